From an optimization exercise on the open Yosys and OpenROAD flow, aimed at small area and a short achievable clock period; shortcuts taken in it are not production practice.
At most, simulation tests tie the RTL to the original design; equivalence was not proved.
Order is by start time. A run may have started before the one above it ended, and the first run may already hold edits.
Some runs may be left out. An edit can pass the tests and still lose a function that they never use.
Only the layout flow was run in runs 3 to 6; the RTL was not checked for function there.

$ cat design/flow/run.sh
#!/bin/bash
# synth_recipe.tcl (not shown) runs the flow's synth.tcl, then flattens the netlist and writes it again
# the make line also repeats each setting of config.mk as NAME=value (left out here)
make -C /OpenROAD-flow-scripts/flow DESIGN_CONFIG=/design/flow/config.mk WORK_HOME=/design/flow/orfs CLKGATE_MAP_FILE= SYNTH_SCRIPT=/design/flow/synth_recipe.tcl finish
$ cat design/flow/config.mk
export PLATFORM = sky130hd
export DESIGN_NAME = switch_4port
export DESIGN_NICKNAME = switch_4port
export VERILOG_FILES = /design/flow/design.v
export SDC_FILE = /design/flow/constraint.sdc
export NUM_CORES = 4
export LEC_CHECK = 0
export CAP_MARGIN = 20
export CORE_MARGIN = 2
export CORE_UTILIZATION = 40
export SLEW_MARGIN = 20
$ cat design/flow/constraint.sdc
create_clock -name core_clock -period 5.5 [get_ports {clk}]
set_input_delay 1.1000 -clock core_clock [delete_from_list [all_inputs] [get_ports {clk}]]
set_output_delay 1.1000 -clock core_clock [all_outputs]
set_load 0.01 [all_outputs]
$ cat design/flow/design.v
package switch_defs;
	localparam PTR_W = $clog2(4);
	localparam PKT_W = 2*4 + 8;
	typedef struct packed {
		logic [4-1:0]  source;
		logic [4-1:0]  target;
		logic [8-1:0] data;
	} packet_t;
endpackage
import switch_defs::*;
module sync_fifo (
	clk,
	rst_n,
	push,
	pop,
	data_in,
	data_out,
	full,
	empty
);
	input  wire          clk;
	input  wire          rst_n;
	input  wire          push;
	input  wire          pop;
	input  wire [switch_defs::PKT_W-1:0] data_in;
	output wire [switch_defs::PKT_W-1:0] data_out;
	output wire          full;
	output wire          empty;
	parameter DEPTH = 16;
	localparam ADDR_W = $clog2(DEPTH);
	reg [switch_defs::PKT_W-1:0] mem [0:DEPTH-1];
	reg [ADDR_W-1:0]     wr_ptr;
	reg [ADDR_W-1:0]     rd_ptr;
	reg [ADDR_W:0]       count;  
	assign full  = (count == DEPTH);
	assign empty = (count == 0);
	assign data_out = mem[rd_ptr];
	always_ff @(posedge clk or negedge rst_n) begin
		if (!rst_n) begin
			wr_ptr <= 0;
			rd_ptr <= 0;
			count  <= 0;
		end else begin
			if (push && !full) begin
				mem[wr_ptr] <= data_in;
				wr_ptr      <= wr_ptr + 1'b1;
			end
			if (pop && !empty) begin
				rd_ptr <= rd_ptr + 1'b1;
			end
			if (push && !full && !(pop && !empty)) begin
				count <= count + 1;
			end
			else if (pop && !empty && !(push && !full)) begin
				count <= count - 1;
			end
		end
	end
endmodule
import switch_defs::*;
module rx_port (
	clk,
	rst_n,
	valid_in,
	pkt_in,
	grant_vec,
	pkt_out,
	pkt_valid,
	req_out
	);
	input  wire                     clk;
	input  wire                     rst_n;
	input  wire                     valid_in;   
	input  wire [switch_defs::PKT_W-1:0]            pkt_in;     
	input  wire [4-1:0]    grant_vec;  
	output wire [switch_defs::PKT_W-1:0]            pkt_out;    
	output reg                      pkt_valid;  
	output wire [4-1:0]    req_out;    
	localparam [0:0] ST_FRESH   = 1'b0;
	localparam [0:0] ST_PARTIAL = 1'b1;
	wire                  push;
	wire                  full;
	wire                  empty;
	logic		   	      pop;
	reg                   current_state;
	reg                   next_state;
	reg [4-1:0]  pending_mask;   
	reg [4-1:0]  targets_to_check;
	reg [4-1:0]  remaining_needs;
	reg                   all_serviced;
	sync_fifo #(.DEPTH(4*4)) rx_fifo (
		.clk      (clk),
		.rst_n    (rst_n),
		.push     (push),
		.pop      (pop),
		.data_in  (pkt_in),
		.data_out (pkt_out),
		.full     (full),
		.empty    (empty)
	);
	assign push = valid_in && !full;
	assign req_out = targets_to_check;
	always_comb begin
		if (current_state == ST_PARTIAL) begin
			targets_to_check = pending_mask;
		end else begin
			targets_to_check = empty ? {4{1'b0}} : pkt_out[8 +: 4]; 
		end
		remaining_needs = targets_to_check & ~grant_vec;
		all_serviced    = (remaining_needs == {4{1'b0}});
	end
	always_ff @(posedge clk or negedge rst_n) begin
		if (!rst_n) 
			current_state <= ST_FRESH;
		else 
			current_state <= next_state;
	end
	always_comb begin
		next_state = current_state; 
		case (current_state)
			ST_FRESH: begin
				if (!empty && !all_serviced) begin
					next_state = ST_PARTIAL;
				end
			end
			ST_PARTIAL: begin
				if (all_serviced) begin
					next_state = ST_FRESH;
				end
			end
		endcase
	end
	always_comb begin
		pop       = 1'b0;
		pkt_valid = 1'b0;
		case (current_state)
			ST_FRESH: begin
				if (!empty) begin
					pkt_valid = 1'b1;
					if (all_serviced) begin
						pop = 1'b1;
					end
				end
			end
			ST_PARTIAL: begin
				pkt_valid = 1'b1;
				if (all_serviced) begin
					pop = 1'b1;
				end
			end
		endcase
	end
	always_ff @(posedge clk or negedge rst_n) begin
		if (!rst_n) begin
			pending_mask <= {4{1'b0}};
		end else begin
			if (current_state == ST_FRESH && !empty && !all_serviced) begin
				pending_mask <= remaining_needs;
			end 
			else if (current_state == ST_PARTIAL && !all_serviced) begin
				pending_mask <= remaining_needs;
			end 
			else if (all_serviced) begin
				pending_mask <= {4{1'b0}};
			end
		end
	end
endmodule
import switch_defs::*;
module tx_port (
	clk,
	rst_n,
	rx_pkts,
	rx_valids,
	rx_reqs,
	grants,
	valid_out,
	pkt_out
);
	input  wire                     	 clk;
	input  wire                     	 rst_n;
	input  wire [4*switch_defs::PKT_W-1:0] rx_pkts;     
	input  wire     [4-1:0]     rx_valids;   
	input  wire     [4-1:0]     rx_reqs;     
	output reg      [4-1:0]     grants;      
	output reg                      	 valid_out;   
	output reg  [switch_defs::PKT_W-1:0]         pkt_out;     
	parameter PORT_ID = 0;
	wire [4-1:0] requests;       
	reg [switch_defs::PTR_W-1:0]       rr_ptr;         
	reg [switch_defs::PTR_W-1:0]       winner_idx;     
	reg                   winner_found;   
	genvar i;                            
	always_comb begin
		winner_found = |requests; 
		if (winner_found) begin
			winner_idx = find_next_grant(requests, rr_ptr);
		end else begin
			winner_idx = '0;
		end
	end
	always_comb begin
		grants = '0;
		if (winner_found) begin
			grants[winner_idx] = 1'b1;
		end
	end
	always_ff @(posedge clk or negedge rst_n) begin
		if (!rst_n) begin
			valid_out <= 1'b0;
			pkt_out   <= '0;
			rr_ptr    <= '0;
		end else begin
			valid_out <= 1'b0;
			if (winner_found) begin
				if (winner_idx == PORT_ID[switch_defs::PTR_W-1:0]) begin
					valid_out <= 1'b0;  
				end else begin
					valid_out <= 1'b1;  
				end
				pkt_out   <= rx_pkts[winner_idx*switch_defs::PKT_W +: switch_defs::PKT_W];
				rr_ptr    <= (winner_idx + 1'b1) % 4;
			end
		end
	end
	generate
		for (i = 0; i < 4; i++) begin : GEN_REQS
			assign requests[i] = rx_valids[i] && rx_reqs[i];
		end
	endgenerate
	function automatic reg [switch_defs::PTR_W-1:0] find_next_grant(
		input reg [4-1:0] reqs,
		input reg [switch_defs::PTR_W-1:0]     ptr
	);
		reg [switch_defs::PTR_W-1:0] idx;
		reg                          found;
		integer j;
		find_next_grant = ptr;
		found           = 1'b0;
		for (j = 0; j < 4; j++) begin
			idx = (ptr + j[switch_defs::PTR_W-1:0]) % 4;
			if (reqs[idx] && !found) begin
				find_next_grant = idx;
				found           = 1'b1;
			end
		end
	endfunction
endmodule
import switch_defs::*;
module switch_4port(
	input  logic       clk,
	input  logic       rst_n,
	input  logic       port0_valid_in,
	input  logic [3:0] port0_source_in,
	input  logic [3:0] port0_target_in,
	input  logic [7:0] port0_data_in,
	output logic       port0_valid_out,
	output logic [3:0] port0_source_out,
	output logic [3:0] port0_target_out,
	output logic [7:0] port0_data_out,
	input  logic       port1_valid_in,
	input  logic [3:0] port1_source_in,
	input  logic [3:0] port1_target_in,
	input  logic [7:0] port1_data_in,
	output logic       port1_valid_out,
	output logic [3:0] port1_source_out,
	output logic [3:0] port1_target_out,
	output logic [7:0] port1_data_out,
	input  logic       port2_valid_in,
	input  logic [3:0] port2_source_in,
	input  logic [3:0] port2_target_in,
	input  logic [7:0] port2_data_in,
	output logic       port2_valid_out,
	output logic [3:0] port2_source_out,
	output logic [3:0] port2_target_out,
	output logic [7:0] port2_data_out,
	input  logic       port3_valid_in,
	input  logic [3:0] port3_source_in,
	input  logic [3:0] port3_target_in,
	input  logic [7:0] port3_data_in,
	output logic       port3_valid_out,
	output logic [3:0] port3_source_out,
	output logic [3:0] port3_target_out,
	output logic [7:0] port3_data_out
);
	localparam NUM_PORTS = 4;
	wire [NUM_PORTS*switch_defs::PKT_W-1:0] rx_pkt_in_structs; 
	wire [NUM_PORTS*switch_defs::PKT_W-1:0] tx_pkt_out_structs;
	wire     [NUM_PORTS-1:0] rx_valids_in;
	wire     [NUM_PORTS-1:0] tx_valids_out;
	assign rx_pkt_in_structs[0*switch_defs::PKT_W +: switch_defs::PKT_W] = {port0_source_in, port0_target_in, port0_data_in};
	assign rx_pkt_in_structs[1*switch_defs::PKT_W +: switch_defs::PKT_W] = {port1_source_in, port1_target_in, port1_data_in};
	assign rx_pkt_in_structs[2*switch_defs::PKT_W +: switch_defs::PKT_W] = {port2_source_in, port2_target_in, port2_data_in};
	assign rx_pkt_in_structs[3*switch_defs::PKT_W +: switch_defs::PKT_W] = {port3_source_in, port3_target_in, port3_data_in};
	assign rx_valids_in[0] = port0_valid_in;
	assign rx_valids_in[1] = port1_valid_in;
	assign rx_valids_in[2] = port2_valid_in;
	assign rx_valids_in[3] = port3_valid_in;
	assign {port0_source_out, port0_target_out, port0_data_out} = tx_pkt_out_structs[0*switch_defs::PKT_W +: switch_defs::PKT_W];
	assign {port1_source_out, port1_target_out, port1_data_out} = tx_pkt_out_structs[1*switch_defs::PKT_W +: switch_defs::PKT_W];
	assign {port2_source_out, port2_target_out, port2_data_out} = tx_pkt_out_structs[2*switch_defs::PKT_W +: switch_defs::PKT_W];
	assign {port3_source_out, port3_target_out, port3_data_out} = tx_pkt_out_structs[3*switch_defs::PKT_W +: switch_defs::PKT_W];
	assign port0_valid_out = tx_valids_out[0];
	assign port1_valid_out = tx_valids_out[1];
	assign port2_valid_out = tx_valids_out[2];
	assign port3_valid_out = tx_valids_out[3];
	wire [NUM_PORTS*switch_defs::PKT_W-1:0] matrix_pkts;      
	wire     [NUM_PORTS-1:0] matrix_valids;    
	wire     [NUM_PORTS-1:0] matrix_reqs   [NUM_PORTS-1:0];
	wire     [NUM_PORTS-1:0] matrix_grants [NUM_PORTS-1:0];
	genvar i;
	generate
		for (i = 0; i < NUM_PORTS; i++) begin : PORTS
			logic [NUM_PORTS-1:0] my_grant_vec;
			logic [NUM_PORTS-1:0] my_req_vec;
			always_comb begin
				for (int j = 0; j < NUM_PORTS; j++) begin
					my_grant_vec[j] = matrix_grants[j][i];
					my_req_vec[j]   = matrix_reqs[j][i];
				end
			end
			rx_port rx_inst (
				.clk(clk), .rst_n(rst_n),
				.valid_in(rx_valids_in[i]), 
				.pkt_in(rx_pkt_in_structs[i*switch_defs::PKT_W +: switch_defs::PKT_W]),
				.pkt_out(matrix_pkts[i*switch_defs::PKT_W +: switch_defs::PKT_W]), 
				.pkt_valid(matrix_valids[i]), 
				.req_out(matrix_reqs[i]),
				.grant_vec(my_grant_vec)
			);
			tx_port #(.PORT_ID(i)) tx_inst (
				.clk(clk), .rst_n(rst_n),
				.rx_pkts(matrix_pkts), 
				.rx_valids(matrix_valids),
				.rx_reqs(my_req_vec),
				.grants(matrix_grants[i]), 
				.valid_out(tx_valids_out[i]), 
				.pkt_out(tx_pkt_out_structs[i*switch_defs::PKT_W +: switch_defs::PKT_W])
			);
		end
	endgenerate
endmodule
==> results of run 1 <==
-- sequential cells by signal, summed over array words and instances (netlist names) --
name,cells
PORTS.rx_inst.rx_fifo.mem,1024
PORTS.tx_inst.valid_out,4
PORTS.rx_inst.rx_fifo.wr_ptr,16
PORTS.rx_inst.pending_mask,16
PORTS.rx_inst.current_state,4
PORTS.tx_inst.rr_ptr,8
PORTS.rx_inst.rx_fifo.count,20
PORTS.tx_inst.pkt_out,64
PORTS.rx_inst.rx_fifo.rd_ptr,16
-- cells by family (layout without fill, tap and decap cells) --
kind of cell    Yosys count  count (layout)  synth area share (%)
fa+ha+maj                72              72                  1.93
other cells               0               2                     0
simple gates            690             690                  6.97
flops                  1172            1172                  71.3
xor+xnor                 44              44                 0.797
compound gates          789             789                  12.5
mux                     186             186                  4.23
buf+inv                 249             624                  2.35
-- worst min-delay path by stage --
stage                     slack [ps]                                              to  depth (start not counted)
after CTS                        310  PORTS[0].rx_inst.rx_fifo.wr_ptr[2]$_DFFE_PN0P_                          1
after floorplan                  450   PORTS[3].rx_inst.rx_fifo.count[4]$_DFFE_PN0P_                          1
final                            330  PORTS[0].rx_inst.rx_fifo.wr_ptr[2]$_DFFE_PN0P_                          1
after detailed placement         480   PORTS[3].rx_inst.rx_fifo.count[4]$_DFFE_PN0P_                          1
after global placement           470   PORTS[3].rx_inst.rx_fifo.count[4]$_DFFE_PN0P_                          1
after global routing             330  PORTS[0].rx_inst.rx_fifo.wr_ptr[2]$_DFFE_PN0P_                          1
-- layout make-up --
type / count / area (µm²)
inverters: 58 / 225
clock inverters: 72 / 843
clock buffers: 153 / 3260
repair buffers: 341 / 2990
flip-flops and latches: 1172 / 34500
fillers: 10300 / 63200
diodes: 2 / 5.00
well taps: 1612 / 2020
multi-input cells: 1781 / 13000
-- per-stage QoR --
step                      worst slack (ps)  hold WS (ps)  utilization, %
after floorplan                        574           455               -
after global placement                 215           474            43.9
after detailed placement              60.0           482            43.9
after CTS                             23.8           312            47.3
after global routing                  8.47           326            47.3
final                                  189           334            47.3
-- metal layers --
metal / GRT usage (%) / part of all wire, %
met5: 0 / 0.014
met4: 7.68 / 3.1
met3: 5.26 / 10
met2: 36.0 / 45
met1: 33.7 / 42
-- placed cells by master, fill, tap and decap left out, drive strengths merged, types with 11 or more instances in the layout --
cell type and instances:
edfxtp 1024, nor2 233, buf 204, nand2 158, clkbuf 154, dfrtp 148, a22oi 143, mux2i 140
clkdlybuf4s50 136, a21oi 102, o21ai 81, nand3 72, ha 68, a221oi 63, inv 63, a22o 57
a222oi 51, clkinv 44, and3 40, xnor2 37, a31oi 37, and2 36, mux2 35, nor3 32
a211oi 31, a32oi 26, o2bb2ai 24, nand4 24, nor2b 24, nand2b 21, a41oi 19, a2111oi 17
bufinv 16, a21boi 15, o211ai 14, o21a 12, mux4 11, a21o 11
-- cell usage after synthesis (12+ instances only) --
| master | number | area share [%] |
|---|---|---|
| edfxtp_1 | 1024 | 64 |
| nor2_1 | 229 | 1.8 |
| nand2_1 | 158 | 1.2 |
| dfrtp_1 | 148 | 7.7 |
| a22oi_1 | 141 | 2.2 |
| mux2i_1 | 140 | 2.9 |
| a21oi_1 | 101 | 1.0 |
| clkbuf_1 | 86 | 0.67 |
| o21ai_0 | 75 | 0.78 |
| nand3_1 | 71 | 0.74 |
| ha_1 | 68 | 1.8 |
| a221oi_1 | 63 | 1.1 |
| a22o_1 | 57 | 1.0 |
| buf_2 | 56 | 0.58 |
| a222oi_1 | 51 | 1.1 |
| inv_1 | 48 | 0.37 |
| and3_1 | 40 | 0.52 |
| xnor2_1 | 37 | 0.67 |
| and2_1 | 35 | 0.45 |
| a31oi_1 | 34 | 0.44 |
| a211oi_1 | 29 | 0.45 |
| nor3_1 | 29 | 0.30 |
| mux2_2 | 27 | 0.63 |
| buf_1 | 26 | 0.20 |
| a32oi_1 | 25 | 0.45 |
| o2bb2ai_1 | 24 | 0.43 |
| nand4_1 | 23 | 0.30 |
| nor2b_1 | 23 | 0.30 |
| nand2b_1 | 21 | 0.27 |
| a41oi_1 | 19 | 0.34 |
| a2111oi_0 | 14 | 0.25 |
| buf_4 | 14 | 0.22 |
| o211ai_1 | 14 | 0.22 |
| o21a_1 | 12 | 0.19 |
-- repair_timing --
action                                  CTS  global route
endpoints found under the hold margin     0             0
endpoints found under the setup margin    0             8
resized for setup                         0            14
==> summary.md, run 1 <==
| Metric | Value |
|---|---|
| Status | `no timing/DRC/antenna violations` |
| Yosys reg bits | `1172` |
| Post-CTS Setup Bufs | `0` |
| Slew HR | `27.0%` |
| Clock tree buffer depth | `3` |
| RSZ-0062 raised after global routing | `false` |
| Cells after Synth | `3202` |
| Mapped Nets | `3344` |
| Worst Path Buf+Inv | `6` |
| Clock latency on the worst-skew pair | `730 ps` |
| Fin. Hold Viols | `0` |
| Number of flops mapped to enable cells by yosys | `1024` |
| Global Route Usage Sum | `23.7%` |
| Die ar. | `124000 µm²` |
| Die Y | `352 µm` |
| Initial DRC Count | `3943` |
| Design Area, Final | `56800 µm²` |
| Drt drc | `0` |
| Worst slew pin tran | `1090 ps` |
| DR vias/cell | `5.95` |
| Worst R2R Path Depth | `25` |
| Die W | `352 µm` |
| Core Region | `120000 µm²` |
| Routed Wire Length | `148 mm` |
| CP endpoint | `PORTS[0].rx_inst.rx_fifo.count[4]$_DFFE_PN0P_` |
| Vias after detailed routing | `30900` |
| Slowest cell on the critical path | `a31oi_1` |
| Clock transition at path regs | `70 ps` |
| FMAX | `188 MHz` |
| CP top delay family | `compound AO/OA/AOI/OAI gates` |
| Placed cell count | `4963` |
| Mean post-synth cell area | `15.1 µm²` |
| Clk_skew | `52.8 ps` |
| Num CTS Buffers | `119` |
| Hold_buf cts | `0` |
| Tcrit/Tclk final | `96.6%` |
| First-pass GRT wire length | `212 mm` |
| FF-to-FF Start | `PORTS[3].rx_inst.rx_fifo.rd_ptr[0]$_DFFE_PN0P_` |
| Post-synth top flop | `edfxtp_1` |
| CTS tree | `yes` |
| Sum Neg Setup Slack | `0 ps` |
| Total gr overflow | `0` |
| Async SR Flop Fraction | `12.6%` |
| R2R Setup Slk | `190 ps` |
| CP Launch Type | `flip-flop` |
| Fin cells | `5191` |
| CP Depth | `25` |
| Cell Area, Synth | `48300 µm²` |
| Worst hold path type | `in2async` |
| Clock Sink Count | `1172` |
| Required @ worst endpoint | `6100 ps` |
| Critical Path Start | `PORTS[3].rx_inst.rx_fifo.rd_ptr[0]$_DFFE_PN0P_` |
| Drt wl/cell | `28.4 µm` |
| Core Rows | `127` |
| Vias in the first global route | `29700` |
| Setup violators final | `0` |
| DR pass1 iterations | `7` |
| I/O pins | `138` |
| Final min period | `5310 ps` |
| Initial antenna violation count | `5` |
| Critical path's largest stage delay | `680 ps` |
| Area Overhead vs Synth | `17.5%` |
| DRT antenna net count | `0` |
| Final layout net count | `3615` |
| Fraction of the yosys area taken by sequential cells | `71.3%` |
| Fin. max-slew vios | `0` |
| Crit. End Element | `flip-flop` |
| Initial core utilization | `40.3%` |
| Critical R2R Capture | `PORTS[0].rx_inst.rx_fifo.count[4]$_DFFE_PN0P_` |
| Port Buffers | `137` |
| Share of cells above drive strength 1 | `15.6%` |
| Gp weighted congestion | `0.903` |
| Placement Cell Area | `52600 µm²` |
| CTS H-tree depth | `3` |
| Clk root buf | `clkbuf_16` |
| Critical path class | `reg2reg` |
| Dpl hpwl | `94.4 mm` |
| YS warnings | `8` |
| Max cap viols | `0` |
| CP Max Fanout | `28` |
| Crit path DAT | `5910 ps` |
| Synth cell types | `103` |
| Largest net degree at the start of global routing | `50` |
Power of run 1 is not shown: the default activity estimate is doubtful for this run.
==> inputs of run 2 (changes only) <==
==> design/flow/design.v (replaced) <==
package switch_defs;
	localparam PTR_W = $clog2(4);
	localparam PKT_W = 2*4 + 8;
	typedef struct packed {
		logic [4-1:0]  source;
		logic [4-1:0]  target;
		logic [8-1:0] data;
	} packet_t;
endpackage
import switch_defs::*;
module sync_fifo (
	input  wire                          clk,
	input  wire                          we,
	input  wire [3:0]                    wr_ptr,
	input  wire [3:0]                    rd_ptr,
	input  wire [switch_defs::PKT_W-1:0] data_in,
	output wire [switch_defs::PKT_W-1:0] data_out
);
	localparam DEPTH = 15;
	reg [switch_defs::PKT_W-1:0] mem [0:DEPTH-1];
	always_ff @(posedge clk) begin
		if (we)
			mem[wr_ptr] <= data_in;
	end
	assign data_out = mem[rd_ptr];
endmodule
import switch_defs::*;
module rx_port (
	input  wire                          clk,
	input  wire                          rst_n,
	input  wire                          valid_in,
	input  wire [switch_defs::PKT_W-1:0] pkt_in,
	input  wire [4-1:0]         grant_vec,
	output reg  [switch_defs::PKT_W-1:0] hd_pkt,
	output reg  [4-1:0]         req
);
	reg        hv;         
	reg [3:0]  cnt;        
	reg [3:0]  rd_ptr;
	reg [3:0]  wr_ptr;
	reg        full;       
	wire [switch_defs::PKT_W-1:0] ring_out;
	wire [4-1:0] owed   = req & ~grant_vec;
	wire                  ld     = (owed == {4{1'b0}});  
	wire                  push   = valid_in & ~full;
	wire                  r_ne   = (cnt != 4'd0);
	wire                  deq    = ld & r_ne;           
	wire                  to_hd  = ld & ~r_ne;          
	wire                  enq    = push & ~to_hd;       
	wire [3:0] cnt_n = cnt + {3'b0, enq} - {3'b0, deq};
	wire       hv_n  = ~ld | r_ne | push;
	sync_fifo ring (
		.clk      (clk),
		.we       (enq),
		.wr_ptr   (wr_ptr),
		.rd_ptr   (rd_ptr),
		.data_in  (pkt_in),
		.data_out (ring_out)
	);
	always_ff @(posedge clk or negedge rst_n) begin
		if (!rst_n) begin
			hv     <= 1'b0;
			cnt    <= 4'd0;
			rd_ptr <= 4'd0;
			wr_ptr <= 4'd0;
			full   <= 1'b0;
			req    <= {4{1'b0}};
		end else begin
			hv     <= hv_n;
			cnt    <= cnt_n;
			full   <= hv_n & (cnt_n == 4'd15);
			if (deq) rd_ptr <= (rd_ptr == 4'd14) ? 4'd0 : rd_ptr + 4'd1;
			if (enq) wr_ptr <= (wr_ptr == 4'd14) ? 4'd0 : wr_ptr + 4'd1;
			if (!ld)
				req <= owed;
			else if (r_ne)
				req <= ring_out[8 +: 4];
			else
				req <= push ? pkt_in[8 +: 4] : {4{1'b0}};
		end
	end
	always_ff @(posedge clk) begin
		if (ld)
			hd_pkt <= r_ne ? ring_out : pkt_in;
	end
endmodule
import switch_defs::*;
module tx_port #(
	parameter PORT_ID = 0
) (
	input  wire                                     clk,
	input  wire                                     rst_n,
	input  wire [4*switch_defs::PKT_W-1:0] rx_pkts,
	input  wire [4-1:0]                    rx_reqs,
	output reg  [4-1:0]                    grants,
	output reg                                      valid_out,
	output reg  [switch_defs::PKT_W-1:0]            pkt_out
);
	reg [1:0] rr_ptr;
	reg [1:0] win;
	wire      any = |rx_reqs;
	reg [switch_defs::PKT_W-1:0] pkt_out_n;
	always_comb begin
		logic [3:0] g;
		for (int i = 0; i < 4; i++) begin
			g[i] = rx_reqs[i];
			for (int j = 0; j < 4; j++) begin
				if (j != i && ((j - rr_ptr) & 3) < ((i - rr_ptr) & 3))
					g[i] = g[i] & ~rx_reqs[j];
			end
		end
		grants = g;
		win = {g[3] | g[2], g[3] | g[1]};
	end
	always_comb begin
		logic [switch_defs::PKT_W-1:0] p;
		p = '0;
		for (int i = 0; i < 4; i++)
			p = p | ({switch_defs::PKT_W{grants[i]}} & rx_pkts[i*switch_defs::PKT_W +: switch_defs::PKT_W]);
		pkt_out_n = p;
	end
	always_ff @(posedge clk or negedge rst_n) begin
		if (!rst_n) begin
			valid_out <= 1'b0;
			rr_ptr    <= 2'd0;
		end else begin
			valid_out <= any & ~grants[PORT_ID];
			if (any)
				rr_ptr <= win + 2'd1;
		end
	end
	always_ff @(posedge clk)
		pkt_out <= pkt_out_n;
endmodule
import switch_defs::*;
module switch_4port(
	input  logic       clk,
	input  logic       rst_n,
	input  logic       port0_valid_in,
	input  logic [3:0] port0_source_in,
	input  logic [3:0] port0_target_in,
	input  logic [7:0] port0_data_in,
	output logic       port0_valid_out,
	output logic [3:0] port0_source_out,
	output logic [3:0] port0_target_out,
	output logic [7:0] port0_data_out,
	input  logic       port1_valid_in,
	input  logic [3:0] port1_source_in,
	input  logic [3:0] port1_target_in,
	input  logic [7:0] port1_data_in,
	output logic       port1_valid_out,
	output logic [3:0] port1_source_out,
	output logic [3:0] port1_target_out,
	output logic [7:0] port1_data_out,
	input  logic       port2_valid_in,
	input  logic [3:0] port2_source_in,
	input  logic [3:0] port2_target_in,
	input  logic [7:0] port2_data_in,
	output logic       port2_valid_out,
	output logic [3:0] port2_source_out,
	output logic [3:0] port2_target_out,
	output logic [7:0] port2_data_out,
	input  logic       port3_valid_in,
	input  logic [3:0] port3_source_in,
	input  logic [3:0] port3_target_in,
	input  logic [7:0] port3_data_in,
	output logic       port3_valid_out,
	output logic [3:0] port3_source_out,
	output logic [3:0] port3_target_out,
	output logic [7:0] port3_data_out
);
	localparam NUM_PORTS = 4;
	localparam W = switch_defs::PKT_W;
	wire [NUM_PORTS*W-1:0] rx_pkt_in;
	wire [NUM_PORTS*W-1:0] tx_pkt_out;
	wire [NUM_PORTS-1:0]   rx_valid_in;
	wire [NUM_PORTS-1:0]   tx_valid_out;
	assign rx_pkt_in[0*W +: W] = {port0_source_in, port0_target_in, port0_data_in};
	assign rx_pkt_in[1*W +: W] = {port1_source_in, port1_target_in, port1_data_in};
	assign rx_pkt_in[2*W +: W] = {port2_source_in, port2_target_in, port2_data_in};
	assign rx_pkt_in[3*W +: W] = {port3_source_in, port3_target_in, port3_data_in};
	assign rx_valid_in = {port3_valid_in, port2_valid_in, port1_valid_in, port0_valid_in};
	assign {port0_source_out, port0_target_out, port0_data_out} = tx_pkt_out[0*W +: W];
	assign {port1_source_out, port1_target_out, port1_data_out} = tx_pkt_out[1*W +: W];
	assign {port2_source_out, port2_target_out, port2_data_out} = tx_pkt_out[2*W +: W];
	assign {port3_source_out, port3_target_out, port3_data_out} = tx_pkt_out[3*W +: W];
	assign {port3_valid_out, port2_valid_out, port1_valid_out, port0_valid_out} = tx_valid_out;
	wire [NUM_PORTS*W-1:0] hd_pkts;
	wire [NUM_PORTS-1:0]   reqs   [NUM_PORTS-1:0];  
	wire [NUM_PORTS-1:0]   grants [NUM_PORTS-1:0];  
	genvar i;
	generate
		for (i = 0; i < NUM_PORTS; i++) begin : PORTS
			logic [NUM_PORTS-1:0] my_grant_vec;
			logic [NUM_PORTS-1:0] my_req_vec;
			always_comb begin
				for (int j = 0; j < NUM_PORTS; j++) begin
					my_grant_vec[j] = grants[j][i];
					my_req_vec[j]   = reqs[j][i];
				end
			end
			rx_port rx_inst (
				.clk(clk), .rst_n(rst_n),
				.valid_in(rx_valid_in[i]),
				.pkt_in(rx_pkt_in[i*W +: W]),
				.grant_vec(my_grant_vec),
				.hd_pkt(hd_pkts[i*W +: W]),
				.req(reqs[i])
			);
			tx_port #(.PORT_ID(i)) tx_inst (
				.clk(clk), .rst_n(rst_n),
				.rx_pkts(hd_pkts),
				.rx_reqs(my_req_vec),
				.grants(grants[i]),
				.valid_out(tx_valid_out[i]),
				.pkt_out(tx_pkt_out[i*W +: W])
			);
		end
	endgenerate
endmodule
==> summary.md, run 2 <==
| Metric | Value |
|---|---|
| Slowest cell on the critical path | `inv_2 (was a31oi_1)` |
| Final layout net count | `2988 (was 3615)` |
| Tcrit/Tclk final | `76.1% (was 96.6%)` |
| Port Buffers | `137 (unchanged)` |
| Setup WS pre-CTS | `1330 ps (was 60.0 ps)` |
| RSZ-0062 raised after global routing | `false (unchanged)` |
| Ranking of synthesized cells by area | `edfxtp_1 (65%), mux4_2 (8.4%), dfrtp_1 (4.3%), dfxtp_1 (2.7%), mux2i_1 (1.7%) (was edfxtp_1 (64%), dfrtp_1 (7.7%), mux2i_1 (2.9%), a22oi_1 (2.2%), nor2_1 (1.8%))` |
| Cells after Synth | `2684 (was 3202)` |
| Clock Sink Count | `1168 (was 1172)` |
| Clock transition at path regs | `70 ps (about the same)` |
| Worst slew pin tran | `1220 ps (was 1090 ps)` |
| Mapped Nets | `2794 (was 3344)` |
| Fraction of the yosys area taken by sequential cells | `72.3% (was 71.3%)` |
| Slew HR | `18.2% (was 27.0%)` |
| Critical path's largest stage delay | `540 ps (was 680 ps)` |
| Number of flops mapped to enable cells by yosys | `1024 (unchanged)` |
| Die W | `347 µm (was 352 µm)` |
| Hold_buf cts | `0 (unchanged)` |
| Clk root buf | `clkbuf_16 (unchanged)` |
| Initial core utilization | `40.4% (was 40.3%)` |
| Fin. max-slew vios | `0 (unchanged)` |
| Gp weighted congestion | `0.861 (was 0.903)` |
| CP Launch Type | `flip-flop (unchanged)` |
| Critical-path cell list | `inv_1 -> ha_1 -> nor2b_1 -> o31ai_1 -> nand4_2 -> inv_2 -> nand2_1 -> inv_1 -> ha_1 -> inv_1 -> ha_1 -> a21o_1 -> a21oi_1 -> xor2_1 -> nand4_1 -> a31oi_1` |
| Share of the synthesized area in the top cell type | `65.3% (was 63.6%)` |
| Status | `no timing/DRC/antenna violations (unchanged)` |
| Fin. Hold Viols | `0 (unchanged)` |
| Async SR Flop Fraction | `6.85% (was 12.6%)` |
| Drt drc | `0 (unchanged)` |
| Yosys reg bits | `1168 (was 1172)` |
| Fin cells | `4504 (was 5191)` |
| Largest net degree at the start of global routing | `66 (was 50)` |
| Commonest non-fill, non-tap cells in the layout | `edfxtp_1 (1024), mux4_2 (176), clkdlybuf4s50_1 (136) (was edfxtp_1 (1024), buf_4 (197), nor2_1 (191))` |
| First-pass GRT wire length | `180 mm (was 212 mm)` |
| Sum Neg Setup Slack | `0 ps (unchanged)` |
| Num CTS Buffers | `117 (was 119)` |
| Required @ worst endpoint | `6110 ps (was 6100 ps)` |
| Core Rows | `125 (was 127)` |
| Post-CTS sizing | `0 (unchanged)` |
| Core Region | `117000 µm² (was 120000 µm²)` |
| Total gr overflow | `0 (unchanged)` |
| Cell Area, Synth | `47100 µm² (was 48300 µm²)` |
| DRT antenna net count | `0 (unchanged)` |
| Vias in the first global route | `26200 (was 29700)` |
| Design Area, Final | `54600 µm² (was 56800 µm²)` |
| Regs by FF count | `PORTS.rx_inst.ring.mem: 960 flops, PORTS.rx_inst.hd_pkt: 64 flops, PORTS.tx_inst.pkt_out: 64 flops (was PORTS.rx_inst.rx_fifo.mem: 1024 flops, PORTS.tx_inst.pkt_out: 64 flops, PORTS.rx_inst.rx_fifo.count: 20 flops)` |
| CTS H-tree depth | `3 (unchanged)` |
| Drt wl/cell | `27.2 µm (was 28.4 µm)` |
| Vias after detailed routing | `26100 (was 30900)` |
| Area Overhead vs Synth | `16.1% (was 17.5%)` |
| Clock latency on the worst-skew pair | `710 ps (was 730 ps)` |
| Crit. End Element | `flip-flop (unchanged)` |
| Yosys top cell by area | `edfxtp_1 (unchanged)` |
| CP Max Fanout | `21 (was 28)` |
| DR vias/cell | `5.79 (was 5.95)` |
| Fillers | `9718 (was 10300)` |
| Crit path DAT | `4790 ps (was 5910 ps)` |
| Setup violators final | `0 (unchanged)` |
| Post-synth top flop | `edfxtp_1 (unchanged)` |
| Placement Cell Area | `50600 µm² (was 52600 µm²)` |
| Top-count cell post-synth | `edfxtp_1 (unchanged)` |
| Global Route Usage Sum | `20.2% (was 23.7%)` |
| Initial DRC Count | `2615 (was 3943)` |
| Final worst setup slack | `1320 ps (was 189 ps)` |
| CTS tree | `yes (unchanged)` |
| I/O pins | `138 (unchanged)` |
| Worst hold path type | `in2async (unchanged)` |
| Clk_skew | `32.0 ps (was 52.8 ps)` |
| Max cap viols | `0 (unchanged)` |
| Share of cells above drive strength 1 | `19.2% (was 15.6%)` |
| Die ar. | `120000 µm² (was 124000 µm²)` |
| Commonest non-fill, non-tap cell in the layout | `edfxtp_1 (unchanged)` |
| FMAX | `239 MHz (was 188 MHz)` |
| Mean post-synth cell area | `17.5 µm² (was 15.1 µm²)` |
| Clock tree buffer depth | `3 (unchanged)` |
| Synth cell types | `68 (was 103)` |
| Dpl hpwl | `77.6 mm (was 94.4 mm)` |
| Post-CTS Setup Bufs | `0 (unchanged)` |
| Max reg flops | `960 (was 1024)` |
| Routed Wire Length | `123 mm (was 148 mm)` |
| Initial antenna violation count | `4 (was 5)` |
| Post-synth top cells | `edfxtp_1 (1024), mux4_2 (176), nand2_1 (122) (was edfxtp_1 (1024), nor2_1 (229), nand2_1 (158))` |
| YS warnings | `7 (was 8)` |
| Die Y | `347 µm (was 352 µm)` |
| Biggest register | `PORTS.rx_inst.ring.mem (was PORTS.rx_inst.rx_fifo.mem)` |
| DR pass1 iterations | `5 (was 7)` |
| Critical path class | `reg2reg (unchanged)` |
| Final min period | `4180 ps (was 5310 ps)` |
| Placed cell count | `4282 (was 4963)` |
-- run 2: changes by cell type after synthesis, moves of 51 or more --
| cell | previous run | this run |
|---|---|---|
| a22oi_1 | 141 | 68 |
| a222oi_1 | 51 | 0 |
| nor2_1 | 229 | 93 |
| a21oi_1 | 101 | 32 |
| mux2i_1 | 140 | 81 |
| mux4_2 | 11 | 176 |
| dfrtp_1 | 148 | 80 |
| nand3_1 | 71 | 3 |
| dfxtp_1 | 0 | 64 |
| a221oi_1 | 63 | 2 |
-- run 2: area by class of cell --
class | count | area [µm²] | share of cell area, %
Sequential cell | 1168 | 34100 | 62.3
Clock buffer | 148 | 3190 | 5.84
Clock inverter | 70 | 858 | 1.57
Timing Repair Buffer | 242 | 2180 | 3.99
Inverter | 58 | 218 | 0.398
Antenna cell | 3 | 7.51 | 0.0137
Multi-Input combinational cell | 1291 | 12200 | 22.4
Tap cell | 1524 | 1910 | 3.49
-- run 2: layer usage --
layer	routed length, µm	GRT usage (%)	vias to the layer above
met5	0	0	-
met4	3040	5.30	0
met3	8620	3.56	188
met2	56700	31.5	1068
met1	54200	29.4	13600
li1	-	-	11300
-- run 2: critical path, delay by kind of cell (launching register included) --
kind	cells	cell delay [ps]
AOI/OAI and AO/OA	4	980
and+or+nand+nor	4	880
buffers and inverters	4	850
adders and majority gates	3	730
DFF	1	430
xor gates and xnor gates	1	220
-- run 2: stage by stage --
step | hold WS, ps | utilization (%)
detailed placement | 562 | 43.4
finish | 429 | 46.9
global route | 441 | 46.9
floorplan | 507 | -
CTS | 407 | 46.9
global placement | 573 | 43.4
-- run 2: logic make-up after synthesis --
family	synth area share (%)
fa+ha+maj	1.13
simple gates	4.59
mux	10.9
buf+inv	2.28
xor+xnor	0.149
compound gates	8.66
flops	72.3
-- run 2: worst paths after layout --
check,startpoint,endpoint,slack [ps],cells past startpoint
max,PORTS[3].tx_inst.rr_ptr[1]$_DFFE_PN0N_,PORTS[2].rx_inst.full$_DFF_PN0_,1320,16
min,rst_n,PORTS[1].rx_inst.wr_ptr[1]$_DFFE_PN0N_,430,1
max reg2reg,PORTS[3].tx_inst.rr_ptr[1]$_DFFE_PN0N_,PORTS[2].rx_inst.full$_DFF_PN0_,1320,16
min reg2reg,PORTS[1].rx_inst.hd_pkt[14]$_DFFE_PN_,PORTS[0].tx_inst.pkt_out[14]$_DFF_P_,590,2
max in group asynchronous,rst_n,PORTS[2].rx_inst.rd_ptr[1]$_DFFE_PN0P_,3990,2
min in group core_clock,PORTS[1].rx_inst.hd_pkt[14]$_DFFE_PN_,PORTS[0].tx_inst.pkt_out[14]$_DFF_P_,590,2
Power of run 2 is not shown: the default activity estimate is doubtful for this run.
==> inputs of run 3 (changes only) <==
--- a/design/flow/design.v
+++ b/design/flow/design.v
@@ -47,11 +47,23 @@
 	wire                  deq    = ld & r_ne;           
 	wire                  to_hd  = ld & ~r_ne;          
 	wire                  enq    = push & ~to_hd;       
-	wire [3:0] cnt_n = cnt + {3'b0, enq} - {3'b0, deq};
+	wire       c14   = (cnt == 4'd14);
+	wire [3:0] cnt_p = cnt + 4'd1;
+	wire [3:0] cnt_m = cnt - 4'd1;
+	wire [3:0] rd_i  = (rd_ptr == 4'd14) ? 4'd0 : rd_ptr + 4'd1;
+	wire [3:0] wr_i  = (wr_ptr == 4'd14) ? 4'd0 : wr_ptr + 4'd1;
 	wire       hv_n  = ~ld | r_ne | push;
+	reg [3:0] cnt_n;
+	always_comb begin
+		case ({enq, deq})
+			2'b10:   cnt_n = cnt_p;
+			2'b01:   cnt_n = cnt_m;
+			default: cnt_n = cnt;
+		endcase
+	end
 	sync_fifo ring (
 		.clk      (clk),
-		.we       (enq),
+		.we       (push),   
 		.wr_ptr   (wr_ptr),
 		.rd_ptr   (rd_ptr),
 		.data_in  (pkt_in),
@@ -68,9 +80,9 @@
 		end else begin
 			hv     <= hv_n;
 			cnt    <= cnt_n;
-			full   <= hv_n & (cnt_n == 4'd15);
-			if (deq) rd_ptr <= (rd_ptr == 4'd14) ? 4'd0 : rd_ptr + 4'd1;
-			if (enq) wr_ptr <= (wr_ptr == 4'd14) ? 4'd0 : wr_ptr + 4'd1;
+			full   <= ~ld & (full | (c14 & push));
+			if (deq) rd_ptr <= rd_i;
+			if (enq) wr_ptr <= wr_i;
 			if (!ld)
 				req <= owed;
 			else if (r_ne)
@@ -96,21 +108,18 @@
 	output reg                                      valid_out,
 	output reg  [switch_defs::PKT_W-1:0]            pkt_out
 );
-	reg [1:0] rr_ptr;
-	reg [1:0] win;
+	reg [3:0] rr;    
 	wire      any = |rx_reqs;
 	reg [switch_defs::PKT_W-1:0] pkt_out_n;
 	always_comb begin
-		logic [3:0] g;
+		logic [3:0] r;
+		r = rx_reqs;
 		for (int i = 0; i < 4; i++) begin
-			g[i] = rx_reqs[i];
-			for (int j = 0; j < 4; j++) begin
-				if (j != i && ((j - rr_ptr) & 3) < ((i - rr_ptr) & 3))
-					g[i] = g[i] & ~rx_reqs[j];
-			end
-		end
-		grants = g;
-		win = {g[3] | g[2], g[3] | g[1]};
+			grants[i] = r[i] & ( rr[i]
+				| (rr[(i+3)%4] & ~r[(i+3)%4])
+				| (rr[(i+2)%4] & ~r[(i+2)%4] & ~r[(i+3)%4])
+				| (rr[(i+1)%4] & ~r[(i+1)%4] & ~r[(i+2)%4] & ~r[(i+3)%4]));
+		end
 	end
 	always_comb begin
 		logic [switch_defs::PKT_W-1:0] p;
@@ -122,11 +131,11 @@
 	always_ff @(posedge clk or negedge rst_n) begin
 		if (!rst_n) begin
 			valid_out <= 1'b0;
-			rr_ptr    <= 2'd0;
+			rr        <= 4'b0001;
 		end else begin
 			valid_out <= any & ~grants[PORT_ID];
 			if (any)
-				rr_ptr <= win + 2'd1;
+				rr <= {grants[2:0], grants[3]};
 		end
 	end
 	always_ff @(posedge clk)
--- a/design/flow/config.mk
+++ b/design/flow/config.mk
@@ -7,5 +7,6 @@
 export LEC_CHECK = 0
 export CAP_MARGIN = 20
 export CORE_MARGIN = 2
-export CORE_UTILIZATION = 40
+export CORE_UTILIZATION = 50
+export SETUP_SLACK_MARGIN = 3.2
 export SLEW_MARGIN = 20
==> summary.md, run 3 <==
| Metric | Value |
|---|---|
| Clock transition at path regs | `70 ps (about the same)` |
| Ranking of synthesized cells by area | `edfxtp_1 (66%), mux4_2 (8.5%), dfrtp_1 (4.5%), dfxtp_1 (2.7%), mux2i_1 (2.4%) (was edfxtp_1 (65%), mux4_2 (8.4%), dfrtp_1 (4.3%), dfxtp_1 (2.7%), mux2i_1 (1.7%))` |
| Yosys top cell by area | `edfxtp_1 (unchanged)` |
| Crit. End Element | `flip-flop (unchanged)` |
| Routed Wire Length | `126 mm (was 123 mm)` |
| Mean post-synth cell area | `17.1 µm² (was 17.5 µm²)` |
| Post-synth top cells | `edfxtp_1 (1024), nand2_1 (232), mux4_2 (177) (was edfxtp_1 (1024), mux4_2 (176), nand2_1 (122))` |
| Multi-input combinational cell area | `13200 µm² (was 12200 µm²)` |
| Synth cell types | `72 (was 68)` |
| Regs by FF count | `PORTS.rx_inst.ring.mem: 960 flops, PORTS.rx_inst.hd_pkt: 64 flops, PORTS.tx_inst.pkt_out: 64 flops (unchanged)` |
| Top-count cell post-synth | `edfxtp_1 (unchanged)` |
| Core Region | `93000 µm² (was 117000 µm²)` |
| Vias in the first global route | `26600 (was 26200)` |
| RSZ-0062 raised after global routing | `true (was false)` |
| Initial antenna violation count | `3 (was 4)` |
| DR pass1 iterations | `9 (was 5)` |
| Clock latency on the worst-skew pair | `710 ps (about the same)` |
| DRT antenna net count | `0 (unchanged)` |
| Critical R2R Capture | `PORTS[0].rx_inst.cnt[3]$_DFFE_PN0P_ (was PORTS[2].rx_inst.full$_DFF_PN0_)` |
| Final layout net count | `3206 (was 2988)` |
| Drt drc | `0 (unchanged)` |
| Fin. Hold Viols | `0 (unchanged)` |
| Final min period | `2600 ps (was 4180 ps)` |
| First-pass GRT wire length | `181 mm (was 180 mm)` |
| R2R Setup Slk | `2900 ps (was 1320 ps)` |
| Sum Neg Setup Slack | `0 ps (unchanged)` |
| Core Rows | `112 (was 125)` |
| Fillers | `6690 (was 9718)` |
| Required @ worst endpoint | `6100 ps (was 6110 ps)` |
| Number of flops mapped to enable cells by yosys | `1024 (unchanged)` |
| CTS tree | `yes (unchanged)` |
| Die W | `310 µm (was 347 µm)` |
| CP endpoint | `PORTS[0].rx_inst.cnt[3]$_DFFE_PN0P_ (was PORTS[2].rx_inst.full$_DFF_PN0_)` |
| Hold_buf cts | `0 (unchanged)` |
| Clk_skew | `28.9 ps (was 32.0 ps)` |
| Total gr overflow | `0 (unchanged)` |
| CP Max Fanout | `4 (was 21)` |
| Status | `no timing/DRC/antenna violations (unchanged)` |
| Worst R2R Path Depth | `12 (was 16)` |
| CTS H-tree depth | `3 (unchanged)` |
| Num CTS Buffers | `119 (was 117)` |
| Slew HR | `36.0% (was 18.2%)` |
| Cell Area, Synth | `46800 µm² (was 47100 µm²)` |
| Setup WS pre-CTS | `1620 ps (was 1330 ps)` |
| Critical Path Start | `PORTS[0].rx_inst.cnt[0]$_DFFE_PN0P_ (was PORTS[3].tx_inst.rr_ptr[1]$_DFFE_PN0N_)` |
| CP Launch Type | `flip-flop (unchanged)` |
| DR vias/cell | `6.10 (was 5.79)` |
| Gp weighted congestion | `0.910 (was 0.861)` |
| Critical path class | `reg2reg (unchanged)` |
| Initial core utilization | `50.3% (was 40.4%)` |
| Port Buffers | `137 (unchanged)` |
| Fraction of the yosys area taken by sequential cells | `73.2% (was 72.3%)` |
| Post-synth top flop | `edfxtp_1 (unchanged)` |
| Clk root buf | `clkbuf_16 (unchanged)` |
| Final worst setup slack | `2900 ps (was 1320 ps)` |
| Share of the synthesized area in the top cell type | `65.7% (was 65.3%)` |
| Yosys reg bits | `1176 (was 1168)` |
| Diodes inserted | `0 (was 3)` |
| Worst hold path type | `in2async (unchanged)` |
| Commonest non-fill, non-tap cell in the layout | `edfxtp_1 (unchanged)` |
| Vias after detailed routing | `27300 (was 26100)` |
| Initial DRC Count | `3719 (was 2615)` |
| Clock tree buffer depth | `3 (unchanged)` |
| YS warnings | `7 (unchanged)` |
| Die Y | `310 µm (was 347 µm)` |
| Worst slew pin tran | `960 ps (was 1220 ps)` |
| Max cap viols | `0 (unchanged)` |
| Setup violators final | `0 (unchanged)` |
| Async SR Flop Fraction | `7.48% (was 6.85%)` |
| Largest net degree at the start of global routing | `42 (was 66)` |
| Mapped Nets | `2821 (was 2794)` |
| Clock Sink Count | `1176 (was 1168)` |
| Crit path DAT | `3200 ps (was 4790 ps)` |
| Seq. cell area | `34400 µm² (was 34100 µm²)` |
| Biggest register | `PORTS.rx_inst.ring.mem (unchanged)` |
| I/O pins | `138 (unchanged)` |
| Tcrit/Tclk final | `47.4% (was 76.1%)` |
| FMAX | `384 MHz (was 239 MHz)` |
| Global Route Usage Sum | `26.1% (was 20.2%)` |
| Dpl hpwl | `75.8 mm (was 77.6 mm)` |
| Commonest non-fill, non-tap cells in the layout | `edfxtp_1 (1024), nand2_1 (227), mux4_2 (177) (was edfxtp_1 (1024), mux4_2 (176), clkdlybuf4s50_1 (136))` |
| Cells after Synth | `2735 (was 2684)` |
| Share of cells above drive strength 1 | `33.1% (was 19.2%)` |
| Area Overhead vs Synth | `23.6% (was 16.1%)` |
| Fin. max-slew vios | `0 (unchanged)` |
| FF-to-FF Start | `PORTS[0].rx_inst.cnt[0]$_DFFE_PN0P_ (was PORTS[3].tx_inst.rr_ptr[1]$_DFFE_PN0N_)` |
| Drt wl/cell | `28.2 µm (was 27.2 µm)` |
| Max reg flops | `960 (unchanged)` |
| Die ar. | `96100 µm² (was 120000 µm²)` |
## run 3: cell count changes in the layout (fill, tap and decap cells not counted), sizes merged, moves of 63 or more
cell,previous run,this run
nor2,94,169
buf,106,334
a222oi,0,64
nand2,122,232
a21oi,32,95
clkdlybuf4s50,136,64
## run 3: per-layer routing
layer / part of all wire [%] / vias to the layer above / wire, µm / GRT usage, %
met4: 2.7 / 0 / 3430 / 7.27
met5: 0 / - / 0 / 0
met2: 46 / 1344 / 58200 / 40.0
met1: 43 / 14100 / 53900 / 39.4
met3: 8.6 / 203 / 10800 / 3.83
li1: - / 11700 / - / -
## run 3: cell families (layout without fill, tap and decap cells)
family	count (synthesis)	after routing	synth area share, %
DFF	1176	1176	73.2
and+or+nand+nor	560	562	5.36
AOI/OAI and AO/OA	429	429	6.28
muxes	355	355	12.5
buffers and inverters	183	670	1.91
adders and majority gates	16	16	0.492
xor gates and xnor gates	16	16	0.299
## run 3: layout make-up
| class | count | share of cell area (%) |
|---|---|---|
| Sequential cell | 1176 | 59.4 |
| Multi-Input combinational cell | 1378 | 22.8 |
| Timing Repair Buffer | 408 | 7.77 |
| Clock buffer | 165 | 5.86 |
| Tap cell | 1254 | 2.71 |
| Clock inverter | 60 | 1.14 |
| Inverter | 36 | 0.290 |
| Timing Repair inverter | 1 | 0.0130 |
## run 3: worst min path at each step
stage	slack, ps	to	startpoint
detailed placement	490	PORTS[0].tx_inst.rr[3]$_DFFE_PN0N_	PORTS[0].tx_inst.rr[3]$_DFFE_PN0N_
finish	330	PORTS[3].rx_inst.full$_DFF_PN0_	rst_n
global placement	480	PORTS[1].tx_inst.rr[3]$_DFFE_PN0N_	PORTS[1].tx_inst.rr[3]$_DFFE_PN0N_
floorplan	460	PORTS[1].rx_inst.full$_DFF_PN0_	PORTS[1].rx_inst.full$_DFF_PN0_
global route	320	PORTS[3].rx_inst.wr_ptr[1]$_DFFE_PN0P_	rst_n
CTS	290	PORTS[3].rx_inst.wr_ptr[1]$_DFFE_PN0P_	rst_n
## run 3: metrics by stage
| stage | util, % | std cells | instance area, µm² | hold slack (ps) |
|---|---|---|---|---|
| after global placement | 53.9 | 4040 | 50100 | 476 |
| after global routing | 62.2 | 4478 | 57800 | 320 |
| after detailed placement | 53.9 | 4040 | 50100 | 495 |
| final | 62.2 | 4478 | 57800 | 328 |
| after CTS | 60.7 | 4407 | 56500 | 293 |
| after floorplan | - | 2735 | 47500 | 463 |
## run 3: repair_timing
action / in CTS / in global routing
setup endpoints to repair: 1119 / 541
gates resized for setup: 516 / 129
pin swaps: 69 / 55
setup buffers: 136 / 66
cloned: 6 / 5
## run 3: worst max-delay path, cell delays in order, from the launching register on
cell and delay, ps:
dfrtp_2 410, or4_4 570, buf_12 160, nand4_1 60, buf_4 140, inv_2 50
ha_4 160, ha_1 270, a21o_1 200, a21oi_2 150, xnor2_1 130, nor2_1 60
xor2_1 130
Power of run 3 is not shown: the default activity estimate is doubtful for this run.
==> inputs of run 4 (changes only) <==
--- a/design/flow/config.mk
+++ b/design/flow/config.mk
@@ -5,6 +5,7 @@
 export SDC_FILE = /design/flow/constraint.sdc
 export NUM_CORES = 4
 export LEC_CHECK = 0
+export ABC_CLOCK_PERIOD_IN_PS = 2000
 export CAP_MARGIN = 20
 export CORE_MARGIN = 2
 export CORE_UTILIZATION = 50
==> summary.md, run 4 <==
| Metric | Value |
|---|---|
| Commonest non-fill, non-tap cell in the layout | `edfxtp_1 (unchanged)` |
| YS warnings | `7 (unchanged)` |
| Mean post-synth cell area | `17.1 µm² (unchanged)` |
| Multi-input combinational cell area | `13200 µm² (unchanged)` |
| Synth cell types | `72 (unchanged)` |
| Yosys reg bits | `1176 (unchanged)` |
| Crit path DAT | `3200 ps (about the same)` |
| DR vias/cell | `6.10 (unchanged)` |
| CTS H-tree depth | `3 (unchanged)` |
| Max cap viols | `0 (unchanged)` |
| Final min period | `2600 ps (unchanged)` |
| CTS tree | `yes (unchanged)` |
| Largest net degree at the start of global routing | `42 (unchanged)` |
| Setup violators final | `0 (unchanged)` |
| Fraction of the yosys area taken by sequential cells | `73.2% (unchanged)` |
| Diodes inserted | `0 (unchanged)` |
| Fin. max-slew vios | `0 (unchanged)` |
| FF-to-FF Start | `PORTS[0].rx_inst.cnt[0]$_DFFE_PN0P_ (unchanged)` |
| Worst hold path type | `in2async (unchanged)` |
| CP Launch Type | `flip-flop (unchanged)` |
| DR pass1 iterations | `9 (unchanged)` |
| Async SR Flop Fraction | `7.48% (unchanged)` |
| Hold_buf cts | `0 (unchanged)` |
| Initial core utilization | `50.3% (unchanged)` |
| Worst slew pin tran | `960 ps (unchanged)` |
| Number of flops mapped to enable cells by yosys | `1024 (unchanged)` |
| Sum Neg Setup Slack | `0 ps (unchanged)` |
| Critical path class | `reg2reg (unchanged)` |
| Regs by FF count | `PORTS.rx_inst.ring.mem: 960 flops, PORTS.rx_inst.hd_pkt: 64 flops, PORTS.tx_inst.pkt_out: 64 flops (unchanged)` |
| Initial DRC Count | `3719 (unchanged)` |
| Num CTS Buffers | `119 (unchanged)` |
| Max reg flops | `960 (unchanged)` |
| Vias after detailed routing | `27300 (unchanged)` |
| First-pass GRT wire length | `181 mm (unchanged)` |
| Core Region | `93000 µm² (unchanged)` |
| Ranking of synthesized cells by area | `edfxtp_1 (66%), mux4_2 (8.5%), dfrtp_1 (4.5%), dfxtp_1 (2.7%), mux2i_1 (2.4%) (unchanged)` |
| Mapped Nets | `2821 (unchanged)` |
| Area Overhead vs Synth | `23.6% (unchanged)` |
| Cells after Synth | `2735 (unchanged)` |
| Slew HR | `36.0% (unchanged)` |
| Clock Sink Count | `1176 (unchanged)` |
| Clock tree buffer depth | `3 (unchanged)` |
| Die W | `310 µm (unchanged)` |
| Die ar. | `96100 µm² (unchanged)` |
| Final layout net count | `3206 (unchanged)` |
| Clk_skew | `28.9 ps (unchanged)` |
| Commonest non-fill, non-tap cells in the layout | `edfxtp_1 (1024), nand2_1 (227), mux4_2 (177) (unchanged)` |
| Gp weighted congestion | `0.910 (unchanged)` |
| Cell Area, Synth | `46800 µm² (unchanged)` |
| DRT antenna net count | `0 (unchanged)` |
| Crit. End Element | `flip-flop (unchanged)` |
| FMAX | `384 MHz (unchanged)` |
| Core Rows | `112 (unchanged)` |
| Yosys top cell by area | `edfxtp_1 (unchanged)` |
| Status | `no timing/DRC/antenna violations (unchanged)` |
| Die Y | `310 µm (unchanged)` |
| I/O pins | `138 (unchanged)` |
| Placed cell count | `4040 (unchanged)` |
| Clock latency on the worst-skew pair | `710 ps (about the same)` |
| Post-synth top flop | `edfxtp_1 (unchanged)` |
| Clock transition at path regs | `70 ps (about the same)` |
| Clk root buf | `clkbuf_16 (unchanged)` |
| Seq. cell area | `34400 µm² (unchanged)` |
| Post-synth top cells | `edfxtp_1 (1024), nand2_1 (232), mux4_2 (177) (unchanged)` |
| Vias in the first global route | `26600 (unchanged)` |
| Global Route Usage Sum | `26.1% (unchanged)` |
| Required @ worst endpoint | `6100 ps (about the same)` |
| Drt drc | `0 (unchanged)` |
| Fin cells | `4478 (unchanged)` |
| Dpl hpwl | `75.8 mm (unchanged)` |
| RSZ-0062 raised after global routing | `true (unchanged)` |
| Share of cells above drive strength 1 | `33.1% (unchanged)` |
| Total gr overflow | `0 (unchanged)` |
| Routed Wire Length | `126 mm (unchanged)` |
| Critical Path Start | `PORTS[0].rx_inst.cnt[0]$_DFFE_PN0P_ (unchanged)` |
| Biggest register | `PORTS.rx_inst.ring.mem (unchanged)` |
| Top-count cell post-synth | `edfxtp_1 (unchanged)` |
| Fillers | `6690 (unchanged)` |
| Share of the synthesized area in the top cell type | `65.7% (unchanged)` |
| Drt wl/cell | `28.2 µm (unchanged)` |
| Tcrit/Tclk final | `47.4% (unchanged)` |
| Initial antenna violation count | `3 (unchanged)` |
| Fin. Hold Viols | `0 (unchanged)` |
| Port Buffers | `137 (unchanged)` |
| CP Max Fanout | `4 (unchanged)` |
[run 4: cell counts after synthesis]
No cell type changed its count.
[run 4: logic make-up (layout without fill, tap and decap cells)]
kind of cell | Yosys count | after routing | synth area share [%]
xor+xnor | 16 | 16 | 0.299
mux | 355 | 355 | 12.5
compound gates | 429 | 429 | 6.28
fa+ha+maj | 16 | 16 | 0.492
buf+inv | 183 | 670 | 1.91
flops | 1176 | 1176 | 73.2
simple gates | 560 | 562 | 5.36
[run 4: area by class of cell]
cell class / count / share of cell area, %
inverter: 36 / 0.290
timing repair inverter: 1 / 0.0130
sequential: 1176 / 59.4
multi-input combinational: 1378 / 22.8
clock buffer: 165 / 5.86
tap: 1254 / 2.71
timing repair buffer: 408 / 7.77
clock inverter: 60 / 1.14
[run 4: through the flow]
stage	worst slack, ps	cell area, µm²	hold slack (ps)	util [%]
after floorplan	2800	47500	463	-
after CTS	2910	56500	293	60.7
final	2900	57800	328	62.2
after global placement	1670	50100	476	53.9
after global routing	2830	57800	320	62.2
after detailed placement	1620	50100	495	53.9
[run 4: worst max-delay path, stage by stage (launching register included)]
cell	delay, ps
dfrtp_2	410
or4_4	570
buf_12	160
nand4_1	60
buf_4	140
inv_2	50
ha_4	160
ha_1	270
a21o_1	200
a21oi_2	150
xnor2_1	130
nor2_1	60
xor2_1	130
[run 4: routing by layer]
layer | track usage (%) | part of all wire [%] | wire length, µm | up-vias
met5 | 0 | 0 | 0 | -
met4 | 7.27 | 2.7 | 3430 | 0
met3 | 3.83 | 8.6 | 10800 | 203
met2 | 40.0 | 46 | 58200 | 1344
met1 | 39.4 | 43 | 53900 | 14100
li1 | - | - | - | 11700
[run 4: final timing paths]
kind,end,slack (ps),depth (start not counted)
worst min register to register,PORTS[2].tx_inst.rr[3]$_DFFE_PN0N_,530,1
worst max-delay path,PORTS[0].rx_inst.cnt[3]$_DFFE_PN0P_,2900,12
worst max register to register,PORTS[0].rx_inst.cnt[3]$_DFFE_PN0P_,2900,12
min in group core_clock,PORTS[2].tx_inst.rr[3]$_DFFE_PN0N_,530,1
worst min-delay path,PORTS[3].rx_inst.full$_DFF_PN0_,330,1
max in group asynchronous,PORTS[2].rx_inst.rd_ptr[0]$_DFFE_PN0P_,4190,2
[run 4: timing repair]
action,4_1_cts,5_1_grt
cloned,6,5
pin swaps,69,55
gates resized for setup,516,129
buffers inserted,136,66
endpoints found under the setup margin,1119,541
Power of run 4 is not shown: the default activity estimate is doubtful for this run.
==> inputs of run 5 (changes only) <==
--- a/design/flow/design.v
+++ b/design/flow/design.v
@@ -35,7 +35,6 @@
 	output reg  [4-1:0]         req
 );
 	reg        hv;         
-	reg [3:0]  cnt;        
 	reg [3:0]  rd_ptr;
 	reg [3:0]  wr_ptr;
 	reg        full;       
@@ -43,24 +42,14 @@
 	wire [4-1:0] owed   = req & ~grant_vec;
 	wire                  ld     = (owed == {4{1'b0}});  
 	wire                  push   = valid_in & ~full;
-	wire                  r_ne   = (cnt != 4'd0);
+	wire                  r_ne   = (rd_ptr != wr_ptr) | full;   
 	wire                  deq    = ld & r_ne;           
 	wire                  to_hd  = ld & ~r_ne;          
 	wire                  enq    = push & ~to_hd;       
-	wire       c14   = (cnt == 4'd14);
-	wire [3:0] cnt_p = cnt + 4'd1;
-	wire [3:0] cnt_m = cnt - 4'd1;
 	wire [3:0] rd_i  = (rd_ptr == 4'd14) ? 4'd0 : rd_ptr + 4'd1;
 	wire [3:0] wr_i  = (wr_ptr == 4'd14) ? 4'd0 : wr_ptr + 4'd1;
+	wire       c14   = (wr_i == rd_ptr);    
 	wire       hv_n  = ~ld | r_ne | push;
-	reg [3:0] cnt_n;
-	always_comb begin
-		case ({enq, deq})
-			2'b10:   cnt_n = cnt_p;
-			2'b01:   cnt_n = cnt_m;
-			default: cnt_n = cnt;
-		endcase
-	end
 	sync_fifo ring (
 		.clk      (clk),
 		.we       (push),   
@@ -72,14 +61,12 @@
 	always_ff @(posedge clk or negedge rst_n) begin
 		if (!rst_n) begin
 			hv     <= 1'b0;
-			cnt    <= 4'd0;
 			rd_ptr <= 4'd0;
 			wr_ptr <= 4'd0;
 			full   <= 1'b0;
 			req    <= {4{1'b0}};
 		end else begin
 			hv     <= hv_n;
-			cnt    <= cnt_n;
 			full   <= ~ld & (full | (c14 & push));
 			if (deq) rd_ptr <= rd_i;
 			if (enq) wr_ptr <= wr_i;
==> design/flow/config.mk (replaced) <==
export PLATFORM = sky130hd
export DESIGN_NAME = switch_4port
export DESIGN_NICKNAME = switch_4port
export VERILOG_FILES = /design/flow/design.v
export SDC_FILE = /design/flow/constraint.sdc
export NUM_CORES = 4
export LEC_CHECK = 0
export CAP_MARGIN = 20
export CORE_MARGIN = 2
export CORE_UTILIZATION = 60
export PLACE_DENSITY = 0.75
export SETUP_SLACK_MARGIN = 3.3
export SLEW_MARGIN = 20
==> summary.md, run 5 <==
| Metric | Value |
|---|---|
| Status | `no timing/DRC/antenna violations (unchanged)` |
| Vias in the first global route | `26900 (was 26600)` |
| Yosys reg bits | `1160 (was 1176)` |
| Yosys top cell by area | `edfxtp_1 (unchanged)` |
| Post-synth top cells | `edfxtp_1 (1024), mux4_2 (240), nand2_1 (225) (was edfxtp_1 (1024), nand2_1 (232), mux4_2 (177))` |
| Gp weighted congestion | `0.921 (was 0.910)` |
| Setup WS pre-CTS | `1410 ps (was 1620 ps)` |
| Die ar. | `79300 µm² (was 96100 µm²)` |
| Clock latency on the worst-skew pair | `710 ps (about the same)` |
| Simple-Gate Fraction of Synth Area | `4.37% (was 5.36%)` |
| Share of cells above drive strength 1 | `36.2% (was 33.1%)` |
| Total gr overflow | `0 (unchanged)` |
| Num CTS Buffers | `111 (was 119)` |
| CP endpoint | `PORTS[0].rx_inst.hd_pkt[3]$_DFFE_PN_ (was PORTS[0].rx_inst.cnt[3]$_DFFE_PN0P_)` |
| DR pass1 iterations | `14 (was 9)` |
| Core Rows | `101 (was 112)` |
| Critical Path Start | `PORTS[0].rx_inst.rd_ptr[0]$_DFFE_PN0P_ (was PORTS[0].rx_inst.cnt[0]$_DFFE_PN0P_)` |
| DRT antenna net count | `0 (unchanged)` |
| Commonest non-fill, non-tap cells in the layout | `edfxtp_1 (1024), mux4_2 (240), nand2_1 (197) (was edfxtp_1 (1024), nand2_1 (227), mux4_2 (177))` |
| Max reg flops | `960 (unchanged)` |
| Compound-Gate Fraction of Synth Area | `5.89% (was 6.28%)` |
| Tcrit/Tclk final | `44.6% (was 47.4%)` |
| FMAX | `408 MHz (was 384 MHz)` |
| Routed Wire Length | `129 mm (was 126 mm)` |
| R2R Setup Slk | `3050 ps (was 2900 ps)` |
| Largest net degree at the start of global routing | `91 (was 42)` |
| I/O pins | `138 (unchanged)` |
| Clock Sink Count | `1160 (was 1176)` |
| Worst hold path type | `in2async (unchanged)` |
| Sum Neg Setup Slack | `0 ps (unchanged)` |
| Post-synth top flop | `edfxtp_1 (unchanged)` |
| FF-to-FF Start | `PORTS[0].rx_inst.rd_ptr[0]$_DFFE_PN0P_ (was PORTS[0].rx_inst.cnt[0]$_DFFE_PN0P_)` |
| CP Max Fanout | `6 (was 4)` |
| Mux cell area share after synthesis | `14.6% (was 12.5%)` |
| First-pass GRT wire length | `179 mm (was 181 mm)` |
| Drt wl/cell | `31.7 µm (was 28.2 µm)` |
| RSZ-0062 raised after global routing | `true (unchanged)` |
| Busiest grt layer | `met2 (unchanged)` |
| Initial antenna violation count | `5 (was 3)` |
| Post-synthesis xor/xnor area fraction | `0.473% (was 0.299%)` |
| Fraction of the yosys area taken by sequential cells | `73.1% (was 73.2%)` |
| Mean post-synth cell area | `18.1 µm² (was 17.1 µm²)` |
| Critical R2R Capture | `PORTS[0].rx_inst.hd_pkt[3]$_DFFE_PN_ (was PORTS[0].rx_inst.cnt[3]$_DFFE_PN0P_)` |
| Biggest register | `PORTS.rx_inst.ring.mem (unchanged)` |
| Final layout net count | `3020 (was 3206)` |
| Area Overhead vs Synth | `25.1% (was 23.6%)` |
| Global Route Usage Sum | `31.3% (was 26.1%)` |
| Core Region | `76200 µm² (was 93000 µm²)` |
| Largest family of logic cells by synthesized area | `multiplexers (unchanged)` |
| Vias after detailed routing | `27800 (was 27300)` |
| Slew HR | `39.9% (was 36.0%)` |
| Post-Synth Adder-Cell Area | `0% (was 0.492%)` |
| Fin. Hold Viols | `0 (unchanged)` |
| Top-count cell post-synth | `edfxtp_1 (unchanged)` |
| Clk_skew | `36.2 ps (was 28.9 ps)` |
| Clock tree buffer depth | `3 (unchanged)` |
| Mapped Nets | `2632 (was 2821)` |
| Drt drc | `0 (unchanged)` |
| GR met1 Demand/Resource | `42.2% (was 39.4%)` |
| Met2 GRT Util | `50.8% (was 40.0%)` |
| Share of the synthesized area in the top cell type | `66.5% (was 65.7%)` |
| Dpl hpwl | `65.3 mm (was 75.8 mm)` |
| Async SR Flop Fraction | `6.21% (was 7.48%)` |
| Port Buffers | `137 (unchanged)` |
| Ranking of synthesized cells by area | `edfxtp_1 (66%), mux4_2 (12%), dfrtp_1 (3.7%), dfxtp_1 (2.8%), nand2_1 (1.8%) (was edfxtp_1 (66%), mux4_2 (8.5%), dfrtp_1 (4.5%), dfxtp_1 (2.7%), mux2i_1 (2.4%))` |
| Final min period | `2450 ps (was 2600 ps)` |
| Cells after Synth | `2562 (was 2735)` |
| Regs by FF count | `PORTS.rx_inst.ring.mem: 960 flops, PORTS.rx_inst.hd_pkt: 64 flops, PORTS.tx_inst.pkt_out: 64 flops (unchanged)` |
| Clock transition at path regs | `70 ps (about the same)` |
| Clk root buf | `clkbuf_16 (unchanged)` |
| Initial DRC Count | `4549 (was 3719)` |
| Synth cell types | `74 (was 72)` |
| Die Y | `282 µm (was 310 µm)` |
| CP Launch Type | `flip-flop (unchanged)` |
| Die W | `282 µm (was 310 µm)` |
| Max cap viols | `0 (unchanged)` |
| Critical path class | `reg2reg (unchanged)` |
| Worst R2R Path Depth | `6 (was 12)` |
| Crit. End Element | `flip-flop (unchanged)` |
| Grt met3 use | `7.33% (was 3.83%)` |
| Required @ worst endpoint | `5940 ps (was 6100 ps)` |
| Cell Area, Synth | `46300 µm² (was 46800 µm²)` |
| Setup violators final | `0 (unchanged)` |
| Initial core utilization | `60.7% (was 50.3%)` |
| Final worst setup slack | `3050 ps (was 2900 ps)` |
| DR vias/cell | `6.83 (was 6.10)` |
| Worst slew pin tran | `898 ps (was 960 ps)` |
| CTS H-tree depth | `3 (unchanged)` |
| Commonest non-fill, non-tap cell in the layout | `edfxtp_1 (unchanged)` |
| Number of flops mapped to enable cells by yosys | `1024 (unchanged)` |
| Fin. max-slew vios | `0 (unchanged)` |
| Hold_ws | `442 ps (was 328 ps)` |
| CTS tree | `yes (unchanged)` |
| YS warnings | `7 (unchanged)` |
| Crit path DAT | `2890 ps (was 3200 ps)` |
==> run 5: cell count changes after synthesis, moves of 19 or more <==
cell / previous run / this run
a221o_1: 0 / 19
nor3_1: 46 / 20
o221ai_1: 30 / 0
a222oi_1: 64 / 16
mux4_2: 177 / 240
a22oi_1: 16 / 67
mux2i_1: 114 / 78
nor2_1: 168 / 88
a21oi_1: 94 / 23
clkbuf_1: 68 / 106
==> run 5: cell type report <==
cell class | count | area, µm²
inverter | 23 | 106
sequential | 1160 | 34000
clock inverter | 59 | 604
fill | 3890 | 18300
antenna | 2 | 5.00
timing repair buffer | 426 | 5560
clock buffer | 145 | 3030
timing repair inverter | 1 | 7.51
multi-input combinational | 1227 | 13300
tap | 1030 | 1290
==> run 5: how the worst min path moves through the flow <==
stage                                           from                              endpoint  slack [ps]  depth (start not counted)
6_report                                       rst_n  PORTS[1].tx_inst.valid_out$_DFF_PN0_         440                          1
5_1_grt                                        rst_n  PORTS[1].tx_inst.valid_out$_DFF_PN0_         480                          1
4_1_cts           PORTS[2].tx_inst.rr[1]$_DFFE_PN0N_    PORTS[2].tx_inst.rr[1]$_DFFE_PN0N_         530                          1
3_5_place_dp      PORTS[3].tx_inst.rr[1]$_DFFE_PN0N_    PORTS[3].tx_inst.rr[1]$_DFFE_PN0N_         530                          1
3_3_place_gp      PORTS[3].tx_inst.rr[3]$_DFFE_PN0N_    PORTS[3].tx_inst.rr[3]$_DFFE_PN0N_         510                          1
2_1_floorplan  PORTS[2].rx_inst.hd_pkt[10]$_DFFE_PN_  PORTS[3].tx_inst.pkt_out[10]$_DFF_P_         490                          2
==> run 5: through the flow <==
step | std cells | cell area [µm²] | util (%)
6_report | 4073 | 57900 | 75.9
3_5_place_dp | 3611 | 49200 | 64.6
5_1_grt | 4072 | 57900 | 75.9
2_1_floorplan | 2562 | 47000 | -
3_3_place_gp | 3610 | 49200 | 64.5
4_1_cts | 4008 | 56400 | 74.0
==> run 5: cell families (layout without fill, tap and decap cells) <==
| kind of cell | after synthesis | count (layout) |
|---|---|---|
| other cells | 0 | 2 |
| compound gates | 390 | 390 |
| mux | 366 | 366 |
| buf+inv | 176 | 654 |
| simple gates | 445 | 446 |
| xor+xnor | 25 | 25 |
| flops | 1160 | 1160 |
==> run 5: metal layers <==
| layer | share of wire, % | routed length (µm) |
|---|---|---|
| met5 | 0.021 | 27 |
| met3 | 11 | 14300 |
| met1 | 35 | 45600 |
| met4 | 4.4 | 5630 |
| met2 | 49 | 63700 |
==> run 5: worst max-delay path: stages, from the launching register on <==
cell and delay, ps:
dfrtp_4 490, buf_6 120, buf_12 140, buf_16 140, mux4_2 520, mux4_2 480, mux2_4 290
==> run 5: timing repair <==
action | 4_1_cts | 5_1_grt
cloned | 25 | 4
pin swaps | 76 | 53
endpoints found under the setup margin | 1158 | 545
gates resized for setup | 523 | 215
hold buffers | 0 | 0
setup buffers | 168 | 59
Power of run 5 is not shown: the default activity estimate is doubtful for this run.
==> inputs of run 6 (changes only) <==
--- a/design/flow/design.v
+++ b/design/flow/design.v
@@ -52,7 +52,7 @@
 	wire       hv_n  = ~ld | r_ne | push;
 	sync_fifo ring (
 		.clk      (clk),
-		.we       (push),   
+		.we       (~full),  
 		.wr_ptr   (wr_ptr),
 		.rd_ptr   (rd_ptr),
 		.data_in  (pkt_in),
==> summary.md, run 6 <==
| Metric | Value |
|---|---|
| YS warnings | `7 (unchanged)` |
| Fillers | `4091 (was 3890)` |
| Mux cell area share after synthesis | `14.5% (was 14.6%)` |
| Critical R2R Capture | `PORTS[3].rx_inst.hd_pkt[1]$_DFFE_PN_ (was PORTS[0].rx_inst.hd_pkt[3]$_DFFE_PN_)` |
| Fin. Hold Viols | `0 (unchanged)` |
| Drt drc | `0 (unchanged)` |
| Cell Area, Synth | `46300 µm² (about the same)` |
| Placed cell count | `3675 (was 3611)` |
| Clk_skew | `38.2 ps (was 36.2 ps)` |
| I/O pins | `138 (unchanged)` |
| Core Rows | `101 (unchanged)` |
| Compound-Gate Fraction of Synth Area | `6.21% (was 5.89%)` |
| Largest net degree at the start of global routing | `73 (was 91)` |
| Clock latency on the worst-skew pair | `700 ps (was 710 ps)` |
| Most common cell on crit path | `mux4_2 (unchanged)` |
| FF-to-FF Start | `PORTS[3].rx_inst.rd_ptr[0]$_DFFE_PN0P_ (was PORTS[0].rx_inst.rd_ptr[0]$_DFFE_PN0P_)` |
| Tcrit/Tclk final | `44.6% (about the same)` |
| Number of flops mapped to enable cells by yosys | `1024 (unchanged)` |
| Max cap viols | `0 (unchanged)` |
| Status | `no timing/DRC/antenna violations (unchanged)` |
| Worst Path Buf+Inv | `3 (unchanged)` |
| DR pass1 iterations | `10 (was 14)` |
| Biggest register | `PORTS.rx_inst.ring.mem (unchanged)` |
| Ranking of synthesized cells by area | `edfxtp_1 (66%), mux4_2 (11%), dfrtp_1 (3.7%), dfxtp_1 (2.8%), a22oi_1 (2.1%) (was edfxtp_1 (66%), mux4_2 (12%), dfrtp_1 (3.7%), dfxtp_1 (2.8%), nand2_1 (1.8%))` |
| Routed Wire Length | `123 mm (was 129 mm)` |
| Total gr overflow | `0 (unchanged)` |
| Critical-path cell list | `buf_6 -> buf_12 -> buf_16 -> mux4_2 -> mux4_2 -> mux2_4 (unchanged)` |
| CP Depth | `6 (unchanged)` |
| Clock Sink Count | `1160 (unchanged)` |
| Post-synth top cells | `edfxtp_1 (1024), mux4_2 (228), nand2_1 (182) (was edfxtp_1 (1024), mux4_2 (240), nand2_1 (225))` |
| Crit path DAT | `2890 ps (about the same)` |
| Fin. max-slew vios | `0 (unchanged)` |
| Share of the synthesized area in the top cell type | `66.4% (was 66.5%)` |
| Commonest non-fill, non-tap cell in the layout | `edfxtp_1 (unchanged)` |
| CP top delay family | `multiplexers (unchanged)` |
| Crit. End Element | `flip-flop (unchanged)` |
| Synth cell types | `59 (was 74)` |
| Multi-input combinational cell area | `12900 µm² (was 13300 µm²)` |
| CTS tree | `yes (unchanged)` |
| CTS H-tree depth | `3 (unchanged)` |
| Required @ worst endpoint | `5940 ps (about the same)` |
| Largest family of logic cells by synthesized area | `multiplexers (unchanged)` |
| Setup violators final | `0 (unchanged)` |
| Die ar. | `79400 µm² (was 79300 µm²)` |
| RSZ-0062 raised after global routing | `true (unchanged)` |
| Seq. cell area | `34000 µm² (about the same)` |
| Fraction of the yosys area taken by sequential cells | `73.0% (was 73.1%)` |
| Post-Synth Adder-Cell Area | `0% (unchanged)` |
| Initial DRC Count | `4012 (was 4549)` |
| Mean post-synth cell area | `17.9 µm² (was 18.1 µm²)` |
| Sum Neg Setup Slack | `0 ps (unchanged)` |
| Slew HR | `31.5% (was 39.9%)` |
| Final layout net count | `3023 (was 3020)` |
| FMAX | `407 MHz (was 408 MHz)` |
| Die Y | `282 µm (about the same)` |
| Die W | `282 µm (about the same)` |
| R2R Setup Slk | `3050 ps (about the same)` |
| Top-count cell post-synth | `edfxtp_1 (unchanged)` |
| Vias after detailed routing | `27300 (was 27800)` |
| First-pass GRT wire length | `174 mm (was 179 mm)` |
| Yosys top cell by area | `edfxtp_1 (unchanged)` |
| Drt wl/cell | `30.0 µm (was 31.7 µm)` |
| Initial core utilization | `60.8% (was 60.7%)` |
| Initial antenna violation count | `4 (was 5)` |
| Mapped Nets | `2664 (was 2632)` |
| DR vias/cell | `6.70 (was 6.83)` |
| Clk root buf | `clkbuf_16 (unchanged)` |
| Critical Path Start | `PORTS[3].rx_inst.rd_ptr[0]$_DFFE_PN0P_ (was PORTS[0].rx_inst.rd_ptr[0]$_DFFE_PN0P_)` |
| Area Overhead vs Synth | `22.3% (was 25.1%)` |
| Vias in the first global route | `26700 (was 26900)` |
| Slowest cell on the critical path | `dfrtp_4 (was mux4_2)` |
| Clock transition at path regs | `70 ps (about the same)` |
| Gp weighted congestion | `0.902 (was 0.921)` |
| Regs by FF count | `PORTS.rx_inst.ring.mem: 960 flops, PORTS.rx_inst.hd_pkt: 64 flops, PORTS.tx_inst.pkt_out: 64 flops (unchanged)` |
| Critical path class | `reg2reg (unchanged)` |
| Worst hold path type | `reg2reg (was in2async)` |
| Clock tree buffer depth | `3 (unchanged)` |
| Max reg flops | `960 (unchanged)` |
| Post-synthesis xor/xnor area fraction | `0.454% (was 0.473%)` |
| Final min period | `2450 ps (about the same)` |
| Share of cells above drive strength 1 | `34.5% (was 36.2%)` |
| Num CTS Buffers | `113 (was 111)` |
| DRT antenna net count | `0 (unchanged)` |
| Core Region | `76200 µm² (unchanged)` |
| Commonest non-fill, non-tap cells in the layout | `edfxtp_1 (1024), mux4_2 (228), nand2_1 (180) (was edfxtp_1 (1024), mux4_2 (240), nand2_1 (197))` |
| Simple-Gate Fraction of Synth Area | `4.09% (was 4.37%)` |
| Yosys reg bits | `1160 (unchanged)` |
| CP Launch Type | `flip-flop (unchanged)` |
| Worst slew pin tran | `1030 ps (was 898 ps)` |
| Port Buffers | `137 (unchanged)` |
| Cells after Synth | `2594 (was 2562)` |
| CP Max Fanout | `7 (was 6)` |
| Post-synth top flop | `edfxtp_1 (unchanged)` |
| Critical path's largest stage delay | `540 ps (was 520 ps)` |
| Worst R2R Path Depth | `6 (unchanged)` |
| Dpl hpwl | `65.0 mm (was 65.3 mm)` |
| Async SR Flop Fraction | `6.21% (unchanged)` |
| Fin cells | `4083 (was 4073)` |
| Global Route Usage Sum | `30.1% (was 31.3%)` |
| CP endpoint | `PORTS[3].rx_inst.hd_pkt[1]$_DFFE_PN_ (was PORTS[0].rx_inst.hd_pkt[3]$_DFFE_PN_)` |
==> run 6: worst min-delay path by stage <==
stage,from,to,cells after the start
after CTS,PORTS[3].rx_inst.hd_pkt[9]$_DFFE_PN_,PORTS[0].tx_inst.pkt_out[9]$_DFF_P_,2
final,PORTS[1].rx_inst.req[2]$_DFF_PN0_,PORTS[2].tx_inst.rr[0]$_DFFE_PN1N_,1
after floorplan,PORTS[1].rx_inst.req[2]$_DFF_PN0_,PORTS[2].tx_inst.rr[0]$_DFFE_PN1N_,1
after global placement,PORTS[2].tx_inst.rr[0]$_DFFE_PN1N_,PORTS[2].tx_inst.rr[0]$_DFFE_PN1N_,2
after detailed placement,PORTS[1].tx_inst.rr[0]$_DFFE_PN1N_,PORTS[1].tx_inst.rr[0]$_DFFE_PN1N_,1
after global routing,PORTS[1].rx_inst.req[2]$_DFF_PN0_,PORTS[2].tx_inst.rr[0]$_DFFE_PN1N_,1
==> run 6: repair_timing <==
action,in CTS,in global routing
pin swaps,32,57
gates resized for setup,543,203
endpoints found under the setup margin,500,457
cloned,18,5
hold buffers,0,0
setup buffers,106,64
==> run 6: final cells by class <==
type / count / share of cell area, %
Sequential cell: 1160 / 59.9
Multi-Input combinational cell: 1241 / 22.8
Timing Repair Buffer: 407 / 8.30
Clock buffer: 149 / 5.49
Tap cell: 1030 / 2.27
Clock inverter: 63 / 0.925
Inverter: 30 / 0.225
Antenna cell: 3 / 0.0133
==> run 6: per-layer routing <==
metal  share of wire, %  vias to the layer above  track usage (%)
met5              0.024                        -                0
met4                3.7                        4             11.1
met3                 11                      345             5.68
met2                 49                     1878             48.4
met1                 36                    13900             41.6
li1                   -                    11200                -
==> run 6: cell families after synthesis <==
family | after synthesis
compound gates | 427
buf+inv | 194
flops | 1160
xor+xnor | 24
simple gates | 411
mux | 378
==> run 6: worst reg2reg max path, delay by kind of cell, from the launching register on <==
kind / cells / cell delay [ps]
buffers and inverters: 3 / 420
DFF: 1 / 540
muxes: 3 / 1240
==> run 6: per-stage QoR <==
step | hold slack [ps] | area (µm²) | worst slack, ps | util, %
after floorplan | 506 | 46700 | 3250 | -
after global placement | 536 | 49200 | 2310 | 64.5
after detailed placement | 557 | 49200 | 2260 | 64.6
after CTS | 567 | 55100 | 3040 | 72.3
after global routing | 557 | 56700 | 3020 | 74.3
final | 521 | 56700 | 3050 | 74.4
Power of run 6 is not shown: the default activity estimate is doubtful for this run.
==> inputs of run 7 (changes only) <==
--- a/design/flow/design.v
+++ b/design/flow/design.v
@@ -12,9 +12,9 @@
 	input  wire                          clk,
 	input  wire                          we,
 	input  wire [3:0]                    wr_ptr,
-	input  wire [3:0]                    rd_ptr,
+	input  wire [14:0]                   rd_oh,
 	input  wire [switch_defs::PKT_W-1:0] data_in,
-	output wire [switch_defs::PKT_W-1:0] data_out
+	output reg  [switch_defs::PKT_W-1:0] data_out
 );
 	localparam DEPTH = 15;
 	reg [switch_defs::PKT_W-1:0] mem [0:DEPTH-1];
@@ -22,7 +22,13 @@
 		if (we)
 			mem[wr_ptr] <= data_in;
 	end
-	assign data_out = mem[rd_ptr];
+	always_comb begin
+		logic [switch_defs::PKT_W-1:0] d;
+		d = '0;
+		for (int k = 0; k < DEPTH; k++)
+			d = d | ({switch_defs::PKT_W{rd_oh[k]}} & mem[k]);
+		data_out = d;
+	end
 endmodule
 import switch_defs::*;
 module rx_port (
@@ -35,40 +41,39 @@
 	output reg  [4-1:0]         req
 );
 	reg        hv;         
-	reg [3:0]  rd_ptr;
+	reg [14:0] rd_oh;      
 	reg [3:0]  wr_ptr;
 	reg        full;       
 	wire [switch_defs::PKT_W-1:0] ring_out;
 	wire [4-1:0] owed   = req & ~grant_vec;
 	wire                  ld     = (owed == {4{1'b0}});  
 	wire                  push   = valid_in & ~full;
-	wire                  r_ne   = (rd_ptr != wr_ptr) | full;   
+	wire                  r_ne   = ~rd_oh[wr_ptr] | full;   
 	wire                  deq    = ld & r_ne;           
 	wire                  to_hd  = ld & ~r_ne;          
 	wire                  enq    = push & ~to_hd;       
-	wire [3:0] rd_i  = (rd_ptr == 4'd14) ? 4'd0 : rd_ptr + 4'd1;
 	wire [3:0] wr_i  = (wr_ptr == 4'd14) ? 4'd0 : wr_ptr + 4'd1;
-	wire       c14   = (wr_i == rd_ptr);    
+	wire       c14   = rd_oh[wr_i];         
 	wire       hv_n  = ~ld | r_ne | push;
 	sync_fifo ring (
 		.clk      (clk),
 		.we       (~full),  
 		.wr_ptr   (wr_ptr),
-		.rd_ptr   (rd_ptr),
+		.rd_oh    (rd_oh),
 		.data_in  (pkt_in),
 		.data_out (ring_out)
 	);
 	always_ff @(posedge clk or negedge rst_n) begin
 		if (!rst_n) begin
 			hv     <= 1'b0;
-			rd_ptr <= 4'd0;
+			rd_oh  <= 15'd1;
 			wr_ptr <= 4'd0;
 			full   <= 1'b0;
 			req    <= {4{1'b0}};
 		end else begin
 			hv     <= hv_n;
 			full   <= ~ld & (full | (c14 & push));
-			if (deq) rd_ptr <= rd_i;
+			if (deq) rd_oh <= {rd_oh[13:0], rd_oh[14]};
 			if (enq) wr_ptr <= wr_i;
 			if (!ld)
 				req <= owed;
--- a/design/flow/config.mk
+++ b/design/flow/config.mk
@@ -8,6 +8,8 @@
 export CAP_MARGIN = 20
 export CORE_MARGIN = 2
 export CORE_UTILIZATION = 60
+export CTS_CLUSTER_DIAMETER = 80
+export CTS_CLUSTER_SIZE = 24
 export PLACE_DENSITY = 0.75
 export SETUP_SLACK_MARGIN = 3.3
 export SLEW_MARGIN = 20
==> summary.md, run 7 <==
| Metric | Value |
|---|---|
| Status | `no timing/DRC/antenna violations (unchanged)` |
| Number of flops mapped to enable cells by yosys | `1024 (unchanged)` |
| Num CTS Buffers | `57 (was 113)` |
| Mean post-synth cell area | `16.0 µm² (was 17.9 µm²)` |
| Fraction of the yosys area taken by sequential cells | `75.9% (was 73.0%)` |
| Setup violators final | `0 (unchanged)` |
| Vias in the first global route | `29000 (was 26700)` |
| CTS tree | `yes (unchanged)` |
| Mapped Nets | `2953 (was 2664)` |
| Top-count cell post-synth | `edfxtp_1 (unchanged)` |
| DR pass1 iterations | `12 (was 10)` |
| Max reg flops | `960 (unchanged)` |
| Clk_skew | `43.0 ps (was 38.2 ps)` |
| Worst slew pin tran | `941 ps (was 1030 ps)` |
| Required @ worst endpoint | `6080 ps (was 5940 ps)` |
| Total gr overflow | `0 (unchanged)` |
| Sum Neg Setup Slack | `0 ps (unchanged)` |
| Crit. End Element | `flip-flop (unchanged)` |
| Yosys reg bits | `1204 (was 1160)` |
| Worst hold path type | `in2async (was reg2reg)` |
| RSZ-0062 raised after global routing | `true (unchanged)` |
| Share of the synthesized area in the top cell type | `66.8% (was 66.4%)` |
| Final layout net count | `3246 (was 3023)` |
| Port Buffers | `137 (unchanged)` |
| Core Region | `75900 µm² (was 76200 µm²)` |
| Critical path class | `reg2reg (unchanged)` |
| Die ar. | `79000 µm² (was 79400 µm²)` |
| Async SR Flop Fraction | `9.63% (was 6.21%)` |
| Slew HR | `36.7% (was 31.5%)` |
| Most common cell on crit path | `buf_6 (was mux4_2)` |
| Biggest register | `PORTS.rx_inst.ring.mem (unchanged)` |
| Vias after detailed routing | `30800 (was 27300)` |
| Regs by FF count | `PORTS.rx_inst.ring.mem: 960 flops, PORTS.rx_inst.hd_pkt: 64 flops, PORTS.tx_inst.pkt_out: 64 flops (unchanged)` |
| Area Overhead vs Synth | `18.8% (was 22.3%)` |
| Clock latency on the worst-skew pair | `690 ps (was 700 ps)` |
| Die W | `281 µm (was 282 µm)` |
| Dpl hpwl | `75.8 mm (was 65.0 mm)` |
| CTS H-tree depth | `2 (was 3)` |
| Drt wl/cell | `32.8 µm (was 30.0 µm)` |
| Placement Cell Area | `48900 µm² (was 49200 µm²)` |
| Initial DRC Count | `5562 (was 4012)` |
| Clock Sink Count | `1204 (was 1160)` |
| Synth cell types | `78 (was 59)` |
| FF-to-FF Start | `PORTS[0].tx_inst.rr[2]$_DFFE_PN0N_ (was PORTS[3].rx_inst.rd_ptr[0]$_DFFE_PN0P_)` |
| Crit path DAT | `3020 ps (was 2890 ps)` |
| Fin. Hold Viols | `0 (unchanged)` |
| DR vias/cell | `7.23 (was 6.70)` |
| Die Y | `281 µm (was 282 µm)` |
| Post-synth top flop | `edfxtp_1 (unchanged)` |
| Final min period | `2440 ps (was 2450 ps)` |
| Max cap viols | `0 (unchanged)` |
| Global Route Usage Sum | `33.9% (was 30.1%)` |
| Clk root buf | `clkbuf_16 (unchanged)` |
| Cell Area, Synth | `46100 µm² (was 46300 µm²)` |
| Initial core utilization | `60.6% (was 60.8%)` |
| First-pass GRT wire length | `194 mm (was 174 mm)` |
| DRT antenna net count | `0 (unchanged)` |
| Design Area, Final | `54700 µm² (was 56700 µm²)` |
| CP Max Fanout | `5 (was 7)` |
| I/O pins | `138 (unchanged)` |
| YS warnings | `7 (unchanged)` |
| Post-synth top cells | `edfxtp_1 (1024), a22oi_1 (220), nand2_1 (191) (was edfxtp_1 (1024), mux4_2 (228), nand2_1 (182))` |
| Hold_buf cts | `0 (unchanged)` |
| Fin. max-slew vios | `0 (unchanged)` |
| Yosys top cell by area | `edfxtp_1 (unchanged)` |
| Critical path's largest stage delay | `600 ps (was 540 ps)` |
| Clock tree buffer depth | `3 (unchanged)` |
| Routed Wire Length | `140 mm (was 123 mm)` |
| Placed cell count | `3949 (was 3675)` |
| Critical-path cell list | `nor4b_4 -> nand2b_4 -> nor2_2 -> or4_4 -> buf_6 -> buf_6 -> o211a_1 -> mux2i_1 (was buf_6 -> buf_12 -> buf_16 -> mux4_2 -> mux4_2 -> mux2_4)` |
| Fin cells | `4261 (was 4083)` |
| CP Launch Type | `flip-flop (unchanged)` |
| Clock transition at path regs | `100 ps (was 70 ps)` |
| FMAX | `409 MHz (was 407 MHz)` |
| Cells after Synth | `2883 (was 2594)` |
| Critical Path Start | `PORTS[0].tx_inst.rr[2]$_DFFE_PN0N_ (was PORTS[3].rx_inst.rd_ptr[0]$_DFFE_PN0P_)` |
| Commonest non-fill, non-tap cell in the layout | `edfxtp_1 (unchanged)` |
| Largest net degree at the start of global routing | `52 (was 73)` |
| Gp weighted congestion | `0.918 (was 0.902)` |
| Tcrit/Tclk final | `44.4% (was 44.6%)` |
| Share of cells above drive strength 1 | `26.3% (was 34.5%)` |
| Ranking of synthesized cells by area | `edfxtp_1 (67%), dfrtp_1 (5.9%), a22oi_1 (3.6%), a222oi_1 (2.8%), dfxtp_1 (2.8%) (was edfxtp_1 (66%), mux4_2 (11%), dfrtp_1 (3.7%), dfxtp_1 (2.8%), a22oi_1 (2.1%))` |
| Initial antenna violation count | `16 (was 4)` |
| Commonest non-fill, non-tap cells in the layout | `edfxtp_1 (1024), a22oi_1 (218), buf_4 (183) (was edfxtp_1 (1024), mux4_2 (228), nand2_1 (180))` |
| Fillers | `4423 (was 4091)` |
| Core Rows | `101 (unchanged)` |
| Slowest cell on the critical path | `or4_4 (was dfrtp_4)` |
| Drt drc | `0 (unchanged)` |
==> run 7: cell count changes after synthesis, sizes merged, moves of 65 or more <==
| cell | previous run | this run |
|---|---|---|
| a221oi | 12 | 86 |
| a222oi | 0 | 128 |
| a22o | 1 | 89 |
| a22oi | 132 | 220 |
| mux2i | 89 | 20 |
| mux4 | 228 | 8 |
| nor2 | 96 | 161 |
| o21ai | 98 | 31 |
==> run 7: what timing repair did <==
| action | 4_1_cts | 5_1_grt |
|---|---|---|
| cloned | 17 | 8 |
| resized for setup | 579 | 274 |
| pin swaps | 38 | 46 |
| setup buffers | 130 | 43 |
| setup endpoints to repair | 799 | 655 |
==> run 7: logic make-up (layout without fill, tap and decap cells) <==
family | after synthesis | in the layout | share of synthesized area, %
other | 0 | 7 | 0
AO/OA/AOI/OAI | 757 | 763 | 13.3
AND/OR/NAND/NOR | 584 | 586 | 5.95
flip-flops | 1204 | 1204 | 75.9
multiplexers | 106 | 106 | 2.90
buffers and inverters | 232 | 565 | 2.03
==> run 7: worst paths after layout <==
path                                                           to  slack [ps]  cells after the start
setup / recovery           PORTS[1].rx_inst.wr_ptr[1]$_DFFE_PN0P_        3060                      8
hold / removal               PORTS[3].tx_inst.valid_out$_DFF_PN0_         500                      1
setup reg to reg           PORTS[1].rx_inst.wr_ptr[1]$_DFFE_PN0P_        3060                      8
hold reg to reg                PORTS[2].tx_inst.rr[0]$_DFFE_PN1N_         550                      1
max in group asynchronous  PORTS[0].rx_inst.rd_oh[11]$_DFFE_PN0P_        3870                      2
min in group core_clock        PORTS[2].tx_inst.rr[0]$_DFFE_PN1N_         550                      1
==> run 7: area by class of cell <==
cell class              instances  area [µm²]  area share [%]
diodes                          7        17.5          0.0320
clock buffers                  97        1620            2.96
clock inverters                10         101           0.185
inverters                      34         160           0.293
multi-input cells            1455       11900            21.8
flip-flops and latches       1204       35200            64.2
well taps                    1030        1290            2.36
repair buffers                423        4440            8.11
repair inverters                1        8.76          0.0160
==> run 7: through the flow <==
stage / hold slack (ps) / utilization [%] / setup WS (ps)
floorplan: 473 / - / 2910
detailed placement: 511 / 64.4 / 1810
finish: 500 / 72.1 / 3060
CTS: 499 / 69.9 / 3100
global route: 530 / 72.0 / 3010
global placement: 494 / 64.4 / 1920
==> run 7: routing by layer <==
metal / part of all wire [%] / GRT usage [%]
met3: 14 / 7.66
met5: 0.050 / 0
met1: 35 / 47.0
met2: 46 / 52.5
met4: 4.5 / 14.3
==> run 7: worst max-delay path, delay by kind of cell, from the launching register on <==
family	cells	cell delay, ps
AOI/OAI and AO/OA	1	230
buffers and inverters	2	280
DFF	1	490
muxes	1	230
and+or+nand+nor	4	1120
Power of run 7 is not shown: the default activity estimate is doubtful for this run.
==> inputs of run 8 (changes only) <==
--- a/design/flow/config.mk
+++ b/design/flow/config.mk
@@ -11,5 +11,5 @@
 export CTS_CLUSTER_DIAMETER = 80
 export CTS_CLUSTER_SIZE = 24
 export PLACE_DENSITY = 0.75
-export SETUP_SLACK_MARGIN = 3.3
+export SETUP_SLACK_MARGIN = 3.1
 export SLEW_MARGIN = 20
==> summary.md, run 8 <==
| Metric | Value |
|---|---|
| Status | `no timing/DRC/antenna violations (unchanged)` |
| Regs by FF count | `PORTS.rx_inst.ring.mem: 960 flops, PORTS.rx_inst.hd_pkt: 64 flops, PORTS.tx_inst.pkt_out: 64 flops (unchanged)` |
| Worst hold path type | `in2async (unchanged)` |
| Final layout net count | `3139 (was 3246)` |
| FMAX | `393 MHz (was 409 MHz)` |
| Num CTS Buffers | `56 (was 57)` |
| DRT antenna net count | `0 (unchanged)` |
| CTS H-tree depth | `2 (unchanged)` |
| RSZ-0062 raised after global routing | `true (unchanged)` |
| DR vias/cell | `7.08 (was 7.23)` |
| Initial core utilization | `60.6% (unchanged)` |
| Port Buffers | `137 (unchanged)` |
| Commonest non-fill, non-tap cell in the layout | `edfxtp_1 (unchanged)` |
| Fin. Hold Viols | `0 (unchanged)` |
| Top-count cell post-synth | `edfxtp_1 (unchanged)` |
| Number of flops mapped to enable cells by yosys | `1024 (unchanged)` |
| Clock Sink Count | `1204 (unchanged)` |
| Hold_ws | `495 ps (was 500 ps)` |
| Share of the synthesized area in the top cell type | `66.8% (unchanged)` |
| Async SR Flop Fraction | `9.63% (unchanged)` |
| Yosys top cell by area | `edfxtp_1 (unchanged)` |
| Clock latency on the worst-skew pair | `670 ps (was 690 ps)` |
| Fillers | `4936 (was 4423)` |
| Crit path DAT | `3070 ps (was 3020 ps)` |
| Vias in the first global route | `27900 (was 29000)` |
| Share of cells above drive strength 1 | `15.4% (was 26.3%)` |
| Critical path's largest stage delay | `950 ps (was 600 ps)` |
| Mapped Nets | `2953 (unchanged)` |
| Slew HR | `22.7% (was 36.7%)` |
| First-pass GRT wire length | `187 mm (was 194 mm)` |
| Clock transition at path regs | `100 ps (about the same)` |
| Post-synth top flop | `edfxtp_1 (unchanged)` |
| Cells after Synth | `2883 (unchanged)` |
| Die Y | `281 µm (unchanged)` |
| Clk root buf | `clkbuf_16 (unchanged)` |
| Die ar. | `79000 µm² (unchanged)` |
| Die W | `281 µm (unchanged)` |
| Post-synth top cells | `edfxtp_1 (1024), a22oi_1 (220), nand2_1 (191) (unchanged)` |
| DR pass1 iterations | `12 (unchanged)` |
| YS warnings | `7 (unchanged)` |
| Fin. max-slew vios | `0 (unchanged)` |
| Crit. End Element | `flip-flop (unchanged)` |
| Area Overhead vs Synth | `12.7% (was 18.8%)` |
| Vias after detailed routing | `29400 (was 30800)` |
| Tcrit/Tclk final | `46.2% (was 44.4%)` |
| Global Route Usage Sum | `32.7% (was 33.9%)` |
| Final min period | `2540 ps (was 2440 ps)` |
| Clock tree buffer depth | `3 (unchanged)` |
| Drt drc | `0 (unchanged)` |
| Slowest cell on the critical path | `o21a_1 (was or4_4)` |
| Required @ worst endpoint | `6030 ps (was 6080 ps)` |
| Clk_skew | `37.0 ps (was 43.0 ps)` |
| CTS tree | `yes (unchanged)` |
| Yosys reg bits | `1204 (unchanged)` |
| CP Max Fanout | `17 (was 5)` |
| Synth cell types | `78 (unchanged)` |
| Worst slew pin tran | `1160 ps (was 941 ps)` |
| Fraction of the yosys area taken by sequential cells | `75.9% (unchanged)` |
| Critical path class | `reg2reg (unchanged)` |
| Initial antenna violation count | `9 (was 16)` |
| Gp weighted congestion | `0.917 (was 0.918)` |
| CP Launch Type | `flip-flop (unchanged)` |
| Critical-path cell list | `nand2b_1 -> a21oi_2 -> o21a_1 -> a222oi_1 -> nand2_1 (was nor4b_4 -> nand2b_4 -> nor2_2 -> or4_4 -> buf_6 -> buf_6 -> o211a_1 -> mux2i_1)` |
| Initial DRC Count | `5189 (was 5562)` |
| I/O pins | `138 (unchanged)` |
| Biggest register | `PORTS.rx_inst.ring.mem (unchanged)` |
| Max reg flops | `960 (unchanged)` |
| Mean post-synth cell area | `16.0 µm² (unchanged)` |
| Worst R2R Path Depth | `5 (was 8)` |
| Sum Neg Setup Slack | `0 ps (unchanged)` |
| Core Rows | `101 (unchanged)` |
| Total gr overflow | `0 (unchanged)` |
| Core Region | `75900 µm² (unchanged)` |
| Commonest non-fill, non-tap cells in the layout | `edfxtp_1 (1024), a22oi_1 (218), nand2_1 (190) (was edfxtp_1 (1024), a22oi_1 (218), buf_4 (183))` |
| Ranking of synthesized cells by area | `edfxtp_1 (67%), dfrtp_1 (5.9%), a22oi_1 (3.6%), a222oi_1 (2.8%), dfxtp_1 (2.8%) (unchanged)` |
| Dpl hpwl | `75.9 mm (was 75.8 mm)` |
| Cell Area, Synth | `46100 µm² (unchanged)` |
| Largest net degree at the start of global routing | `69 (was 52)` |
| Drt wl/cell | `31.9 µm (was 32.8 µm)` |
| Max cap viols | `0 (unchanged)` |
| Setup violators final | `0 (unchanged)` |
| Routed Wire Length | `132 mm (was 140 mm)` |
## run 8: cell types whose count changed in the layout (fill, tap and decap cells not counted), moves of 23 or more
| cell | before | now |
|---|---|---|
| mux2_4 | 60 | 32 |
| nor2_4 | 34 | 3 |
| dfxtp_2 | 44 | 0 |
| nor2_1 | 112 | 151 |
| buf_4 | 183 | 152 |
| a21oi_1 | 29 | 52 |
| mux2_2 | 18 | 44 |
| dlygate4sd2_1 | 0 | 49 |
| buf_6 | 95 | 13 |
| dfxtp_1 | 17 | 63 |
## run 8: routing by layer
metal | share of wire, % | global-route usage [%]
met4 | 4.1 | 11.7
met2 | 46 | 51.4
met1 | 37 | 46.6
met5 | 0.061 | 0
met3 | 13 | 5.89
## run 8: critical path, delay by kind of cell (launching register included)
family          cells  cell delay, ps
flops               1             460
compound gates      3            1390
simple gates        2             570
## run 8: path summary, 6_finish.rpt
path | endpoint | slack (ps) | from
worst max register to register | PORTS[0].tx_inst.pkt_out[5]$_DFF_P_ | 2960 | PORTS[3].rx_inst.req[0]$_DFF_PN0_
min in group core_clock | PORTS[1].tx_inst.rr[0]$_DFFE_PN1N_ | 550 | PORTS[1].tx_inst.rr[0]$_DFFE_PN1N_
worst max-delay path | PORTS[0].tx_inst.pkt_out[5]$_DFF_P_ | 2960 | PORTS[3].rx_inst.req[0]$_DFF_PN0_
max in group asynchronous | PORTS[0].rx_inst.wr_ptr[1]$_DFFE_PN0P_ | 3460 | rst_n
worst min register to register | PORTS[1].tx_inst.rr[0]$_DFFE_PN1N_ | 550 | PORTS[1].tx_inst.rr[0]$_DFFE_PN1N_
worst min-delay path | PORTS[1].rx_inst.rd_oh[7]$_DFFE_PN0P_ | 500 | rst_n
## run 8: metrics by stage
| step | utilization, % | instances | setup WS (ps) | cell area [µm²] |
|---|---|---|---|---|
| after floorplan | - | 2883 | 2910 | 46200 |
| after global placement | 64.3 | 3956 | 2080 | 48800 |
| after detailed placement | 64.3 | 3956 | 2000 | 48800 |
| after CTS | 67.4 | 4110 | 2970 | 51200 |
| after global routing | 68.3 | 4148 | 3020 | 51900 |
| final | 68.3 | 4150 | 2960 | 51900 |
## run 8: what timing repair did
item,in CTS,in global routing
hold buffers,0,0
hold endpoints to repair,0,0
pin swaps,7,6
endpoints found under the setup margin,420,223
resized for setup,178,89
gates cloned,5,5
setup buffers,45,30
## run 8: logic make-up after synthesis
family          count (synthesis)  share of synthesized area, %
mux                           106                          2.90
buf+inv                       232                          2.03
compound gates                757                          13.3
simple gates                  584                          5.95
flops                        1204                          75.9
## run 8: area by class of cell
cell class                 instances  area, µm²  share of cell area [%]
clock buffer                     101       1600                    3.09
tap                             1030       1290                    2.48
antenna                            5       12.5                  0.0241
timing repair inverter             1       8.76                  0.0169
inverter                          34        170                   0.328
sequential                      1204      35100                    67.6
multi-input combinational       1450      10700                    20.6
timing repair buffer             322       3030                    5.83
clock inverter                     3       22.5                  0.0434
Power of run 8 is not shown: the default activity estimate is doubtful for this run.
==> inputs of run 9 (changes only) <==
--- a/design/flow/design.v
+++ b/design/flow/design.v
@@ -44,16 +44,18 @@
 	reg [14:0] rd_oh;      
 	reg [3:0]  wr_ptr;
 	reg        full;       
+	reg        r_ne;       
 	wire [switch_defs::PKT_W-1:0] ring_out;
 	wire [4-1:0] owed   = req & ~grant_vec;
 	wire                  ld     = (owed == {4{1'b0}});  
 	wire                  push   = valid_in & ~full;
-	wire                  r_ne   = ~rd_oh[wr_ptr] | full;   
 	wire                  deq    = ld & r_ne;           
 	wire                  to_hd  = ld & ~r_ne;          
 	wire                  enq    = push & ~to_hd;       
 	wire [3:0] wr_i  = (wr_ptr == 4'd14) ? 4'd0 : wr_ptr + 4'd1;
 	wire       c14   = rd_oh[wr_i];         
+	wire [14:0] rd_n = {rd_oh[13:0], rd_oh[14]};
+	wire       c1    = rd_n[wr_ptr];        
 	wire       hv_n  = ~ld | r_ne | push;
 	sync_fifo ring (
 		.clk      (clk),
@@ -69,11 +71,13 @@
 			rd_oh  <= 15'd1;
 			wr_ptr <= 4'd0;
 			full   <= 1'b0;
+			r_ne   <= 1'b0;
 			req    <= {4{1'b0}};
 		end else begin
 			hv     <= hv_n;
 			full   <= ~ld & (full | (c14 & push));
-			if (deq) rd_oh <= {rd_oh[13:0], rd_oh[14]};
+			r_ne   <= enq | (r_ne & ~(deq & c1));
+			if (deq) rd_oh <= rd_n;
 			if (enq) wr_ptr <= wr_i;
 			if (!ld)
 				req <= owed;
==> summary.md, run 9 <==
| Metric | Value |
|---|---|
| Status | `no timing/DRC/antenna violations (unchanged)` |
| Fin. max-slew vios | `0 (unchanged)` |
| Worst hold path type | `in2async (unchanged)` |
| RSZ-0062 raised after global routing | `true (unchanged)` |
| Critical path class | `reg2reg (unchanged)` |
| Clk_skew | `17.6 ps (was 37.0 ps)` |
| Sum Neg Setup Slack | `0 ps (unchanged)` |
| Final layout net count | `3084 (was 3139)` |
| Core Region | `75900 µm² (unchanged)` |
| Initial DRC Count | `4460 (was 5189)` |
| Share of the synthesized area in the top cell type | `66.7% (was 66.8%)` |
| First-pass GRT wire length | `180 mm (was 187 mm)` |
| Top-count cell post-synth | `edfxtp_1 (unchanged)` |
| Die W | `281 µm (about the same)` |
| Port Buffers | `137 (unchanged)` |
| DR vias/cell | `6.95 (was 7.08)` |
| Yosys top cell by area | `edfxtp_1 (unchanged)` |
| Largest net degree at the start of global routing | `57 (was 69)` |
| Synth cell types | `76 (was 78)` |
| Vias after detailed routing | `28500 (was 29400)` |
| Die ar. | `79100 µm² (was 79000 µm²)` |
| Fin cells | `4099 (was 4150)` |
| Vias in the first global route | `27000 (was 27900)` |
| Commonest non-fill, non-tap cells in the layout | `edfxtp_1 (1024), a22oi_1 (352), nand2_1 (236) (was edfxtp_1 (1024), a22oi_1 (218), nand2_1 (190))` |
| CP Max Fanout | `17 (unchanged)` |
| Tcrit/Tclk final | `45.0% (was 46.2%)` |
| Initial antenna violation count | `13 (was 9)` |
| Biggest register | `PORTS.rx_inst.ring.mem (unchanged)` |
| Clock Sink Count | `1208 (was 1204)` |
| Commonest non-fill, non-tap cell in the layout | `edfxtp_1 (unchanged)` |
| CTS H-tree depth | `2 (unchanged)` |
| Fraction of the yosys area taken by sequential cells | `76.0% (was 75.9%)` |
| Fin. Hold Viols | `0 (unchanged)` |
| Dpl hpwl | `73.1 mm (was 75.9 mm)` |
| Setup violators final | `0 (unchanged)` |
| Drt wl/cell | `30.4 µm (was 31.9 µm)` |
| Final min period | `2470 ps (was 2540 ps)` |
| CP top delay family | `compound AO/OA/AOI/OAI gates (unchanged)` |
| Critical path's largest stage delay | `620 ps (was 950 ps)` |
| DR pass1 iterations | `13 (was 12)` |
| Mapped Nets | `2962 (was 2953)` |
| Die Y | `281 µm (about the same)` |
| Share of cells above drive strength 1 | `13.1% (was 15.4%)` |
| Worst slew pin tran | `1080 ps (was 1160 ps)` |
| Max reg flops | `960 (unchanged)` |
| Worst Path Buf+Inv | `0 (unchanged)` |
| Post-synth top cells | `edfxtp_1 (1024), a22oi_1 (352), nand2_1 (237) (was edfxtp_1 (1024), a22oi_1 (220), nand2_1 (191))` |
| I/O pins | `138 (unchanged)` |
| Clk root buf | `clkbuf_16 (unchanged)` |
| CP Launch Type | `flip-flop (unchanged)` |
| Cells after Synth | `2892 (was 2883)` |
| Regs by FF count | `PORTS.rx_inst.ring.mem: 960 flops, PORTS.rx_inst.hd_pkt: 64 flops, PORTS.tx_inst.pkt_out: 64 flops (unchanged)` |
| Yosys reg bits | `1208 (was 1204)` |
| Number of flops mapped to enable cells by yosys | `1024 (unchanged)` |
| DRT antenna net count | `0 (unchanged)` |
| Routed Wire Length | `125 mm (was 132 mm)` |
| Placed cell count | `3968 (was 3956)` |
| Global Route Usage Sum | `31.4% (was 32.7%)` |
| Post-synth top flop | `edfxtp_1 (unchanged)` |
| Required @ worst endpoint | `5960 ps (was 6030 ps)` |
| R2R Setup Slk | `3030 ps (was 2960 ps)` |
| Num CTS Buffers | `57 (was 56)` |
| Clock transition at path regs | `90 ps (was 100 ps)` |
| Max cap viols | `0 (unchanged)` |
| Crit path DAT | `2940 ps (was 3070 ps)` |
| Total gr overflow | `0 (unchanged)` |
| Async SR Flop Fraction | `9.93% (was 9.63%)` |
| Ranking of synthesized cells by area | `edfxtp_1 (67%), dfrtp_1 (6.1%), a22oi_1 (5.7%), dfxtp_1 (2.8%), nand2_1 (1.9%) (was edfxtp_1 (67%), dfrtp_1 (5.9%), a22oi_1 (3.6%), a222oi_1 (2.8%), dfxtp_1 (2.8%))` |
| YS warnings | `7 (unchanged)` |
| Cell Area, Synth | `46100 µm² (about the same)` |
| Gp weighted congestion | `0.924 (was 0.917)` |
| Drt drc | `0 (unchanged)` |
| Clock tree buffer depth | `3 (unchanged)` |
| FMAX | `404 MHz (was 393 MHz)` |
| CTS tree | `yes (unchanged)` |
| Core Rows | `101 (unchanged)` |
| Critical-path cell list | `nand2b_1 -> a21oi_1 -> o21a_1 -> a222oi_1 -> nand2_1 (was nand2b_1 -> a21oi_2 -> o21a_1 -> a222oi_1 -> nand2_1)` |
| Slowest cell on the critical path | `a222oi_1 (was o21a_1)` |
| Mean post-synth cell area | `15.9 µm² (was 16.0 µm²)` |
| Slew HR | `28.1% (was 22.7%)` |
| Crit. End Element | `flip-flop (unchanged)` |
| Area Overhead vs Synth | `10.9% (was 12.7%)` |
| Initial core utilization | `60.7% (was 60.6%)` |
| Clock latency on the worst-skew pair | `670 ps (about the same)` |
-- run 9: changes by cell type after synthesis, sizes merged, moves of 39 or more --
cell and change:
nand4 +92, a222oi -64, nand3 -39, o22a +47, nor2 -76, nand2 +46, a22oi +132
-- run 9: final timing paths --
path                                                       startpoint                                     end  cells after the start
worst min register to register  PORTS[0].rx_inst.rd_oh[9]$_DFFE_PN0P_  PORTS[0].rx_inst.rd_oh[10]$_DFFE_PN0P_                      2
min in group core_clock         PORTS[0].rx_inst.rd_oh[9]$_DFFE_PN0P_  PORTS[0].rx_inst.rd_oh[10]$_DFFE_PN0P_                      2
worst max register to register      PORTS[3].rx_inst.req[0]$_DFF_PN0_     PORTS[0].tx_inst.pkt_out[3]$_DFF_P_                      5
worst max-delay path                PORTS[3].rx_inst.req[0]$_DFF_PN0_     PORTS[0].tx_inst.pkt_out[3]$_DFF_P_                      5
max in group asynchronous                                       rst_n   PORTS[0].rx_inst.rd_oh[1]$_DFFE_PN0P_                      2
worst min-delay path                                            rst_n  PORTS[1].rx_inst.wr_ptr[2]$_DFFE_PN0P_                      1
-- run 9: cell families after synthesis --
group,synth area share (%)
simple gates,6.30
buf+inv,1.95
flops,76.0
compound gates,13.0
mux,2.71
-- run 9: repair_timing --
action / CTS / global route
gates resized for setup: 119 / 61
hold buffers: 0 / 0
endpoints found under the hold margin: 0 / 0
pin swaps: 5 / 1
gates cloned: 2 / 0
buffers inserted: 9 / 6
endpoints found under the setup margin: 440 / 289
-- run 9: final cells by class --
class / count / area, µm²
inverters: 25 / 97.6
repair buffers: 266 / 2350
clock buffers: 98 / 1630
fillers: 4998 / 24800
diodes: 6 / 15.0
multi-input cells: 1456 / 10600
well taps: 1030 / 1290
clock inverters: 10 / 90.1
flip-flops and latches: 1208 / 35100
-- run 9: per-stage QoR --
step / hold WS (ps) / cell area [µm²] / setup slack, ps / util (%)
2_1_floorplan: 488 / 46300 / 2810 / -
3_3_place_gp: 512 / 49000 / 2280 / 64.6
3_5_place_dp: 498 / 49000 / 2160 / 64.6
4_1_cts: 289 / 50900 / 3100 / 67.1
5_1_grt: 299 / 51100 / 3070 / 67.3
6_report: 303 / 51100 / 3030 / 67.3
-- run 9: per-layer routing --
metal | track usage, % | part of all wire, %
met1 | 45.7 | 39
met2 | 47.5 | 45
met3 | 6.81 | 12
met4 | 10.6 | 3.4
met5 | 0 | 0.041
Power of run 9 is not shown: the default activity estimate is doubtful for this run.
==> inputs of run 10 (changes only) <==
--- a/design/flow/config.mk
+++ b/design/flow/config.mk
@@ -11,5 +11,5 @@
 export CTS_CLUSTER_DIAMETER = 80
 export CTS_CLUSTER_SIZE = 24
 export PLACE_DENSITY = 0.75
-export SETUP_SLACK_MARGIN = 3.1
+export SETUP_SLACK_MARGIN = 3.2
 export SLEW_MARGIN = 20
==> summary.md, run 10 <==
| Metric | Value |
|---|---|
| Status | `no timing/DRC/antenna violations (unchanged)` |
| DR pass1 iterations | `7 (was 13)` |
| Clock Sink Count | `1208 (unchanged)` |
| Async SR Flop Fraction | `9.93% (unchanged)` |
| DR vias/cell | `7.00 (was 6.95)` |
| Clock transition at path regs | `100 ps (was 90 ps)` |
| Total gr overflow | `0 (unchanged)` |
| Mapped Nets | `2962 (unchanged)` |
| Hold_ws | `542 ps (was 303 ps)` |
| Clock latency on the worst-skew pair | `650 ps (was 670 ps)` |
| Cells after Synth | `2892 (unchanged)` |
| Cell Area, Synth | `46100 µm² (unchanged)` |
| Drt wl/cell | `30.9 µm (was 30.4 µm)` |
| Initial DRC Count | `4847 (was 4460)` |
| Global Route Usage Sum | `31.7% (was 31.4%)` |
| Share of the synthesized area in the top cell type | `66.7% (unchanged)` |
| Busiest grt layer | `met2 (unchanged)` |
| Routed Wire Length | `127 mm (was 125 mm)` |
| Max reg flops | `960 (unchanged)` |
| Regs by FF count | `PORTS.rx_inst.ring.mem: 960 flops, PORTS.rx_inst.hd_pkt: 64 flops, PORTS.tx_inst.pkt_out: 64 flops (unchanged)` |
| Die W | `281 µm (unchanged)` |
| Largest net degree at the start of global routing | `68 (was 57)` |
| Worst hold path type | `reg2reg (was in2async)` |
| Biggest register | `PORTS.rx_inst.ring.mem (unchanged)` |
| Clk_skew | `20.2 ps (was 17.6 ps)` |
| Post-synth top cells | `edfxtp_1 (1024), a22oi_1 (352), nand2_1 (237) (unchanged)` |
| Slew HR | `29.5% (was 28.1%)` |
| Required @ worst endpoint | `6040 ps (was 5960 ps)` |
| GR met1 Demand/Resource | `45.5% (was 45.7%)` |
| Initial core utilization | `60.7% (unchanged)` |
| Hold_buf cts | `0 (unchanged)` |
| First-pass GRT wire length | `182 mm (was 180 mm)` |
| Commonest non-fill, non-tap cells in the layout | `edfxtp_1 (1024), a22oi_1 (352), nand2_1 (236) (unchanged)` |
| I/O pins | `138 (unchanged)` |
| Drt drc | `0 (unchanged)` |
| Critical path class | `reg2reg (unchanged)` |
| Design Area, Final | `51300 µm² (was 51100 µm²)` |
| Synth cell types | `76 (unchanged)` |
| Placement Cell Area | `49000 µm² (about the same)` |
| Final Util | `67.6% (was 67.3%)` |
| Num CTS Buffers | `57 (unchanged)` |
| Final min period | `2330 ps (was 2470 ps)` |
| Clock tree buffer depth | `3 (unchanged)` |
| Final layout net count | `3092 (was 3084)` |
| FMAX | `430 MHz (was 404 MHz)` |
| Initial antenna violation count | `6 (was 13)` |
| Crit. End Element | `flip-flop (unchanged)` |
| Setup violators final | `0 (unchanged)` |
| DRT antenna net count | `0 (unchanged)` |
| CTS tree | `yes (unchanged)` |
| YS warnings | `7 (unchanged)` |
| Fraction of the yosys area taken by sequential cells | `76.0% (unchanged)` |
| Commonest non-fill, non-tap cell in the layout | `edfxtp_1 (unchanged)` |
| Die ar. | `79100 µm² (unchanged)` |
| Share of cells above drive strength 1 | `17.1% (was 13.1%)` |
| Clk root buf | `clkbuf_16 (unchanged)` |
| Fin. max-slew vios | `0 (unchanged)` |
| CTS H-tree depth | `2 (unchanged)` |
| Yosys top cell by area | `edfxtp_1 (unchanged)` |
| Grt met3 use | `7.11% (was 6.81%)` |
| Core Rows | `101 (unchanged)` |
| Gp weighted congestion | `0.913 (was 0.924)` |
| Ranking of synthesized cells by area | `edfxtp_1 (67%), dfrtp_1 (6.1%), a22oi_1 (5.7%), dfxtp_1 (2.8%), nand2_1 (1.9%) (unchanged)` |
| Tcrit/Tclk final | `42.3% (was 45.0%)` |
| Max cap viols | `0 (unchanged)` |
| CP Launch Type | `flip-flop (unchanged)` |
| RSZ-0062 raised after global routing | `true (unchanged)` |
| Met2 GRT Util | `48.4% (was 47.5%)` |
| Mean post-synth cell area | `15.9 µm² (unchanged)` |
| Yosys reg bits | `1208 (unchanged)` |
| Number of flops mapped to enable cells by yosys | `1024 (unchanged)` |
| Core Region | `75900 µm² (unchanged)` |
| Port Buffers | `137 (unchanged)` |
| Crit path DAT | `2870 ps (was 2940 ps)` |
| CP Max Fanout | `8 (was 17)` |
| Fin. Hold Viols | `0 (unchanged)` |
| Sum Neg Setup Slack | `0 ps (unchanged)` |
| Die Y | `281 µm (unchanged)` |
| Vias in the first global route | `27500 (was 27000)` |
| Post-synth top flop | `edfxtp_1 (unchanged)` |
| Vias after detailed routing | `28700 (was 28500)` |
| Worst slew pin tran | `1050 ps (was 1080 ps)` |
| Top-count cell post-synth | `edfxtp_1 (unchanged)` |
| Dpl hpwl | `73.4 mm (was 73.1 mm)` |
| Area Overhead vs Synth | `11.4% (was 10.9%)` |
[run 10: cell counts after synthesis]
No cell type changed its count.
[run 10: through the flow]
step           cells  worst slack, ps
2_1_floorplan   2892             2810
3_3_place_gp    3953             2630
3_5_place_dp    3953             2600
4_1_cts         4070             3130
5_1_grt         4100             3020
6_report        4102             3170
[run 10: worst paths after layout]
| check | from | to | slack, ps | cells after the start |
|---|---|---|---|---|
| max in group asynchronous | rst_n | PORTS[1].rx_inst.rd_oh[4]$_DFFE_PN0P_ | 3550 | 2 |
| min in group asynchronous | rst_n | PORTS[1].rx_inst.wr_ptr[2]$_DFFE_PN0P_ | 560 | 1 |
| min reg2reg | PORTS[0].tx_inst.rr[3]$_DFFE_PN0N_ | PORTS[0].tx_inst.rr[3]$_DFFE_PN0N_ | 540 | 1 |
| max | PORTS[1].tx_inst.rr[0]$_DFFE_PN1N_ | PORTS[2].rx_inst.rd_oh[8]$_DFFE_PN0P_ | 3170 | 7 |
| min | PORTS[0].tx_inst.rr[3]$_DFFE_PN0N_ | PORTS[0].tx_inst.rr[3]$_DFFE_PN0N_ | 540 | 1 |
| max reg2reg | PORTS[1].tx_inst.rr[0]$_DFFE_PN1N_ | PORTS[2].rx_inst.rd_oh[8]$_DFFE_PN0P_ | 3170 | 7 |
[run 10: kinds of logic after synthesis]
| family | after synthesis | share of synthesized area (%) |
|---|---|---|
| flip-flops | 1208 | 76.0 |
| AO/OA/AOI/OAI | 773 | 13.0 |
| AND/OR/NAND/NOR | 585 | 6.30 |
| buffers and inverters | 229 | 1.95 |
| multiplexers | 97 | 2.71 |
[run 10: critical path: stages (launching register included)]
cell      delay (ps)
dfstp_2          600
nor2_2            50
a221oi_2         290
nor3b_2          130
nor4_4           420
buf_12           170
and2_4           250
mux2_4           310
[run 10: what timing repair did]
action | CTS | global route
gates resized for setup | 381 | 87
hold endpoints to repair | 0 | 0
setup endpoints to repair | 667 | 379
cloned | 4 | 3
buffers inserted | 8 | 25
pin swaps | 6 | 18
[run 10: layout make-up]
cell class	count	area (µm²)
inverters	25	97.6
repair buffers	272	2300
clock inverters	4	46.3
clock buffers	101	1600
well taps	1030	1290
diodes	4	10.0
fillers	4942	24600
multi-input cells	1458	10800
flip-flops and latches	1208	35200
[run 10: per-layer routing]
metal  part of all wire, %  up-vias
met4                   3.7        4
li1                      -    12000
met3                    12      315
met2                    46     2043
met1                    38    14400
met5                 0.021        -
Power of run 10 is not shown: the default activity estimate is doubtful for this run.
==> inputs of run 11 (changes only) <==
--- a/design/flow/config.mk
+++ b/design/flow/config.mk
@@ -7,9 +7,9 @@
 export LEC_CHECK = 0
 export CAP_MARGIN = 20
 export CORE_MARGIN = 2
-export CORE_UTILIZATION = 60
+export CORE_UTILIZATION = 65
 export CTS_CLUSTER_DIAMETER = 80
 export CTS_CLUSTER_SIZE = 24
-export PLACE_DENSITY = 0.75
-export SETUP_SLACK_MARGIN = 3.2
+export PLACE_DENSITY = 0.8
+export SETUP_SLACK_MARGIN = 3.1
 export SLEW_MARGIN = 20
==> summary.md, run 11 <==
| Metric | Value |
|---|---|
| Critical R2R Capture | `PORTS[2].rx_inst.ring.mem[9][5]$_DFFE_PP_ (was PORTS[2].rx_inst.rd_oh[8]$_DFFE_PN0P_)` |
| Num CTS Buffers | `56 (was 57)` |
| Slowest cell on the critical path | `dfrtp_1 (was dfstp_2)` |
| Critical-path cell list | `nor2b_1 -> nand2b_1 -> nor2_1 -> buf_4 (was nor2_2 -> a221oi_2 -> nor3b_2 -> nor4_4 -> buf_12 -> and2_4 -> mux2_4)` |
| Commonest non-fill, non-tap cells in the layout | `edfxtp_1 (1024), a22oi_1 (352), nand2_1 (236) (unchanged)` |
| Setup violators final | `0 (unchanged)` |
| Number of flops mapped to enable cells by yosys | `1024 (unchanged)` |
| Regs by FF count | `PORTS.rx_inst.ring.mem: 960 flops, PORTS.rx_inst.hd_pkt: 64 flops, PORTS.tx_inst.pkt_out: 64 flops (unchanged)` |
| Multi-input combinational cell area | `10700 µm² (was 10800 µm²)` |
| Hold_buf cts | `0 (unchanged)` |
| I/O pins | `138 (unchanged)` |
| Status | `no timing/DRC/antenna violations (unchanged)` |
| FMAX | `393 MHz (was 430 MHz)` |
| Slew HR | `25.3% (was 29.5%)` |
| Final layout net count | `3071 (was 3092)` |
| Tcrit/Tclk final | `46.3% (was 42.3%)` |
| Diodes inserted | `0 (was 4)` |
| Commonest non-fill, non-tap cell in the layout | `edfxtp_1 (unchanged)` |
| DR vias/cell | `7.25 (was 7.00)` |
| Worst Path Buf+Inv | `1 (unchanged)` |
| Critical Path Start | `PORTS[2].rx_inst.wr_ptr[3]$_DFFE_PN0P_ (was PORTS[1].tx_inst.rr[0]$_DFFE_PN1N_)` |
| Worst slew pin tran | `1120 ps (was 1050 ps)` |
| Die Y | `270 µm (was 281 µm)` |
| Biggest register | `PORTS.rx_inst.ring.mem (unchanged)` |
| Max cap viols | `0 (unchanged)` |
| DR pass1 iterations | `12 (was 7)` |
| Vias in the first global route | `27400 (was 27500)` |
| CP Launch Type | `flip-flop (unchanged)` |
| Final min period | `2550 ps (was 2330 ps)` |
| Sum Neg Setup Slack | `0 ps (unchanged)` |
| CTS tree | `yes (unchanged)` |
| Die ar. | `73100 µm² (was 79100 µm²)` |
| Cells after Synth | `2892 (unchanged)` |
| Drt drc | `0 (unchanged)` |
| Vias after detailed routing | `28900 (was 28700)` |
| Max reg flops | `960 (unchanged)` |
| CP Max Fanout | `16 (was 8)` |
| Fraction of the yosys area taken by sequential cells | `76.0% (unchanged)` |
| Routed Wire Length | `125 mm (was 127 mm)` |
| Ranking of synthesized cells by area | `edfxtp_1 (67%), dfrtp_1 (6.1%), a22oi_1 (5.7%), dfxtp_1 (2.8%), nand2_1 (1.9%) (unchanged)` |
| Total gr overflow | `0 (unchanged)` |
| Critical path's largest stage delay | `640 ps (was 600 ps)` |
| Yosys reg bits | `1208 (unchanged)` |
| Global Route Usage Sum | `33.5% (was 31.7%)` |
| Clock Sink Count | `1208 (unchanged)` |
| Worst hold path type | `in2async (was reg2reg)` |
| Core Rows | `97 (was 101)` |
| Post-synth top cells | `edfxtp_1 (1024), a22oi_1 (352), nand2_1 (237) (unchanged)` |
| Share of the synthesized area in the top cell type | `66.7% (unchanged)` |
| Yosys top cell by area | `edfxtp_1 (unchanged)` |
| Fillers | `4328 (was 4942)` |
| Initial core utilization | `65.7% (was 60.7%)` |
| Fin. max-slew vios | `0 (unchanged)` |
| CP top delay family | `simple AND/OR/NAND/NOR gates (unchanged)` |
| Fin. Hold Viols | `0 (unchanged)` |
| Clock tree buffer depth | `3 (unchanged)` |
| Crit. End Element | `flip-flop (unchanged)` |
| Clock transition at path regs | `100 ps (about the same)` |
| Fin cells | `3987 (was 4102)` |
| CP endpoint | `PORTS[2].rx_inst.ring.mem[9][5]$_DFFE_PP_ (was PORTS[2].rx_inst.rd_oh[8]$_DFFE_PN0P_)` |
| Cell Area, Synth | `46100 µm² (unchanged)` |
| CTS H-tree depth | `2 (unchanged)` |
| Crit path DAT | `2890 ps (was 2870 ps)` |
| Area Overhead vs Synth | `10.4% (was 11.4%)` |
| Placed cell count | `3866 (was 3953)` |
| Clk root buf | `clkbuf_16 (unchanged)` |
| Synth cell types | `76 (unchanged)` |
| Largest net degree at the start of global routing | `65 (was 68)` |
| Post-synth top flop | `edfxtp_1 (unchanged)` |
| Top-count cell post-synth | `edfxtp_1 (unchanged)` |
| Async SR Flop Fraction | `9.93% (unchanged)` |
| Dpl hpwl | `74.1 mm (was 73.4 mm)` |
| Drt wl/cell | `31.3 µm (was 30.9 µm)` |
| Required @ worst endpoint | `5840 ps (was 6040 ps)` |
| Core Region | `70100 µm² (was 75900 µm²)` |
| Initial DRC Count | `5201 (was 4847)` |
| Seq. cell area | `35100 µm² (was 35200 µm²)` |
| Mean post-synth cell area | `15.9 µm² (unchanged)` |
| Share of cells above drive strength 1 | `12.6% (was 17.1%)` |
| Critical path class | `reg2reg (unchanged)` |
| Gp weighted congestion | `0.926 (was 0.913)` |
| R2R Setup Slk | `2950 ps (was 3170 ps)` |
| YS warnings | `7 (unchanged)` |
| Clk_skew | `36.9 ps (was 20.2 ps)` |
| Mapped Nets | `2962 (unchanged)` |
| Hold_ws | `405 ps (was 542 ps)` |
| Initial antenna violation count | `5 (was 6)` |
| Clock latency on the worst-skew pair | `660 ps (was 650 ps)` |
| FF-to-FF Start | `PORTS[2].rx_inst.wr_ptr[3]$_DFFE_PN0P_ (was PORTS[1].tx_inst.rr[0]$_DFFE_PN1N_)` |
| DRT antenna net count | `0 (unchanged)` |
| First-pass GRT wire length | `181 mm (was 182 mm)` |
| CP Depth | `4 (was 7)` |
| Die W | `270 µm (was 281 µm)` |
| Port Buffers | `137 (unchanged)` |
| Worst R2R Path Depth | `4 (was 7)` |
| RSZ-0062 raised after global routing | `true (unchanged)` |
run 11: cell counts after synthesis:
No cell type changed its count.
run 11: how the worst min path moves through the flow:
stage / startpoint / end
finish: rst_n / PORTS[1].rx_inst.wr_ptr[1]$_DFFE_PN0P_
global route: rst_n / PORTS[1].rx_inst.wr_ptr[1]$_DFFE_PN0P_
CTS: rst_n / PORTS[1].rx_inst.wr_ptr[1]$_DFFE_PN0P_
detailed placement: PORTS[2].tx_inst.rr[3]$_DFFE_PN0N_ / PORTS[2].tx_inst.rr[3]$_DFFE_PN0N_
global placement: PORTS[2].tx_inst.rr[3]$_DFFE_PN0N_ / PORTS[2].tx_inst.rr[3]$_DFFE_PN0N_
floorplan: PORTS[3].tx_inst.rr[3]$_DFFE_PN0N_ / PORTS[3].tx_inst.rr[3]$_DFFE_PN0N_
run 11: worst register-to-register path, stage by stage (launching register included):
cell and delay [ps]:
dfrtp_1 640, nor2b_1 360, nand2b_1 180, nor2_1 630
buf_4 400
run 11: metal layers:
metal	track usage [%]	part of all wire, %	vias up
li1	-	-	11900
met1	49.0	37	14300
met2	50.9	46	2318
met3	6.98	14	330
met4	11.5	3.7	4
met5	0	0.015	-
run 11: kinds of logic after synthesis:
family / Yosys count / share of synthesized area, %
compound gates: 773 / 13.0
buf+inv: 229 / 1.95
flops: 1208 / 76.0
mux: 97 / 2.71
simple gates: 585 / 6.30
run 11: final cells by class:
type | count | share of cell area [%]
inverters | 25 | 0.192
clock inverters | 4 | 0.0688
repair buffers | 252 | 4.41
well taps | 940 | 2.31
flip-flops and latches | 1208 | 68.9
clock buffers | 100 | 3.16
multi-input cells | 1458 | 20.9
run 11: per-stage QoR:
stage | worst slack [ps] | area (µm²) | utilization, %
6_report | 2950 | 50900 | 72.5
5_1_grt | 2910 | 50900 | 72.5
4_1_cts | 3040 | 50700 | 72.3
3_5_place_dp | 2620 | 48800 | 69.6
3_3_place_gp | 2690 | 48800 | 69.6
2_1_floorplan | 2810 | 46300 | -
run 11: repair_timing:
action	4_1_cts	5_1_grt
pin swaps	6	6
buffers inserted	10	2
setup endpoints to repair	473	274
cloned	3	2
gates resized for setup	123	52
Power of run 11 is not shown: the default activity estimate is doubtful for this run.
==> inputs of run 12 (changes only) <==
--- a/design/flow/design.v
+++ b/design/flow/design.v
@@ -13,6 +13,7 @@
 	input  wire                          we,
 	input  wire [3:0]                    wr_ptr,
 	input  wire [14:0]                   rd_oh,
+	input  wire                          byp,       
 	input  wire [switch_defs::PKT_W-1:0] data_in,
 	output reg  [switch_defs::PKT_W-1:0] data_out
 );
@@ -24,9 +25,9 @@
 	end
 	always_comb begin
 		logic [switch_defs::PKT_W-1:0] d;
-		d = '0;
+		d = {switch_defs::PKT_W{byp}} & data_in;
 		for (int k = 0; k < DEPTH; k++)
-			d = d | ({switch_defs::PKT_W{rd_oh[k]}} & mem[k]);
+			d = d | ({switch_defs::PKT_W{rd_oh[k] & ~byp}} & mem[k]);
 		data_out = d;
 	end
 endmodule
@@ -62,6 +63,7 @@
 		.we       (~full),  
 		.wr_ptr   (wr_ptr),
 		.rd_oh    (rd_oh),
+		.byp      (~r_ne),
 		.data_in  (pkt_in),
 		.data_out (ring_out)
 	);
@@ -81,15 +83,13 @@
 			if (enq) wr_ptr <= wr_i;
 			if (!ld)
 				req <= owed;
-			else if (r_ne)
-				req <= ring_out[8 +: 4];
 			else
-				req <= push ? pkt_in[8 +: 4] : {4{1'b0}};
+				req <= ring_out[8 +: 4] & {4{r_ne | push}};
 		end
 	end
 	always_ff @(posedge clk) begin
 		if (ld)
-			hd_pkt <= r_ne ? ring_out : pkt_in;
+			hd_pkt <= ring_out;
 	end
 endmodule
 import switch_defs::*;
--- a/design/flow/config.mk
+++ b/design/flow/config.mk
@@ -7,9 +7,9 @@
 export LEC_CHECK = 0
 export CAP_MARGIN = 20
 export CORE_MARGIN = 2
-export CORE_UTILIZATION = 65
+export CORE_UTILIZATION = 60
 export CTS_CLUSTER_DIAMETER = 80
 export CTS_CLUSTER_SIZE = 24
-export PLACE_DENSITY = 0.8
-export SETUP_SLACK_MARGIN = 3.1
+export PLACE_DENSITY = 0.75
+export SETUP_SLACK_MARGIN = 3.2
 export SLEW_MARGIN = 20
==> summary.md, run 12 <==
| Metric | Value |
|---|---|
| Status | `no timing/DRC/antenna violations (unchanged)` |
| Ranking of synthesized cells by area | `edfxtp_1 (67%), dfrtp_1 (6.1%), a22oi_1 (3.7%), dfxtp_1 (2.8%), a22o_1 (2.2%) (was edfxtp_1 (67%), dfrtp_1 (6.1%), a22oi_1 (5.7%), dfxtp_1 (2.8%), nand2_1 (1.9%))` |
| FF-to-FF Start | `PORTS[0].tx_inst.rr[0]$_DFFE_PN1N_ (was PORTS[2].rx_inst.wr_ptr[3]$_DFFE_PN0P_)` |
| Fillers | `4943 (was 4328)` |
| YS warnings | `7 (unchanged)` |
| Post-synthesis xor/xnor area fraction | `0% (unchanged)` |
| Top Metal Used | `met5 (unchanged)` |
| Num CTS Buffers | `57 (was 56)` |
| Clk_skew | `26.5 ps (was 36.9 ps)` |
| Largest net degree at the start of global routing | `74 (was 65)` |
| Yosys reg bits | `1208 (unchanged)` |
| CP Max Fanout | `8 (was 16)` |
| Hold_buf cts | `0 (unchanged)` |
| Fraction of the yosys area taken by sequential cells | `76.3% (was 76.0%)` |
| Slew HR | `23.4% (was 25.3%)` |
| WL met2 | `56.6 mm (was 57.3 mm)` |
| Biggest register | `PORTS.rx_inst.ring.mem (unchanged)` |
| Met3 WL | `16.0 mm (was 16.9 mm)` |
| Post-Synth Adder-Cell Area | `0% (unchanged)` |
| Tcrit/Tclk final | `44.0% (was 46.3%)` |
| Crit path DAT | `2980 ps (was 2890 ps)` |
| Critical path class | `reg2reg (unchanged)` |
| DR vias/cell | `7.18 (was 7.25)` |
| Clock Sink Count | `1208 (unchanged)` |
| DR pass1 iterations | `7 (was 12)` |
| Cell Area, Synth | `45900 µm² (was 46100 µm²)` |
| Vias after detailed routing | `28400 (was 28900)` |
| CP Launch Type | `flip-flop (unchanged)` |
| Critical-path cell list | `nor2_1 -> a211oi_2 -> nor3b_2 -> or4_4 -> buf_6 -> clkinv_8 -> nand2_8 -> mux2_4 (was nor2b_1 -> nand2b_1 -> nor2_1 -> buf_4)` |
| Fin. Hold Viols | `0 (unchanged)` |
| Die W | `281 µm (was 270 µm)` |
| Setup violators final | `0 (unchanged)` |
| Drt drc | `0 (unchanged)` |
| Clock transition at path regs | `100 ps (about the same)` |
| Top-count cell post-synth | `edfxtp_1 (unchanged)` |
| Max cap viols | `0 (unchanged)` |
| Cells after Synth | `2800 (was 2892)` |
| CTS H-tree depth | `2 (unchanged)` |
| Placed cell count | `3806 (was 3866)` |
| Mean post-synth cell area | `16.4 µm² (was 15.9 µm²)` |
| Global Route Usage Sum | `31.4% (was 33.5%)` |
| Initial DRC Count | `5081 (was 5201)` |
| Fin cells | `3962 (was 3987)` |
| Fin. max-slew vios | `0 (unchanged)` |
| Clock latency on the worst-skew pair | `680 ps (was 660 ps)` |
| Die Y | `281 µm (was 270 µm)` |
| Max reg flops | `960 (unchanged)` |
| Post-synth top flop | `edfxtp_1 (unchanged)` |
| Largest family of logic cells by synthesized area | `compound AO/OA/AOI/OAI gates (unchanged)` |
| Worst slew pin tran | `1150 ps (was 1120 ps)` |
| Core Region | `75800 µm² (was 70100 µm²)` |
| CP top delay family | `simple AND/OR/NAND/NOR gates (unchanged)` |
| R2R Setup Slk | `3080 ps (was 2950 ps)` |
| Clock tree buffer depth | `3 (unchanged)` |
| First-pass GRT wire length | `180 mm (was 181 mm)` |
| Critical path's largest stage delay | `580 ps (was 640 ps)` |
| Core Rows | `101 (was 97)` |
| Final min period | `2420 ps (was 2550 ps)` |
| Critical R2R Capture | `PORTS[2].rx_inst.rd_oh[10]$_DFFE_PN0P_ (was PORTS[2].rx_inst.ring.mem[9][5]$_DFFE_PP_)` |
| Die ar. | `78700 µm² (was 73100 µm²)` |
| Drt wl/cell | `31.6 µm (was 31.3 µm)` |
| Worst hold path type | `in2async (unchanged)` |
| Commonest non-fill, non-tap cells in the layout | `edfxtp_1 (1024), a22oi_1 (226), nor2_1 (130) (was edfxtp_1 (1024), a22oi_1 (352), nand2_1 (236))` |
| I/O pins | `138 (unchanged)` |
| CTS tree | `yes (unchanged)` |
| Mux cell area share after synthesis | `2.69% (was 2.71%)` |
| Commonest non-fill, non-tap cell in the layout | `edfxtp_1 (unchanged)` |
| Area Overhead vs Synth | `11.2% (was 10.4%)` |
| Required @ worst endpoint | `6070 ps (was 5840 ps)` |
| Final layout net count | `3001 (was 3071)` |
| Routed Wire Length | `125 mm (about the same)` |
| Initial core utilization | `60.5% (was 65.7%)` |
| Total gr overflow | `0 (unchanged)` |
| DRT antenna net count | `0 (unchanged)` |
| Port Buffers | `137 (unchanged)` |
| Compound-Gate Fraction of Synth Area | `13.8% (was 13.0%)` |
| Share of cells above drive strength 1 | `18.0% (was 12.6%)` |
| Initial antenna violation count | `7 (was 5)` |
| Metal-1 WL | `48.7 mm (was 45.9 mm)` |
| Worst R2R Path Depth | `8 (was 4)` |
| Gp weighted congestion | `0.911 (was 0.926)` |
| Mapped Nets | `2870 (was 2962)` |
| Number of flops mapped to enable cells by yosys | `1024 (unchanged)` |
| Worst Path Buf+Inv | `2 (was 1)` |
| Share of the synthesized area in the top cell type | `67.0% (was 66.7%)` |
| RSZ-0062 raised after global routing | `true (unchanged)` |
| Vias in the first global route | `26800 (was 27400)` |
| Yosys top cell by area | `edfxtp_1 (unchanged)` |
| Crit. End Element | `flip-flop (unchanged)` |
| Post-synth top cells | `edfxtp_1 (1024), a22oi_1 (226), clkbuf_1 (169) (was edfxtp_1 (1024), a22oi_1 (352), nand2_1 (237))` |
| Synth cell types | `70 (was 76)` |
| Async SR Flop Fraction | `9.93% (unchanged)` |
| Sum Neg Setup Slack | `0 ps (unchanged)` |
| FMAX | `413 MHz (was 393 MHz)` |
| Clk root buf | `clkbuf_16 (unchanged)` |
| Simple-Gate Fraction of Synth Area | `5.19% (was 6.30%)` |
| Slowest cell on the critical path | `dfstp_2 (was dfrtp_1)` |
| Dpl hpwl | `72.1 mm (was 74.1 mm)` |
| Regs by FF count | `PORTS.rx_inst.ring.mem: 960 flops, PORTS.rx_inst.hd_pkt: 64 flops, PORTS.tx_inst.pkt_out: 64 flops (unchanged)` |
[run 12: cell types whose count changed in the layout (fill, tap and decap cells not counted), moves of 20 or more]
cell and delta:
nand2_1 -124, o22a_1 -48, nor2_1 +62, a22oi_1 -126
buf_2 +55, dfxtp_1 -20, dlygate4sd2_1 -54, a222oi_1 +32
a22o_1 +53, a41oi_1 +48, a221oi_1 +42, nand4_1 -88
and3_1 +47, o21ai_0 -27
[run 12: stage by stage]
step / area, µm² / setup WS (ps) / utilization, % / hold slack, ps
6_report: 51000 / 3080 / 67.3 / 415
3_5_place_dp: 48600 / 2190 / 64.2 / 512
3_3_place_gp: 48600 / 2310 / 64.1 / 513
5_1_grt: 51000 / 3000 / 67.3 / 484
2_1_floorplan: 46100 / 2930 / - / 488
4_1_cts: 50700 / 3020 / 66.8 / 470
[run 12: cells by family (layout without fill, tap and decap cells)]
logic type,Yosys count,after routing
buffers and inverters,228,405
and+or+nand+nor,490,493
AOI/OAI and AO/OA,783,783
other,0,4
muxes,91,91
DFF,1208,1208
[run 12: worst max path at each step]
| stage | startpoint | to | slack, ps | cells after the start |
|---|---|---|---|---|
| floorplan | PORTS[2].rx_inst.wr_ptr[1]$_DFFE_PN0P_ | PORTS[2].rx_inst.ring.mem[0][0]$_DFFE_PP_ | 2930 | 4 |
| global placement | PORTS[1].tx_inst.rr[0]$_DFFE_PN1N_ | PORTS[1].rx_inst.rd_oh[8]$_DFFE_PN0P_ | 2310 | 6 |
| detailed placement | PORTS[2].rx_inst.req[2]$_DFF_PN0_ | PORTS[1].rx_inst.rd_oh[11]$_DFFE_PN0P_ | 2190 | 6 |
| CTS | PORTS[2].tx_inst.pkt_out[14]$_DFF_P_ | port2_source_out[2] | 3020 | 1 |
| global route | PORTS[1].rx_inst.req[0]$_DFF_PN0_ | PORTS[3].rx_inst.wr_ptr[2]$_DFFE_PN0P_ | 3000 | 6 |
| finish | PORTS[0].tx_inst.rr[0]$_DFFE_PN1N_ | PORTS[2].rx_inst.rd_oh[10]$_DFFE_PN0P_ | 3080 | 8 |
[run 12: repair_timing]
| action | CTS | global route |
|---|---|---|
| buffers inserted | 23 | 15 |
| pin swaps | 9 | 8 |
| resized for setup | 389 | 67 |
| endpoints found under the setup margin | 518 | 489 |
| gates cloned | 5 | 1 |
| endpoints found under the hold margin | 0 | 0 |
[run 12: routing by layer]
layer  GRT usage [%]  vias to the layer above
met3            6.94                      271
met4            9.60                        8
li1                -                    11700
met2            47.3                     2152
met5               0                        -
met1            46.4                    14300
[run 12: area by class of cell]
type	count	area [µm²]	area share, %
Timing Repair Buffer	268	2120	4.15
Sequential cell	1208	35100	68.8
Timing Repair inverter	2	17.5	0.0343
Clock buffer	103	1670	3.28
Inverter	27	126	0.248
Clock inverter	5	60.1	0.118
Tap cell	978	1220	2.40
Multi-Input combinational cell	1367	10700	20.9
Antenna cell	4	10.0	0.0196
Power of run 12 is not shown: the default activity estimate is doubtful for this run.
==> inputs of run 13 (changes only) <==
--- a/design/flow/design.v
+++ b/design/flow/design.v
@@ -13,7 +13,6 @@
 	input  wire                          we,
 	input  wire [3:0]                    wr_ptr,
 	input  wire [14:0]                   rd_oh,
-	input  wire                          byp,       
 	input  wire [switch_defs::PKT_W-1:0] data_in,
 	output reg  [switch_defs::PKT_W-1:0] data_out
 );
@@ -25,9 +24,9 @@
 	end
 	always_comb begin
 		logic [switch_defs::PKT_W-1:0] d;
-		d = {switch_defs::PKT_W{byp}} & data_in;
+		d = '0;
 		for (int k = 0; k < DEPTH; k++)
-			d = d | ({switch_defs::PKT_W{rd_oh[k] & ~byp}} & mem[k]);
+			d = d | ({switch_defs::PKT_W{rd_oh[k]}} & mem[k]);
 		data_out = d;
 	end
 endmodule
@@ -63,7 +62,6 @@
 		.we       (~full),  
 		.wr_ptr   (wr_ptr),
 		.rd_oh    (rd_oh),
-		.byp      (~r_ne),
 		.data_in  (pkt_in),
 		.data_out (ring_out)
 	);
@@ -83,13 +81,15 @@
 			if (enq) wr_ptr <= wr_i;
 			if (!ld)
 				req <= owed;
+			else if (r_ne)
+				req <= ring_out[8 +: 4];
 			else
-				req <= ring_out[8 +: 4] & {4{r_ne | push}};
+				req <= push ? pkt_in[8 +: 4] : {4{1'b0}};
 		end
 	end
 	always_ff @(posedge clk) begin
 		if (ld)
-			hd_pkt <= ring_out;
+			hd_pkt <= r_ne ? ring_out : pkt_in;
 	end
 endmodule
 import switch_defs::*;
--- a/design/flow/config.mk
+++ b/design/flow/config.mk
@@ -11,5 +11,5 @@
 export CTS_CLUSTER_DIAMETER = 80
 export CTS_CLUSTER_SIZE = 24
 export PLACE_DENSITY = 0.75
-export SETUP_SLACK_MARGIN = 3.2
+export SETUP_SLACK_MARGIN = 3.3
 export SLEW_MARGIN = 20
==> summary.md, run 13 <==
| Metric | Value |
|---|---|
| Sum Neg Setup Slack | `0 ps (unchanged)` |
| Initial antenna violation count | `4 (was 7)` |
| Crit path DAT | `2860 ps (was 2980 ps)` |
| Die W | `281 µm (about the same)` |
| Mean post-synth cell area | `15.9 µm² (was 16.4 µm²)` |
| Biggest register | `PORTS.rx_inst.ring.mem (unchanged)` |
| Commonest non-fill, non-tap cell in the layout | `edfxtp_1 (unchanged)` |
| Fraction of the yosys area taken by sequential cells | `76.0% (was 76.3%)` |
| Port Buffers | `137 (unchanged)` |
| Drt drc | `0 (unchanged)` |
| Routed Wire Length | `128 mm (was 125 mm)` |
| Number of flops mapped to enable cells by yosys | `1024 (unchanged)` |
| Initial DRC Count | `5077 (was 5081)` |
| Regs by FF count | `PORTS.rx_inst.ring.mem: 960 flops, PORTS.rx_inst.hd_pkt: 64 flops, PORTS.tx_inst.pkt_out: 64 flops (unchanged)` |
| Post-Synth Adder-Cell Area | `0% (unchanged)` |
| Simple-Gate Fraction of Synth Area | `6.30% (was 5.19%)` |
| Cells after Synth | `2892 (was 2800)` |
| Vias after detailed routing | `29300 (was 28400)` |
| DRT antenna net count | `0 (unchanged)` |
| Yosys reg bits | `1208 (unchanged)` |
| Multi-input combinational cell area | `11200 µm² (was 10700 µm²)` |
| Max reg flops | `960 (unchanged)` |
| YS warnings | `7 (unchanged)` |
| Tcrit/Tclk final | `42.1% (was 44.0%)` |
| Clock transition at path regs | `100 ps (about the same)` |
| Post-synthesis xor/xnor area fraction | `0% (unchanged)` |
| Max cap viols | `0 (unchanged)` |
| CTS tree | `yes (unchanged)` |
| Final min period | `2320 ps (was 2420 ps)` |
| Commonest non-fill, non-tap cells in the layout | `edfxtp_1 (1024), a22oi_1 (352), nand2_1 (234) (was edfxtp_1 (1024), a22oi_1 (226), nor2_1 (130))` |
| Core Rows | `101 (unchanged)` |
| Hold_buf cts | `0 (unchanged)` |
| Fillers | `4800 (was 4943)` |
| Post-synth top flop | `edfxtp_1 (unchanged)` |
| Worst slew pin tran | `888 ps (was 1150 ps)` |
| Die Y | `281 µm (about the same)` |
| Core Region | `75900 µm² (was 75800 µm²)` |
| Area Overhead vs Synth | `14.1% (was 11.2%)` |
| Global Route Usage Sum | `32.0% (was 31.4%)` |
| Crit. End Element | `flip-flop (unchanged)` |
| Vias in the first global route | `27800 (was 26800)` |
| Mux cell area share after synthesis | `2.71% (was 2.69%)` |
| Share of the synthesized area in the top cell type | `66.7% (was 67.0%)` |
| Async SR Flop Fraction | `9.93% (unchanged)` |
| Top-count cell post-synth | `edfxtp_1 (unchanged)` |
| Clk root buf | `clkbuf_16 (unchanged)` |
| FMAX | `432 MHz (was 413 MHz)` |
| Dpl hpwl | `73.9 mm (was 72.1 mm)` |
| First-pass GRT wire length | `184 mm (was 180 mm)` |
| Critical path class | `reg2reg (unchanged)` |
| Required @ worst endpoint | `6050 ps (was 6070 ps)` |
| Ranking of synthesized cells by area | `edfxtp_1 (67%), dfrtp_1 (6.1%), a22oi_1 (5.7%), dfxtp_1 (2.8%), nand2_1 (1.9%) (was edfxtp_1 (67%), dfrtp_1 (6.1%), a22oi_1 (3.7%), dfxtp_1 (2.8%), a22o_1 (2.2%))` |
| Post-synth top cells | `edfxtp_1 (1024), a22oi_1 (352), nand2_1 (237) (was edfxtp_1 (1024), a22oi_1 (226), clkbuf_1 (169))` |
| Num CTS Buffers | `56 (was 57)` |
| Share of cells above drive strength 1 | `21.0% (was 18.0%)` |
| Gp weighted congestion | `0.933 (was 0.911)` |
| Clock latency on the worst-skew pair | `660 ps (was 680 ps)` |
| Die ar. | `79100 µm² (was 78700 µm²)` |
| Seq. cell area | `35200 µm² (was 35100 µm²)` |
| Cell Area, Synth | `46100 µm² (was 45900 µm²)` |
| Clock tree buffer depth | `3 (unchanged)` |
| Worst hold path type | `in2async (unchanged)` |
| RSZ-0062 raised after global routing | `true (unchanged)` |
| Clk_skew | `20.9 ps (was 26.5 ps)` |
| Slew HR | `40.2% (was 23.4%)` |
| Drt wl/cell | `30.7 µm (was 31.6 µm)` |
| Fin. max-slew vios | `0 (unchanged)` |
| Largest family of logic cells by synthesized area | `compound AO/OA/AOI/OAI gates (unchanged)` |
| DR vias/cell | `7.04 (was 7.18)` |
| Final layout net count | `3152 (was 3001)` |
| Status | `no timing/DRC/antenna violations (unchanged)` |
| CP Max Fanout | `4 (was 8)` |
| CP Launch Type | `flip-flop (unchanged)` |
| Largest net degree at the start of global routing | `70 (was 74)` |
| Initial core utilization | `60.7% (was 60.5%)` |
| Mapped Nets | `2962 (was 2870)` |
| Fin. Hold Viols | `0 (unchanged)` |
| CTS H-tree depth | `2 (unchanged)` |
| Synth cell types | `76 (was 70)` |
| DR pass1 iterations | `9 (was 7)` |
| Total gr overflow | `0 (unchanged)` |
| Compound-Gate Fraction of Synth Area | `13.0% (was 13.8%)` |
| I/O pins | `138 (unchanged)` |
| Setup violators final | `0 (unchanged)` |
| Clock Sink Count | `1208 (unchanged)` |
| Yosys top cell by area | `edfxtp_1 (unchanged)` |
-- run 13: cell types whose count changed after synthesis, sizes merged, moves of 16 or more --
cell	previous run	this run
a221oi	102	63
a22oi	226	352
nor2	160	85
o21ai	29	54
o22a	1	49
nand4	16	105
a22o	115	62
a221o	17	1
and3	49	3
a41oi	48	0
nand2	114	238
a222oi	96	64
-- run 13: final timing paths --
check / start / to / cells after the start / slack, ps
max: PORTS[2].rx_inst.req[0]$_DFF_PN0_ / PORTS[0].rx_inst.rd_oh[8]$_DFFE_PN0P_ / 10 / 3180
min: rst_n / PORTS[1].rx_inst.rd_oh[6]$_DFFE_PN0P_ / 1 / 490
max reg2reg: PORTS[2].rx_inst.req[0]$_DFF_PN0_ / PORTS[0].rx_inst.rd_oh[8]$_DFFE_PN0P_ / 10 / 3180
min reg2reg: PORTS[3].tx_inst.rr[2]$_DFFE_PN0N_ / PORTS[3].tx_inst.rr[2]$_DFFE_PN0N_ / 1 / 560
max in group asynchronous: rst_n / PORTS[3].rx_inst.wr_ptr[0]$_DFFE_PN0P_ / 2 / 3820
min in group core_clock: PORTS[3].tx_inst.rr[2]$_DFFE_PN0N_ / PORTS[3].tx_inst.rr[2]$_DFFE_PN0N_ / 1 / 560
-- run 13: timing repair --
action | in CTS | in global routing
endpoints found under the setup margin | 959 | 631
resized for setup | 494 | 133
gates cloned | 8 | 1
setup buffers | 46 | 56
pin swaps | 25 | 30
endpoints found under the hold margin | 0 | 0
-- run 13: layout make-up --
cell class / instances / area share, %
tap: 1030 / 2.45
clock buffer: 101 / 3.03
sequential: 1208 / 66.9
clock inverter: 3 / 0.0381
timing repair buffer: 332 / 6.10
multi-input combinational: 1459 / 21.3
antenna: 1 / 0.00476
inverter: 25 / 0.181
-- run 13: through the flow --
step | hold WS (ps) | setup slack [ps] | utilization [%] | instance area (µm²) | instances
after floorplan | 488 | 2930 | - | 46400 | 2892
after global placement | 514 | 2450 | 64.5 | 49000 | 3943
after detailed placement | 518 | 2350 | 64.5 | 49000 | 3943
after CTS | 512 | 3130 | 68.0 | 51600 | 4101
after global routing | 536 | 3110 | 69.2 | 52600 | 4158
final | 492 | 3180 | 69.2 | 52600 | 4159
-- run 13: worst max-delay path: stages, from the launching register on --
cell and delay (ps):
dfrtp_2 440, buf_6 130, nor2b_4 130, a211oi_4 260
o32ai_4 150, buf_6 150, nor4_4 270, buf_6 150
buf_12 110, buf_16 110, mux2_4 300
-- run 13: cell families after synthesis --
kind of cell / count (synthesis)
AO/OA/AOI/OAI: 773
multiplexers: 97
AND/OR/NAND/NOR: 585
buffers and inverters: 229
flip-flops: 1208
-- run 13: metal layers --
layer  routed length, µm  GRT usage [%]  up-vias  share of wire, %
met5                  13              0        -             0.010
li1                    -              -    12100                 -
met2               58700           49.0     2127                46
met1               49000           46.9    14800                38
met3               15400           5.51      319                12
met4                4640           11.1        2               3.6
Power of run 13 is not shown: the default activity estimate is doubtful for this run.
==> inputs of run 14 (changes only) <==
--- a/design/flow/design.v
+++ b/design/flow/design.v
@@ -13,6 +13,7 @@
 	input  wire                          we,
 	input  wire [3:0]                    wr_ptr,
 	input  wire [14:0]                   rd_oh,
+	input  wire                          byp,       
 	input  wire [switch_defs::PKT_W-1:0] data_in,
 	output reg  [switch_defs::PKT_W-1:0] data_out
 );
@@ -24,9 +25,9 @@
 	end
 	always_comb begin
 		logic [switch_defs::PKT_W-1:0] d;
-		d = '0;
+		d = {switch_defs::PKT_W{byp}} & data_in;
 		for (int k = 0; k < DEPTH; k++)
-			d = d | ({switch_defs::PKT_W{rd_oh[k]}} & mem[k]);
+			d = d | ({switch_defs::PKT_W{rd_oh[k] & ~byp}} & mem[k]);
 		data_out = d;
 	end
 endmodule
@@ -62,6 +63,7 @@
 		.we       (~full),  
 		.wr_ptr   (wr_ptr),
 		.rd_oh    (rd_oh),
+		.byp      (~r_ne),
 		.data_in  (pkt_in),
 		.data_out (ring_out)
 	);
@@ -81,15 +83,13 @@
 			if (enq) wr_ptr <= wr_i;
 			if (!ld)
 				req <= owed;
-			else if (r_ne)
-				req <= ring_out[8 +: 4];
 			else
-				req <= push ? pkt_in[8 +: 4] : {4{1'b0}};
+				req <= ring_out[8 +: 4] & {4{r_ne | push}};
 		end
 	end
 	always_ff @(posedge clk) begin
 		if (ld)
-			hd_pkt <= r_ne ? ring_out : pkt_in;
+			hd_pkt <= ring_out;
 	end
 endmodule
 import switch_defs::*;
==> summary.md, run 14 <==
| Metric | Value |
|---|---|
| Port Buffers | `137 (unchanged)` |
| Die Y | `281 µm (about the same)` |
| Routed Wire Length | `128 mm (about the same)` |
| DR vias/cell | `7.14 (was 7.04)` |
| I/O pins | `138 (unchanged)` |
| Initial DRC Count | `4785 (was 5077)` |
| Critical path's largest stage delay | `440 ps (about the same)` |
| Drt wl/cell | `31.9 µm (was 30.7 µm)` |
| Vias after detailed routing | `28600 (was 29300)` |
| FMAX | `424 MHz (was 432 MHz)` |
| Global Route Usage Sum | `32.1% (was 32.0%)` |
| Placed cell count | `3800 (was 3943)` |
| Tcrit/Tclk final | `42.9% (was 42.1%)` |
| Initial antenna violation count | `8 (was 4)` |
| Core Region | `75800 µm² (was 75900 µm²)` |
| Sum Neg Setup Slack | `0 ps (unchanged)` |
| Initial core utilization | `60.5% (was 60.7%)` |
| R2R Setup Slk | `3150 ps (was 3180 ps)` |
| Biggest register | `PORTS.rx_inst.ring.mem (unchanged)` |
| Regs by FF count | `PORTS.rx_inst.ring.mem: 960 flops, PORTS.rx_inst.hd_pkt: 64 flops, PORTS.tx_inst.pkt_out: 64 flops (unchanged)` |
| Clock tree buffer depth | `3 (unchanged)` |
| Synth cell types | `70 (was 76)` |
| Mux cell area share after synthesis | `2.69% (was 2.71%)` |
| Ranking of synthesized cells by area | `edfxtp_1 (67%), dfrtp_1 (6.1%), a22oi_1 (3.7%), dfxtp_1 (2.8%), a22o_1 (2.2%) (was edfxtp_1 (67%), dfrtp_1 (6.1%), a22oi_1 (5.7%), dfxtp_1 (2.8%), nand2_1 (1.9%))` |
| DR pass1 iterations | `11 (was 9)` |
| Post-synth top cells | `edfxtp_1 (1024), a22oi_1 (226), clkbuf_1 (169) (was edfxtp_1 (1024), a22oi_1 (352), nand2_1 (237))` |
| Share of the synthesized area in the top cell type | `67.0% (was 66.7%)` |
| Yosys top cell by area | `edfxtp_1 (unchanged)` |
| Core Rows | `101 (unchanged)` |
| Clk_skew | `24.0 ps (was 20.9 ps)` |
| Status | `no timing/DRC/antenna violations (unchanged)` |
| Dpl hpwl | `73.3 mm (was 73.9 mm)` |
| Max reg flops | `960 (unchanged)` |
| Fin. Hold Viols | `0 (unchanged)` |
| Worst slew pin tran | `1030 ps (was 888 ps)` |
| Async SR Flop Fraction | `9.93% (unchanged)` |
| Area Overhead vs Synth | `13.7% (was 14.1%)` |
| Crit. End Element | `primary output (was flip-flop)` |
| Critical-path cell list | `buf_2 (was buf_6 -> nor2b_4 -> a211oi_4 -> o32ai_4 -> buf_6 -> nor4_4 -> buf_6 -> buf_12 -> buf_16 -> mux2_4)` |
| Vias in the first global route | `27100 (was 27800)` |
| Yosys reg bits | `1208 (unchanged)` |
| CP Depth | `1 (was 10)` |
| Simple-Gate Fraction of Synth Area | `5.19% (was 6.30%)` |
| Cells after Synth | `2800 (was 2892)` |
| CP Max Fanout | `1 (was 4)` |
| Hold_ws | `454 ps (was 492 ps)` |
| Final min period | `2360 ps (was 2320 ps)` |
| Slew HR | `31.0% (was 40.2%)` |
| Fraction of the yosys area taken by sequential cells | `76.3% (was 76.0%)` |
| Post-synthesis xor/xnor area fraction | `0% (unchanged)` |
| Largest net degree at the start of global routing | `71 (was 70)` |
| Num CTS Buffers | `57 (was 56)` |
| Post-synth top flop | `edfxtp_1 (unchanged)` |
| Post-Synth Adder-Cell Area | `0% (unchanged)` |
| DRT antenna net count | `0 (unchanged)` |
| YS warnings | `7 (unchanged)` |
| Clk root buf | `clkbuf_16 (unchanged)` |
| CTS tree | `yes (unchanged)` |
| Worst hold path type | `in2async (unchanged)` |
| Crit path DAT | `1260 ps (was 2860 ps)` |
| Die ar. | `78700 µm² (was 79100 µm²)` |
| CTS H-tree depth | `2 (unchanged)` |
| Clock transition at path regs | `100 ps (about the same)` |
| Largest family of logic cells by synthesized area | `compound AO/OA/AOI/OAI gates (unchanged)` |
| CP top delay family | `flip-flops (was buffers and inverters)` |
| Slowest cell on the critical path | `dfrtp_1 (was dfrtp_2)` |
| Fin cells | `4004 (was 4159)` |
| Commonest non-fill, non-tap cells in the layout | `edfxtp_1 (1024), a22oi_1 (226), buf_4 (154) (was edfxtp_1 (1024), a22oi_1 (352), nand2_1 (234))` |
| Mapped Nets | `2870 (was 2962)` |
| Setup violators final | `0 (unchanged)` |
| Critical path class | `reg2out (was reg2reg)` |
| Total gr overflow | `0 (unchanged)` |
| Clock Sink Count | `1208 (unchanged)` |
| Worst Path Buf+Inv | `1 (was 5)` |
| FF-to-FF Start | `PORTS[1].tx_inst.rr[0]$_DFFE_PN1N_ (was PORTS[2].rx_inst.req[0]$_DFF_PN0_)` |
| Mean post-synth cell area | `16.4 µm² (was 15.9 µm²)` |
| Fin. max-slew vios | `0 (unchanged)` |
| Worst R2R Path Depth | `7 (was 10)` |
| Final layout net count | `3048 (was 3152)` |
| Commonest non-fill, non-tap cell in the layout | `edfxtp_1 (unchanged)` |
| Die W | `281 µm (about the same)` |
| Max cap viols | `0 (unchanged)` |
| Critical R2R Capture | `PORTS[2].rx_inst.rd_oh[5]$_DFFE_PN0P_ (was PORTS[0].rx_inst.rd_oh[8]$_DFFE_PN0P_)` |
| Top-count cell post-synth | `edfxtp_1 (unchanged)` |
| First-pass GRT wire length | `184 mm (about the same)` |
| Compound-Gate Fraction of Synth Area | `13.8% (was 13.0%)` |
| Gp weighted congestion | `0.950 (was 0.933)` |
| Share of cells above drive strength 1 | `21.5% (was 21.0%)` |
| Drt drc | `0 (unchanged)` |
| CP Launch Type | `flip-flop (unchanged)` |
| Clock latency on the worst-skew pair | `670 ps (was 660 ps)` |
| RSZ-0062 raised after global routing | `true (unchanged)` |
| Number of flops mapped to enable cells by yosys | `1024 (unchanged)` |
| Required @ worst endpoint | `4400 ps (was 6050 ps)` |
| Cell Area, Synth | `45900 µm² (was 46100 µm²)` |
[run 14: cell count changes after synthesis, moves of 13 or more]
cell / change
nand2_1: -125
nand3_1: -13
nor2_1: +76
and3_1: +46
a221o_1: +16
a221oi_1: +41
a22oi_1: -126
a41oi_1: +48
o22a_1: -48
o21ai_0: -26
a222oi_1: +32
a22o_1: +53
nand4_1: -88
[run 14: cells by family (layout without fill, tap and decap cells)]
logic type,after synthesis,after routing
other,0,2
AOI/OAI and AO/OA,783,783
DFF,1208,1208
muxes,91,91
buffers and inverters,228,447
and+or+nand+nor,490,495
[run 14: repair_timing]
item,CTS,global route
pin swaps,23,22
gates cloned,7,2
setup buffers,39,48
gates resized for setup,435,145
endpoints found under the setup margin,875,541
hold buffers,0,0
[run 14: area by class of cell]
type                       instances  area [µm²]
antenna                            2        5.00
clock buffer                     102        1660
clock inverter                     3        37.5
fill                            4822       23700
inverter                          27         130
multi-input combinational       1369       11100
sequential                      1208       35200
tap                              978        1220
timing repair buffer             312        2820
timing repair inverter             3        41.3
[run 14: per-stage QoR]
step | cell area (µm²) | setup WS [ps] | util [%]
finish | 52200 | 3140 | 68.8
global placement | 48800 | 2280 | 64.3
CTS | 51200 | 3110 | 67.5
detailed placement | 48800 | 2180 | 64.3
global route | 52200 | 3100 | 68.8
floorplan | 46300 | 2930 | -
[run 14: how the worst max path moves through the flow]
stage	from	end	slack, ps
floorplan	PORTS[2].rx_inst.wr_ptr[1]$_DFFE_PN0P_	PORTS[2].rx_inst.ring.mem[0][0]$_DFFE_PP_	2930
global placement	PORTS[1].tx_inst.rr[0]$_DFFE_PN1N_	PORTS[1].rx_inst.rd_oh[3]$_DFFE_PN0P_	2280
detailed placement	PORTS[1].tx_inst.rr[0]$_DFFE_PN1N_	PORTS[1].rx_inst.rd_oh[10]$_DFFE_PN0P_	2180
CTS	PORTS[1].tx_inst.valid_out$_DFF_PN0_	port1_valid_out	3110
global route	PORTS[1].tx_inst.rr[0]$_DFFE_PN1N_	PORTS[2].rx_inst.rd_oh[12]$_DFFE_PN0P_	3100
finish	PORTS[1].tx_inst.valid_out$_DFF_PN0_	port1_valid_out	3140
[run 14: routing by layer]
metal  part of all wire, %  track usage (%)
met5                 0.056                0
met1                    38             46.5
met2                    46             48.8
met4                   3.1             9.71
met3                    13             7.61
[run 14: worst register-to-register path, cell delays in order (launching register included)]
cell,delay [ps]
dfstp_2,600
nor2_2,50
a221oi_2,330
nor3b_2,100
or4_4,620
clkinv_8,130
nand2_8,90
mux2_4,310
Power of run 14 is not shown: the default activity estimate is doubtful for this run.
==> inputs of run 15 (changes only) <==
--- a/design/flow/design.v
+++ b/design/flow/design.v
@@ -13,7 +13,6 @@
 	input  wire                          we,
 	input  wire [3:0]                    wr_ptr,
 	input  wire [14:0]                   rd_oh,
-	input  wire                          byp,       
 	input  wire [switch_defs::PKT_W-1:0] data_in,
 	output reg  [switch_defs::PKT_W-1:0] data_out
 );
@@ -25,9 +24,9 @@
 	end
 	always_comb begin
 		logic [switch_defs::PKT_W-1:0] d;
-		d = {switch_defs::PKT_W{byp}} & data_in;
+		d = '0;
 		for (int k = 0; k < DEPTH; k++)
-			d = d | ({switch_defs::PKT_W{rd_oh[k] & ~byp}} & mem[k]);
+			d = d | ({switch_defs::PKT_W{rd_oh[k]}} & mem[k]);
 		data_out = d;
 	end
 endmodule
@@ -63,7 +62,6 @@
 		.we       (~full),  
 		.wr_ptr   (wr_ptr),
 		.rd_oh    (rd_oh),
-		.byp      (~r_ne),
 		.data_in  (pkt_in),
 		.data_out (ring_out)
 	);
@@ -83,13 +81,15 @@
 			if (enq) wr_ptr <= wr_i;
 			if (!ld)
 				req <= owed;
+			else if (r_ne)
+				req <= ring_out[8 +: 4];
 			else
-				req <= ring_out[8 +: 4] & {4{r_ne | push}};
+				req <= push ? pkt_in[8 +: 4] : {4{1'b0}};
 		end
 	end
 	always_ff @(posedge clk) begin
 		if (ld)
-			hd_pkt <= ring_out;
+			hd_pkt <= r_ne ? ring_out : pkt_in;
 	end
 endmodule
 import switch_defs::*;
--- a/design/flow/config.mk
+++ b/design/flow/config.mk
@@ -7,9 +7,9 @@
 export LEC_CHECK = 0
 export CAP_MARGIN = 20
 export CORE_MARGIN = 2
-export CORE_UTILIZATION = 60
+export CORE_UTILIZATION = 55
 export CTS_CLUSTER_DIAMETER = 80
 export CTS_CLUSTER_SIZE = 24
-export PLACE_DENSITY = 0.75
-export SETUP_SLACK_MARGIN = 3.3
+export PLACE_DENSITY = 0.7
+export SETUP_SLACK_MARGIN = 3.2
 export SLEW_MARGIN = 20
==> summary.md, run 15 <==
| Metric | Value |
|---|---|
| Drt drc | `0 (unchanged)` |
| DRT antenna net count | `0 (unchanged)` |
| Area Overhead vs Synth | `11.9% (was 13.7%)` |
| FF-to-FF Start | `PORTS[2].rx_inst.wr_ptr[2]$_DFFE_PN0P_ (was PORTS[1].tx_inst.rr[0]$_DFFE_PN1N_)` |
| Critical path class | `reg2reg (was reg2out)` |
| Max reg flops | `960 (unchanged)` |
| CTS H-tree depth | `2 (unchanged)` |
| Fin. max-slew vios | `0 (unchanged)` |
| I/O pins | `138 (unchanged)` |
| Final min period | `2330 ps (was 2360 ps)` |
| Fin. Hold Viols | `0 (unchanged)` |
| Worst Path Buf+Inv | `2 (was 1)` |
| Fillers | `5949 (was 4822)` |
| Async SR Flop Fraction | `9.93% (unchanged)` |
| Critical path's largest stage delay | `550 ps (was 440 ps)` |
| Cell Area, Synth | `46100 µm² (was 45900 µm²)` |
| Clock latency on the worst-skew pair | `670 ps (about the same)` |
| Max cap viols | `0 (unchanged)` |
| Placed cell count | `4011 (was 3800)` |
| Final worst setup slack | `3170 ps (was 3140 ps)` |
| Core Region | `83300 µm² (was 75800 µm²)` |
| Status | `no timing/DRC/antenna violations (unchanged)` |
| FMAX | `429 MHz (was 424 MHz)` |
| Post-synth top flop | `edfxtp_1 (unchanged)` |
| Initial antenna violation count | `6 (was 8)` |
| Mean post-synth cell area | `15.9 µm² (was 16.4 µm²)` |
| Required @ worst endpoint | `5850 ps (was 4400 ps)` |
| DR pass1 iterations | `11 (unchanged)` |
| Cells after Synth | `2892 (was 2800)` |
| Slowest cell on the critical path | `dfrtp_2 (was dfrtp_1)` |
| YS warnings | `7 (unchanged)` |
| Worst slew pin tran | `978 ps (was 1030 ps)` |
| Gp weighted congestion | `0.908 (was 0.950)` |
| Initial DRC Count | `4435 (was 4785)` |
| Clock transition at path regs | `100 ps (about the same)` |
| Slew HR | `34.8% (was 31.0%)` |
| Top-count cell post-synth | `edfxtp_1 (unchanged)` |
| Yosys reg bits | `1208 (unchanged)` |
| Hold_ws | `415 ps (was 454 ps)` |
| Core Rows | `106 (was 101)` |
| Share of cells above drive strength 1 | `17.7% (was 21.5%)` |
| CP Max Fanout | `18 (was 1)` |
| Diodes inserted | `0 (was 2)` |
| Initial core utilization | `55.4% (was 60.5%)` |
| Total gr overflow | `0 (unchanged)` |
| Clk_skew | `34.0 ps (was 24.0 ps)` |
| Post-synth top cells | `edfxtp_1 (1024), a22oi_1 (352), nand2_1 (237) (was edfxtp_1 (1024), a22oi_1 (226), clkbuf_1 (169))` |
| Fraction of the yosys area taken by sequential cells | `76.0% (was 76.3%)` |
| DR vias/cell | `6.91 (was 7.14)` |
| Number of flops mapped to enable cells by yosys | `1024 (unchanged)` |
| Die Y | `294 µm (was 281 µm)` |
| Hold_buf cts | `0 (unchanged)` |
| Worst hold path type | `in2async (unchanged)` |
| Critical-path cell list | `inv_1 -> or3_1 -> nor2_2 -> buf_4 (was buf_2)` |
| CP top delay family | `simple AND/OR/NAND/NOR gates (was flip-flops)` |
| First-pass GRT wire length | `187 mm (was 184 mm)` |
| Clock tree buffer depth | `3 (unchanged)` |
| Crit. End Element | `flip-flop (was primary output)` |
| Setup WS pre-CTS | `2520 ps (was 2180 ps)` |
| Routed Wire Length | `130 mm (was 128 mm)` |
| Yosys top cell by area | `edfxtp_1 (unchanged)` |
| Sum Neg Setup Slack | `0 ps (unchanged)` |
| CTS tree | `yes (unchanged)` |
| CP Launch Type | `flip-flop (unchanged)` |
| Clk root buf | `clkbuf_16 (unchanged)` |
| Worst R2R Path Depth | `4 (was 7)` |
| Mapped Nets | `2962 (was 2870)` |
| Final layout net count | `3100 (was 3048)` |
| Clock Sink Count | `1208 (unchanged)` |
| Setup violators final | `0 (unchanged)` |
| Vias in the first global route | `27200 (was 27100)` |
| Die ar. | `86200 µm² (was 78700 µm²)` |
| Commonest non-fill, non-tap cell in the layout | `edfxtp_1 (unchanged)` |
| Largest net degree at the start of global routing | `76 (was 71)` |
| Critical R2R Capture | `PORTS[2].rx_inst.ring.mem[4][12]$_DFFE_PP_ (was PORTS[2].rx_inst.rd_oh[5]$_DFFE_PN0P_)` |
| Global Route Usage Sum | `29.6% (was 32.1%)` |
| Drt wl/cell | `31.2 µm (was 31.9 µm)` |
| R2R Setup Slk | `3170 ps (was 3150 ps)` |
| Synth cell types | `76 (was 70)` |
| Num CTS Buffers | `58 (was 57)` |
| Port Buffers | `137 (unchanged)` |
| CP Depth | `4 (was 1)` |
| Ranking of synthesized cells by area | `edfxtp_1 (67%), dfrtp_1 (6.1%), a22oi_1 (5.7%), dfxtp_1 (2.8%), nand2_1 (1.9%) (was edfxtp_1 (67%), dfrtp_1 (6.1%), a22oi_1 (3.7%), dfxtp_1 (2.8%), a22o_1 (2.2%))` |
| Biggest register | `PORTS.rx_inst.ring.mem (unchanged)` |
| Regs by FF count | `PORTS.rx_inst.ring.mem: 960 flops, PORTS.rx_inst.hd_pkt: 64 flops, PORTS.tx_inst.pkt_out: 64 flops (unchanged)` |
| Fin cells | `4160 (was 4004)` |
| Crit path DAT | `2690 ps (was 1260 ps)` |
| Share of the synthesized area in the top cell type | `66.7% (was 67.0%)` |
| Vias after detailed routing | `28700 (was 28600)` |
| Tcrit/Tclk final | `42.4% (was 42.9%)` |
| Die W | `294 µm (was 281 µm)` |
| RSZ-0062 raised after global routing | `true (unchanged)` |
| Commonest non-fill, non-tap cells in the layout | `edfxtp_1 (1024), a22oi_1 (352), nand2_1 (236) (was edfxtp_1 (1024), a22oi_1 (226), buf_4 (154))` |
| Dpl hpwl | `75.3 mm (was 73.3 mm)` |
==> run 15: cell types whose count changed in the layout (fill, tap and decap cells not counted), moves of 24 or more <==
cell      delta
buf_2       +33
nand4_1     +88
and3_1      -47
a22o_1      -53
a221oi_1    -41
a41oi_1     -48
a22oi_1    +126
nand2_1    +125
o22a_1      +48
dfrtp_1     +24
nor2_1      -73
buf_6       -37
a222oi_1    -32
buf_4       -31
==> run 15: worst max-delay path by stage <==
stage,end,slack (ps),startpoint
2_1_floorplan,PORTS[3].rx_inst.ring.mem[4][0]$_DFFE_PP_,2810,PORTS[3].rx_inst.wr_ptr[0]$_DFFE_PN0P_
3_3_place_gp,PORTS[2].rx_inst.rd_oh[3]$_DFFE_PN0P_,2570,PORTS[2].tx_inst.rr[0]$_DFFE_PN1N_
3_5_place_dp,PORTS[2].rx_inst.rd_oh[3]$_DFFE_PN0P_,2520,PORTS[2].tx_inst.rr[0]$_DFFE_PN1N_
4_1_cts,PORTS[2].rx_inst.ring.mem[0][2]$_DFFE_PP_,3110,PORTS[2].rx_inst.wr_ptr[0]$_DFFE_PN0P_
5_1_grt,PORTS[2].rx_inst.ring.mem[4][3]$_DFFE_PP_,3110,PORTS[2].rx_inst.wr_ptr[2]$_DFFE_PN0P_
6_report,PORTS[2].rx_inst.ring.mem[4][12]$_DFFE_PP_,3170,PORTS[2].rx_inst.wr_ptr[2]$_DFFE_PN0P_
==> run 15: worst register-to-register path, cell delays in order, from the launching register on <==
cell and delay [ps]:
dfrtp_2 550, inv_1 160, or3_1 510, nor2_2 460, buf_4 330
==> run 15: what timing repair did <==
| action | CTS | global route |
|---|---|---|
| cloned | 3 | 3 |
| pin swaps | 15 | 12 |
| endpoints found under the setup margin | 723 | 411 |
| gates resized for setup | 385 | 70 |
| setup buffers | 18 | 15 |
==> run 15: cell type report <==
class	count	area (µm²)	share of cell area, %
clock buffers	100	1680	3.26
clock inverters	10	80.1	0.155
inverters	25	101	0.196
multi-input cells	1459	10900	21.1
flip-flops and latches	1208	35100	68.1
well taps	1080	1350	2.62
repair buffers	278	2380	4.61
==> run 15: logic make-up (layout without fill, tap and decap cells) <==
kind of cell | after synthesis | after routing | share of synthesized area, %
flops | 1208 | 1208 | 76.0
compound gates | 773 | 773 | 13.0
simple gates | 585 | 589 | 6.30
buf+inv | 229 | 413 | 1.95
mux | 97 | 97 | 2.71
==> run 15: stage by stage <==
| stage | util, % | area, µm² |
|---|---|---|
| floorplan | - | 46400 |
| global placement | 59.0 | 49100 |
| detailed placement | 59.0 | 49100 |
| CTS | 61.4 | 51200 |
| global route | 62.0 | 51600 |
| finish | 62.0 | 51600 |
==> run 15: layer usage <==
metal | track usage (%) | share of wire [%] | vias up
met1 | 45.1 | 41 | 14700
met3 | 4.73 | 11 | 234
li1 | - | - | 12000
met5 | 0 | 0.032 | -
met4 | 7.73 | 2.7 | 6
met2 | 45.0 | 46 | 1883
Power of run 15 is not shown: the default activity estimate is doubtful for this run.
==> inputs of run 16 (changes only) <==
--- a/design/flow/config.mk
+++ b/design/flow/config.mk
@@ -7,9 +7,9 @@
 export LEC_CHECK = 0
 export CAP_MARGIN = 20
 export CORE_MARGIN = 2
-export CORE_UTILIZATION = 55
+export CORE_UTILIZATION = 50
 export CTS_CLUSTER_DIAMETER = 80
 export CTS_CLUSTER_SIZE = 24
-export PLACE_DENSITY = 0.7
+export PLACE_DENSITY = 0.65
 export SETUP_SLACK_MARGIN = 3.2
 export SLEW_MARGIN = 20
==> summary.md, run 16 <==
| Metric | Value |
|---|---|
| Synth cell types | `76 (unchanged)` |
| Fillers | `7066 (was 5949)` |
| Number of flops mapped to enable cells by yosys | `1024 (unchanged)` |
| Hold_buf cts | `0 (unchanged)` |
| Clock tree buffer depth | `3 (unchanged)` |
| Post-synth top cells | `edfxtp_1 (1024), a22oi_1 (352), nand2_1 (237) (unchanged)` |
| Setup violators final | `0 (unchanged)` |
| Fin cells | `4290 (was 4160)` |
| Biggest register | `PORTS.rx_inst.ring.mem (unchanged)` |
| Top-count cell post-synth | `edfxtp_1 (unchanged)` |
| Fin. Hold Viols | `0 (unchanged)` |
| Clk root buf | `clkbuf_16 (unchanged)` |
| Clock transition at path regs | `90 ps (was 100 ps)` |
| Mapped Nets | `2962 (unchanged)` |
| Die W | `308 µm (was 294 µm)` |
| Vias in the first global route | `27300 (was 27200)` |
| Clock latency on the worst-skew pair | `690 ps (was 670 ps)` |
| Clock Sink Count | `1208 (unchanged)` |
| Fraction of the yosys area taken by sequential cells | `76.0% (unchanged)` |
| Tcrit/Tclk final | `42.6% (was 42.4%)` |
| Fin. max-slew vios | `0 (unchanged)` |
| Core Rows | `111 (was 106)` |
| Clk_skew | `35.9 ps (was 34.0 ps)` |
| Crit. End Element | `flip-flop (unchanged)` |
| CTS tree | `yes (unchanged)` |
| Area Overhead vs Synth | `12.5% (was 11.9%)` |
| Slowest cell on the critical path | `dfstp_2 (was dfrtp_2)` |
| Worst Path Buf+Inv | `2 (unchanged)` |
| Critical path class | `reg2reg (unchanged)` |
| Critical path's largest stage delay | `570 ps (was 550 ps)` |
| DR vias/cell | `6.62 (was 6.91)` |
| Yosys top cell by area | `edfxtp_1 (unchanged)` |
| CTS H-tree depth | `2 (unchanged)` |
| Worst slew pin tran | `1010 ps (was 978 ps)` |
| I/O pins | `138 (unchanged)` |
| Post-synthesis xor/xnor area fraction | `0% (unchanged)` |
| Commonest non-fill, non-tap cell in the layout | `edfxtp_1 (unchanged)` |
| YS warnings | `7 (unchanged)` |
| Critical-path cell list | `or4b_4 -> nand4_4 -> o32ai_4 -> a221oi_4 -> buf_6 -> buf_8 -> nand2_8 -> mux2_4 (was inv_1 -> or3_1 -> nor2_2 -> buf_4)` |
| Compound-Gate Fraction of Synth Area | `13.0% (unchanged)` |
| Gp weighted congestion | `0.955 (was 0.908)` |
| Global Route Usage Sum | `27.1% (was 29.6%)` |
| Final min period | `2350 ps (was 2330 ps)` |
| DRT antenna net count | `0 (unchanged)` |
| Post-synth top flop | `edfxtp_1 (unchanged)` |
| Die ar. | `94700 µm² (was 86200 µm²)` |
| Sum Neg Setup Slack | `0 ps (unchanged)` |
| Required @ worst endpoint | `6050 ps (was 5850 ps)` |
| Max reg flops | `960 (unchanged)` |
| Cells after Synth | `2892 (unchanged)` |
| Cell Area, Synth | `46100 µm² (unchanged)` |
| Placed cell count | `4123 (was 4011)` |
| Share of the synthesized area in the top cell type | `66.7% (unchanged)` |
| CP Launch Type | `flip-flop (unchanged)` |
| Largest net degree at the start of global routing | `78 (was 76)` |
| Routed Wire Length | `131 mm (was 130 mm)` |
| Core Region | `91500 µm² (was 83300 µm²)` |
| CP top delay family | `simple AND/OR/NAND/NOR gates (unchanged)` |
| Die Y | `308 µm (was 294 µm)` |
| Commonest non-fill, non-tap cells in the layout | `edfxtp_1 (1024), a22oi_1 (352), nand2_1 (236) (unchanged)` |
| Status | `no timing/DRC/antenna violations (unchanged)` |
| Drt drc | `0 (unchanged)` |
| Initial antenna violation count | `8 (was 6)` |
| Crit path DAT | `2900 ps (was 2690 ps)` |
| Initial core utilization | `50.4% (was 55.4%)` |
| Mean post-synth cell area | `15.9 µm² (unchanged)` |
| Regs by FF count | `PORTS.rx_inst.ring.mem: 960 flops, PORTS.rx_inst.hd_pkt: 64 flops, PORTS.tx_inst.pkt_out: 64 flops (unchanged)` |
| Ranking of synthesized cells by area | `edfxtp_1 (67%), dfrtp_1 (6.1%), a22oi_1 (5.7%), dfxtp_1 (2.8%), nand2_1 (1.9%) (unchanged)` |
| Mux cell area share after synthesis | `2.71% (unchanged)` |
| DR pass1 iterations | `11 (unchanged)` |
| Async SR Flop Fraction | `9.93% (unchanged)` |
| Yosys reg bits | `1208 (unchanged)` |
| Port Buffers | `137 (unchanged)` |
| Num CTS Buffers | `57 (was 58)` |
| Simple-Gate Fraction of Synth Area | `6.30% (unchanged)` |
| Final layout net count | `3121 (was 3100)` |
| Total gr overflow | `0 (unchanged)` |
| Worst hold path type | `in2async (unchanged)` |
| Share of cells above drive strength 1 | `18.0% (was 17.7%)` |
| Slew HR | `32.7% (was 34.8%)` |
| FMAX | `426 MHz (was 429 MHz)` |
| Dpl hpwl | `76.4 mm (was 75.3 mm)` |
| Drt wl/cell | `30.5 µm (was 31.2 µm)` |
| Largest family of logic cells by synthesized area | `compound AO/OA/AOI/OAI gates (unchanged)` |
| Vias after detailed routing | `28400 (was 28700)` |
| Max cap viols | `0 (unchanged)` |
| CP Max Fanout | `8 (was 18)` |
| Initial DRC Count | `4238 (was 4435)` |
| RSZ-0062 raised after global routing | `true (unchanged)` |
| First-pass GRT wire length | `188 mm (was 187 mm)` |
| Post-Synth Adder-Cell Area | `0% (unchanged)` |
==> run 16: cell counts after synthesis <==
Identical to the previous run, type by type.
==> run 16: final cells by class <==
| type | instances | area (µm²) | area share, % |
|---|---|---|---|
| sequential | 1208 | 35100 | 67.8 |
| inverter | 25 | 97.6 | 0.188 |
| timing repair buffer | 300 | 2540 | 4.90 |
| antenna | 4 | 10.0 | 0.0193 |
| clock inverter | 6 | 46.3 | 0.0893 |
| clock buffer | 102 | 1670 | 3.22 |
| multi-input combinational | 1459 | 10900 | 21.0 |
| tap | 1186 | 1480 | 2.86 |
==> run 16: routing by layer <==
metal	global-route usage, %	share of wire, %
met2	41.8	46
met1	39.8	42
met3	5.02	10
met4	6.89	2.6
met5	0	0.039
==> run 16: stage by stage <==
stage / hold slack (ps) / util, % / instance area (µm²) / setup slack (ps)
finish: 431 / 56.7 / 51900 / 3150
global route: 489 / 56.7 / 51800 / 3090
CTS: 477 / 56.1 / 51300 / 3160
detailed placement: 519 / 53.9 / 49300 / 2420
global placement: 514 / 53.9 / 49300 / 2540
floorplan: 488 / - / 46400 / 2810
==> run 16: final timing paths <==
| check | startpoint | endpoint | slack (ps) | cells past startpoint |
|---|---|---|---|---|
| worst min register to register | PORTS[1].tx_inst.rr[0]$_DFFE_PN1N_ | PORTS[1].tx_inst.rr[0]$_DFFE_PN1N_ | 560 | 1 |
| worst max-delay path | PORTS[2].tx_inst.rr[0]$_DFFE_PN1N_ | PORTS[3].rx_inst.rd_oh[10]$_DFFE_PN0P_ | 3150 | 8 |
| worst max register to register | PORTS[2].tx_inst.rr[0]$_DFFE_PN1N_ | PORTS[3].rx_inst.rd_oh[10]$_DFFE_PN0P_ | 3150 | 8 |
| max in group asynchronous | rst_n | PORTS[1].rx_inst.rd_oh[13]$_DFFE_PN0P_ | 3820 | 2 |
| min in group core_clock | PORTS[1].tx_inst.rr[0]$_DFFE_PN1N_ | PORTS[1].tx_inst.rr[0]$_DFFE_PN1N_ | 560 | 1 |
| worst min-delay path | rst_n | PORTS[1].rx_inst.wr_ptr[2]$_DFFE_PN0P_ | 430 | 1 |
==> run 16: worst register-to-register path, delay by kind of cell (launching register included) <==
family / cells / cell delay [ps]
AO/OA/AOI/OAI: 2 / 350
buffers and inverters: 2 / 280
flip-flops: 1 / 570
multiplexers: 1 / 340
AND/OR/NAND/NOR: 3 / 690
==> run 16: repair_timing <==
item / CTS / global route
endpoints found under the setup margin: 772 / 423
buffers inserted: 25 / 25
resized for setup: 380 / 65
pin swaps: 14 / 11
gates cloned: 2 / 3
==> run 16: cells by family (layout without fill, tap and decap cells) <==
| kind of cell | after synthesis | count (layout) |
|---|---|---|
| AO/OA/AOI/OAI | 773 | 773 |
| buffers and inverters | 229 | 433 |
| flip-flops | 1208 | 1208 |
| multiplexers | 97 | 97 |
| other | 0 | 4 |
| AND/OR/NAND/NOR | 585 | 589 |
Power of run 16 is not shown: the default activity estimate is doubtful for this run.
==> inputs of run 17 (changes only) <==
--- a/design/flow/design.v
+++ b/design/flow/design.v
@@ -13,6 +13,7 @@
 	input  wire                          we,
 	input  wire [3:0]                    wr_ptr,
 	input  wire [14:0]                   rd_oh,
+	input  wire                          byp,       
 	input  wire [switch_defs::PKT_W-1:0] data_in,
 	output reg  [switch_defs::PKT_W-1:0] data_out
 );
@@ -24,9 +25,9 @@
 	end
 	always_comb begin
 		logic [switch_defs::PKT_W-1:0] d;
-		d = '0;
+		d = {switch_defs::PKT_W{byp}} & data_in;
 		for (int k = 0; k < DEPTH; k++)
-			d = d | ({switch_defs::PKT_W{rd_oh[k]}} & mem[k]);
+			d = d | ({switch_defs::PKT_W{rd_oh[k] & ~byp}} & mem[k]);
 		data_out = d;
 	end
 endmodule
@@ -62,6 +63,7 @@
 		.we       (~full),  
 		.wr_ptr   (wr_ptr),
 		.rd_oh    (rd_oh),
+		.byp      (~r_ne),
 		.data_in  (pkt_in),
 		.data_out (ring_out)
 	);
@@ -81,15 +83,13 @@
 			if (enq) wr_ptr <= wr_i;
 			if (!ld)
 				req <= owed;
-			else if (r_ne)
-				req <= ring_out[8 +: 4];
 			else
-				req <= push ? pkt_in[8 +: 4] : {4{1'b0}};
+				req <= ring_out[8 +: 4] & {4{r_ne | push}};
 		end
 	end
 	always_ff @(posedge clk) begin
 		if (ld)
-			hd_pkt <= r_ne ? ring_out : pkt_in;
+			hd_pkt <= ring_out;
 	end
 endmodule
 import switch_defs::*;
--- a/design/flow/config.mk
+++ b/design/flow/config.mk
@@ -7,9 +7,9 @@
 export LEC_CHECK = 0
 export CAP_MARGIN = 20
 export CORE_MARGIN = 2
-export CORE_UTILIZATION = 50
+export CORE_UTILIZATION = 55
 export CTS_CLUSTER_DIAMETER = 80
 export CTS_CLUSTER_SIZE = 24
-export PLACE_DENSITY = 0.65
+export PLACE_DENSITY = 0.7
 export SETUP_SLACK_MARGIN = 3.2
 export SLEW_MARGIN = 20
==> summary.md, run 17 <==
| Metric | Value |
|---|---|
| Status | `no timing/DRC/antenna violations (unchanged)` |
| Clock transition at path regs | `100 ps (was 90 ps)` |
| Port Buffers | `137 (unchanged)` |
| Dpl hpwl | `74.6 mm (was 76.4 mm)` |
| Critical Path Start | `PORTS[0].rx_inst.req[0]$_DFF_PN0_ (was PORTS[2].tx_inst.rr[0]$_DFFE_PN1N_)` |
| Yosys top cell by area | `edfxtp_1 (unchanged)` |
| Share of cells above drive strength 1 | `18.4% (was 18.0%)` |
| Biggest register | `PORTS.rx_inst.ring.mem (unchanged)` |
| Die W | `293 µm (was 308 µm)` |
| Fin cells | `4058 (was 4290)` |
| Post-Synth Adder-Cell Area | `0% (unchanged)` |
| Tcrit/Tclk final | `43.5% (was 42.6%)` |
| Placed cell count | `3910 (was 4123)` |
| Initial antenna violation count | `4 (was 8)` |
| Drt wl/cell | `31.6 µm (was 30.5 µm)` |
| DR pass1 iterations | `14 (was 11)` |
| Fraction of the yosys area taken by sequential cells | `76.3% (was 76.0%)` |
| Total gr overflow | `0 (unchanged)` |
| Final min period | `2390 ps (was 2350 ps)` |
| Global Route Usage Sum | `29.5% (was 27.1%)` |
| DRT antenna net count | `0 (unchanged)` |
| RSZ-0062 raised after global routing | `true (unchanged)` |
| Clock Sink Count | `1208 (unchanged)` |
| Hold_buf cts | `0 (unchanged)` |
| Mean post-synth cell area | `16.4 µm² (was 15.9 µm²)` |
| Max reg flops | `960 (unchanged)` |
| FF-to-FF Start | `PORTS[0].rx_inst.req[0]$_DFF_PN0_ (was PORTS[2].tx_inst.rr[0]$_DFFE_PN1N_)` |
| CP Max Fanout | `8 (unchanged)` |
| Placement Cell Area | `48900 µm² (was 49300 µm²)` |
| Commonest non-fill, non-tap cells in the layout | `edfxtp_1 (1024), a22oi_1 (226), nor2_1 (137) (was edfxtp_1 (1024), a22oi_1 (352), nand2_1 (236))` |
| Num CTS Buffers | `57 (unchanged)` |
| Post-synthesis xor/xnor area fraction | `0% (unchanged)` |
| Gp weighted congestion | `0.933 (was 0.955)` |
| Max cap viols | `0 (unchanged)` |
| Critical-path cell list | `and2b_1 -> a211oi_2 -> nor3b_1 -> or4_4 -> clkinv_8 -> nand2_8 -> mux2_4 (was or4b_4 -> nand4_4 -> o32ai_4 -> a221oi_4 -> buf_6 -> buf_8 -> nand2_8 -> mux2_4)` |
| Top-count cell post-synth | `edfxtp_1 (unchanged)` |
| Initial DRC Count | `5082 (was 4238)` |
| Area Overhead vs Synth | `11.7% (was 12.5%)` |
| Diodes inserted | `0 (was 4)` |
| Commonest non-fill, non-tap cell in the layout | `edfxtp_1 (unchanged)` |
| Cell Area, Synth | `45900 µm² (was 46100 µm²)` |
| Routed Wire Length | `128 mm (was 131 mm)` |
| CTS H-tree depth | `2 (unchanged)` |
| DR vias/cell | `7.00 (was 6.62)` |
| Design Area, Final | `51300 µm² (was 51900 µm²)` |
| Core Region | `82400 µm² (was 91500 µm²)` |
| CP Launch Type | `flip-flop (unchanged)` |
| Final layout net count | `3009 (was 3121)` |
| Cells after Synth | `2800 (was 2892)` |
| Crit. End Element | `flip-flop (unchanged)` |
| YS warnings | `7 (unchanged)` |
| Worst hold path type | `in2async (unchanged)` |
| Initial core utilization | `55.7% (was 50.4%)` |
| Mux cell area share after synthesis | `2.69% (was 2.71%)` |
| Core Rows | `105 (was 111)` |
| Worst slew pin tran | `1130 ps (was 1010 ps)` |
| I/O pins | `138 (unchanged)` |
| Required @ worst endpoint | `6050 ps (about the same)` |
| Vias in the first global route | `27000 (was 27300)` |
| Die ar. | `85800 µm² (was 94700 µm²)` |
| Number of flops mapped to enable cells by yosys | `1024 (unchanged)` |
| Slowest cell on the critical path | `or4_4 (was dfstp_2)` |
| Simple-Gate Fraction of Synth Area | `5.19% (was 6.30%)` |
| CTS tree | `yes (unchanged)` |
| Setup violators final | `0 (unchanged)` |
| Regs by FF count | `PORTS.rx_inst.ring.mem: 960 flops, PORTS.rx_inst.hd_pkt: 64 flops, PORTS.tx_inst.pkt_out: 64 flops (unchanged)` |
| Critical path class | `reg2reg (unchanged)` |
| Clock tree buffer depth | `3 (unchanged)` |
| Crit path DAT | `2940 ps (was 2900 ps)` |
| Clock latency on the worst-skew pair | `670 ps (was 690 ps)` |
| Largest family of logic cells by synthesized area | `compound AO/OA/AOI/OAI gates (unchanged)` |
| Ranking of synthesized cells by area | `edfxtp_1 (67%), dfrtp_1 (6.1%), a22oi_1 (3.7%), dfxtp_1 (2.8%), a22o_1 (2.2%) (was edfxtp_1 (67%), dfrtp_1 (6.1%), a22oi_1 (5.7%), dfxtp_1 (2.8%), nand2_1 (1.9%))` |
| Share of the synthesized area in the top cell type | `67.0% (was 66.7%)` |
| Vias after detailed routing | `28400 (about the same)` |
| Sum Neg Setup Slack | `0 ps (unchanged)` |
| Async SR Flop Fraction | `9.93% (unchanged)` |
| R2R Setup Slk | `3110 ps (was 3150 ps)` |
| Post-synth top flop | `edfxtp_1 (unchanged)` |
| Fin. Hold Viols | `0 (unchanged)` |
| Synth cell types | `70 (was 76)` |
| Post-synth top cells | `edfxtp_1 (1024), a22oi_1 (226), clkbuf_1 (169) (was edfxtp_1 (1024), a22oi_1 (352), nand2_1 (237))` |
| Die Y | `293 µm (was 308 µm)` |
| Clk_skew | `36.9 ps (was 35.9 ps)` |
| Slew HR | `24.8% (was 32.7%)` |
| Drt drc | `0 (unchanged)` |
| Critical path's largest stage delay | `590 ps (was 570 ps)` |
| Clk root buf | `clkbuf_16 (unchanged)` |
| Hold_ws | `461 ps (was 431 ps)` |
| First-pass GRT wire length | `185 mm (was 188 mm)` |
| Mapped Nets | `2870 (was 2962)` |
| Largest net degree at the start of global routing | `75 (was 78)` |
| Fin. max-slew vios | `0 (unchanged)` |
| Compound-Gate Fraction of Synth Area | `13.8% (was 13.0%)` |
| Yosys reg bits | `1208 (unchanged)` |
| FMAX | `418 MHz (was 426 MHz)` |
[run 17: cell types whose count changed in the layout (fill, tap and decap cells not counted), moves of 53 or more]
cell | previous run | this run
nand4_1 | 104 | 16
nand2_1 | 236 | 112
a22o_1 | 62 | 115
nor2_1 | 54 | 137
a22oi_1 | 352 | 226
[run 17: area by class of cell]
type	instances	area, µm²
clock buffers	103	1670
clock inverters	5	51.3
multi-input cells	1369	10800
inverters	27	126
repair inverters	2	20.0
fillers	5797	31100
repair buffers	274	2160
flip-flops and latches	1208	35100
well taps	1070	1340
[run 17: timing repair]
item                       CTS  global route
buffers inserted            17            15
gates cloned                 4             4
setup endpoints to repair  457           403
pin swaps                    9            15
hold endpoints to repair     0             0
resized for setup          414            76
[run 17: worst max-delay path: cells and delay by family, from the launching register on]
family	cells	cell delay, ps
muxes	1	340
AOI/OAI and AO/OA	1	260
buffers and inverters	1	110
and+or+nand+nor	4	1050
DFF	1	490
[run 17: worst paths after layout]
path,endpoint,depth (start not counted)
setup / recovery,PORTS[2].rx_inst.rd_oh[6]$_DFFE_PN0P_,7
max in group asynchronous,PORTS[3].rx_inst.wr_ptr[0]$_DFFE_PN0P_,2
hold / removal,PORTS[0].rx_inst.wr_ptr[1]$_DFFE_PN0P_,1
min in group core_clock,PORTS[0].tx_inst.rr[0]$_DFFE_PN1N_,1
setup reg to reg,PORTS[2].rx_inst.rd_oh[6]$_DFFE_PN0P_,7
hold reg to reg,PORTS[0].tx_inst.rr[0]$_DFFE_PN1N_,1
[run 17: stage by stage]
step | util (%) | setup slack (ps)
global placement | 59.3 | 2220
finish | 62.3 | 3110
CTS | 61.7 | 3030
detailed placement | 59.3 | 2150
global route | 62.3 | 3060
floorplan | - | 2930
[run 17: routing by layer]
layer  up-vias  track usage [%]  wire length [µm]
li1      11800                -                 -
met1     14400             43.2             50300
met2      1991             45.0             58600
met3       268             6.56             15800
met4         6             7.95              3760
met5         -                0                39
[run 17: logic make-up after synthesis]
| logic type | Yosys count |
|---|---|
| compound gates | 783 |
| flops | 1208 |
| simple gates | 490 |
| mux | 91 |
| buf+inv | 228 |
Power of run 17 is not shown: the default activity estimate is doubtful for this run.

## static timing again, ports no longer ideal
No port has a modelled driver above. Below, the same layouts with a new extraction and two added sets of constraints. Step 1, drivers: a clkbuf_16 drives clk and a buf_2 each remaining input, both assumed. Step 2 moves the port delays by t, midway between the first and last clock arrival at a register: inputs arrive t later, outputs are due t later. That takes back most of the time a late clock gives input paths. Slacks: no drivers / after step 1 / after step 2; pairs: no drivers / after step 1.
| run | shift t [ns] | setup WS [ns] | cell pins on the clock port's net |
|---|---|---|---|
| run 1 | 0.776 | 0.189 / 0.189 / 0.189 | 1 |
| run 2 | 0.766 | 1.316 / 1.316 / 1.316 | 1 |
| run 3 | 0.764 | 2.895 / 2.895 / 2.381 | 1 |
| run 4 | 0.764 | 2.895 / 2.895 / 2.381 | 1 |
| run 5 | 0.754 | 3.046 / 3.046 / 2.471 | 1 |
| run 6 | 0.756 | 3.046 / 3.030 / 2.748 | 1 |
| run 7 | 0.730 | 3.057 / 3.056 / 2.443 | 1 |
| run 8 | 0.716 | 2.959 / 2.959 / 2.469 | 1 |
| run 9 | 0.723 | 3.026 / 3.026 / 2.711 | 1 |
| run 10 | 0.712 | 3.173 / 3.156 / 2.679 | 1 |
| run 11 | 0.708 | 2.952 / 2.952 / 2.654 | 1 |
| run 12 | 0.728 | 3.080 / 3.071 / 2.666 | 1 |
| run 13 | 0.720 | 3.183 / 3.146 / 2.666 | 1 |
| run 14 | 0.726 | 3.142 / 3.074 / 2.685 | 1 |
| run 15 | 0.722 | 3.167 / 3.154 / 2.661 | 1 |
| run 16 | 0.739 | 3.155 / 3.121 / 2.672 | 1 |
| run 17 | 0.716 | 3.109 / 3.078 / 2.636 | 1 |
After both steps every run listed still meets setup and hold. The setup slack of run 7, which loses most, moves by -0.001 ns with the drivers and by -0.614 ns with both steps.
